Background: an optimization exercise with open tools, aiming at small area, a short achievable clock period and few clock cycles. Do not read the settings as production practice.
Where RTL was checked, it was by simulation tests only, not by an equivalence proof against the original.
Order is by start time. A run may have started before the one above it ended, and the first run may already hold edits.
Some runs may be left out. An edit can pass the tests and still lose a function that they never use.
For runs 4 and 5, only the layout was checked, not whether the RTL still works.

--- flow/run.sh ---
#!/bin/bash
# synth_recipe.tcl (not shown) runs the flow's synth.tcl, then flattens the netlist and writes it again
# the make line also repeats each setting of config.mk as NAME=value (left out here)
make -C /OpenROAD-flow-scripts/flow DESIGN_CONFIG=/design/flow/config.mk WORK_HOME=/design/flow/orfs CLKGATE_MAP_FILE= SYNTH_SCRIPT=/design/flow/synth_recipe.tcl finish
--- flow/config.mk ---
export PLATFORM = sky130hd
export DESIGN_NAME = JAM
export DESIGN_NICKNAME = JAM
export VERILOG_FILES = /design/flow/design.v
export SDC_FILE = /design/flow/constraint.sdc
export NUM_CORES = 4
export LEC_CHECK = 0
export CAP_MARGIN = 20
export CORE_MARGIN = 2
export CORE_UTILIZATION = 40
export SLEW_MARGIN = 20
--- flow/constraint.sdc ---
create_clock -name core_clock -period 5.0 [get_ports {CLK}]
set_input_delay 1.0000 -clock core_clock [delete_from_list [all_inputs] [get_ports {CLK}]]
set_output_delay 1.0000 -clock core_clock [all_outputs]
set_load 0.01 [all_outputs]
--- flow/design.v ---
module JAM (
			input CLK,
			input RST,
			output reg [2:0] W,
			output reg [2:0] J,
			input [6:0] Cost,
			output reg [3:0] MatchCount,
			output reg [9:0] MinCost,
			output reg Valid 
			);
reg [2:0] J_data[0:7];
reg [2:0] count;
reg flag;
reg [2:0] ex_value;
reg [2:0] sort[0:7];
reg [2:0] ex_pos;
reg [2:0] exed_pos;
reg [2:0] exed_value;
reg [1:0] op;
reg [9:0] min;
reg [3:0] cost_cnt;
reg en;
integer i;
always @(posedge CLK or posedge RST) begin
	if (RST) begin
		W <= 7;
	end
	else begin
		if (W == 7) begin
			W <= (flag == 1)? ( W + 1 ) : W;
		end
		else begin
			W <= W + 1;
		end
	end
end
always @(*) begin
	J = J_data[W];
end
always @(posedge CLK or posedge RST) begin
	if (RST) begin
		for(i = 0; i < 8; i = i+1) begin
			J_data[i] <= i;
		end
	end
	else begin
		if (W == 7) begin
			for(i = 0; i < 8; i = i+1) begin
				J_data[i] <= sort[i];
			end
		end
		else begin
			for(i = 0; i < 8; i = i+1) begin
				J_data[i] <= J_data[i];
			end
		end
	end
end
always @(posedge CLK or posedge RST) begin
	if (RST) begin
		for(i = 0; i < 8; i = i+1) begin
			sort[i] <= 7 - i;
		end
	end
	else begin
		case(op)
			2: begin
				if(flag == 1) begin
					for(i = 0; i < 8; i = i+1) begin
						sort[i] <= sort[i];
					end
				end
				else begin
					sort[ex_pos] <= sort[exed_pos];
					sort[exed_pos] <= sort[ex_pos];
				end
			end
			3: begin
				if(flag == 1) begin
					for(i = 0; i < 8; i = i+1) begin
						sort[i] <= sort[i];
					end
				end
				else begin
					sort[count] <= sort[ex_pos - count - 1];
					sort[ex_pos - count - 1] <= sort[count];
				end
			end
			default: begin
				for(i = 0; i < 8; i = i+1) begin
					sort[i] <= sort[i];
				end
			end
		endcase
	end
end
always @(posedge CLK or posedge RST) begin
	if (RST) begin
		count <= 0;
	end
	else begin
		case(op)
			0: count <= 0;
			1: count <= count + 1;
			2: count <= 0;
			3: count <= (count == ( ex_pos ) >> 1 )? count : count + 1;
		endcase
	end
end
always @(posedge CLK or posedge RST) begin
	if (RST) begin
		op <= 0;
	end
	else begin
		case(op)
			0: begin
				if(W == 0) begin
					op <= op;
				end
				else begin
					if (sort[W - 1] == sort[W] + 1) begin
						op <= (flag == 1)? op : 2;
					end
					else begin
						if (sort[W - 1] > sort[W]) begin
							op <= (flag == 1)? op : 1;
						end
						else begin
							op <= op;
						end
					end
				end
			end
			1: begin
				if(ex_value + 1 == sort[count]) begin
					op <= 2;
				end
				else begin
					if (count + 1 == ex_pos) begin
						op <= 2;
					end
					else begin
						op <= op;
					end
				end
			end
			2: begin
				if (ex_pos == 1) begin
					op <= (W == 7)? 0 : op;
				end
				else begin
					op <= 3;
				end
			end
			3: begin
				if (count == ( ex_pos ) >> 1) begin
					op <= (W == 7)? 0 : op;
				end
				else begin
					op <= 3;
				end
			end
			default: op <= op;
		endcase
	end
end
always @(posedge CLK or posedge RST) begin
	if (RST) begin
		ex_pos <= 0;
		ex_value <= 0;
	end
	else begin
		if (W == 7 && flag == 1) begin
			ex_pos <= 0;
			ex_value <= 0; 
		end
		else begin
			if (sort[W - 1] > sort[W]) begin
				ex_pos <= (op == 0)? W : ex_pos;
				ex_value <= (op == 0)? sort[W] : ex_value;
			end
			else begin
				ex_pos <= ex_pos;
				ex_value <= ex_value;
			end
		end
	end
end
always @(posedge CLK or posedge RST) begin
	if (RST) begin
		exed_pos <= 0;
		exed_value <= 7;
	end
	else begin
		case(op)
			0: begin
				exed_pos <= W - 1;
				exed_value <= sort[W - 1];
			end
			1: begin
				if (ex_value + 1 == sort[count]) begin
					exed_pos <= count;
					exed_value <= sort[count];
				end
				else begin
					if (sort[count] < exed_value) begin
						exed_pos <= (sort[count] < ex_value)? exed_pos : count;
						exed_value <= (sort[count] < ex_value)? exed_value : sort[count];
					end
					else begin
						exed_pos <= exed_pos;
						exed_value <= exed_value;
					end
				end
			end
			default: begin
				exed_pos <= exed_pos;
				exed_value <= exed_value;
			end
		endcase
	end
end
always @(posedge CLK or posedge RST) begin
	if (RST) begin
		flag <= 1;
	end
	else begin
		if (W == 7 && flag == 1) begin
			flag <= 0;
		end
		else begin
			case(op)
				2: begin
					if (ex_pos == 1) begin
						flag <= 1;
					end
					else begin
						flag <= flag;
					end
				end
				3: begin
					if (count + 1 == ( ex_pos ) >> 1) begin
						flag <= 1;
					end
					else begin
						flag <= flag;
					end
				end
				default: flag <= flag;
			endcase
		end	
	end
end
always @(posedge CLK or posedge RST) begin
	if (RST) begin
		cost_cnt <= 7;
	end
	else begin
		if (en) begin
			cost_cnt <= cost_cnt + 1;
		end
		else begin
			cost_cnt <= 0;
		end
	end
end
always @(posedge CLK or posedge RST) begin
	if (RST) begin
		en <= 0;
	end
	else begin
		if (W == 6) begin
			en <= 1;
		end
		else begin
			en <= (W == 1)? 0 : en;
		end
	end
end
always @(posedge CLK or posedge RST) begin
	if (RST) begin
		min <= 0;
	end
	else begin
		if (en == 1 && W == 1) begin
			min <= Cost;
		end
		else begin
			if(en == 0 && W == 0 && J == 7) min <= 0;
			else min <= min + Cost;
		end
	end
end
always @(posedge CLK or posedge RST) begin
	if (RST) begin
		MinCost <= 10'd1023;
	end
	else begin
		MinCost <= (cost_cnt == 2)? ( ( min < MinCost )? min : MinCost ) : MinCost;
	end
end
always @(posedge CLK or posedge RST) begin
	if (RST) begin
		MatchCount <= 0;
	end
	else begin
		if (cost_cnt == 2) begin
			if (min == MinCost) begin
				MatchCount <= MatchCount + 1;
			end
			else begin
				MatchCount <= (min < MinCost)? 1 : MatchCount;
			end
		end
		else begin
			MatchCount <= MatchCount;
		end
	end
end
always @(posedge CLK or posedge RST) begin
	if (RST) begin
		Valid <= 0;
	end
	else begin
		if (cost_cnt == 4'hf) begin
			Valid <= 1;
		end
		else begin
			Valid <= 0;
		end
	end
end
endmodule
==> out/metrics.cfg, run 1 <==
[timing]
clock_skew_ns = 0.0155
drv_slew = 0
grt_setup_unrepaired = no
final.period_utilization = 0.838
slew_headroom = 0.293
fmax_mhz = 239
setup_tns_ns = 0
worstMarginPinSlew_ns = 1.03
min_period_ns = 4.19
setup_viol = 0
hold_violations = 0

[yosys]
syn-num-nets = 871
ys_seq_area_frac = 0.323
synth_enable_flop_cells = 0
synthCells = 811
ys_async_sr_fraction = 1.00
synth_ff_type = dfrtp_1
netlist_area_um2 = 7830
ys.warnings.count = 3
avgSynthCellArea_um2 = 9.66
ys_types = 86
ys_ff_latch = 99

[clock_tree]
cts_made_buffers = 9
cts_tree = built
ctsResizeCount = 0
postCtsHoldBufs = 0
root_buffer = clkbuf_16
path_clk_slew_ns = 0.09
post-cts-setup-buffers = 0
h-tree-depth = 3
clkSinkCount = 99
insertion_delay_ns = 0.37
clock_tree.buffer_depth = 2

[grt]
busiest_layer = met2
grtUsageTotal = 0.237
grt_use_met2 = 0.358
grt.met1_usage = 0.335
grt_max_degree = 47
grt-ovfl-total = 0
grt_pass1_wl_mm = 37.3
grt_util_met3 = 0.0526
antenna_found_initial = 0
grt_pass1_vias = 6307

[die]
start_util = 0.405
fp-row-count = 51
die_h_um = 144
fp.coreArea_um2 = 19300
dieWidth_um = 144
ioPinCount = 30
die-area_um2 = 20700

[drt]
drc = 0
vias = 6722
dr.pass1.iters = 7
wl_per_cell_um = 21.9
wirelength_mm = 23.9
vias_per_cell = 6.16
initialDrtViolationCount = 844
detail-route-antenna-nets = 0

[cells_and_area]
layout_commonest_cell = dfrtp_1
antenna_cells = 0
final_cell_mix = 55 x dfrtp_1, 53 x nand2_1, 50 x inv_1
syn2layout_area_growth_pct = 10.6
nets = 881
drive_above_1_share = 0.194
fillers = 1841

[worst_setup_path]
worst_setup_path_start_kind = register
worst-path-max-fanout = 22
cp.required_ns = 4.00
path_class = reg2out
crit_arrival_ns = 3.19
reg2reg_slack_ns = 1.04
endpoint_kind = output port

[placement]
port_buffers = 29
dp_hpwl_mm = 16.9
gp_congestion = 0.964

[run]
max-cap-violations = 0

[worst_hold_path]
timing.hold.worst.class = reg2reg

[outcome]
status = no timing/DRC/antenna violations

==> Yosys cell counts (8+ instances only) <==
library cell,count,area [µm²]
dfrtp_1,55,1380
nand2_1,53,199
inv_1,51,191
ha_1,49,613
mux2_2,47,529
dfstp_2,44,1160
nor2_1,39,146
a21oi_1,37,185
mux2i_1,36,360
o21ai_0,28,140
clkbuf_1,27,101
nand3_1,26,130
nor3_1,23,115
nor2b_1,22,138
a221oi_1,15,131
o21ai_1,13,65.1
a22o_1,11,96.3
nand2b_1,11,68.8
a222oi_1,10,100
a211o_1,9,78.8
a21o_1,9,67.6
a31oi_1,9,56.3
and2_1,9,56.3
buf_2,9,45.0
mux4_2,9,203
xnor2_1,9,78.8
o31a_1,8,70.1
xor2_1,8,70.1
==> metal layers <==
| layer | up-vias | share of wire |
|---|---|---|
| li1 | 3077 | - |
| met1 | 3270 | 0.45 |
| met2 | 319 | 0.44 |
| met3 | 56 | 0.082 |
| met4 | 0 | 0.028 |
| met5 | - | 0 |
==> registers in the layout, summed over array words and instances, names as in the netlist, 2 cells and up <==
register	flops
exed_value	3
cost_cnt	4
J_data	24
MinCost	10
min	10
op	2
W	3
sort	24
ex_pos	3
MatchCount	4
exed_pos	3
count	3
ex_value	3
==> area by class of cell <==
cell class	count	area, µm²	share of cell area
repair buffers	42	388	0.0448
well taps	265	332	0.0383
inverters	53	201	0.0233
multi-input cells	616	4900	0.566
flip-flops and latches	99	2530	0.292
clock buffers	9	225	0.0260
clock inverters	7	80.1	0.00924
==> worst max-delay path: stages, from the launching register on <==
cell,delay (ns)
dfstp_2,0.78
inv_1,0.22
ha_1,0.35
nor3_1,0.49
and2_1,0.25
o31a_1,0.18
clkdlybuf4s50_1,0.54
==> final timing paths <==
check | cells past startpoint | start | end
worst max-delay path | 6 | W[2] | J[2]
worst min-delay path | 1 | MatchCount[3] | MatchCount[3]
worst max register to register | 11 | W[2] | op[0]
worst min register to register | 1 | MatchCount[3] | MatchCount[3]
max in group asynchronous | 3 | RST | J_data[1][0]
min in group asynchronous | 2 | RST | exed_pos[2]
==> metrics by stage <==
| stage | setup WS, ns | area, µm² | instances | hold WS, ns | utilization |
|---|---|---|---|---|---|
| final | 0.810 | 8660 | 1091 | 0.471 | 0.448 |
| after global routing | 0.632 | 8660 | 1091 | 0.491 | 0.448 |
| after CTS | 0.809 | 8660 | 1091 | 0.477 | 0.448 |
| after detailed placement | 1.10 | 8360 | 1075 | 0.465 | 0.432 |
| after global placement | 1.17 | 8360 | 1075 | 0.472 | 0.432 |
| after floorplan | 1.28 | 7830 | 811 | 0.448 | - |
==> logic make-up (layout without fill, tap and decap cells) <==
group,count (synthesis),count (layout),share of synthesized area
xor gates and xnor gates,19,19,0.0251
buffers and inverters,96,111,0.0503
DFF,99,99,0.323
muxes,96,96,0.146
adders and majority gates,51,51,0.0834
AOI/OAI and AO/OA,223,223,0.216
and+or+nand+nor,227,227,0.155
Testbench counts, summed over its fixed seeds: cycles 5,356,720.
Power of run 1 is not shown: the default activity estimate is doubtful for this run.
==> run 2, diff against run 1 <==
==> flow/design.v (replaced) <==
module JAM (
	input CLK,
	input RST,
	output [2:0] W,
	output [2:0] J,
	input [6:0] Cost,
	output [3:0] MatchCount,
	output reg [9:0] MinCost,
	output reg Valid
);
localparam S_ITER = 2'd0, S_WALK = 2'd1, S_BM = 2'd2, S_DONE = 2'd3;
reg [1:0] st;
reg [2:0] ph;         
reg       first;      
reg [7:0] pend;       
reg [2:0] r;          
reg       dec;        
reg       vA, vB;     
reg [7:0] used;       
reg [7:0] mt;         
reg       wdone;      
reg [3:0] rdone;      
reg       ddone;      
reg [7:0] nv [0:7];   
reg [8:0] M  [0:7];   
reg [2:0] way[0:7];
reg [7:0] wroot;
reg [6:0] wc [0:7];   
reg [2:0] p  [0:7];   
reg [6:0] cm [0:7];   
reg [7:0] T  [0:7];   
reg [8:0] K;          
reg [8:0] D;          
reg [2:0] j0;         
reg [2:0] wj;         
reg [2:0] jA, rowA;
reg [8:0] KVA;
reg       lastA, startA;
reg [2:0] jB, rowB;
reg [8:0] xB;
reg [6:0] CB;
reg [7:0] UB;
reg [2:0] pB;
reg       mtB, lastB, startB;
reg [8:0] Dmin;
reg [2:0] j1;
reg [7:0] Ubest;
reg [2:0] pbest;
reg       mtbest;
reg [2:0] L;
reg [2:0] stk [0:6];
reg [7:0] um;
reg       res;
reg [3:0] cnt;
reg [3:0] kacc;
assign MatchCount = cnt;
function [2:0] lowest;
	input [7:0] m;
	begin
		casez (m)
			8'b???????1: lowest = 3'd0;
			8'b??????10: lowest = 3'd1;
			8'b?????100: lowest = 3'd2;
			8'b????1000: lowest = 3'd3;
			8'b???10000: lowest = 3'd4;
			8'b??100000: lowest = 3'd5;
			8'b?1000000: lowest = 3'd6;
			default:     lowest = 3'd7;
		endcase
	end
endfunction
function [7:0] qoh;
	input [2:0] x;
	integer i;
	begin
		for (i = 0; i < 8; i = i + 1) qoh[i] = (p[i] == x);
	end
endfunction
wire       dec_go   = dec & mtbest;               
wire [7:0] oh_j1    = 8'd1 << j1;
wire [7:0] pend_i   = dec_go ? ~(used | oh_j1) : pend;
wire       issue    = (st == S_ITER || st == S_BM) && (pend_i != 8'd0) && !(dec && !mtbest);
wire [2:0] jc       = lowest(pend_i);
wire [7:0] oh_jc    = 8'd1 << jc;
wire [8:0] Kc       = Dmin - {1'b0, Ubest};
wire [8:0] Ksel     = dec_go ? Kc : K;
wire       zinit    = (st == S_ITER) && first && (ph == 3'd0);
wire [6:0] nvj      = zinit ? 7'd0 : nv[jc][6:0];
wire [8:0] KV       = {2'b00, nvj} + Ksel;
wire [7:0] pend_n   = pend_i & ~oh_jc;
assign W = dec_go ? pbest : r;
assign J = jc;
wire [7:0] qA   = qoh(rowA);
reg  [2:0] uidx;
always @(*) begin
	uidx = jA;
	if (st != S_ITER) uidx = lowest(qA);
end
wire [7:0] UA = {1'b0, cm[uidx]} + {1'b0, nv[uidx][6:0]};
wire [8:0] Mj    = M[jB];
wire       lt_xM = xB < Mj;
wire       lt_xD = xB < Dmin;
wire       lt_MD = Mj < Dmin;
wire       less  = first | lt_xM;
wire       better = startB | (less ? lt_xD : lt_MD);
wire [8:0] newM  = less ? xB : Mj;
wire [7:0] rowL  = T[L];
wire [7:0] above = res ? ~((8'd2 << stk[L]) - 8'd1) : 8'hff;
wire [7:0] cand  = rowL & ~um & above;
wire [7:0] fr    = ~um;
wire [2:0] fa    = lowest(fr);
wire [7:0] frb   = fr & ~(8'd1 << fa);
wire [2:0] fb    = lowest(frb);
wire [7:0] T6    = T[6];
wire [7:0] T7    = T[7];
wire [1:0] leaves = {1'b0, T6[fa] & T7[fb]} + {1'b0, T6[fb] & T7[fa]};
wire       drun  = (st == S_BM) && !ddone && (rdone > {1'b0, L}) && (L != 3'd6 || rdone[3]);
always @(posedge CLK or posedge RST) begin
	if (RST) begin
		st <= S_ITER;
		ph <= 3'd0;
		first <= 1'b1;
		pend <= 8'hff;
		r <= 3'd0;
		dec <= 1'b0;
		vA <= 1'b0;
		vB <= 1'b0;
		used <= 8'd0;
		mt <= 8'd0;
		wdone <= 1'b0;
		rdone <= 4'd0;
		ddone <= 1'b0;
		K <= 9'd0;
		Valid <= 1'b0;
		L <= 3'd0;
		um <= 8'd0;
		res <= 1'b0;
		cnt <= 4'd0;
		kacc <= 4'd0;
	end else begin
		vA <= issue;
		if (issue) pend <= pend_n;
		vB <= vA;
		dec <= vB && lastB && (st == S_ITER);
		if (vB && st == S_BM && lastB) rdone <= rdone + 4'd1;
		if (dec) begin
			if (mtbest) begin
				used <= used | oh_j1;
				K <= Kc;
				r <= pbest;
				first <= 1'b0;
			end else begin
				st <= S_WALK;
				mt <= mt | oh_j1;
				wdone <= 1'b0;
			end
		end
		if (st == S_WALK) begin
			if (!wdone && wroot[wj]) wdone <= 1'b1;
			if (used != 8'd0) used <= used & ~(8'd1 << lowest(used));
			if (wdone && used == 8'd0) begin
				if (ph == 3'd7) begin
					st <= S_BM;
					r <= 3'd0;
					pend <= ~qoh(3'd0);
					K <= 9'd0;
					rdone <= 4'd0;
					kacc <= 4'd0;
					L <= 3'd0;
					um <= 8'd0;
					res <= 1'b0;
					cnt <= 4'd0;
					ddone <= 1'b0;
				end else begin
					st <= S_ITER;
					ph <= ph + 3'd1;
					r <= ph + 3'd1;
					first <= 1'b1;
					pend <= 8'hff;
					K <= 9'd0;
				end
			end
		end
		if (st == S_BM) begin
			if (issue && pend_n == 8'd0 && r != 3'd7) begin
				r <= r + 3'd1;
				pend <= ~qoh(r + 3'd1);
			end
			if (!kacc[3]) kacc <= kacc + 4'd1;
		end
		if (drun) begin
			if (L == 3'd6) begin
				cnt <= cnt + {2'b00, leaves};
				L <= 3'd5;
				um <= um & ~(8'd1 << stk[5]);
				res <= 1'b1;
			end else if (cand != 8'd0) begin
				um <= um | (8'd1 << lowest(cand));
				L <= L + 3'd1;
				res <= 1'b0;
			end else if (L == 3'd0) begin
				ddone <= 1'b1;
				Valid <= 1'b1;
			end else begin
				L <= L - 3'd1;
				um <= um & ~(8'd1 << stk[L - 3'd1]);
				res <= 1'b1;
			end
		end
		if (st == S_BM && ddone) st <= S_DONE;
	end
end
always @(posedge CLK) begin
	if (zinit && issue) nv[jc] <= 8'd0;
	jA <= jc;
	rowA <= W;
	KVA <= KV;
	lastA <= (pend_n == 8'd0);
	startA <= dec_go | (st == S_ITER && pend == 8'hff);
	jB <= jA;
	rowB <= rowA;
	xB <= {2'b00, Cost} + KVA;
	CB <= Cost;
	UB <= UA;
	pB <= p[jA];
	mtB <= mt[jA];
	lastB <= lastA;
	startB <= startA;
	if (vB && st == S_ITER) begin
		if (less) begin
			M[jB] <= xB;
			way[jB] <= j0;
			wroot[jB] <= first;
			wc[jB] <= CB;
		end
		if (better) begin
			Dmin <= newM;
			j1 <= jB;
			Ubest <= UB;
			pbest <= pB;
			mtbest <= mtB;
		end
	end
	if (vB && st == S_BM) T[rowB][jB] <= (xB == {1'b0, UB});
	if (dec) begin
		D <= Dmin;
		if (mtbest) begin
			nv[j1] <= nv[j1] - Dmin[7:0];
			j0 <= j1;
		end else begin
			wj <= j1;
		end
	end
	if (st == S_WALK) begin
		if (!wdone) begin
			p[wj] <= wroot[wj] ? ph : p[way[wj]];
			cm[wj] <= wc[wj];
			wj <= way[wj];
		end
		if (used != 8'd0) nv[lowest(used)] <= nv[lowest(used)] + D[7:0];
		if (wdone && used == 8'd0 && ph == 3'd7) begin
			T[0] <= qoh(3'd0);
			MinCost <= 10'd0;
		end
	end
	if (st == S_BM) begin
		if (issue && pend_n == 8'd0 && r != 3'd7) T[r + 3'd1] <= qoh(r + 3'd1);
		if (!kacc[3]) MinCost <= MinCost + {3'd0, cm[kacc[2:0]]};
	end
	if (drun && L != 3'd6 && cand != 8'd0) stk[L] <= lowest(cand);
end
endmodule
==> run 2 against run 1 <==
Register-to-register slack lost 0.67 ns; count of clock-buffer cells in the layout rose by 71; still clean on timing, DRC and antenna; utilization increased by 1.4 points; sequential share of layout area increased by 16 points; critical path type is now reg2reg.
==> out/metrics.cfg, run 2 <==
[yosys]
netlist_area_um2 = 30100  ; was 7830 µm²
ys.warnings.count = 1  ; was 3
yosysMostFrequentCell = edfxtp_1  ; was dfrtp_1
synthCells = 2474  ; was 811
ys_seq_area_frac = 0.520  ; was 0.323
synth-compound-area-share = 0.114  ; was 0.216
synth_enable_flop_cells = 415  ; was 0
synth_top_area_frac = 0.414  ; was 0.176
synth_top_family_by_area = multiplexers  ; was compound AO/OA/AOI/OAI gates
yosys.area_share.simple = 0.0884  ; was 0.155
yosys-top-cells-count = 415 x edfxtp_1, 215 x mux2i_1, 199 x o21ai_0  ; was 55 x dfrtp_1, 53 x nand2_1, 51 x inv_1
avgSynthCellArea_um2 = 12.2  ; was 9.66 µm²
ys_types = 86  ; unchanged
synth.area.top_cells = edfxtp_1 41%, mux2i_1 7.1%, mux4_2 7.1%  ; was dfrtp_1 18%, dfstp_2 15%, ha_1 7.8%
ys_ff_latch = 556  ; was 99
syn-num-nets = 2585  ; was 871
muxShareOfSynthArea = 0.174  ; was 0.146
synth_xor_area_frac = 0.0302  ; was 0.0251
ys_async_sr_fraction = 0.129  ; was 1.00
synth_ff_type = edfxtp_1  ; was dfrtp_1
yosysTopAreaCell = edfxtp_1  ; was dfrtp_1
yosys.area_share.adder = 0.0443  ; was 0.0834

[cells_and_area]
antenna_cells = 0  ; unchanged
largest_reg_flops = 72
layout_commonest_cell = edfxtp_1  ; was dfrtp_1
nets = 2666  ; was 881
syn2layout_area_growth_pct = 14.4  ; was 10.6%
drive_above_1_share = 0.177  ; was 0.194
final_cell_mix = 415 x edfxtp_1, 215 x mux2i_1, 199 x o21ai_0  ; was 55 x dfrtp_1, 53 x nand2_1, 50 x inv_1
regMostFlops = M
largestRegisters = M x72, T x64  ; was J_data x24, sort x24

[clock_tree]
path_clk_slew_ns = 0.06  ; was 0.09 ns
postCtsHoldBufs = 0  ; unchanged
ctsResizeCount = 0  ; unchanged
insertion_delay_ns = 0.63  ; was 0.37 ns
clkSinkCount = 556  ; was 99
h-tree-depth = 3  ; unchanged
cts_tree = built  ; unchanged
cts_made_buffers = 66  ; was 9
root_buffer = clkbuf_16  ; unchanged
clock_tree.buffer_depth = 3  ; was 2
post-cts-setup-buffers = 0  ; unchanged

[drt]
wirelength_mm = 88.3  ; was 23.9 mm
initialDrtViolationCount = 1731  ; was 844
drc = 0  ; unchanged
detail-route-antenna-nets = 0  ; unchanged
wl_per_cell_um = 24.7  ; was 21.9 µm
vias_per_cell = 5.90  ; was 6.16
dr.pass1.iters = 5  ; was 7
vias = 21100  ; was 6722

[grt]
grtUsageTotal = 0.227  ; was 0.237
grt_pass1_wl_mm = 134  ; was 37.3 mm
grt-ovfl-total = 0  ; unchanged
grt_max_degree = 57  ; was 47
antenna_found_initial = 1  ; was 0
grt_pass1_vias = 21400  ; was 6307

[timing]
setup_tns_ns = 0  ; unchanged
slew_headroom = 0.259  ; was 0.293
setup_viol = 0  ; unchanged
fmax_mhz = 216  ; was 239 MHz
hold_violations = 0  ; unchanged
final.period_utilization = 0.926  ; was 0.838
clock_skew_ns = 0.0384  ; was 0.0155 ns
grt_setup_unrepaired = no  ; unchanged
drv_slew = 0  ; unchanged
min_period_ns = 4.63  ; was 4.19 ns
worstMarginPinSlew_ns = 1.11  ; was 1.03 ns

[outcome]
status = no timing/DRC/antenna violations  ; unchanged

[worst_setup_path]
cp_slowest_cell = edfxtp_1  ; was dfstp_2
worst-path-max-fanout = 16  ; was 22
path_buf_inv = 4  ; was 2
cp_top_family = compound AO/OA/AOI/OAI gates  ; was flip-flops
path_cells = nand2_1, inv_1, buf_4, and4b_1, a2bb2o_1, a21o_1, inv_1, mux4_2, a22o_1, ha_1, fa_1, a21o_1, a21oi_1, o21bai_1, a21oi_1, inv_1, a21oi_1, nor2_1, xnor2_1  ; was inv_1, ha_1, nor3_1, and2_1, o31a_1, clkdlybuf4s50_1
cp.required_ns = 5.51  ; was 4.00 ns
path_class = reg2reg  ; was reg2out
worst_setup_path_start_kind = register  ; unchanged
endpoint_kind = register  ; was output port
slowest_delay_ns = 0.50  ; was 0.78 ns
crit_arrival_ns = 5.14  ; was 3.19 ns

[die]
fp-row-count = 100  ; was 51
fp.coreArea_um2 = 74600  ; was 19300 µm²
die_h_um = 278  ; was 144 µm
dieWidth_um = 278  ; was 144 µm
ioPinCount = 30  ; unchanged
die-area_um2 = 77600  ; was 20700 µm²
start_util = 0.404  ; was 0.405

[placement]
dp_hpwl_mm = 62.8  ; was 16.9 mm
port_buffers = 29  ; unchanged
gp_congestion = 0.933  ; was 0.964

[run]
max-cap-violations = 0  ; unchanged

[worst_hold_path]
timing.hold.worst.class = reg2reg  ; unchanged

run 2: cell types whose count changed in the layout (fill, tap and decap cells not counted), moves of 69 or more:
cell and delta:
nand2_1 +139, mux4_2 +86, buf_4 +99, o21ai_0 +171
edfxtp_1 +415, nor2_1 +69, dfxtp_1 +69, mux2i_1 +179
run 2: metrics by stage:
step	cell area [µm²]	instances	setup WS, ns	hold WS, ns	util
5_1_grt	34500	3578	0.0284	0.348	0.462
3_5_place_dp	32200	3456	0.381	0.312	0.431
3_3_place_gp	32200	3456	0.372	0.317	0.431
4_1_cts	34500	3578	0.387	0.326	0.462
2_1_floorplan	30100	2474	0.100	0.310	-
6_report	34500	3578	0.372	0.326	0.462
run 2: cell families (layout without fill, tap and decap cells):
kind of cell             Yosys count  after routing
flip-flops                       556            556
AND/OR/NAND/NOR                  550            550
AO/OA/AOI/OAI                    543            543
multiplexers                     394            394
buffers and inverters            225            360
XOR/XNOR                         104            104
adder cells (fa/ha/maj)          102            102
run 2: cell type report:
| class | count | area [µm²] |
|---|---|---|
| fill | 6675 | 40100 |
| sequential | 556 | 15700 |
| multi-input combinational | 1693 | 13700 |
| clock buffer | 80 | 1800 |
| timing repair buffer | 148 | 1260 |
| tap | 969 | 1210 |
| clock inverter | 42 | 495 |
| inverter | 90 | 339 |
run 2: worst paths after layout:
path	start	endpoint	slack [ns]	depth (start not counted)
hold reg to reg	lastA	lastB	0.33	0
setup reg to reg	mtbest	KVA[8]	0.37	19
min in group asynchronous	RST	um[6]	0.75	2
setup / recovery	mtbest	KVA[8]	0.37	19
hold / removal	lastA	lastB	0.33	0
max in group asynchronous	RST	used[4]	3.19	3
run 2: metal layers:
| layer | share of wire | wire [µm] | global-route usage |
|---|---|---|---|
| met3 | 0.058 | 5120 | 0.0322 |
| met2 | 0.48 | 42400 | 0.378 |
| met4 | 0.041 | 3660 | 0.0921 |
| met5 | 0.00015 | 13 | 0 |
| met1 | 0.42 | 37100 | 0.300 |
Testbench counts for the RTL of run 2, summed over its fixed seeds: cycles 4,373.
Power of run 2 is not shown: the default activity estimate is doubtful for this run.
==> run 3, diff against run 2 <==
==> flow/design.v (replaced) <==
module JAM (
	input CLK,
	input RST,
	output [2:0] W,
	output [2:0] J,
	input [6:0] Cost,
	output [3:0] MatchCount,
	output reg [9:0] MinCost,
	output reg Valid
);
integer k;
localparam S_ITER = 2'd0, S_WALK = 2'd1, S_BM = 2'd2, S_DONE = 2'd3;
reg [1:0] st;
reg [2:0] ph;         
reg       first;      
reg [7:0] pend;       
reg [2:0] jc;         
reg [2:0] r;          
reg       dec;        
reg       vA, vB;     
reg [7:0] used;       
reg [7:0] inT;        
reg [7:0] mt;         
reg       wdone;      
reg [3:0] rdone;      
reg       ddone;      
reg [8:0] K;          
reg [4:0] kacc;
reg [2:0] L;
reg       res;
reg [3:0] cnt;
reg [7:0] nv [0:7];   
reg [7:0] ur [0:7];   
reg [8:0] M  [0:7];   
reg [2:0] way[0:7];
reg [7:0] wroot;
reg [2:0] p  [0:7];   
reg [7:0] T  [0:7];   
reg [8:0] D;          
reg [2:0] j0;         
reg [2:0] wj;         
reg [2:0] jA, rowA;
reg [8:0] KVA;
reg       lastA, startA;
reg [2:0] jB, rowB;
reg [8:0] xB;
reg [7:0] UB;
reg [2:0] pB;
reg       mtB, lastB, startB;
reg [7:0] pnB;
reg [2:0] jnB;
reg [8:0] Dmin;
reg [2:0] j1;
reg [8:0] Kbest;
reg [2:0] pbest;
reg       mtbest;
reg [7:0] pnbest;
reg [2:0] jnbest;
reg [2:0] stk [0:5];
reg [5:0] hm;         
assign MatchCount = cnt;
function [2:0] lowest;
	input [7:0] m;
	begin
		casez (m)
			8'b???????1: lowest = 3'd0;
			8'b??????10: lowest = 3'd1;
			8'b?????100: lowest = 3'd2;
			8'b????1000: lowest = 3'd3;
			8'b???10000: lowest = 3'd4;
			8'b??100000: lowest = 3'd5;
			8'b?1000000: lowest = 3'd6;
			default:     lowest = 3'd7;
		endcase
	end
endfunction
function [7:0] qoh;
	input [2:0] x;
	integer i;
	begin
		for (i = 0; i < 8; i = i + 1) qoh[i] = (p[i] == x);
	end
endfunction
wire       issue  = (st == S_ITER || st == S_BM) && (pend != 8'd0) && !(dec && !mtbest);
wire [7:0] pend_n = pend & ~(8'd1 << jc);
wire       zinit  = (st == S_ITER) && first && (ph == 3'd0);
wire [6:0] nvj    = zinit ? 7'd0 : nv[jc][6:0];
wire [8:0] KV     = {2'b00, nvj} + (dec ? Kbest : K);
assign W = dec ? pbest : r;
assign J = jc;
wire [8:0] Mj     = M[jB];
wire       lt_xM  = xB < Mj;
wire       lt_xD  = xB < Dmin;
wire       lt_MD  = Mj < Dmin;
wire       less   = first | lt_xM;
wire       better = startB | (less ? lt_xD : lt_MD);
wire [8:0] newM   = less ? xB : Mj;
wire [8:0] Knew   = (less ? xB : Mj) - {1'b0, UB};
wire       wfin   = wdone | wroot[wj];
wire [7:0] used_r = used & (used - 8'd1);
wire [7:0] inT_r  = inT & (inT - 8'd1);
wire       trans  = (st == S_WALK) && (ph == 3'd7 ? wdone : wfin) && (used_r == 8'd0) && (inT_r == 8'd0);
reg  [7:0] um;
always @(*) begin
	um = 8'd0;
	for (k = 0; k < 6; k = k + 1)
		if (k < L) um = um | (8'd1 << stk[k]);
end
reg  [2:0] bl;
reg        bany;
always @(*) begin
	bany = 1'b0;
	bl = 3'd0;
	for (k = 0; k < 6; k = k + 1)
		if (hm[k] && k < L) begin bany = 1'b1; bl = k; end
end
wire [7:0] rowL  = T[L];
wire [7:0] above = res ? ~((8'd2 << stk[L]) - 8'd1) : 8'hff;
wire [7:0] cand  = rowL & ~um & above;
wire [7:0] fr    = ~um;
wire [2:0] fa    = lowest(fr);
wire [2:0] fb    = lowest(fr & ~(8'd1 << fa));
wire [7:0] T6    = T[6];
wire [7:0] T7    = T[7];
wire [1:0] leaves = {1'b0, T6[fa] & T7[fb]} + {1'b0, T6[fb] & T7[fa]};
wire       drun  = (st == S_BM) && !ddone && (rdone > {1'b0, L}) && (L != 3'd6 || rdone[3]);
always @(posedge CLK or posedge RST) begin
	if (RST) begin
		st <= S_ITER;
		ph <= 3'd0;
		first <= 1'b1;
		pend <= 8'hff;
		jc <= 3'd0;
		r <= 3'd0;
		dec <= 1'b0;
		vA <= 1'b0;
		vB <= 1'b0;
		used <= 8'd0;
		inT <= 8'd0;
		mt <= 8'd0;
		wdone <= 1'b0;
		rdone <= 4'd0;
		ddone <= 1'b0;
		K <= 9'd0;
		Valid <= 1'b0;
		kacc <= 5'd0;
		L <= 3'd0;
		res <= 1'b0;
		cnt <= 4'd0;
	end else begin
		vA <= issue;
		if (issue) begin
			pend <= pend_n;
			jc <= lowest(pend_n);
		end
		vB <= vA;
		dec <= vB && lastB && (st == S_ITER);
		if (vB && lastB && st == S_ITER) begin
			pend <= better ? pnB : pnbest;
			jc <= better ? jnB : jnbest;
		end
		if (vB && st == S_BM && lastB) rdone <= rdone + 4'd1;
		if (dec) begin
			if (mtbest) begin
				used <= used | (8'd1 << j1);
				inT <= inT | (8'd1 << pbest);
				K <= Kbest;
				r <= pbest;
				first <= 1'b0;
			end else begin
				st <= S_WALK;
				mt <= mt | (8'd1 << j1);
				wdone <= 1'b0;
			end
		end
		if (st == S_WALK) begin
			if (wroot[wj]) wdone <= 1'b1;
			used <= used_r;
			inT <= inT_r;
		end
		if (trans) begin
			if (ph == 3'd7) begin
				st <= S_BM;
				r <= 3'd0;
				pend <= ~qoh(3'd0);
				jc <= lowest(~qoh(3'd0));
				K <= 9'd0;
				rdone <= 4'd0;
				kacc <= 5'd0;
				L <= 3'd0;
				res <= 1'b0;
				cnt <= 4'd0;
				ddone <= 1'b0;
			end else begin
				st <= S_ITER;
				ph <= ph + 3'd1;
				r <= ph + 3'd1;
				first <= 1'b1;
				pend <= 8'hff;
				jc <= 3'd0;
				K <= 9'd0;
			end
		end
		if (st == S_BM) begin
			if (issue && pend_n == 8'd0 && r != 3'd7) begin
				r <= r + 3'd1;
				pend <= ~qoh(r + 3'd1);
				jc <= lowest(~qoh(r + 3'd1));
			end
			if (!kacc[4]) kacc <= kacc + 5'd1;
		end
		if (drun) begin
			if (L == 3'd6 || cand == 8'd0) begin
				if (L == 3'd6) cnt <= cnt + {2'b00, leaves};
				if (bany) begin
					L <= bl;
					res <= 1'b1;
				end else begin
					ddone <= 1'b1;
					Valid <= 1'b1;
				end
			end else begin
				L <= L + 3'd1;
				res <= 1'b0;
			end
		end
		if (st == S_BM && ddone) st <= S_DONE;
	end
end
always @(posedge CLK) begin
	if (zinit && issue) nv[jc] <= 8'd0;
	jA <= jc;
	rowA <= W;
	KVA <= KV;
	lastA <= (pend_n == 8'd0);
	startA <= dec || (st == S_ITER && pend == 8'hff);
	jB <= jA;
	rowB <= rowA;
	xB <= {2'b00, Cost} + KVA;
	UB <= ur[(st == S_BM) ? rowA : p[jA]];
	pB <= p[jA];
	mtB <= mt[jA];
	lastB <= lastA;
	startB <= startA;
	pnB <= ~(used | (8'd1 << jA));
	jnB <= lowest(~(used | (8'd1 << jA)));
	if (vB && st == S_ITER) begin
		if (less) begin
			M[jB] <= xB;
			way[jB] <= j0;
			wroot[jB] <= first;
		end
		if (better) begin
			Dmin <= newM;
			j1 <= jB;
			Kbest <= Knew;
			pbest <= pB;
			mtbest <= mtB;
			pnbest <= pnB;
			jnbest <= jnB;
		end
	end
	if (vB && st == S_BM) T[rowB][jB] <= (xB == {1'b0, UB});
	if (dec) begin
		D <= Dmin;
		if (mtbest) begin
			nv[j1] <= nv[j1] - Dmin[7:0];
			ur[pbest] <= ur[pbest] - Dmin[7:0];
			j0 <= j1;
		end else begin
			wj <= j1;
			ur[ph] <= Dmin[7:0];
		end
	end
	if (st == S_WALK) begin
		if (!wdone) begin
			p[wj] <= wroot[wj] ? ph : p[way[wj]];
			wj <= way[wj];
		end
		if (used != 8'd0) nv[lowest(used)] <= nv[lowest(used)] + D[7:0];
		if (inT != 8'd0) ur[lowest(inT)] <= ur[lowest(inT)] + D[7:0];
	end
	if (trans && ph == 3'd7) begin
		T[0] <= qoh(3'd0);
		MinCost <= 10'd0;
	end
	if (st == S_BM) begin
		if (issue && pend_n == 8'd0 && r != 3'd7) T[r + 3'd1] <= qoh(r + 3'd1);
		if (!kacc[4]) begin
			if (!kacc[3]) MinCost <= MinCost + {3'd0, ur[kacc[2:0]][6:0]};
			else          MinCost <= MinCost - {3'd0, nv[kacc[2:0]][6:0]};
		end
	end
	if (drun && L != 3'd6 && cand != 8'd0) begin
		stk[L] <= lowest(cand);
		hm[L] <= (cand & ~(8'd1 << lowest(cand))) != 8'd0;
	end
end
endmodule
==> run 3 against run 2 <==
Worst hold slack worse by 0.0045 ns; clock skew fell by 0.019 ns; sequential share of layout area shrank 3.9 points; largest cell class is now multi-input gates; die area rose by 8.2%; via count is 14% higher; first-iteration DRC count up 40%; critical path type unchanged; area after synthesis is 8.3% higher; still clean; setup slack got worse by 0.064 ns; count of clock-buffer cells in the layout grew 4.
==> out/metrics.cfg, run 3 <==
[yosys]
ys_seq_area_frac = 0.463  ; was 0.520
synthCells = 2818  ; was 2474
synth_top_area_frac = 0.358  ; was 0.414
ys_ff_latch = 541  ; was 556
avgSynthCellArea_um2 = 11.6  ; was 12.2 µm²
synth_ff_type = edfxtp_1  ; unchanged
ys_async_sr_fraction = 0.140  ; was 0.129
ys.warnings.count = 1  ; unchanged
syn-num-nets = 2940  ; was 2585
ys_types = 115  ; was 86
yosysTopAreaCell = edfxtp_1  ; unchanged
synth_enable_flop_cells = 389  ; was 415
netlist_area_um2 = 32600  ; was 30100 µm²
yosysMostFrequentCell = edfxtp_1  ; unchanged
synth.area.top_cells = edfxtp_1 36%, mux4_2 9.0%, mux2i_1 8.1%  ; was edfxtp_1 41%, mux2i_1 7.1%, mux4_2 7.1%
yosys-top-cells-count = 389 x edfxtp_1, 264 x mux2i_1, 214 x nand2_1  ; was 415 x edfxtp_1, 215 x mux2i_1, 199 x o21ai_0

[drt]
top_layer_used = met4  ; was met5
drc = 0  ; unchanged
initialDrtViolationCount = 2431  ; was 1731
wl_per_cell_um = 24.9  ; was 24.7 µm
vias_per_cell = 6.07  ; was 5.90
wl_met1_mm = 40.6  ; was 37.1 mm
vias = 24000  ; was 21100
dr_wl_met3_mm = 6.97  ; was 5.12 mm
dr_wl_met2_mm = 47.3  ; was 42.4 mm
dr.pass1.iters = 5  ; unchanged
wirelength_mm = 98.7  ; was 88.3 mm
detail-route-antenna-nets = 0  ; unchanged

[grt]
grt-ovfl-total = 0  ; unchanged
antenna_found_initial = 0  ; was 1
grtUsageTotal = 0.235  ; was 0.227
grt_max_degree = 45  ; was 57
grt_pass1_vias = 24000  ; was 21400
grt_pass1_wl_mm = 150  ; was 134 mm

[clock_tree]
cts_made_buffers = 61  ; was 66
clock_tree.buffer_depth = 3  ; unchanged
post-cts-setup-buffers = 0  ; unchanged
root_buffer = clkbuf_16  ; unchanged
cts_tree = built  ; unchanged
insertion_delay_ns = 0.63  ; about the same
path_clk_slew_ns = 0.06  ; about the same
clkSinkCount = 541  ; was 556
h-tree-depth = 2  ; was 3
postCtsHoldBufs = 0  ; unchanged

[cells_and_area]
largest_reg_flops = 72  ; unchanged
syn2layout_area_growth_pct = 11.4  ; was 14.4%
regMostFlops = M  ; unchanged
antenna_cells = 0  ; unchanged
largestRegisters = M x72, T x64, ur x64  ; was M x72, T x64
layout_commonest_cell = edfxtp_1  ; unchanged
fin_cells = 3960  ; was 3578
nets = 2970  ; was 2666
drive_above_1_share = 0.168  ; was 0.177
final_core_util = 0.451  ; was 0.462
final_cell_mix = 389 x edfxtp_1, 261 x mux2i_1, 214 x nand2_1  ; was 415 x edfxtp_1, 215 x mux2i_1, 199 x o21ai_0

[die]
fp-row-count = 104  ; was 100
die_h_um = 290  ; was 278 µm
start_util = 0.405  ; was 0.404
ioPinCount = 30  ; unchanged
dieWidth_um = 290  ; was 278 µm
fp.coreArea_um2 = 80700  ; was 74600 µm²
die-area_um2 = 83900  ; was 77600 µm²

[timing]
fmax_mhz = 213  ; was 216 MHz
final.period_utilization = 0.938  ; was 0.926
worstMarginPinSlew_ns = 1.12  ; was 1.11 ns
slew_headroom = 0.251  ; was 0.259
drv_slew = 0  ; unchanged
hold_violations = 0  ; unchanged
setup_viol = 0  ; unchanged
clock_skew_ns = 0.0195  ; was 0.0384 ns
setup_tns_ns = 0  ; unchanged
grt_setup_unrepaired = no  ; unchanged
min_period_ns = 4.69  ; was 4.63 ns
setup_ws_ns = 0.308  ; was 0.372 ns

[worst_setup_path]
worst_setup_path_start_kind = register  ; unchanged
path_class = reg2reg  ; unchanged
cp.required_ns = 5.51  ; about the same
endpoint_kind = register  ; unchanged
crit_arrival_ns = 5.20  ; was 5.14 ns
worst-path-max-fanout = 14  ; was 16

[run]
max-cap-violations = 0  ; unchanged

[worst_hold_path]
timing.hold.worst.class = reg2reg  ; unchanged

[placement]
place_worst_setup_slack_ns = 0.0594  ; was 0.381 ns
dp_cells = 3845  ; was 3456
port_buffers = 29  ; unchanged
gp_congestion = 0.910  ; was 0.933
dp_hpwl_mm = 70.7  ; was 62.8 mm

[outcome]
status = no timing/DRC/antenna violations  ; unchanged

## run 3: critical path, cell delays in order, from the launching register on
cell and delay [ns]:
dfrtp_1 0.56, buf_4 0.28, o21bai_2 0.22, o22ai_1 0.16
a2111oi_4 0.69, nor2_1 0.20, a32oi_1 0.38, o211ai_2 0.24
mux2_2 0.27, mux2i_1 0.06, a221oi_1 0.79, fa_1 0.35
ha_1 0.15, nand2_1 0.07, nand3_1 0.10, o21ai_1 0.06
## run 3: cells by family after synthesis
kind of cell,after synthesis,share of synthesized area
buffers and inverters,281,0.0355
AOI/OAI and AO/OA,629,0.127
xor gates and xnor gates,100,0.0273
DFF,541,0.463
muxes,469,0.197
adders and majority gates,114,0.0457
and+or+nand+nor,684,0.104
## run 3: worst paths after layout
check / startpoint / endpoint / cells after the start / slack, ns
max in group asynchronous: RST / first / 3 / 3.12
max reg2reg: L[2] / cnt[2] / 15 / 0.31
max: L[2] / cnt[2] / 15 / 0.31
min: lastA / lastB / 0 / 0.32
min reg2reg: lastA / lastB / 0 / 0.32
min in group asynchronous: RST / cnt[2] / 2 / 0.83
## run 3: area by class of cell
class | instances | area (µm²)
clock buffer | 84 | 1680
clock inverter | 31 | 277
fill | 7399 | 44300
inverter | 108 | 407
multi-input combinational | 1996 | 16400
sequential | 541 | 15100
tap | 1060 | 1330
timing repair buffer | 140 | 1120
## run 3: stage by stage
| stage | area, µm² | hold slack (ns) |
|---|---|---|
| 3_3_place_gp | 34400 | 0.313 |
| 2_1_floorplan | 32600 | 0.310 |
| 3_5_place_dp | 34400 | 0.315 |
| 6_report | 36400 | 0.321 |
| 4_1_cts | 36400 | 0.323 |
| 5_1_grt | 36400 | 0.327 |
## run 3: routing by layer
layer,GRT usage,vias up
met1,0.313,12000
met2,0.390,1060
met5,0,-
li1,-,10800
met3,0.0341,201
met4,0.0867,0
## run 3: repair_timing
action / 4_1_cts / 5_1_grt
endpoints found under the setup margin: 0 / 11
resized for setup: 0 / 3
endpoints found under the hold margin: 0 / 0
Testbench counts for the RTL of run 3, summed over its fixed seeds: cycles 4,008.
Power of run 3 is not shown: the default activity estimate is doubtful for this run.
==> run 4, diff against run 3 <==
==> flow/design.v (replaced) <==
module JAM (
	input CLK,
	input RST,
	output [2:0] W,
	output [2:0] J,
	input [6:0] Cost,
	output [3:0] MatchCount,
	output reg [9:0] MinCost,
	output reg Valid
);
integer k;
localparam S_ITER = 2'd0, S_WALK = 2'd1, S_BM = 2'd2, S_DONE = 2'd3;
reg [1:0] st;
reg [2:0] ph;         
reg       first;      
reg [7:0] pend;       
reg [2:0] jc;         
reg [2:0] r;          
reg       dec;        
reg       vA, vB;     
reg [7:0] used;       
reg [7:0] inT;        
reg [7:0] mt;         
reg       walking;    
reg       dfix;       
reg [3:0] rdone;      
reg       ddone;      
reg [8:0] K;          
reg [4:0] kacc;
reg [2:0] L;
reg       res;
reg [3:0] cnt;
reg [7:0] nv [0:7];   
reg [7:0] ur [0:7];   
reg [8:0] M  [0:7];   
reg [2:0] way[0:7];
reg [7:0] wroot;
reg [2:0] p  [0:7];   
reg [7:0] T  [0:7];   
reg [8:0] D;          
reg [2:0] j0;         
reg [2:0] wj;         
reg [2:0] wrow;       
reg [2:0] jA, rowA;
reg [8:0] KselA;
reg       foldA, zinitA;
reg [8:0] MjB;
reg       lastA, startA;
reg [2:0] jB, rowB;
reg [8:0] xB;
reg [7:0] UB;
reg [2:0] pB;
reg       mtB, lastB, startB;
reg [7:0] pnB;
reg [2:0] jnB;
reg [8:0] Dmin;
reg [2:0] j1;
reg [8:0] Kbest;
reg [2:0] pbest;
reg       mtbest;
reg [7:0] pnbest;
reg [2:0] jnbest;
reg [2:0] stk [0:5];
reg [5:0] hm;         
assign MatchCount = cnt;
function [2:0] lowest;
	input [7:0] m;
	begin
		casez (m)
			8'b???????1: lowest = 3'd0;
			8'b??????10: lowest = 3'd1;
			8'b?????100: lowest = 3'd2;
			8'b????1000: lowest = 3'd3;
			8'b???10000: lowest = 3'd4;
			8'b??100000: lowest = 3'd5;
			8'b?1000000: lowest = 3'd6;
			default:     lowest = 3'd7;
		endcase
	end
endfunction
function [9:0] fadd;
	input [9:0] a, b;
	input cin;
	reg [9:0] p, G, P, Gn, Pn;
	integer i, d;
	begin
		p = a ^ b;
		G = a & b;
		P = a | b;
		for (d = 1; d < 10; d = d * 2) begin
			Gn = G;
			Pn = P;
			for (i = d; i < 10; i = i + 1) begin
				Gn[i] = G[i] | (P[i] & G[i - d]);
				Pn[i] = P[i] & P[i - d];
			end
			G = Gn;
			P = Pn;
		end
		fadd[0] = p[0] ^ cin;
		for (i = 1; i < 10; i = i + 1)
			fadd[i] = p[i] ^ (G[i - 1] | (P[i - 1] & cin));
	end
endfunction
function flt;
	input [8:0] a, b;
	reg [8:0] G, P, Gn, Pn;
	integer i, d;
	begin
		G = a & ~b;
		P = a | ~b;
		for (d = 1; d < 9; d = d * 2) begin
			Gn = G;
			Pn = P;
			for (i = d; i < 9; i = i + 1) begin
				Gn[i] = G[i] | (P[i] & G[i - d]);
				Pn[i] = P[i] & P[i - d];
			end
			G = Gn;
			P = Pn;
		end
		flt = ~(G[8] | P[8]);
	end
endfunction
function [7:0] qoh;
	input [2:0] x;
	integer i;
	begin
		for (i = 0; i < 8; i = i + 1) qoh[i] = (p[i] == x);
	end
endfunction
wire       dec_go = dec & mtbest & (~first | dfix);    
wire       dec_fx = dec & mtbest & first & ~dfix;      
wire       issue  = (st == S_ITER || st == S_BM) && (pend != 8'd0) && !(dec && !dec_go);
wire [7:0] pend_n = pend & ~(8'd1 << jc);
wire       zinit  = (st == S_ITER) && first && !dec && (ph == 3'd0);
wire       fold   = issue && first && !dec && (st == S_ITER);
wire       fixing = (first || st == S_WALK) && !dec && (inT != 8'd0);
wire [8:0] Ksel   = used[jc] ? D : (dec ? Kbest : K);
assign W = dec ? pbest : r;
assign J = jc;
wire [7:0] nvA  = zinitA ? 8'd0 : nv[jA];
wire [9:0] opa  = {3'b000, Cost};
wire [9:0] opb  = {nvA[7], nvA[7], nvA};
wire [9:0] opc  = {1'b0, KselA};
wire [9:0] mj3  = (opa & opb) | (opa & opc) | (opb & opc);
wire [9:0] x3   = fadd(opa ^ opb ^ opc, {mj3[8:0], 1'b0}, 1'b0);
wire [9:0] nvW  = fadd(opb, opc, 1'b0);
wire [8:0] Mj     = MjB;
wire       lt_xM  = flt(xB, Mj);
wire       lt_xD  = flt(xB, Dmin);
wire       lt_MD  = flt(Mj, Dmin);
wire [9:0] Kx     = fadd({1'b0, xB}, {2'b11, ~UB}, 1'b1);
wire [9:0] KM     = fadd({1'b0, Mj}, {2'b11, ~UB}, 1'b1);
wire       less   = first | lt_xM;
wire       better = startB | (less ? lt_xD : lt_MD);
wire [8:0] newM   = less ? xB : Mj;
wire [8:0] Knew   = less ? Kx[8:0] : KM[8:0];
wire [7:0] used_r = used & (used - 8'd1);
wire [7:0] inT_r  = inT & (inT - 8'd1);
wire       trans  = (st == S_WALK) && !walking && (used_r == 8'd0) && (inT_r == 8'd0);
reg  [2:0] bl;
reg        bany;
reg  [7:0] um;        
reg  [7:0] umj;       
always @(*) begin
	umj = 8'd0;
	for (k = 0; k < 5; k = k + 1)
		if (k < bl) umj = umj | (8'd1 << stk[k]);
end
always @(*) begin
	bany = 1'b0;
	bl = 3'd0;
	for (k = 0; k < 6; k = k + 1)
		if (hm[k] && k < L) begin bany = 1'b1; bl = k; end
end
wire [7:0] rowL  = T[L];
wire [7:0] above = res ? ~((8'd2 << stk[L]) - 8'd1) : 8'hff;
wire [7:0] cand  = rowL & ~um & above;
wire [7:0] fr    = ~um;
wire [7:0] x6    = T[6] & fr;
wire [7:0] x7    = T[7] & fr;
wire       two   = (x6 == fr) && (x7 == fr);
wire       one   = (x6 != 8'd0) && (x7 != 8'd0) && ((x6 | x7) == fr);
wire [1:0] leaves = two ? 2'd2 : (one ? 2'd1 : 2'd0);
wire       drun  = (st == S_BM) && !ddone && (rdone > {1'b0, L}) && (L != 3'd6 || rdone[3]);
always @(posedge CLK or posedge RST) begin
	if (RST) begin
		st <= S_ITER;
		ph <= 3'd0;
		first <= 1'b1;
		pend <= 8'hff;
		jc <= 3'd0;
		r <= 3'd0;
		dec <= 1'b0;
		vA <= 1'b0;
		vB <= 1'b0;
		used <= 8'd0;
		inT <= 8'd0;
		mt <= 8'd0;
		walking <= 1'b0;
		dfix <= 1'b0;
		rdone <= 4'd0;
		ddone <= 1'b0;
		K <= 9'd0;
		Valid <= 1'b0;
		kacc <= 5'd0;
		L <= 3'd0;
		um <= 8'd0;
		res <= 1'b0;
		cnt <= 4'd0;
	end else begin
		vA <= issue;
		if (issue) begin
			pend <= pend_n;
			jc <= lowest(pend_n);
		end
		vB <= vA;
		dec <= vB && lastB && (st == S_ITER);
		if (vB && lastB && st == S_ITER) begin
			pend <= better ? pnB : pnbest;
			jc <= better ? jnB : jnbest;
		end
		if (vB && st == S_BM && lastB) rdone <= rdone + 4'd1;
		if (fold) used <= used & ~(8'd1 << jc);
		if (dec_fx) begin
			dfix <= 1'b1;
			dec <= 1'b1;
		end
		if (dec_go) begin
			used <= used | (8'd1 << j1);
			inT <= inT | (8'd1 << pbest);
			K <= Kbest;
			r <= pbest;
			first <= 1'b0;
			dfix <= 1'b0;
		end
		if (dec && !mtbest) begin
			mt <= mt | (8'd1 << j1);
			walking <= 1'b1;
			dfix <= 1'b0;
			if (ph == 3'd7) begin
				st <= S_WALK;
			end else begin
				ph <= ph + 3'd1;
				r <= ph + 3'd1;
				first <= 1'b1;
				pend <= 8'hff;
				jc <= 3'd0;
				K <= 9'd0;
			end
		end
		if (walking && wroot[wj]) walking <= 1'b0;
		if (fixing) inT <= inT_r;
		if (st == S_WALK) used <= used_r;
		if (trans) begin
			st <= S_BM;
			r <= 3'd0;
			pend <= ~qoh(3'd0);
			jc <= lowest(~qoh(3'd0));
			K <= 9'd0;
			rdone <= 4'd0;
			kacc <= 5'd0;
			L <= 3'd0;
			um <= 8'd0;
			res <= 1'b0;
			cnt <= 4'd0;
			ddone <= 1'b0;
		end
		if (st == S_BM) begin
			if (issue && pend_n == 8'd0 && r != 3'd7) begin
				r <= r + 3'd1;
				pend <= ~qoh(r + 3'd1);
				jc <= lowest(~qoh(r + 3'd1));
			end
			if (!kacc[4]) kacc <= kacc + 5'd1;
		end
		if (drun) begin
			if (L == 3'd6 || cand == 8'd0) begin
				if (L == 3'd6) cnt <= cnt + {2'b00, leaves};
				if (bany) begin
					L <= bl;
					um <= umj;
					res <= 1'b1;
				end else begin
					ddone <= 1'b1;
					Valid <= 1'b1;
				end
			end else begin
				L <= L + 3'd1;
				um <= um | (8'd1 << lowest(cand));
				res <= 1'b0;
			end
		end
		if (st == S_BM && ddone) st <= S_DONE;
	end
end
always @(posedge CLK) begin
	jA <= jc;
	rowA <= W;
	KselA <= Ksel;
	foldA <= fold;
	zinitA <= zinit;
	lastA <= (pend_n == 8'd0);
	startA <= dec || (st == S_ITER && pend == 8'hff);
	jB <= jA;
	rowB <= rowA;
	xB <= x3[8:0];
	MjB <= M[jA];
	if (foldA) nv[jA] <= nvW[7:0];
	UB <= ur[(st == S_BM) ? rowA : p[jA]];
	pB <= p[jA];
	mtB <= mt[jA];
	lastB <= lastA;
	startB <= startA;
	pnB <= ~((first ? 8'd0 : used) | (8'd1 << jA));
	jnB <= lowest(~((first ? 8'd0 : used) | (8'd1 << jA)));
	if (vB && st == S_ITER) begin
		if (less) M[jB] <= xB;
		if (less && !first) begin
			way[jB] <= j0;
			wroot[jB] <= 1'b0;
		end
		if (better) begin
			Dmin <= newM;
			j1 <= jB;
			Kbest <= Knew;
			pbest <= pB;
			mtbest <= mtB;
			pnbest <= pnB;
			jnbest <= jnB;
		end
	end
	if (vB && st == S_BM) T[rowB][jB] <= (xB == {1'b0, UB});
	if (dec && first && !dfix) wroot <= 8'hff;
	if (dec_fx) begin
		pbest <= p[j1];
		Kbest <= fadd({1'b0, Dmin}, {2'b11, ~ur[p[j1]]}, 1'b1);
	end
	if (dec_go) begin
		D <= Dmin;
		nv[j1] <= fadd({2'b00, nv[j1]}, {2'b11, ~Dmin[7:0]}, 1'b1);
		ur[pbest] <= fadd({2'b00, ur[pbest]}, {2'b11, ~Dmin[7:0]}, 1'b1);
		j0 <= j1;
	end
	if (dec && !mtbest) begin
		D <= Dmin;
		wj <= j1;
		wrow <= ph;
		ur[ph] <= Dmin[7:0];
	end
	if (walking) begin
		p[wj] <= wroot[wj] ? wrow : p[way[wj]];
		wj <= way[wj];
	end
	if (fixing) ur[lowest(inT)] <= fadd({2'b00, ur[lowest(inT)]}, {2'b00, D[7:0]}, 1'b0);
	if (st == S_WALK && used != 8'd0) nv[lowest(used)] <= fadd({2'b00, nv[lowest(used)]}, {2'b00, D[7:0]}, 1'b0);
	if (trans) begin
		T[0] <= qoh(3'd0);
		MinCost <= 10'd0;
	end
	if (st == S_BM) begin
		if (issue && pend_n == 8'd0 && r != 3'd7) T[r + 3'd1] <= qoh(r + 3'd1);
		if (!kacc[4]) begin
			if (!kacc[3]) MinCost <= fadd(MinCost, {3'd0, ur[kacc[2:0]][6:0]}, 1'b0);
			else          MinCost <= fadd(MinCost, {3'b111, ~nv[kacc[2:0]][6:0]}, 1'b1);
		end
	end
	if (drun && L != 3'd6 && cand != 8'd0) begin
		stk[L] <= lowest(cand);
		hm[L] <= (cand & ~(8'd1 << lowest(cand))) != 8'd0;
	end
end
endmodule
--- a/flow/config.mk
+++ b/flow/config.mk
@@ -5,7 +5,9 @@
 export SDC_FILE = /design/flow/constraint.sdc
 export NUM_CORES = 4
 export LEC_CHECK = 0
+export ABC_CLOCK_PERIOD_IN_PS = 2500
 export CAP_MARGIN = 20
 export CORE_MARGIN = 2
 export CORE_UTILIZATION = 40
+export SETUP_SLACK_MARGIN = 2.0
 export SLEW_MARGIN = 20
==> run 4 against run 3 <==
Largest cell class unchanged; register-to-register slack improved by 0.97 ns; worst hold slack improved by 0.0037 ns; cell area rose by 27%; critical path depth rose by 2; fmax rose by 26%; setup slack improved by 0.97 ns.
==> out/metrics.cfg, run 4 <==
[cells_and_area]
layout_commonest_cell = edfxtp_1  ; unchanged
syn2layout_area_growth_pct = 27.7  ; was 11.4%
largest_reg_flops = 72  ; unchanged
regMostFlops = M  ; unchanged
nets = 3876  ; was 2970
fillers = 7759  ; was 7399
drive_above_1_share = 0.326  ; was 0.168
final_cell_mix = 396 x edfxtp_1, 292 x nand2_1, 230 x nor2_1  ; was 389 x edfxtp_1, 261 x mux2i_1, 214 x nand2_1
fin_area_um2 = 46200  ; was 36400 µm²

[clock_tree]
cts_tree = built  ; unchanged
h-tree-depth = 3  ; was 2
insertion_delay_ns = 0.64  ; was 0.63 ns
postCtsHoldBufs = 0  ; unchanged
path_clk_slew_ns = 0.06  ; about the same
cts_made_buffers = 67  ; was 61
clock_tree.buffer_depth = 3  ; unchanged
root_buffer = clkbuf_16  ; unchanged
clkSinkCount = 576  ; was 541

[die]
die-area_um2 = 92800  ; was 83900 µm²
ioPinCount = 30  ; unchanged
dieWidth_um = 305  ; was 290 µm
fp.coreArea_um2 = 89700  ; was 80700 µm²
start_util = 0.403  ; was 0.405
die_h_um = 305  ; was 290 µm
fp-row-count = 110  ; was 104

[grt]
grt.met1_usage = 0.354  ; was 0.313
grtUsageTotal = 0.258  ; was 0.235
grt_max_degree = 86  ; was 45
antenna_found_initial = 4  ; was 0
grt_use_met2 = 0.411  ; was 0.390
grt_util_met3 = 0.0451  ; was 0.0341
busiest_layer = met2  ; unchanged
grt-ovfl-total = 0  ; unchanged
grt_pass1_vias = 28000  ; was 24000
grt_pass1_wl_mm = 182  ; was 150 mm

[worst_setup_path]
slowest_delay_ns = 0.52  ; was 0.79 ns
cp.required_ns = 5.35  ; was 5.51 ns
worst_setup_path_start_kind = register  ; unchanged
endpoint_kind = register  ; unchanged
cp_slowest_cell = or4_4  ; was a221oi_1
path_class = reg2reg  ; unchanged
worst-path-max-fanout = 8  ; was 14
cp_common_cell = a21oi_2
worstReg2RegStart = used[1]  ; was L[2]
path_cells = or4_4, or3_4, buf_12, buf_8, a21oi_2, nor2_1, o211a_4, ha_4, nand2b_4, a21oi_4, o21ai_1, a21oi_1, nor2_2, o21bai_1, a21oi_2, xor3_2, o22ai_2  ; was buf_4, o21bai_2, o22ai_1, a2111oi_4, nor2_1, a32oi_1, o211ai_2, mux2_2, mux2i_1, a221oi_1, fa_1, ha_1, nand2_1, nand3_1, o21ai_1
reg2reg_slack_ns = 1.28  ; was 0.31 ns
r2r_end = nv[1][7]  ; was cnt[2]
path_buf_inv = 2  ; was 1
r2r_cells = 17  ; was 15
cp_top_family = simple AND/OR/NAND/NOR gates  ; was compound AO/OA/AOI/OAI gates
crit_arrival_ns = 4.08  ; was 5.20 ns

[timing]
hold-worst-slack_ns = 0.325  ; was 0.321 ns
min_period_ns = 3.72  ; was 4.69 ns
clock_skew_ns = 0.0450  ; was 0.0195 ns
grt_setup_unrepaired = yes  ; was no
drv_slew = 0  ; unchanged
slew_headroom = 0.218  ; was 0.251
worstMarginPinSlew_ns = 1.17  ; was 1.12 ns
final.period_utilization = 0.745  ; was 0.938
fmax_mhz = 269  ; was 213 MHz
hold_violations = 0  ; unchanged
setup_tns_ns = 0  ; unchanged
setup_viol = 0  ; unchanged

[worst_hold_path]
min_to = lastB  ; unchanged
hp-start = lastA  ; unchanged
timing.hold.worst.class = reg2reg  ; unchanged
min_path_cells = 0  ; unchanged

[drt]
vias_per_cell = 6.00  ; was 6.07
vias = 29500  ; was 24000
wirelength_mm = 123  ; was 98.7 mm
detail-route-antenna-nets = 0  ; unchanged
drc = 0  ; unchanged
initialDrtViolationCount = 3372  ; was 2431
wl_per_cell_um = 25.1  ; was 24.9 µm
dr.pass1.iters = 6  ; was 5

[yosys]
netlist_area_um2 = 36100  ; was 32600 µm²
ys.warnings.count = 1  ; unchanged
ys_async_sr_fraction = 0.148  ; was 0.140
yosysMostFrequentCell = edfxtp_1  ; unchanged
ys_ff_latch = 576  ; was 541
synth.area.top_cells = edfxtp_1 33%, mux4_2 9.3%, ha_1 6.2%  ; was edfxtp_1 36%, mux4_2 9.0%, mux2i_1 8.1%
avgSynthCellArea_um2 = 10.7  ; was 11.6 µm²
synth_enable_flop_cells = 396  ; was 389
synth_top_area_frac = 0.329  ; was 0.358
ys_types = 102  ; was 115
yosys-top-cells-count = 396 x edfxtp_1, 328 x nand2_1, 279 x nor2_1  ; was 389 x edfxtp_1, 264 x mux2i_1, 214 x nand2_1
synthCells = 3379  ; was 2818
syn-num-nets = 3581  ; was 2940
synth_ff_type = edfxtp_1  ; unchanged
ys_seq_area_frac = 0.441  ; was 0.463
yosysTopAreaCell = edfxtp_1  ; unchanged

[placement]
dp_hpwl_mm = 84.5  ; was 70.7 mm
port_buffers = 29  ; unchanged
placed_cell_area_um2 = 38300  ; was 34400 µm²
gp_congestion = 0.932  ; was 0.910

[outcome]
status = no timing/DRC/antenna violations  ; unchanged

[run]
max-cap-violations = 0  ; unchanged

run 4: cell count changes after synthesis, moves of 20 or more:
cell | previous run | this run
inv_1 | 106 | 228
nor2_1 | 171 | 279
mux2i_1 | 264 | 203
a211oi_1 | 7 | 45
clkbuf_1 | 106 | 126
o21ai_1 | 35 | 7
nand2_1 | 214 | 328
a21oi_1 | 133 | 231
nor2b_1 | 32 | 54
o21ai_0 | 160 | 190
ha_1 | 104 | 180
run 4: stage by stage:
| step | setup WS, ns | utilization | std cells |
|---|---|---|---|
| floorplan | 1.31 | - | 3379 |
| CTS | 1.24 | 0.495 | 4834 |
| global placement | 0.840 | 0.427 | 4500 |
| finish | 1.28 | 0.514 | 4907 |
| detailed placement | 0.798 | 0.427 | 4501 |
| global route | 1.16 | 0.514 | 4905 |
run 4: cells by family after synthesis:
family,Yosys count,synth area share
AO/OA/AOI/OAI,750,0.131
adder cells (fa/ha/maj),205,0.0729
multiplexers,415,0.169
XOR/XNOR,106,0.0261
AND/OR/NAND/NOR,925,0.116
buffers and inverters,402,0.0441
flip-flops,576,0.441
run 4: worst reg2reg max path: stages (launching register included):
cell      delay [ns]
dfrtp_2         0.42
or4_4           0.52
or3_4           0.37
buf_12          0.15
buf_8           0.13
a21oi_2         0.10
nor2_1          0.06
o211a_4         0.17
ha_4            0.16
nand2b_4        0.14
a21oi_4         0.16
o21ai_1         0.08
a21oi_1         0.21
nor2_2          0.07
o21bai_1        0.18
a21oi_2         0.09
xor3_2          0.36
o22ai_2         0.10
run 4: layer usage:
layer	vias to the layer above	wire (µm)
met1	14700	51000
met5	-	38
met4	6	5130
li1	13100	-
met3	307	10100
met2	1396	56900
run 4: worst max path at each step:
stage / startpoint / endpoint / cells past startpoint
finish: used[1] / nv[1][7] / 17
detailed placement: register / Kbest[8] / 14
CTS: register / Kbest[8] / 18
floorplan: L[1] / stk[2][0] / 16
global placement: Dmin[1] / Kbest[1] / 9
global route: used[1] / nv[1][7] / 17
run 4: area by class of cell:
type	instances	area [µm²]	share of cell area
Timing Repair Buffer	391	3930	0.0851
Timing Repair inverter	1	7.51	0.000163
Antenna cell	2	5.00	0.000108
Sequential cell	576	16000	0.346
Tap cell	1176	1470	0.0319
Inverter	232	921	0.0199
Clock buffer	88	1860	0.0403
Multi-Input combinational cell	2405	21600	0.467
Clock inverter	36	398	0.00862
run 4: what timing repair did:
| action | in CTS | in global routing |
|---|---|---|
| setup endpoints to repair | 603 | 604 |
| endpoints found under the hold margin | 0 | 0 |
| setup buffers | 202 | 68 |
| pin swaps | 174 | 107 |
| gates cloned | 7 | 3 |
| gates resized for setup | 539 | 280 |
Power of run 4 is not shown: the default activity estimate is doubtful for this run.
==> run 5, diff against run 4 <==
==> flow/config.mk (replaced) <==
export PLATFORM = sky130hd
export DESIGN_NAME = JAM
export DESIGN_NICKNAME = JAM
export VERILOG_FILES = /design/flow/design.v
export SDC_FILE = /design/flow/constraint.sdc
export NUM_CORES = 4
export LEC_CHECK = 0
export ABC_CLOCK_PERIOD_IN_PS = 3500
export CAP_MARGIN = 20
export CORE_MARGIN = 2
export CORE_UTILIZATION = 40
export SETUP_SLACK_MARGIN = 1.0
export SLEW_MARGIN = 20
==> run 5 against run 4 <==
Still clean on timing, DRC and antenna; critical path depth shrank 9; via count shrank 5.5%; register-to-register slack lost 0.32 ns; sequential share of layout area grew 4.3 points; critical path type unchanged; largest cell class unchanged.
==> out/metrics.cfg, run 5 <==
[worst_setup_path]
reg2reg_slack_ns = 0.95  ; was 1.28 ns
cp-endpoint = T[5][3]  ; was nv[1][7]
r2r_cells = 8  ; was 17
path_class = reg2reg  ; unchanged
r2r_end = T[5][3]  ; was nv[1][7]
worst-path-max-fanout = 18  ; was 8
worstReg2RegStart = jc[1]  ; was used[1]
endpoint_kind = register  ; unchanged
cp.required_ns = 5.31  ; was 5.35 ns
startpoint = jc[1]  ; was used[1]
worst_setup_path_start_kind = register  ; unchanged
crit_arrival_ns = 4.35  ; was 4.08 ns

[run]
max-cap-violations = 0  ; unchanged

[grt]
busiest_layer = met2  ; unchanged
grt_util_met3 = 0.0344  ; was 0.0451
grt_pass1_wl_mm = 174  ; was 182 mm
grt-ovfl-total = 0  ; unchanged
grt_max_degree = 49  ; was 86
antenna_found_initial = 0  ; was 4
grt.met1_usage = 0.336  ; was 0.354
grtUsageTotal = 0.246  ; was 0.258
grt_pass1_vias = 26800  ; was 28000
grt_use_met2 = 0.398  ; was 0.411

[drt]
vias_per_cell = 5.95  ; was 6.00
wl_per_cell_um = 24.8  ; was 25.1 µm
detail-route-antenna-nets = 0  ; unchanged
wirelength_mm = 116  ; was 123 mm
initialDrtViolationCount = 3238  ; was 3372
vias = 27800  ; was 29500
drc = 0  ; unchanged
dr.pass1.iters = 6  ; unchanged

[cells_and_area]
nets = 3650  ; was 3876
antenna_cells = 0  ; was 2
largest_reg_flops = 72  ; unchanged
fin_area_um2 = 41000  ; was 46200 µm²
drive_above_1_share = 0.165  ; was 0.326
layout_commonest_cell = edfxtp_1  ; unchanged
fin_cells = 4679  ; was 4907
regMostFlops = M  ; unchanged
final_cell_mix = 396 x edfxtp_1, 324 x nand2_1, 271 x nor2_1  ; was 396 x edfxtp_1, 292 x nand2_1, 230 x nor2_1
final_core_util = 0.457  ; was 0.514
syn2layout_area_growth_pct = 13.4  ; was 27.7%

[die]
die-area_um2 = 92800  ; unchanged
die_h_um = 305  ; unchanged
fp-row-count = 110  ; unchanged
start_util = 0.403  ; unchanged
fp.coreArea_um2 = 89700  ; unchanged
dieWidth_um = 305  ; unchanged
ioPinCount = 30  ; unchanged

[timing]
drv_slew = 0  ; unchanged
slew_headroom = 0.268  ; was 0.218
fmax_mhz = 247  ; was 269 MHz
clock_skew_ns = 0.0246  ; was 0.0450 ns
setup_tns_ns = 0  ; unchanged
grt_setup_unrepaired = yes  ; unchanged
setup_viol = 0  ; unchanged
worstMarginPinSlew_ns = 1.09  ; was 1.17 ns
hold_violations = 0  ; unchanged
min_period_ns = 4.05  ; was 3.72 ns
final.period_utilization = 0.809  ; was 0.745

[yosys]
ys_seq_area_frac = 0.441  ; unchanged
synth_top_area_frac = 0.329  ; unchanged
yosys.area_share.simple = 0.116  ; unchanged
yosys.area_share.adder = 0.0729  ; unchanged
yosysMostFrequentCell = edfxtp_1  ; unchanged
yosysTopAreaCell = edfxtp_1  ; unchanged
synth_ff_type = edfxtp_1  ; unchanged
ys_async_sr_fraction = 0.148  ; unchanged
synth_xor_area_frac = 0.0261  ; unchanged
ys_ff_latch = 576  ; unchanged
avgSynthCellArea_um2 = 10.7  ; unchanged
synth-compound-area-share = 0.131  ; unchanged
syn-num-nets = 3581  ; unchanged
muxShareOfSynthArea = 0.169  ; unchanged
synth_enable_flop_cells = 396  ; unchanged
netlist_area_um2 = 36100  ; unchanged
synth.area.top_cells = edfxtp_1 33%, mux4_2 9.3%, ha_1 6.2%  ; unchanged
ys_types = 102  ; unchanged
synth_top_family_by_area = multiplexers  ; unchanged
ys.warnings.count = 1  ; unchanged
synthCells = 3379  ; unchanged
yosys-top-cells-count = 396 x edfxtp_1, 328 x nand2_1, 279 x nor2_1  ; unchanged

[clock_tree]
postCtsHoldBufs = 0  ; unchanged
clock_tree.buffer_depth = 3  ; unchanged
cts_tree = built  ; unchanged
path_clk_slew_ns = 0.06  ; about the same
root_buffer = clkbuf_16  ; unchanged
insertion_delay_ns = 0.63  ; was 0.64 ns
h-tree-depth = 3  ; unchanged
clkSinkCount = 576  ; unchanged
cts_made_buffers = 67  ; unchanged

[placement]
placed_cell_area_um2 = 38000  ; was 38300 µm²
dp_hpwl_mm = 84.4  ; was 84.5 mm
gp_congestion = 0.950  ; was 0.932
port_buffers = 29  ; unchanged
dp_cells = 4505  ; was 4501

[outcome]
status = no timing/DRC/antenna violations  ; unchanged

[worst_hold_path]
timing.hold.worst.class = reg2reg  ; unchanged

run 5: metal layers:
layer  vias up  part of all wire
li1      12600                 -
met1     13800              0.42
met2      1274              0.46
met3       219             0.075
met4         0             0.038
met5         -                 0
run 5: worst max-delay path, cell delays in order, from the launching register on:
cell     delay, ns
dfrtp_1       0.61
nor2_1        0.47
a31oi_1       0.21
nor2_1        0.25
nand3_1       0.13
or4_1         0.71
nor2_1        0.44
nand2_1       0.60
o21ai_0       0.30
run 5: cells by family (layout without fill, tap and decap cells):
kind of cell / Yosys count / after routing
flip-flops: 576 / 576
XOR/XNOR: 106 / 106
multiplexers: 415 / 415
AO/OA/AOI/OAI: 750 / 750
adder cells (fa/ha/maj): 205 / 205
buffers and inverters: 402 / 526
AND/OR/NAND/NOR: 925 / 925
run 5: final cells by class:
| type | count | area (µm²) |
|---|---|---|
| Fill cell | 8334 | 48700 |
| Multi-Input combinational cell | 2401 | 19000 |
| Sequential cell | 576 | 16000 |
| Clock buffer | 76 | 1760 |
| Tap cell | 1176 | 1470 |
| Timing Repair Buffer | 170 | 1420 |
| Inverter | 232 | 881 |
| Clock inverter | 48 | 532 |
run 5: timing repair:
item / CTS / global route
hold endpoints to repair: 0 / 0
gates resized for setup: 26 / 53
pin swaps: 3 / 9
setup buffers: 13 / 34
endpoints found under the setup margin: 139 / 222
cloned: 0 / 2
run 5: how the worst min path moves through the flow:
stage          startpoint  depth (start not counted)    end
2_1_floorplan       lastA                          0  lastB
3_3_place_gp        lastA                          0  lastB
3_5_place_dp        lastA                          0  lastB
4_1_cts             lastA                          0  lastB
5_1_grt             lastA                          0  lastB
6_report            lastA                          0  lastB
run 5: metrics by stage:
stage / hold slack [ns] / setup WS [ns]
2_1_floorplan: 0.310 / 1.03
3_3_place_gp: 0.313 / 0.616
3_5_place_dp: 0.321 / 0.524
4_1_cts: 0.335 / 0.884
5_1_grt: 0.346 / 0.713
6_report: 0.332 / 0.954
Power of run 5 is not shown: the default activity estimate is doubtful for this run.
==> run 6, diff against run 5 <==
--- a/flow/design.v
+++ b/flow/design.v
@@ -174,6 +174,12 @@
 	for (k = 0; k < 6; k = k + 1)
 		if (hm[k] && k < L) begin bany = 1'b1; bl = k; end
 end
+reg        dead;
+always @(*) begin
+	dead = 1'b0;
+	for (k = 1; k < 8; k = k + 1)
+		if (k > L && rdone > k && (T[k] & ~um) == 8'd0) dead = 1'b1;
+end
 wire [7:0] rowL  = T[L];
 wire [7:0] above = res ? ~((8'd2 << stk[L]) - 8'd1) : 8'hff;
 wire [7:0] cand  = rowL & ~um & above;
@@ -276,7 +282,7 @@
 			if (!kacc[4]) kacc <= kacc + 5'd1;
 		end
 		if (drun) begin
-			if (L == 3'd6 || cand == 8'd0) begin
+			if (L == 3'd6 || cand == 8'd0 || dead) begin
 				if (L == 3'd6) cnt <= cnt + {2'b00, leaves};
 				if (bany) begin
 					L <= bl;
@@ -366,7 +372,7 @@
 			else          MinCost <= fadd(MinCost, {3'b111, ~nv[kacc[2:0]][6:0]}, 1'b1);
 		end
 	end
-	if (drun && L != 3'd6 && cand != 8'd0) begin
+	if (drun && L != 3'd6 && cand != 8'd0 && !dead) begin
 		stk[L] <= lowest(cand);
 		hm[L] <= (cand & ~(8'd1 << lowest(cand))) != 8'd0;
 	end
==> flow/config.mk (replaced) <==
export PLATFORM = sky130hd
export DESIGN_NAME = JAM
export DESIGN_NICKNAME = JAM
export VERILOG_FILES = /design/flow/design.v
export SDC_FILE = /design/flow/constraint.sdc
export NUM_CORES = 4
export LEC_CHECK = 0
export CAP_MARGIN = 20
export CORE_MARGIN = 2
export CORE_UTILIZATION = 40
export SLEW_MARGIN = 20
==> run 6 against run 5 <==
Count of clock-buffer cells in the layout rose by 10; sequential share of layout area decreased by 0.16 points; non-clock buffer count decreased by 27; synthesized cell count is 0.36% higher; routed wire length up 0.27%.
==> out/metrics.cfg, run 6 <==
[grt]
grtUsageTotal = 0.245  ; was 0.246
antenna_found_initial = 3  ; was 0
grt_max_degree = 60  ; was 49
grt_pass1_vias = 27000  ; was 26800
grt-ovfl-total = 0  ; unchanged
grt_pass1_wl_mm = 174  ; about the same

[timing]
worstMarginPinSlew_ns = 1.01  ; was 1.09 ns
slew_headroom = 0.313  ; was 0.268
hold_violations = 0  ; unchanged
fmax_mhz = 225  ; was 247 MHz
clock_skew_ns = 0.0416  ; was 0.0246 ns
setup_viol = 0  ; unchanged
final.period_utilization = 0.890  ; was 0.809
min_period_ns = 4.45  ; was 4.05 ns
drv_slew = 0  ; unchanged
grt_setup_unrepaired = no  ; was yes
hold-worst-slack_ns = 0.330  ; was 0.332 ns
setup_tns_ns = 0  ; unchanged

[die]
die-area_um2 = 94200  ; was 92800 µm²
ioPinCount = 30  ; unchanged
fp-row-count = 111  ; was 110
dieWidth_um = 307  ; was 305 µm
die_h_um = 307  ; was 305 µm
fp.coreArea_um2 = 91200  ; was 89700 µm²
start_util = 0.402  ; was 0.403

[clock_tree]
cts_tree = built  ; unchanged
insertion_delay_ns = 0.65  ; was 0.63 ns
root_buffer = clkbuf_16  ; unchanged
path_clk_slew_ns = 0.06  ; about the same
post-cts-setup-buffers = 0  ; was 13
clkSinkCount = 576  ; unchanged
cts_made_buffers = 69  ; was 67
clock_tree.buffer_depth = 3  ; unchanged
h-tree-depth = 3  ; unchanged

[cells_and_area]
antenna_cells = 0  ; unchanged
layout_commonest_cell = edfxtp_1  ; unchanged
drive_above_1_share = 0.153  ; was 0.165
nets = 3625  ; was 3650
syn2layout_area_growth_pct = 12.0  ; was 13.4%
regMostFlops = M  ; unchanged
largest_reg_flops = 72  ; unchanged
final_cell_mix = 396 x edfxtp_1, 321 x nand2_1, 220 x inv_1  ; was 396 x edfxtp_1, 324 x nand2_1, 271 x nor2_1

[drt]
dr.pass1.iters = 8  ; was 6
wl_per_cell_um = 25.0  ; was 24.8 µm
vias_per_cell = 6.01  ; was 5.95
wirelength_mm = 117  ; was 116 mm
detail-route-antenna-nets = 0  ; unchanged
initialDrtViolationCount = 3095  ; was 3238
vias = 28000  ; was 27800
drc = 0  ; unchanged

[worst_setup_path]
r2r_cells = 18  ; was 8
cp.required_ns = 5.49  ; was 5.31 ns
path_class = reg2reg  ; unchanged
crit_arrival_ns = 4.94  ; was 4.35 ns
worst_setup_path_start_kind = register  ; unchanged
endpoint_kind = register  ; unchanged
worst-path-max-fanout = 22  ; was 18

[yosys]
ys_ff_latch = 576  ; unchanged
synth_top_area_frac = 0.324  ; was 0.329
yosysTopAreaCell = edfxtp_1  ; unchanged
synth_enable_flop_cells = 396  ; unchanged
ys.warnings.count = 1  ; unchanged
synth_ff_type = edfxtp_1  ; unchanged
netlist_area_um2 = 36700  ; was 36100 µm²
synth.area.top_cells = edfxtp_1 32%, mux4_2 9.1%, ha_1 6.3%  ; was edfxtp_1 33%, mux4_2 9.3%, ha_1 6.2%
ys_types = 106  ; was 102
yosysMostFrequentCell = edfxtp_1  ; unchanged
avgSynthCellArea_um2 = 10.8  ; was 10.7 µm²
ys_seq_area_frac = 0.434  ; was 0.441
syn-num-nets = 3599  ; was 3581
synthCells = 3391  ; was 3379
yosys-top-cells-count = 396 x edfxtp_1, 321 x nand2_1, 225 x mux2i_1  ; was 396 x edfxtp_1, 328 x nand2_1, 279 x nor2_1
ys_async_sr_fraction = 0.148  ; unchanged

[placement]
dp_hpwl_mm = 84.2  ; was 84.4 mm
port_buffers = 29  ; unchanged
gp_congestion = 0.952  ; was 0.950

[worst_hold_path]
timing.hold.worst.class = reg2reg  ; unchanged
min_path_cells = 0  ; unchanged

[outcome]
status = no timing/DRC/antenna violations  ; unchanged

[run]
max-cap-violations = 0  ; unchanged

run 6: timing repair:
item,CTS,global route
endpoints found under the setup margin,0,8
hold buffers,0,0
gates resized for setup,0,1
run 6: final timing paths:
| path | startpoint | to | slack, ns |
|---|---|---|---|
| setup / recovery | used[3] | nv[0][6] | 0.55 |
| hold / removal | lastA | lastB | 0.33 |
| setup reg to reg | used[3] | nv[0][6] | 0.55 |
| hold reg to reg | lastA | lastB | 0.33 |
| max in group asynchronous | RST | used[6] | 3.21 |
| min in group asynchronous | RST | kacc[1] | 0.91 |
run 6: logic make-up after synthesis:
logic type / Yosys count / synth area share
buffers and inverters: 413 / 0.0447
flip-flops: 576 / 0.434
adder cells (fa/ha/maj): 214 / 0.0747
AO/OA/AOI/OAI: 744 / 0.129
XOR/XNOR: 107 / 0.0255
multiplexers: 456 / 0.178
AND/OR/NAND/NOR: 881 / 0.114
run 6: final cells by class:
cell class	instances	area [µm²]
well taps	1186	1480
fillers	8425	50100
repair buffers	143	1160
clock buffers	86	1910
flip-flops and latches	576	15900
multi-input cells	2402	19300
clock inverters	42	527
inverters	225	847
run 6: metrics by stage:
| step | cell area, µm² | utilization | setup WS [ns] | instances |
|---|---|---|---|---|
| CTS | 41100 | 0.451 | 0.379 | 4660 |
| global route | 41100 | 0.451 | 0.0963 | 4660 |
| detailed placement | 38700 | 0.424 | 0.395 | 4532 |
| floorplan | 36700 | - | 0.770 | 3391 |
| global placement | 38700 | 0.424 | 0.456 | 4532 |
| finish | 41100 | 0.451 | 0.550 | 4660 |
run 6: worst max-delay path, stage by stage, from the launching register on:
cell	delay, ns
dfrtp_1	0.47
or4_1	0.63
nor2_1	0.31
a21oi_4	0.21
buf_4	0.29
mux2i_1	0.15
a211oi_1	0.32
ha_1	0.23
inv_1	0.06
fa_1	0.44
o21bai_1	0.15
a21oi_1	0.11
nor2_1	0.10
nor2_1	0.05
nor2_1	0.08
nor2_1	0.07
xnor2_2	0.37
nor2_1	0.10
a21oi_1	0.15
run 6: routing by layer:
| metal | global-route usage | routed length [µm] | vias up |
|---|---|---|---|
| li1 | - | - | 12600 |
| met1 | 0.330 | 48200 | 13900 |
| met2 | 0.394 | 54700 | 1316 |
| met3 | 0.0413 | 9100 | 252 |
| met4 | 0.0952 | 4540 | 6 |
| met5 | 0 | 42 | - |
Testbench counts for the RTL of run 6, summed over its fixed seeds: cycles 3,720.
Power of run 6 is not shown: the default activity estimate is doubtful for this run.
==> run 7, diff against run 6 <==
--- a/flow/design.v
+++ b/flow/design.v
@@ -22,11 +22,9 @@
 reg [7:0] inT;        
 reg [7:0] mt;         
 reg       walking;    
-reg       dfix;       
 reg [3:0] rdone;      
 reg       ddone;      
 reg [8:0] K;          
-reg [4:0] kacc;
 reg [2:0] L;
 reg       res;
 reg [3:0] cnt;
@@ -51,15 +49,11 @@
 reg [7:0] UB;
 reg [2:0] pB;
 reg       mtB, lastB, startB;
-reg [7:0] pnB;
-reg [2:0] jnB;
 reg [8:0] Dmin;
 reg [2:0] j1;
-reg [8:0] Kbest;
+reg [7:0] Ubest;
 reg [2:0] pbest;
 reg       mtbest;
-reg [7:0] pnbest;
-reg [2:0] jnbest;
 reg [2:0] stk [0:5];
 reg [5:0] hm;         
 assign MatchCount = cnt;
@@ -129,16 +123,22 @@
 		for (i = 0; i < 8; i = i + 1) qoh[i] = (p[i] == x);
 	end
 endfunction
-wire       dec_go = dec & mtbest & (~first | dfix);    
-wire       dec_fx = dec & mtbest & first & ~dfix;      
-wire       issue  = (st == S_ITER || st == S_BM) && (pend != 8'd0) && !(dec && !dec_go);
-wire [7:0] pend_n = pend & ~(8'd1 << jc);
+wire       dec_go = dec & mtbest;                           
+wire       newph  = dec & ~mtbest & (ph != 3'd7) & (st == S_ITER);  
+wire [2:0] p1     = p[j1];
+wire [2:0] pcur   = first ? p1 : pbest;
+wire [9:0] Kc     = fadd({1'b0, Dmin}, {2'b11, ~(first ? ur[p1] : Ubest)}, 1'b1);
+wire [8:0] Kcur   = Kc[8:0];
+wire       issue  = (st == S_ITER || st == S_BM) && (newph || dec_go || ((pend != 8'd0) && !dec));
+wire [7:0] pendi  = newph ? 8'hff : (dec_go ? ~(used | (8'd1 << j1)) : pend);
+wire [2:0] jci    = newph ? 3'd0 : (dec_go ? lowest(pendi) : jc);
+wire [7:0] pend_n = pendi & ~(8'd1 << jci);
 wire       zinit  = (st == S_ITER) && first && !dec && (ph == 3'd0);
-wire       fold   = issue && first && !dec && (st == S_ITER);
+wire       fold   = issue && (st == S_ITER) && ((first && !dec) || newph);
 wire       fixing = (first || st == S_WALK) && !dec && (inT != 8'd0);
-wire [8:0] Ksel   = used[jc] ? D : (dec ? Kbest : K);
-assign W = dec ? pbest : r;
-assign J = jc;
+wire [8:0] Ksel   = used[jci] ? (newph ? Dmin : D) : (newph ? 9'd0 : (dec ? Kcur : K));
+assign W = newph ? ph + 3'd1 : (dec ? pcur : r);
+assign J = jci;
 wire [7:0] nvA  = zinitA ? 8'd0 : nv[jA];
 wire [9:0] opa  = {3'b000, Cost};
 wire [9:0] opb  = {nvA[7], nvA[7], nvA};
@@ -150,12 +150,9 @@
 wire       lt_xM  = flt(xB, Mj);
 wire       lt_xD  = flt(xB, Dmin);
 wire       lt_MD  = flt(Mj, Dmin);
-wire [9:0] Kx     = fadd({1'b0, xB}, {2'b11, ~UB}, 1'b1);
-wire [9:0] KM     = fadd({1'b0, Mj}, {2'b11, ~UB}, 1'b1);
 wire       less   = first | lt_xM;
 wire       better = startB | (less ? lt_xD : lt_MD);
 wire [8:0] newM   = less ? xB : Mj;
-wire [8:0] Knew   = less ? Kx[8:0] : KM[8:0];
 wire [7:0] used_r = used & (used - 8'd1);
 wire [7:0] inT_r  = inT & (inT - 8'd1);
 wire       trans  = (st == S_WALK) && !walking && (used_r == 8'd0) && (inT_r == 8'd0);
@@ -205,12 +202,10 @@
 		inT <= 8'd0;
 		mt <= 8'd0;
 		walking <= 1'b0;
-		dfix <= 1'b0;
 		rdone <= 4'd0;
 		ddone <= 1'b0;
 		K <= 9'd0;
 		Valid <= 1'b0;
-		kacc <= 5'd0;
 		L <= 3'd0;
 		um <= 8'd0;
 		res <= 1'b0;
@@ -223,36 +218,24 @@
 		end
 		vB <= vA;
 		dec <= vB && lastB && (st == S_ITER);
-		if (vB && lastB && st == S_ITER) begin
-			pend <= better ? pnB : pnbest;
-			jc <= better ? jnB : jnbest;
-		end
 		if (vB && st == S_BM && lastB) rdone <= rdone + 4'd1;
-		if (fold) used <= used & ~(8'd1 << jc);
-		if (dec_fx) begin
-			dfix <= 1'b1;
-			dec <= 1'b1;
-		end
+		if (fold) used <= used & ~(8'd1 << jci);
 		if (dec_go) begin
 			used <= used | (8'd1 << j1);
-			inT <= inT | (8'd1 << pbest);
-			K <= Kbest;
-			r <= pbest;
+			inT <= inT | (8'd1 << pcur);
+			K <= Kcur;
+			r <= pcur;
 			first <= 1'b0;
-			dfix <= 1'b0;
 		end
 		if (dec && !mtbest) begin
 			mt <= mt | (8'd1 << j1);
 			walking <= 1'b1;
-			dfix <= 1'b0;
 			if (ph == 3'd7) begin
 				st <= S_WALK;
 			end else begin
 				ph <= ph + 3'd1;
 				r <= ph + 3'd1;
 				first <= 1'b1;
-				pend <= 8'hff;
-				jc <= 3'd0;
 				K <= 9'd0;
 			end
 		end
@@ -266,7 +249,6 @@
 			jc <= lowest(~qoh(3'd0));
 			K <= 9'd0;
 			rdone <= 4'd0;
-			kacc <= 5'd0;
 			L <= 3'd0;
 			um <= 8'd0;
 			res <= 1'b0;
@@ -279,7 +261,6 @@
 				pend <= ~qoh(r + 3'd1);
 				jc <= lowest(~qoh(r + 3'd1));
 			end
-			if (!kacc[4]) kacc <= kacc + 5'd1;
 		end
 		if (drun) begin
 			if (L == 3'd6 || cand == 8'd0 || dead) begin
@@ -302,7 +283,7 @@
 	end
 end
 always @(posedge CLK) begin
-	jA <= jc;
+	jA <= jci;
 	rowA <= W;
 	KselA <= Ksel;
 	foldA <= fold;
@@ -319,8 +300,6 @@
 	mtB <= mt[jA];
 	lastB <= lastA;
 	startB <= startA;
-	pnB <= ~((first ? 8'd0 : used) | (8'd1 << jA));
-	jnB <= lowest(~((first ? 8'd0 : used) | (8'd1 << jA)));
 	if (vB && st == S_ITER) begin
 		if (less) M[jB] <= xB;
 		if (less && !first) begin
@@ -330,27 +309,22 @@
 		if (better) begin
 			Dmin <= newM;
 			j1 <= jB;
-			Kbest <= Knew;
+			Ubest <= UB;
 			pbest <= pB;
 			mtbest <= mtB;
-			pnbest <= pnB;
-			jnbest <= jnB;
 		end
 	end
 	if (vB && st == S_BM) T[rowB][jB] <= (xB == {1'b0, UB});
-	if (dec && first && !dfix) wroot <= 8'hff;
-	if (dec_fx) begin
-		pbest <= p[j1];
-		Kbest <= fadd({1'b0, Dmin}, {2'b11, ~ur[p[j1]]}, 1'b1);
-	end
+	if (dec && first) wroot <= 8'hff;
 	if (dec_go) begin
 		D <= Dmin;
 		nv[j1] <= fadd({2'b00, nv[j1]}, {2'b11, ~Dmin[7:0]}, 1'b1);
-		ur[pbest] <= fadd({2'b00, ur[pbest]}, {2'b11, ~Dmin[7:0]}, 1'b1);
+		ur[pcur] <= fadd({2'b00, ur[pcur]}, {2'b11, ~Dmin[7:0]}, 1'b1);
 		j0 <= j1;
 	end
 	if (dec && !mtbest) begin
 		D <= Dmin;
+		MinCost <= fadd((ph == 3'd0) ? 10'd0 : MinCost, {1'b0, Dmin}, 1'b0);
 		wj <= j1;
 		wrow <= ph;
 		ur[ph] <= Dmin[7:0];
@@ -363,14 +337,9 @@
 	if (st == S_WALK && used != 8'd0) nv[lowest(used)] <= fadd({2'b00, nv[lowest(used)]}, {2'b00, D[7:0]}, 1'b0);
 	if (trans) begin
 		T[0] <= qoh(3'd0);
-		MinCost <= 10'd0;
 	end
 	if (st == S_BM) begin
 		if (issue && pend_n == 8'd0 && r != 3'd7) T[r + 3'd1] <= qoh(r + 3'd1);
-		if (!kacc[4]) begin
-			if (!kacc[3]) MinCost <= fadd(MinCost, {3'd0, ur[kacc[2:0]][6:0]}, 1'b0);
-			else          MinCost <= fadd(MinCost, {3'b111, ~nv[kacc[2:0]][6:0]}, 1'b1);
-		end
 	end
 	if (drun && L != 3'd6 && cand != 8'd0 && !dead) begin
 		stk[L] <= lowest(cand);
==> run 7 against run 6 <==
Critical path depth is 9 lower; clock skew is 0.029 ns higher; sequential share of layout area is 1.1 points higher; routed wire length is 6.1% lower; count of clock-buffer cells in the layout is 12 lower; setup slack worse by 0.39 ns; global-route usage is 0.30 points lower; cell area is 6.9% lower; die area is 6.4% lower; synthesized cell count is 6.4% lower; fmax is 8.0% lower; first-iteration DRC count is 1.3% lower; highest routed layer is now met4.
==> out/metrics.cfg, run 7 <==
[outcome]
status = no timing/DRC/antenna violations  ; unchanged

[die]
fp.coreArea_um2 = 85100  ; was 91200 µm²
fp-row-count = 107  ; was 111
start_util = 0.403  ; was 0.402
ioPinCount = 30  ; unchanged
dieWidth_um = 297  ; was 307 µm
die_h_um = 297  ; was 307 µm
die-area_um2 = 88200  ; was 94200 µm²

[grt]
grt-ovfl-total = 0  ; unchanged
antenna_found_initial = 0  ; was 3
grtUsageTotal = 0.242  ; was 0.245
grt_max_degree = 40  ; was 60
grt_pass1_vias = 25300  ; was 27000
grt_pass1_wl_mm = 164  ; was 174 mm

[cells_and_area]
seqCellArea_um2 = 15200  ; was 15900 µm²
multi_input_area_um2 = 17700  ; was 19300 µm²
fin_cells = 4395  ; was 4660
final_cell_mix = 394 x edfxtp_1, 285 x nand2_1, 250 x nor2_1  ; was 396 x edfxtp_1, 321 x nand2_1, 220 x inv_1
layout_commonest_cell = edfxtp_1  ; unchanged
nets = 3363  ; was 3625
syn2layout_area_growth_pct = 11.5  ; was 12.0%
final_core_util = 0.449  ; was 0.451
fillers = 7982  ; was 8425
largest_reg_flops = 72  ; unchanged
antenna_cells = 0  ; unchanged
regMostFlops = M  ; unchanged
drive_above_1_share = 0.145  ; was 0.153

[yosys]
ys_types = 107  ; was 106
netlist_area_um2 = 34300  ; was 36700 µm²
ys_seq_area_frac = 0.444  ; was 0.434
synth_xor_area_frac = 0.0246  ; was 0.0255
synth_top_family_by_area = multiplexers  ; unchanged
ys.warnings.count = 1  ; unchanged
syn-num-nets = 3338  ; was 3599
avgSynthCellArea_um2 = 10.8  ; about the same
yosys-top-cells-count = 394 x edfxtp_1, 285 x nand2_1, 250 x nor2_1  ; was 396 x edfxtp_1, 321 x nand2_1, 225 x mux2i_1
ys_ff_latch = 544  ; was 576
synth_top_area_frac = 0.345  ; was 0.324
yosysMostFrequentCell = edfxtp_1  ; unchanged
ys_async_sr_fraction = 0.145  ; was 0.148
yosys.area_share.adder = 0.0623  ; was 0.0747
synthCells = 3174  ; was 3391
yosysTopAreaCell = edfxtp_1  ; unchanged
synth-compound-area-share = 0.144  ; was 0.129
synth_enable_flop_cells = 394  ; was 396
muxShareOfSynthArea = 0.159  ; was 0.178
yosys.area_share.simple = 0.122  ; was 0.114
synth.area.top_cells = edfxtp_1 34%, mux4_2 8.0%, mux2i_1 6.2%  ; was edfxtp_1 32%, mux4_2 9.1%, ha_1 6.3%
synth_ff_type = edfxtp_1  ; unchanged

[worst_setup_path]
path_class = reg2out  ; was reg2reg
worst-path-max-fanout = 18  ; was 22
cp.required_ns = 4.00  ; was 5.49 ns
crit_arrival_ns = 3.84  ; was 4.94 ns
endpoint_kind = output port  ; was register
worst_setup_path_start_kind = register  ; unchanged

[drt]
wirelength_mm = 109  ; was 117 mm
vias_per_cell = 6.01  ; about the same
detail-route-antenna-nets = 0  ; unchanged
dr.pass1.iters = 6  ; was 8
vias = 26400  ; was 28000
initialDrtViolationCount = 3054  ; was 3095
drc = 0  ; unchanged
wl_per_cell_um = 24.9  ; was 25.0 µm

[timing]
worstMarginPinSlew_ns = 1.16  ; was 1.01 ns
slew_headroom = 0.222  ; was 0.313
min_period_ns = 4.84  ; was 4.45 ns
clock_skew_ns = 0.0704  ; was 0.0416 ns
final.period_utilization = 0.967  ; was 0.890
setup_tns_ns = 0  ; unchanged
drv_slew = 0  ; unchanged
fmax_mhz = 207  ; was 225 MHz
hold-worst-slack_ns = 0.291  ; was 0.330 ns
hold_violations = 0  ; unchanged
grt_setup_unrepaired = no  ; unchanged
setup_viol = 0  ; unchanged

[clock_tree]
cts_made_buffers = 60  ; was 69
insertion_delay_ns = 0.68  ; was 0.65 ns
path_clk_slew_ns = 0.06  ; about the same
clock_tree.buffer_depth = 3  ; unchanged
cts_tree = built  ; unchanged
clkSinkCount = 544  ; was 576
h-tree-depth = 2  ; was 3
root_buffer = clkbuf_16  ; unchanged

[worst_hold_path]
timing.hold.worst.class = reg2reg  ; unchanged

[placement]
gp_congestion = 0.941  ; was 0.952
dp_hpwl_mm = 79.2  ; was 84.2 mm
dp_cells = 4280  ; was 4532
port_buffers = 29  ; unchanged

[run]
max-cap-violations = 0  ; unchanged

-- run 7: changes by cell type after synthesis, sizes merged, moves of 27 or more --
| cell | change |
|---|---|
| mux2 | -30 |
| inv | -34 |
| o21ai | -40 |
| ha | -44 |
| nor2 | +40 |
| nand2 | -34 |
| a211oi | +28 |
| clkbuf | -35 |
| mux4 | -27 |
-- run 7: layer usage --
layer  global-route usage  part of all wire
met4               0.0857             0.037
met2                0.376              0.45
met1                0.342              0.43
met5                    0                 0
met3               0.0367             0.079
-- run 7: kinds of logic after synthesis --
logic type                 count (synthesis)
and+or+nand+nor                          867
AOI/OAI and AO/OA                        755
DFF                                      544
muxes                                    386
buffers and inverters                    362
adders and majority gates                165
xor gates and xnor gates                  95
-- run 7: worst paths after layout --
check | start | endpoint | slack [ns] | cells past startpoint
worst max-delay path | register | W[2] | 0.16 | 9
worst min-delay path | lastA | lastB | 0.29 | 0
worst max register to register | register | ur[1][7] | 0.30 | 20
worst min register to register | lastA | lastB | 0.29 | 0
max in group asynchronous | RST | used[1] | 3.49 | 3
min in group asynchronous | RST | cnt[2] | 0.64 | 2
-- run 7: area by class of cell --
cell class,instances,area share
Clock inverter,40,0.0122
Multi-Input combinational cell,2268,0.463
Tap cell,1144,0.0374
Inverter,190,0.0187
Sequential cell,544,0.398
Clock buffer,74,0.0422
Timing Repair Buffer,135,0.0284
-- run 7: worst max-delay path, cell delays in order (launching register included) --
cell and delay (ns):
dfxtp_1 0.50, buf_4 0.40, mux4_2 0.56, mux2i_2 0.34, a21o_1 0.22, clkinv_1 0.11
buf_4 0.17, mux2i_1 0.14, o21ai_0 0.17, clkdlybuf4s50_1 0.55
-- run 7: per-stage QoR --
stage                     worst slack (ns)  instance area, µm²
after global placement               0.380               36200
final                                0.163               38300
after global routing               0.00567               38300
after detailed placement             0.285               36200
after floorplan                      0.187               34300
after CTS                            0.126               38200
-- run 7: repair_timing --
action / CTS / global route
resized for setup: 0 / 3
buffers inserted: 0 / 0
hold buffers: 0 / 0
endpoints found under the setup margin: 0 / 14
hold endpoints to repair: 0 / 0
Testbench counts for the RTL of run 7, summed over its fixed seeds: cycles 3,556.
Power of run 7 is not shown: the default activity estimate is doubtful for this run.
==> run 8, diff against run 7 <==
--- a/flow/design.v
+++ b/flow/design.v
@@ -75,45 +75,14 @@
 function [9:0] fadd;
 	input [9:0] a, b;
 	input cin;
-	reg [9:0] p, G, P, Gn, Pn;
-	integer i, d;
 	begin
-		p = a ^ b;
-		G = a & b;
-		P = a | b;
-		for (d = 1; d < 10; d = d * 2) begin
-			Gn = G;
-			Pn = P;
-			for (i = d; i < 10; i = i + 1) begin
-				Gn[i] = G[i] | (P[i] & G[i - d]);
-				Pn[i] = P[i] & P[i - d];
-			end
-			G = Gn;
-			P = Pn;
-		end
-		fadd[0] = p[0] ^ cin;
-		for (i = 1; i < 10; i = i + 1)
-			fadd[i] = p[i] ^ (G[i - 1] | (P[i - 1] & cin));
+		fadd = a + b + {9'd0, cin};
 	end
 endfunction
 function flt;
 	input [8:0] a, b;
-	reg [8:0] G, P, Gn, Pn;
-	integer i, d;
 	begin
-		G = a & ~b;
-		P = a | ~b;
-		for (d = 1; d < 9; d = d * 2) begin
-			Gn = G;
-			Pn = P;
-			for (i = d; i < 9; i = i + 1) begin
-				Gn[i] = G[i] | (P[i] & G[i - d]);
-				Pn[i] = P[i] & P[i - d];
-			end
-			G = Gn;
-			P = Pn;
-		end
-		flt = ~(G[8] | P[8]);
+		flt = a < b;
 	end
 endfunction
 function [7:0] qoh;
==> run 8 against run 7 <==
Utilization about the same; count of clock-buffer cells in the layout up 6; highest routed layer unchanged; final cell count down 3.3%; clock skew up 0.013 ns; sequential share of layout area up 0.85 points; synthesized cell count down 2.9%; global-route usage down 0.10 points.
==> out/metrics.cfg, run 8 <==
[outcome]
status = no timing/DRC/antenna violations  ; unchanged

[cells_and_area]
regMostFlops = M  ; unchanged
nets = 3254  ; was 3363
fillers = 7738  ; was 7982
seqCellArea_um2 = 15200  ; unchanged
final_cell_mix = 394 x edfxtp_1, 345 x nand2_1, 244 x nor2_1  ; was 394 x edfxtp_1, 285 x nand2_1, 250 x nor2_1
largest_reg_flops = 72  ; unchanged
multi_input_area_um2 = 17100  ; was 17700 µm²
fin_cells = 4251  ; was 4395
drive_above_1_share = 0.158  ; was 0.145
layout_commonest_cell = edfxtp_1  ; unchanged
syn2layout_area_growth_pct = 11.9  ; was 11.5%

[clock_tree]
clock_tree.buffer_depth = 3  ; unchanged
cts_tree = built  ; unchanged
h-tree-depth = 2  ; unchanged
path_clk_slew_ns = 0.07  ; was 0.06 ns
insertion_delay_ns = 0.70  ; was 0.68 ns
cts_made_buffers = 61  ; was 60
ctsResizeCount = 0  ; unchanged
root_buffer = clkbuf_16  ; unchanged
post-cts-setup-buffers = 0  ; unchanged
clkSinkCount = 544  ; unchanged
postCtsHoldBufs = 0  ; unchanged

[drt]
wirelength_mm = 105  ; was 109 mm
vias = 25600  ; was 26400
dr.pass1.iters = 7  ; was 6
drc = 0  ; unchanged
wl_per_cell_um = 24.6  ; was 24.9 µm
initialDrtViolationCount = 2745  ; was 3054
vias_per_cell = 6.02  ; was 6.01
detail-route-antenna-nets = 0  ; unchanged

[worst_setup_path]
worst_setup_path_start_kind = register  ; unchanged
worst-path-max-fanout = 13  ; was 18
crit_arrival_ns = 3.85  ; was 3.84 ns
cp_slowest_cell = clkdlybuf4s50_1  ; was mux4_2
path_cells = ha_1, ha_1, nor3b_2, buf_4, nand2_1, buf_4, nand3_1, o41a_4, a21oi_4, clkdlybuf4s50_1  ; was buf_4, mux4_2, mux2i_2, a21o_1, clkinv_1, buf_4, mux2i_1, o21ai_0, clkdlybuf4s50_1
slowest_delay_ns = 0.77  ; was 0.56 ns
path_class = reg2out  ; unchanged
endpoint_kind = output port  ; unchanged
reg2reg_slack_ns = 0.36  ; was 0.30 ns
cp.required_ns = 4.00  ; about the same

[yosys]
syn-num-nets = 3218  ; was 3338
yosysMostFrequentCell = edfxtp_1  ; unchanged
synth_enable_flop_cells = 394  ; unchanged
synth.area.top_cells = edfxtp_1 35%, mux4_2 9.1%, dfrtp_1 5.2%  ; was edfxtp_1 34%, mux4_2 8.0%, mux2i_1 6.2%
synth_ff_type = edfxtp_1  ; unchanged
ys_async_sr_fraction = 0.145  ; unchanged
ys_seq_area_frac = 0.455  ; was 0.444
ys_ff_latch = 544  ; unchanged
yosys-top-cells-count = 394 x edfxtp_1, 345 x nand2_1, 246 x nor2_1  ; was 394 x edfxtp_1, 285 x nand2_1, 250 x nor2_1
ys.warnings.count = 1  ; unchanged
synthCells = 3081  ; was 3174
netlist_area_um2 = 33500  ; was 34300 µm²
synth_top_area_frac = 0.353  ; was 0.345
yosysTopAreaCell = edfxtp_1  ; unchanged
ys_types = 118  ; was 107
avgSynthCellArea_um2 = 10.9  ; was 10.8 µm²

[timing]
min_period_ns = 4.85  ; was 4.84 ns
slew_headroom = 0.245  ; was 0.222
hold_violations = 0  ; unchanged
setup_tns_ns = 0  ; unchanged
drv_slew = 0  ; unchanged
clock_skew_ns = 0.0832  ; was 0.0704 ns
setup_viol = 0  ; unchanged
grt_setup_unrepaired = no  ; unchanged
fmax_mhz = 206  ; was 207 MHz
worstMarginPinSlew_ns = 1.12  ; was 1.16 ns
final.period_utilization = 0.970  ; was 0.967

[grt]
grt_max_degree = 43  ; was 40
grt_pass1_vias = 24800  ; was 25300
busiest_layer = met2  ; unchanged
grtUsageTotal = 0.241  ; was 0.242
grt.met1_usage = 0.320  ; was 0.342
grt_pass1_wl_mm = 158  ; was 164 mm
grt_util_met3 = 0.0415  ; was 0.0367
grt-ovfl-total = 0  ; unchanged
grt_use_met2 = 0.389  ; was 0.376
antenna_found_initial = 0  ; unchanged

[placement]
dp_hpwl_mm = 75.9  ; was 79.2 mm
port_buffers = 29  ; unchanged
gp_congestion = 0.942  ; was 0.941
dp_cells = 4131  ; was 4280

[die]
ioPinCount = 30  ; unchanged
die-area_um2 = 86000  ; was 88200 µm²
fp.coreArea_um2 = 83300  ; was 85100 µm²
fp-row-count = 106  ; was 107
start_util = 0.402  ; was 0.403
die_h_um = 293  ; was 297 µm
dieWidth_um = 293  ; was 297 µm

[run]
max-cap-violations = 0  ; unchanged

[worst_hold_path]
timing.hold.worst.class = reg2reg  ; unchanged

run 8: changes by cell type after synthesis, moves of 14 or more:
cell	previous run	this run
xnor2_1	71	55
a21oi_1	195	214
clkbuf_1	107	125
and3_1	9	24
mux2_2	50	70
a211oi_1	76	56
mux4_2	122	136
nand2_1	285	345
mux2i_1	212	139
inv_1	183	127
ha_1	142	112
run 8: final timing paths:
path                               start        to  depth (start not counted)
worst min register to register     lastA     lastB                          0
worst min-delay path               lastA     lastB                          0
min in group asynchronous            RST     Valid                          2
worst max-delay path               ph[0]      J[0]                         10
max in group asynchronous            RST       dec                          3
worst max register to register  register  ur[7][6]                         18
run 8: critical path: cells and delay by family (launching register included):
family          cells  cell delay, ns
simple gates        3            0.31
fa+ha+maj           2            0.42
flops               1            0.44
buf+inv             3            1.14
compound gates      2            0.84
run 8: per-stage QoR:
step | utilization | cell area (µm²) | hold slack (ns) | worst slack (ns)
floorplan | - | 33500 | 0.310 | 0.162
global placement | 0.424 | 35400 | 0.311 | 0.320
detailed placement | 0.424 | 35400 | 0.312 | 0.324
CTS | 0.449 | 37400 | 0.323 | 0.177
global route | 0.450 | 37500 | 0.331 | 0.0131
finish | 0.450 | 37500 | 0.321 | 0.149
run 8: logic make-up (layout without fill, tap and decap cells):
logic type	after synthesis	count (layout)	share of synthesized area
simple gates	952	952	0.137
compound gates	715	715	0.139
flops	544	544	0.455
mux	346	346	0.157
buf+inv	306	395	0.0370
fa+ha+maj	132	132	0.0526
xor+xnor	86	86	0.0225
other cells	0	1	0
run 8: layout make-up:
| type | count | area share |
|---|---|---|
| Multi-Input combinational cell | 2231 | 0.456 |
| Sequential cell | 544 | 0.407 |
| Clock buffer | 80 | 0.0448 |
| Tap cell | 1080 | 0.0361 |
| Timing Repair Buffer | 147 | 0.0321 |
| Inverter | 132 | 0.0133 |
| Clock inverter | 36 | 0.0104 |
| Antenna cell | 1 | 0.0000668 |
run 8: metal layers:
metal,up-vias,wire length (µm)
li1,11600,-
met1,12700,43200
met2,1123,48800
met3,225,8150
met4,0,4590
met5,-,0
Testbench counts for the RTL of run 8, summed over its fixed seeds: cycles 3,556.
Power of run 8 is not shown: the default activity estimate is doubtful for this run.
==> run 9, diff against run 8 <==
--- a/flow/config.mk
+++ b/flow/config.mk
@@ -7,5 +7,5 @@
 export LEC_CHECK = 0
 export CAP_MARGIN = 20
 export CORE_MARGIN = 2
-export CORE_UTILIZATION = 40
+export CORE_UTILIZATION = 65
 export SLEW_MARGIN = 20
==> run 9 against run 8 <==
Critical path type unchanged; setup slack improved by 0.12 ns; sequential share of layout area rose by 0.54 points; area after synthesis did not move; die area fell by 38%; sequential cell count did not move; count of clock-buffer cells in the layout fell by 5; clock skew fell by 0.033 ns; final cell count fell by 9.8%; highest routed layer unchanged; via count rose by 5.4%; still clean on timing, DRC and antenna; critical path depth fell by 1; fmax rose by 2.6%.
==> out/metrics.cfg, run 9 <==
[outcome]
status = no timing/DRC/antenna violations  ; unchanged

[drt]
dr.pass1.iters = 6  ; was 7
vias = 27000  ; was 25600
drc = 0  ; unchanged
vias_per_cell = 7.04  ; was 6.02
wirelength_mm = 106  ; was 105 mm
wl_per_cell_um = 27.7  ; was 24.6 µm
initialDrtViolationCount = 3448  ; was 2745
detail-route-antenna-nets = 0  ; unchanged

[yosys]
netlist_area_um2 = 33500  ; unchanged
ys_async_sr_fraction = 0.145  ; unchanged
synth.area.top_cells = edfxtp_1 35%, mux4_2 9.1%, dfrtp_1 5.2%  ; unchanged
syn-num-nets = 3218  ; unchanged
avgSynthCellArea_um2 = 10.9  ; unchanged
yosys-top-cells-count = 394 x edfxtp_1, 345 x nand2_1, 246 x nor2_1  ; unchanged
ys_types = 118  ; unchanged
ys_ff_latch = 544  ; unchanged
ys_seq_area_frac = 0.455  ; unchanged
ys.warnings.count = 1  ; unchanged
synthCells = 3081  ; unchanged
synth_ff_type = edfxtp_1  ; unchanged
synth_top_area_frac = 0.353  ; unchanged
synth_enable_flop_cells = 394  ; unchanged
yosysTopAreaCell = edfxtp_1  ; unchanged
yosysMostFrequentCell = edfxtp_1  ; unchanged

[timing]
setup_tns_ns = 0  ; unchanged
hold-worst-slack_ns = 0.332  ; was 0.321 ns
fmax_mhz = 212  ; was 206 MHz
hold_violations = 0  ; unchanged
clock_skew_ns = 0.0507  ; was 0.0832 ns
worstMarginPinSlew_ns = 1.23  ; was 1.12 ns
slew_headroom = 0.179  ; was 0.245
grt_setup_unrepaired = no  ; unchanged
final.period_utilization = 0.946  ; was 0.970
setup_viol = 0  ; unchanged
min_period_ns = 4.73  ; was 4.85 ns
drv_slew = 0  ; unchanged

[die]
fp.coreArea_um2 = 51100  ; was 83300 µm²
dieWidth_um = 231  ; was 293 µm
ioPinCount = 30  ; unchanged
die-area_um2 = 53300  ; was 86000 µm²
fp-row-count = 83  ; was 106
start_util = 0.655  ; was 0.402
die_h_um = 231  ; was 293 µm

[worst_setup_path]
path_class = reg2out  ; unchanged
crit_arrival_ns = 3.73  ; was 3.85 ns
worst_setup_path_start_kind = register  ; unchanged
endpoint_kind = output port  ; unchanged
reg2reg_slack_ns = 0.30  ; was 0.36 ns
cp.required_ns = 4.00  ; about the same
worst-path-max-fanout = 19  ; was 13
r2r_cells = 17  ; was 18
worstReg2RegStart = p[1][1]
r2r_end = ur[0][7]  ; was ur[7][6]

[cells_and_area]
fin_cells = 3834  ; was 4251
drive_above_1_share = 0.157  ; was 0.158
final_cell_mix = 394 x edfxtp_1, 345 x nand2_1, 245 x nor2_1  ; was 394 x edfxtp_1, 345 x nand2_1, 244 x nor2_1
syn2layout_area_growth_pct = 10.4  ; was 11.9%
layout_commonest_cell = edfxtp_1  ; unchanged
largest_reg_flops = 72  ; unchanged
seqCellArea_um2 = 15200  ; about the same
antenna_cells = 0  ; was 1
regMostFlops = M  ; unchanged
fillers = 3572  ; was 7738
nets = 3242  ; was 3254
multi_input_area_um2 = 17100  ; about the same

[run]
max-cap-violations = 0  ; unchanged

[placement]
dp_cells = 3723  ; was 4131
dp_hpwl_mm = 76.2  ; was 75.9 mm
port_buffers = 29  ; unchanged
gp_congestion = 0.973  ; was 0.942

[worst_hold_path]
hp-start = lastA  ; unchanged
min_path_cells = 0  ; unchanged
min_to = lastB  ; unchanged
timing.hold.worst.class = reg2reg  ; unchanged

[clock_tree]
cts_tree = built  ; unchanged
h-tree-depth = 2  ; unchanged
clock_tree.buffer_depth = 3  ; unchanged
cts_made_buffers = 57  ; was 61
path_clk_slew_ns = 0.06  ; was 0.07 ns
clkSinkCount = 544  ; unchanged
insertion_delay_ns = 0.66  ; was 0.70 ns
root_buffer = clkbuf_16  ; unchanged
postCtsHoldBufs = 0  ; unchanged

[grt]
antenna_found_initial = 0  ; unchanged
grt_pass1_vias = 26400  ; was 24800
grtUsageTotal = 0.400  ; was 0.241
grt-ovfl-total = 0  ; unchanged
grt_max_degree = 50  ; was 43
grt_pass1_wl_mm = 161  ; was 158 mm

-- run 9: cell count changes in the layout (fill, tap and decap cells not counted), sizes merged, moves of 3 or more --
cell,delta
clkbuf,-4
inv,+3
clkinv,-12
clkinvlp,+3
bufinv,+3
buf,-9
-- run 9: cell families (layout without fill, tap and decap cells) --
| kind of cell | Yosys count | in the layout | share of synthesized area |
|---|---|---|---|
| AND/OR/NAND/NOR | 952 | 952 | 0.137 |
| AO/OA/AOI/OAI | 715 | 715 | 0.139 |
| flip-flops | 544 | 544 | 0.455 |
| multiplexers | 346 | 346 | 0.157 |
| buffers and inverters | 306 | 379 | 0.0370 |
| adder cells (fa/ha/maj) | 132 | 132 | 0.0526 |
| XOR/XNOR | 86 | 86 | 0.0225 |
-- run 9: critical path, stage by stage (launching register included) --
cell and delay, ns:
dfrtp_1 0.44, ha_1 0.23, ha_1 0.25, nor3b_2 0.52
nand2_1 0.20, buf_4 0.26, a311o_1 0.34, nand3_2 0.19
inv_1 0.14, clkdlybuf4s50_1 0.50
-- run 9: routing by layer --
metal	wire, µm	vias up	GRT usage
li1	-	11600	-
met1	38900	13100	0.523
met2	50200	1876	0.650
met3	11100	393	0.0673
met4	6090	0	0.202
met5	0	-	0
-- run 9: timing repair --
item                       in CTS  in global routing
buffers inserted                0                  2
setup endpoints to repair       0                 20
resized for setup               0                  8
-- run 9: worst max-delay path by stage --
stage,start,endpoint,slack [ns],depth (start not counted)
finish,ph[0],J[1],0.27,9
global route,register,ur[0][7],0.01,17
CTS,register,KselA[8],0.04,20
detailed placement,register,ur[1][7],0.09,16
global placement,register,KselA[8],0.25,20
floorplan,register,KselA[8],0.16,21
-- run 9: final cells by class --
class                      instances  share of cell area
clock buffer                      75              0.0446
clock inverter                    33              0.0128
inverter                         132              0.0135
multi-input combinational       2231               0.462
sequential                       544               0.412
tap                              680              0.0230
timing repair buffer             139              0.0312
-- run 9: per-stage QoR --
step,setup slack [ns],utilization,instance area (µm²)
2_1_floorplan,0.162,-,33500
3_3_place_gp,0.249,0.681,34800
3_5_place_dp,0.0907,0.681,34800
4_1_cts,0.0352,0.723,36900
5_1_grt,0.00997,0.724,37000
6_report,0.272,0.724,37000
Power of run 9 is not shown: the default activity estimate is doubtful for this run.
==> run 10, diff against run 9 <==
--- a/flow/config.mk
+++ b/flow/config.mk
@@ -5,7 +5,8 @@
 export SDC_FILE = /design/flow/constraint.sdc
 export NUM_CORES = 4
 export LEC_CHECK = 0
+export ABC_AREA = 1
 export CAP_MARGIN = 20
 export CORE_MARGIN = 2
-export CORE_UTILIZATION = 65
+export CORE_UTILIZATION = 40
 export SLEW_MARGIN = 20
==> run 10 against run 9 <==
Die area up 62%; routed wire length up 11%; global-route usage down 13 points; critical path type is now reg2reg; first-iteration DRC count up 10%; non-clock buffer count down 17; cell area up 0.90%; largest cell class unchanged; highest routed layer is now met5; sequential cell count unchanged; critical endpoint is now nv[6][7].
==> out/metrics.cfg, run 10 <==
[outcome]
status = no timing/DRC/antenna violations  ; unchanged

[cells_and_area]
final_cell_mix = 855 x nand2_1, 499 x inv_1, 480 x o21ai_0  ; was 394 x edfxtp_1, 345 x nand2_1, 245 x nor2_1
syn2layout_area_growth_pct = 11.2  ; was 10.4%
nets = 4325  ; was 3242
antenna_cells = 0  ; unchanged
fin_area_um2 = 37300  ; was 37000 µm²
drive_above_1_share = 0.0665  ; was 0.157
fillers = 8221  ; was 3572
regMostFlops = M  ; unchanged
largest_reg_flops = 72  ; unchanged
layout_commonest_cell = nand2_1  ; was edfxtp_1

[yosys]
synthCells = 4164  ; was 3081
yosys-top-cells-count = 858 x nand2_1, 501 x inv_1, 484 x o21ai_0  ; was 394 x edfxtp_1, 345 x nand2_1, 246 x nor2_1
syn-num-nets = 4301  ; was 3218
yosysTopAreaCell = edfxtp_1  ; unchanged
ys_seq_area_frac = 0.454  ; was 0.455
synth_enable_flop_cells = 394  ; unchanged
netlist_area_um2 = 33500  ; about the same
ys_ff_latch = 544  ; unchanged
synth.area.top_cells = edfxtp_1 35%, nand2_1 9.6%, o21ai_0 7.2%  ; was edfxtp_1 35%, mux4_2 9.1%, dfrtp_1 5.2%
ys_types = 64  ; was 118
ys.warnings.count = 1  ; unchanged
synth_top_area_frac = 0.353  ; about the same
avgSynthCellArea_um2 = 8.06  ; was 10.9 µm²
yosysMostFrequentCell = nand2_1  ; was edfxtp_1
synth_ff_type = edfxtp_1  ; unchanged
ys_async_sr_fraction = 0.145  ; unchanged

[timing]
drv_slew = 0  ; unchanged
slew_headroom = 0.235  ; was 0.179
fmax_mhz = 218  ; was 212 MHz
setup_tns_ns = 0  ; unchanged
clock_skew_ns = 0.0420  ; was 0.0507 ns
setup_viol = 0  ; unchanged
hold_violations = 0  ; unchanged
grt_setup_unrepaired = no  ; unchanged
min_period_ns = 4.58  ; was 4.73 ns
worstMarginPinSlew_ns = 1.14  ; was 1.23 ns
final.period_utilization = 0.916  ; was 0.946
hold-worst-slack_ns = 0.316  ; was 0.332 ns

[worst_setup_path]
startpoint = used[1]  ; was ph[0]
path_class = reg2reg  ; was reg2out
endpoint_kind = register  ; was output port
worst_setup_path_start_kind = register  ; unchanged
cp.required_ns = 5.38  ; was 4.00 ns
worst-path-max-fanout = 12  ; was 19
crit_arrival_ns = 4.96  ; was 3.73 ns
worstReg2RegStart = used[1]  ; was p[1][1]

[clock_tree]
insertion_delay_ns = 0.67  ; was 0.66 ns
cts_made_buffers = 61  ; was 57
cts_tree = built  ; unchanged
clkSinkCount = 544  ; unchanged
h-tree-depth = 2  ; unchanged
root_buffer = clkbuf_16  ; unchanged
path_clk_slew_ns = 0.06  ; about the same
clock_tree.buffer_depth = 3  ; unchanged
postCtsHoldBufs = 0  ; unchanged

[placement]
port_buffers = 29  ; unchanged
gp_congestion = 0.998  ; was 0.973
placed_cell_area_um2 = 35100  ; was 34800 µm²
dp_hpwl_mm = 88.6  ; was 76.2 mm

[drt]
wirelength_mm = 118  ; was 106 mm
drc = 0  ; unchanged
dr.pass1.iters = 8  ; was 6
wl_per_cell_um = 22.2  ; was 27.7 µm
vias = 30900  ; was 27000
vias_per_cell = 5.82  ; was 7.04
detail-route-antenna-nets = 0  ; unchanged
initialDrtViolationCount = 3795  ; was 3448

[grt]
antenna_found_initial = 1  ; was 0
grtUsageTotal = 0.269  ; was 0.400
grt_pass1_wl_mm = 178  ; was 161 mm
grt-ovfl-total = 0  ; unchanged
grt_pass1_vias = 28900  ; was 26400
grt_max_degree = 69  ; was 50

[worst_hold_path]
timing.hold.worst.class = reg2reg  ; unchanged
hp-start = rowA[1]  ; was lastA

[die]
die_h_um = 294  ; was 231 µm
ioPinCount = 30  ; unchanged
start_util = 0.403  ; was 0.655
fp.coreArea_um2 = 83300  ; was 51100 µm²
fp-row-count = 106  ; was 83
dieWidth_um = 294  ; was 231 µm
die-area_um2 = 86200  ; was 53300 µm²

[run]
max-cap-violations = 0  ; unchanged

-- run 10: cells by family after synthesis --
group / count (synthesis) / synth area share
multiplexers: 2 / 0.000597
flip-flops: 544 / 0.454
AND/OR/NAND/NOR: 1603 / 0.200
XOR/XNOR: 75 / 0.0196
buffers and inverters: 685 / 0.0805
AO/OA/AOI/OAI: 1127 / 0.194
adder cells (fa/ha/maj): 128 / 0.0513
-- run 10: path summary, 6_finish.rpt --
kind                             to  slack, ns  depth (start not counted)
max                        nv[6][7]       0.42                         24
max in group asynchronous     first       3.20                          3
min reg2reg                 rowB[1]       0.32                          0
min in group asynchronous      r[1]       0.82                          2
min                         rowB[1]       0.32                          0
max reg2reg                nv[6][7]       0.42                         24
-- run 10: cell type report --
| type | instances | area, µm² | share of cell area |
|---|---|---|---|
| clock buffer | 67 | 1550 | 0.0415 |
| multi-input combinational | 2935 | 15700 | 0.421 |
| timing repair buffer | 122 | 996 | 0.0267 |
| inverter | 524 | 1980 | 0.0531 |
| tap | 1080 | 1350 | 0.0362 |
| clock inverter | 48 | 490 | 0.0131 |
| sequential | 544 | 15200 | 0.409 |
-- run 10: repair_timing --
action	in CTS	in global routing
setup buffers	0	4
endpoints found under the setup margin	0	36
gates resized for setup	0	17
-- run 10: critical path, stage by stage (launching register included) --
cell,delay (ns)
dfrtp_1,0.43
inv_1,0.11
nand2_1,0.26
nor2_1,0.09
nand2_1,0.10
nor2_1,0.07
o21ai_0,0.10
nand2_2,0.17
inv_1,0.30
buf_4,0.26
nand2_1,0.07
o211ai_1,0.09
nand2_1,0.08
a221oi_1,0.26
ha_1,0.34
a21oi_1,0.14
nand2_1,0.09
a21oi_1,0.16
o21bai_1,0.11
nand2_1,0.07
nand2_1,0.05
a21oi_1,0.20
xor2_2,0.38
xnor2_4,0.23
o21ai_0,0.14
-- run 10: per-stage QoR --
step | setup slack (ns) | util | instances
after floorplan | 0.823 | - | 4164
after global placement | 0.236 | 0.422 | 5199
after detailed placement | 0.136 | 0.422 | 5199
after CTS | 0.123 | 0.446 | 5314
after global routing | 0.0551 | 0.448 | 5320
final | 0.420 | 0.448 | 5320
-- run 10: layer usage --
layer  part of all wire  vias to the layer above  track usage
li1                   -                    14400            -
met2               0.46                     1508        0.437
met3              0.080                      299       0.0376
met5            0.00010                        -            0
met1               0.42                    14700        0.361
met4              0.042                        2        0.107
Power of run 10 is not shown: the default activity estimate is doubtful for this run.
==> run 11, diff against run 10 <==
--- a/flow/design.v
+++ b/flow/design.v
@@ -51,7 +51,6 @@
 reg       mtB, lastB, startB;
 reg [8:0] Dmin;
 reg [2:0] j1;
-reg [7:0] Ubest;
 reg [2:0] pbest;
 reg       mtbest;
 reg [2:0] stk [0:5];
@@ -94,20 +93,17 @@
 endfunction
 wire       dec_go = dec & mtbest;                           
 wire       newph  = dec & ~mtbest & (ph != 3'd7) & (st == S_ITER);  
-wire [2:0] p1     = p[j1];
-wire [2:0] pcur   = first ? p1 : pbest;
-wire [9:0] Kc     = fadd({1'b0, Dmin}, {2'b11, ~(first ? ur[p1] : Ubest)}, 1'b1);
+wire [9:0] Kc     = fadd({1'b0, Dmin}, {2'b11, ~ur[r]}, 1'b1);
 wire [8:0] Kcur   = Kc[8:0];
-wire       issue  = (st == S_ITER || st == S_BM) && (newph || dec_go || ((pend != 8'd0) && !dec));
-wire [7:0] pendi  = newph ? 8'hff : (dec_go ? ~(used | (8'd1 << j1)) : pend);
-wire [2:0] jci    = newph ? 3'd0 : (dec_go ? lowest(pendi) : jc);
-wire [7:0] pend_n = pendi & ~(8'd1 << jci);
+wire       issue  = (st == S_ITER || st == S_BM) && (pend != 8'd0) && (!dec || mtbest || newph);
+wire [2:0] jci    = jc;
+wire [7:0] pend_n = pend & ~(8'd1 << jc);
 wire       zinit  = (st == S_ITER) && first && !dec && (ph == 3'd0);
 wire       fold   = issue && (st == S_ITER) && ((first && !dec) || newph);
 wire       fixing = (first || st == S_WALK) && !dec && (inT != 8'd0);
 wire [8:0] Ksel   = used[jci] ? (newph ? Dmin : D) : (newph ? 9'd0 : (dec ? Kcur : K));
-assign W = newph ? ph + 3'd1 : (dec ? pcur : r);
-assign J = jci;
+assign W = r;
+assign J = jc;
 wire [7:0] nvA  = zinitA ? 8'd0 : nv[jA];
 wire [9:0] opa  = {3'b000, Cost};
 wire [9:0] opb  = {nvA[7], nvA[7], nvA};
@@ -122,6 +118,11 @@
 wire       less   = first | lt_xM;
 wire       better = startB | (less ? lt_xD : lt_MD);
 wire [8:0] newM   = less ? xB : Mj;
+wire       sb     = vB && lastB && (st == S_ITER);
+wire [2:0] j1f    = better ? jB : j1;
+wire       mtf    = better ? mtB : mtbest;
+wire [2:0] pf     = first ? p[j1f] : (better ? pB : pbest);
+wire [7:0] pnf    = ~(used | (8'd1 << j1f));
 wire [7:0] used_r = used & (used - 8'd1);
 wire [7:0] inT_r  = inT & (inT - 8'd1);
 wire       trans  = (st == S_WALK) && !walking && (used_r == 8'd0) && (inT_r == 8'd0);
@@ -188,12 +189,22 @@
 		vB <= vA;
 		dec <= vB && lastB && (st == S_ITER);
 		if (vB && st == S_BM && lastB) rdone <= rdone + 4'd1;
+		if (sb) begin
+			if (mtf) begin
+				r <= pf;
+				pend <= pnf;
+				jc <= lowest(pnf);
+			end else if (ph != 3'd7) begin
+				r <= ph + 3'd1;
+				pend <= 8'hff;
+				jc <= 3'd0;
+			end
+		end
 		if (fold) used <= used & ~(8'd1 << jci);
 		if (dec_go) begin
 			used <= used | (8'd1 << j1);
-			inT <= inT | (8'd1 << pcur);
+			inT <= inT | (8'd1 << r);
 			K <= Kcur;
-			r <= pcur;
 			first <= 1'b0;
 		end
 		if (dec && !mtbest) begin
@@ -203,7 +214,6 @@
 				st <= S_WALK;
 			end else begin
 				ph <= ph + 3'd1;
-				r <= ph + 3'd1;
 				first <= 1'b1;
 				K <= 9'd0;
 			end
@@ -264,7 +274,7 @@
 	xB <= x3[8:0];
 	MjB <= M[jA];
 	if (foldA) nv[jA] <= nvW[7:0];
-	UB <= ur[(st == S_BM) ? rowA : p[jA]];
+	UB <= ur[rowA];
 	pB <= p[jA];
 	mtB <= mt[jA];
 	lastB <= lastA;
@@ -278,7 +288,6 @@
 		if (better) begin
 			Dmin <= newM;
 			j1 <= jB;
-			Ubest <= UB;
 			pbest <= pB;
 			mtbest <= mtB;
 		end
@@ -288,7 +297,7 @@
 	if (dec_go) begin
 		D <= Dmin;
 		nv[j1] <= fadd({2'b00, nv[j1]}, {2'b11, ~Dmin[7:0]}, 1'b1);
-		ur[pcur] <= fadd({2'b00, ur[pcur]}, {2'b11, ~Dmin[7:0]}, 1'b1);
+		ur[r] <= fadd({2'b00, ur[r]}, {2'b11, ~Dmin[7:0]}, 1'b1);
 		j0 <= j1;
 	end
 	if (dec && !mtbest) begin
--- a/flow/config.mk
+++ b/flow/config.mk
@@ -5,7 +5,6 @@
 export SDC_FILE = /design/flow/constraint.sdc
 export NUM_CORES = 4
 export LEC_CHECK = 0
-export ABC_AREA = 1
 export CAP_MARGIN = 20
 export CORE_MARGIN = 2
 export CORE_UTILIZATION = 40
==> run 11 against run 10 <==
Still clean; register-to-register slack got worse by 0.08 ns; sequential cell count fell by 8; die area fell by 4.2%; critical path type unchanged.
==> out/metrics.cfg, run 11 <==
[outcome]
status = no timing/DRC/antenna violations  ; unchanged

[clock_tree]
ctsResizeCount = 0  ; unchanged
path_clk_slew_ns = 0.06  ; about the same
cts_tree = built  ; unchanged
cts_made_buffers = 61  ; unchanged
clock_tree.buffer_depth = 3  ; unchanged
root_buffer = clkbuf_16  ; unchanged
h-tree-depth = 2  ; unchanged
postCtsHoldBufs = 0  ; unchanged
post-cts-setup-buffers = 0  ; unchanged
clkSinkCount = 536  ; was 544
insertion_delay_ns = 0.68  ; was 0.67 ns

[yosys]
syn-num-nets = 3102  ; was 4301
ys_types = 92  ; was 64
yosysMostFrequentCell = edfxtp_1  ; was nand2_1
synthCells = 2961  ; was 4164
synth_top_family_by_area = multiplexers  ; was simple AND/OR/NAND/NOR gates
netlist_area_um2 = 32100  ; was 33500 µm²
muxShareOfSynthArea = 0.149  ; was 0.000597
yosysTopAreaCell = edfxtp_1  ; unchanged
synth_ff_type = edfxtp_1  ; unchanged
yosys.area_share.simple = 0.131  ; was 0.200
synth-compound-area-share = 0.137  ; was 0.194
ys_seq_area_frac = 0.467  ; was 0.454
synth.area.top_cells = edfxtp_1 36%, mux4_2 8.9%, dfrtp_1 5.5%  ; was edfxtp_1 35%, nand2_1 9.6%, o21ai_0 7.2%
ys_async_sr_fraction = 0.147  ; was 0.145
synth_top_area_frac = 0.361  ; was 0.353
ys.warnings.count = 1  ; unchanged
yosys-top-cells-count = 386 x edfxtp_1, 307 x nand2_1, 242 x nor2_1  ; was 858 x nand2_1, 501 x inv_1, 484 x o21ai_0
avgSynthCellArea_um2 = 10.8  ; was 8.06 µm²
synth_xor_area_frac = 0.0251  ; was 0.0196
ys_ff_latch = 536  ; was 544
synth_enable_flop_cells = 386  ; was 394
yosys.area_share.adder = 0.0564  ; was 0.0513

[drt]
dr.pass1.iters = 6  ; was 8
wirelength_mm = 106  ; was 118 mm
vias_per_cell = 6.17  ; was 5.82
initialDrtViolationCount = 2993  ; was 3795
vias = 25300  ; was 30900
wl_per_cell_um = 25.8  ; was 22.2 µm
detail-route-antenna-nets = 0  ; unchanged
drc = 0  ; unchanged

[cells_and_area]
largest_reg_flops = 72  ; unchanged
drive_above_1_share = 0.147  ; was 0.0665
fillers = 7323  ; was 8221
antenna_cells = 0  ; unchanged
nets = 3137  ; was 4325
fin_cells = 4099  ; was 5320
layout_commonest_cell = edfxtp_1  ; was nand2_1
regMostFlops = M  ; unchanged
fin_area_um2 = 36100  ; was 37300 µm²
syn2layout_area_growth_pct = 12.4  ; was 11.2%
final_cell_mix = 386 x edfxtp_1, 307 x nand2_1, 242 x nor2_1  ; was 855 x nand2_1, 499 x inv_1, 480 x o21ai_0
seqCellArea_um2 = 15000  ; was 15200 µm²
multi_input_area_um2 = 16100  ; was 15700 µm²

[grt]
antenna_found_initial = 0  ; was 1
grt.met1_usage = 0.340  ; was 0.361
grt_pass1_wl_mm = 159  ; was 178 mm
grt-ovfl-total = 0  ; unchanged
grt_util_met3 = 0.0359  ; was 0.0376
grt_use_met2 = 0.413  ; was 0.437
grt_pass1_vias = 24900  ; was 28900
grtUsageTotal = 0.254  ; was 0.269
busiest_layer = met2  ; unchanged
grt_max_degree = 52  ; was 69

[placement]
dp_cells = 3981  ; was 5199
dp_hpwl_mm = 76.2  ; was 88.6 mm
gp_congestion = 0.954  ; was 0.998
placed_cell_area_um2 = 33900  ; was 35100 µm²
port_buffers = 29  ; unchanged

[worst_setup_path]
reg2reg_slack_ns = 0.34  ; was 0.42 ns
worst_setup_path_start_kind = register  ; unchanged
endpoint_kind = register  ; unchanged
r2r_cells = 17  ; was 24
path_class = reg2reg  ; unchanged
cp.required_ns = 5.38  ; about the same
crit_arrival_ns = 5.04  ; was 4.96 ns
worst-path-max-fanout = 13  ; was 12

[timing]
drv_slew = 0  ; unchanged
setup_viol = 0  ; unchanged
worstMarginPinSlew_ns = 1.06  ; was 1.14 ns
slew_headroom = 0.277  ; was 0.235
fmax_mhz = 215  ; was 218 MHz
setup_tns_ns = 0  ; unchanged
hold-worst-slack_ns = 0.328  ; was 0.316 ns
final.period_utilization = 0.932  ; was 0.916
min_period_ns = 4.66  ; was 4.58 ns
grt_setup_unrepaired = no  ; unchanged
clock_skew_ns = 0.0599  ; was 0.0420 ns
hold_violations = 0  ; unchanged

[die]
fp-row-count = 103  ; was 106
fp.coreArea_um2 = 79300  ; was 83300 µm²
die-area_um2 = 82500  ; was 86200 µm²
ioPinCount = 30  ; unchanged
start_util = 0.405  ; was 0.403
die_h_um = 287  ; was 294 µm
dieWidth_um = 287  ; was 294 µm

[worst_hold_path]
timing.hold.worst.class = reg2reg  ; unchanged
min_path_cells = 0  ; unchanged

[run]
max-cap-violations = 0  ; unchanged

-- run 11: changes by cell type in the layout (fill, tap and decap cells not counted), moves of 66 or more --
cell / previous run / this run
a21oi_1: 283 / 217
nand3_1: 206 / 75
inv_1: 499 / 111
nor2_1: 400 / 242
nand2_1: 855 / 307
o21ai_0: 480 / 182
mux4_2: 0 / 127
mux2i_1: 2 / 129
-- run 11: worst max-delay path: stages, from the launching register on --
cell      delay, ns
dfrtp_1        0.46
or2_1          0.27
or3_1          0.38
nor2_1         0.30
a21o_1         0.45
buf_4          0.21
buf_4          0.21
mux2i_1        0.21
a32oi_1        0.06
and3_1         0.19
ha_1           0.27
inv_1          0.06
o21bai_1       0.15
a21oi_1        0.14
o21bai_1       0.14
a21oi_1        0.09
xnor2_1        0.60
mux2i_1        0.19
-- run 11: cell families after synthesis --
| kind of cell | Yosys count |
|---|---|
| simple gates | 901 |
| compound gates | 700 |
| flops | 536 |
| mux | 312 |
| buf+inv | 284 |
| fa+ha+maj | 136 |
| xor+xnor | 92 |
-- run 11: path summary, 6_finish.rpt --
check                      endpoint    start
min in group asynchronous    cnt[3]      RST
setup reg to reg           nv[4][7]  used[0]
hold / removal                lastB    lastA
max in group asynchronous     first      RST
hold reg to reg               lastB    lastA
setup / recovery           nv[4][7]  used[0]
-- run 11: metal layers --
| metal | vias to the layer above | wire length, µm |
|---|---|---|
| met1 | 12500 | 43200 |
| li1 | 11200 | - |
| met3 | 301 | 7960 |
| met2 | 1291 | 49700 |
| met5 | - | 0 |
| met4 | 0 | 5030 |
-- run 11: layout make-up --
| type | instances | area share |
|---|---|---|
| multi-input combinational | 2141 | 0.445 |
| sequential | 536 | 0.416 |
| clock buffer | 77 | 0.0474 |
| tap | 1050 | 0.0364 |
| timing repair buffer | 139 | 0.0313 |
| inverter | 117 | 0.0122 |
| clock inverter | 39 | 0.0122 |
-- run 11: through the flow --
step	util	setup slack, ns
global placement	0.428	0.569
finish	0.455	0.340
floorplan	-	0.481
global route	0.455	0.0337
detailed placement	0.428	0.423
CTS	0.455	0.377
Testbench counts for the RTL of run 11, summed over its fixed seeds: cycles 3,556.
Power of run 11 is not shown: the default activity estimate is doubtful for this run.
==> run 12, diff against run 11 <==
==> flow/design.v (replaced) <==
module JAM (
	input CLK,
	input RST,
	output [2:0] W,
	output [2:0] J,
	input [6:0] Cost,
	output [3:0] MatchCount,
	output reg [9:0] MinCost,
	output reg Valid
);
integer k;
localparam S_ITER = 2'd0, S_WALK = 2'd1, S_BM = 2'd2, S_DONE = 2'd3;
reg [1:0] st;
reg [2:0] ph;         
reg       first;      
reg [7:0] pend;       
reg [2:0] jc;         
reg [2:0] r;          
reg       dec;        
reg       spec1;      
reg       specok;     
reg       vA;         
reg [7:0] used;       
reg [7:0] inT;        
reg [7:0] mt;         
reg       walking;    
reg [3:0] rdone;      
reg       ddone;      
reg [8:0] K;          
reg [2:0] L;
reg       res;
reg [3:0] cnt;
reg [7:0] nv [0:7];   
reg [7:0] ur [0:7];   
reg [8:0] M  [0:7];   
reg [2:0] way[0:7];
reg [7:0] wroot;
reg [2:0] p  [0:7];   
reg [7:0] T  [0:7];   
reg [8:0] D;          
reg [2:0] j0;         
reg [2:0] wj;         
reg [2:0] wrow;       
reg [2:0] jA, rowA;
reg [9:0] nvKA;       
reg [8:0] MA;
reg [2:0] pA;
reg       mtA, lastA, startA;
reg [7:0] pnA;
reg [2:0] jnA;
reg [8:0] Dmin;
reg [2:0] j1;
reg [2:0] pbest;
reg       mtbest;
reg [7:0] pnbest;
reg [2:0] jnbest;
reg [2:0] stk [0:5];
reg [5:0] hm;         
assign MatchCount = cnt;
function [2:0] lowest;
	input [7:0] m;
	begin
		casez (m)
			8'b???????1: lowest = 3'd0;
			8'b??????10: lowest = 3'd1;
			8'b?????100: lowest = 3'd2;
			8'b????1000: lowest = 3'd3;
			8'b???10000: lowest = 3'd4;
			8'b??100000: lowest = 3'd5;
			8'b?1000000: lowest = 3'd6;
			default:     lowest = 3'd7;
		endcase
	end
endfunction
function [9:0] fadd;
	input [9:0] a, b;
	input cin;
	begin
		fadd = a + b + {9'd0, cin};
	end
endfunction
function flt;
	input [8:0] a, b;
	begin
		flt = a < b;
	end
endfunction
function [7:0] qoh;
	input [2:0] x;
	integer i;
	begin
		for (i = 0; i < 8; i = i + 1) qoh[i] = (p[i] == x);
	end
endfunction
wire       dupd   = dec & mtbest;                           
wire       dec_go = dupd & ~specok;                         
wire       dK     = dec_go | spec1 | (dec & specok);        
wire       newph  = dec & ~mtbest & (st == S_ITER);         
wire [2:0] rr     = (dec_go && first) ? p[j1] : r;
wire [7:0] Ur     = ur[rr];
wire       issue  = (st == S_ITER || st == S_BM) && (pend != 8'd0) && (!dec || mtbest || newph) &&
                    !(st == S_BM && walking && pend_n == 8'd0);    
wire [7:0] pend_n = pend & ~(8'd1 << jc);
wire       zinit  = (st == S_ITER) && first && !dec && !spec1 && (ph == 3'd0);
wire       fold   = issue && (((st == S_ITER) && ((first && !dec && !spec1) || newph)) || (st == S_BM && r == 3'd0));
wire       fixing = (first || st == S_BM) && !dec && (inT != 8'd0);
wire [7:0] nvj    = zinit ? 8'd0 : nv[jc];
wire [9:0] kop    = dK ? {1'b0, Dmin} :
                    used[jc] ? {1'b0, (newph ? Dmin : D)} :
                    newph ? 10'd0 : {K[8], K};
wire [9:0] uop    = dK ? {2'b11, ~Ur} : 10'd0;
wire [9:0] nvK    = {nvj[7], nvj[7], nvj} + kop + uop + {9'd0, dK};
wire [7:0] nvF    = nvj + ((used[jc] && !zinit) ? (newph ? Dmin[7:0] : D[7:0]) : 8'd0);
wire [9:0] Kn     = {1'b0, Dmin} + {2'b11, ~Ur} + 10'd1;
wire [7:0] usedE  = dK ? (used | (8'd1 << j1)) : ((first || newph) ? 8'd0 : used);
wire [7:0] pnI    = ~(usedE | (8'd1 << jc));
assign W = rr;
assign J = jc;
wire [8:0] x      = {2'b00, Cost} + nvKA[8:0];
wire [9:0] CA     = {1'b0, MA} - nvKA;
wire [9:0] DK     = {1'b0, Dmin} - nvKA;
wire       lt_xM  = {3'b100, Cost} < {~CA[9], CA[8:0]};
wire       lt_xD  = {3'b100, Cost} < {~DK[9], DK[8:0]};
wire       lt_MD  = MA < Dmin;
wire       firstE = first & ~(dec & specok);    
wire       less   = firstE | lt_xM;
wire       better = startA | (less ? lt_xD : lt_MD);
wire [8:0] newM   = less ? x : MA;
wire       sb     = vA && lastA && (st == S_ITER);
wire       mtf    = better ? mtA : mtbest;
wire [2:0] pf     = better ? pA : pbest;
wire [7:0] pnf    = better ? pnA : pnbest;
wire [2:0] jnf    = better ? jnA : jnbest;
wire       bV     = vA && (st == S_ITER) && better;
wire       lastI  = issue && (st == S_ITER) && (pend_n == 8'd0);
wire       mt_r   = bV ? mtA : mtbest;
wire [2:0] j1_r   = bV ? jA : j1;
wire       specgo = lastI && vA && !lastA && mt_r && !dec && !spec1 && (!first || !walking);
wire [2:0] rspec  = first ? p[j1_r] : (bV ? pA : pbest);
wire [7:0] urE    = ur[rowA] + (inT[rowA] ? D[7:0] : 8'd0);
wire [7:0] used_r = used & (used - 8'd1);
wire [7:0] inT_r  = inT & (inT - 8'd1);
reg  [2:0] bl;
reg        bany;
reg  [7:0] um;        
reg  [7:0] umj;       
always @(*) begin
	umj = 8'd0;
	for (k = 0; k < 5; k = k + 1)
		if (k < bl) umj = umj | (8'd1 << stk[k]);
end
always @(*) begin
	bany = 1'b0;
	bl = 3'd0;
	for (k = 0; k < 6; k = k + 1)
		if (hm[k] && k < L) begin bany = 1'b1; bl = k; end
end
reg        dead;
always @(*) begin
	dead = 1'b0;
	for (k = 1; k < 8; k = k + 1)
		if (k > L && rdone > k && (T[k] & ~um) == 8'd0) dead = 1'b1;
end
wire [7:0] rowL  = T[L];
wire [7:0] above = res ? ~((8'd2 << stk[L]) - 8'd1) : 8'hff;
wire [7:0] cand  = rowL & ~um & above;
wire [7:0] fr    = ~um;
wire [7:0] x6    = T[6] & fr;
wire [7:0] x7    = T[7] & fr;
wire       two   = (x6 == fr) && (x7 == fr);
wire       one   = (x6 != 8'd0) && (x7 != 8'd0) && ((x6 | x7) == fr);
wire [1:0] leaves = two ? 2'd2 : (one ? 2'd1 : 2'd0);
wire       drun  = (st == S_BM) && !ddone && (rdone > {1'b0, L}) && (L != 3'd6 || rdone[3]);
always @(posedge CLK or posedge RST) begin
	if (RST) begin
		st <= S_ITER;
		ph <= 3'd0;
		first <= 1'b1;
		pend <= 8'hff;
		jc <= 3'd0;
		r <= 3'd0;
		dec <= 1'b0;
		spec1 <= 1'b0;
		specok <= 1'b0;
		vA <= 1'b0;
		used <= 8'd0;
		inT <= 8'd0;
		mt <= 8'd0;
		walking <= 1'b0;
		rdone <= 4'd0;
		ddone <= 1'b0;
		K <= 9'd0;
		Valid <= 1'b0;
		L <= 3'd0;
		um <= 8'd0;
		res <= 1'b0;
		cnt <= 4'd0;
	end else begin
		vA <= issue && !(spec1 && better);
		spec1 <= specgo;
		specok <= spec1 && !better;
		if (issue) begin
			pend <= pend_n;
			jc <= lowest(pend_n);
		end
		dec <= sb;
		if (vA && st == S_BM && lastA) rdone <= rdone + 4'd1;
		if (sb && !(spec1 && !better)) begin
			if (mtf) begin
				r <= pf;
				pend <= pnf;
				jc <= jnf;
			end else begin
				r <= (ph == 3'd7) ? 3'd0 : ph + 3'd1;
				pend <= 8'hff;
				jc <= 3'd0;
			end
		end
		if (fold) used <= used & ~(8'd1 << jc);
		if (specgo) begin
			r <= rspec;
			pend <= bV ? pnA : pnbest;
			jc <= bV ? jnA : jnbest;
		end
		if (dupd) begin
			used <= used | (8'd1 << j1);
			inT <= inT | (8'd1 << rr);
			K <= Kn[8:0];
			if (!specok) r <= rr;
			first <= 1'b0;
		end
		if (dec && !mtbest) begin
			mt <= mt | (8'd1 << j1);
			walking <= 1'b1;
			K <= 9'd0;
			if (ph == 3'd7) begin
				st <= S_BM;
				rdone <= 4'd0;
				L <= 3'd0;
				um <= 8'd0;
				res <= 1'b0;
				cnt <= 4'd0;
				ddone <= 1'b0;
			end else begin
				ph <= ph + 3'd1;
				first <= 1'b1;
				K <= 9'd0;
			end
		end
		if (walking && wroot[wj]) walking <= 1'b0;
		if (fixing) inT <= inT_r;
		if (st == S_BM) begin
			if (issue && pend_n == 8'd0 && r != 3'd7) begin
				r <= r + 3'd1;
				pend <= ~qoh(r + 3'd1);
				jc <= lowest(~qoh(r + 3'd1));
			end
		end
		if (drun) begin
			if (L == 3'd6 || cand == 8'd0 || dead) begin
				if (L == 3'd6) cnt <= cnt + {2'b00, leaves};
				if (bany) begin
					L <= bl;
					um <= umj;
					res <= 1'b1;
				end else begin
					ddone <= 1'b1;
					Valid <= 1'b1;
				end
			end else begin
				L <= L + 3'd1;
				um <= um | (8'd1 << lowest(cand));
				res <= 1'b0;
			end
		end
		if (st == S_BM && ddone) st <= S_DONE;
	end
end
always @(posedge CLK) begin
	if (fold) nv[jc] <= nvF;
	jA <= jc;
	rowA <= r;
	nvKA <= nvK;
	MA <= (vA && (st == S_ITER) && less && jA == jc) ? x : M[jc];    
	pA <= p[jc];
	mtA <= mt[jc] | (newph && jc == j1);
	pnA <= pnI;
	jnA <= lowest(pnI);
	lastA <= (pend_n == 8'd0);
	startA <= (dec && !specok) || spec1 || (st == S_ITER && pend == 8'hff);
	if (dec && first) wroot <= 8'hff;
	if (vA && st == S_ITER) begin
		if (less) M[jA] <= x;
		if (less && !firstE) begin
			way[jA] <= (dec && specok) ? j1 : j0;
			wroot[jA] <= 1'b0;
		end
		if (better) begin
			Dmin <= newM;
			j1 <= jA;
			pbest <= pA;
			mtbest <= mtA;
			pnbest <= pnA;
			jnbest <= jnA;
		end
	end
	if (vA && st == S_BM) T[rowA][jA] <= (x == {1'b0, urE});
	if (dupd) begin
		D <= Dmin;
		nv[j1] <= fadd({2'b00, nv[j1]}, {2'b11, ~Dmin[7:0]}, 1'b1);
		ur[rr] <= fadd({2'b00, ur[rr]}, {2'b11, ~Dmin[7:0]}, 1'b1);
		j0 <= j1;
	end
	if (dec && !mtbest) begin
		D <= Dmin;
		MinCost <= fadd((ph == 3'd0) ? 10'd0 : MinCost, {1'b0, Dmin}, 1'b0);
		wj <= j1;
		wrow <= ph;
		ur[ph] <= Dmin[7:0];
	end
	if (walking) begin
		p[wj] <= wroot[wj] ? wrow : p[way[wj]];
		wj <= way[wj];
	end
	if (fixing) ur[lowest(inT)] <= fadd({2'b00, ur[lowest(inT)]}, {2'b00, D[7:0]}, 1'b0);
	if (st == S_BM) begin
		if (issue && pend_n == 8'd0 && r != 3'd7) T[r + 3'd1] <= qoh(r + 3'd1);
	end
	if (drun && L != 3'd6 && cand != 8'd0 && !dead) begin
		stk[L] <= lowest(cand);
		hm[L] <= (cand & ~(8'd1 << lowest(cand))) != 8'd0;
	end
end
endmodule
--- a/flow/config.mk
+++ b/flow/config.mk
@@ -5,6 +5,7 @@
 export SDC_FILE = /design/flow/constraint.sdc
 export NUM_CORES = 4
 export LEC_CHECK = 0
+export ABC_AREA = 1
 export CAP_MARGIN = 20
 export CORE_MARGIN = 2
 export CORE_UTILIZATION = 40
==> run 12 against run 11 <==
Die area increased by 0.55%; routed wire length is 7.4% higher; first-iteration DRC count is 13% higher; sequential share of layout area down 1.5 points; fmax barely moved; critical endpoint is now nvKA[9]; via count increased by 15%; critical path depth rose by 11; synthesized cell count rose by 28%; utilization is 0.76 points higher.
==> out/metrics.cfg, run 12 <==
[timing]
worstMarginPinSlew_ns = 1.07  ; was 1.06 ns
setup_viol = 0  ; unchanged
final.period_utilization = 0.933  ; was 0.932
min_period_ns = 4.66  ; about the same
fmax_mhz = 214  ; was 215 MHz
setup_tns_ns = 0  ; unchanged
hold-worst-slack_ns = 0.466  ; was 0.328 ns
hold_violations = 0  ; unchanged
slew_headroom = 0.282  ; was 0.277
clock_skew_ns = 0.0628  ; was 0.0599 ns
drv_slew = 0  ; unchanged

[yosys]
synth_top_area_frac = 0.369  ; was 0.361
netlist_area_um2 = 32300  ; was 32100 µm²
ys.warnings.count = 1  ; unchanged
ys_seq_area_frac = 0.461  ; was 0.467
synth_ff_type = edfxtp_1  ; unchanged
syn-num-nets = 3959  ; was 3102
yosys-top-cells-count = 678 x nand2_1, 502 x inv_1, 401 x o21ai_0  ; was 386 x edfxtp_1, 307 x nand2_1, 242 x nor2_1
yosysMostFrequentCell = nand2_1  ; was edfxtp_1
ys_ff_latch = 524  ; was 536
synth.area.top_cells = edfxtp_1 37%, nand2_1 7.9%, o21ai_0 6.2%  ; was edfxtp_1 36%, mux4_2 8.9%, dfrtp_1 5.5%
avgSynthCellArea_um2 = 8.51  ; was 10.8 µm²
synth_enable_flop_cells = 397  ; was 386
synthCells = 3795  ; was 2961
yosysTopAreaCell = edfxtp_1  ; unchanged
ys_types = 72  ; was 92
ys_async_sr_fraction = 0.153  ; was 0.147

[grt]
grt_pass1_wl_mm = 169  ; was 159 mm
grt_pass1_vias = 27200  ; was 24900
antenna_found_initial = 2  ; was 0
grtUsageTotal = 0.270  ; was 0.254
grt_max_degree = 49  ; was 52
grt-ovfl-total = 0  ; unchanged

[drt]
detail-route-antenna-nets = 0  ; unchanged
wirelength_mm = 114  ; was 106 mm
vias_per_cell = 5.71  ; was 6.17
dr.pass1.iters = 7  ; was 6
vias = 29100  ; was 25300
wl_per_cell_um = 22.3  ; was 25.8 µm
drc = 0  ; unchanged
initialDrtViolationCount = 3369  ; was 2993

[cells_and_area]
nets = 4146  ; was 3137
largest_reg_flops = 72  ; unchanged
antenna_cells = 0  ; unchanged
fin_area_um2 = 37100  ; was 36100 µm²
final_cell_mix = 676 x nand2_1, 499 x inv_1, 399 x o21ai_0  ; was 386 x edfxtp_1, 307 x nand2_1, 242 x nor2_1
drive_above_1_share = 0.114  ; was 0.147
syn2layout_area_growth_pct = 15.0  ; was 12.4%
layout_commonest_cell = nand2_1  ; was edfxtp_1
regMostFlops = M  ; unchanged

[die]
die_h_um = 288  ; was 287 µm
start_util = 0.403  ; was 0.405
die-area_um2 = 83000  ; was 82500 µm²
fp-row-count = 104  ; was 103
fp.coreArea_um2 = 80200  ; was 79300 µm²
dieWidth_um = 288  ; was 287 µm
ioPinCount = 30  ; unchanged

[clock_tree]
postCtsHoldBufs = 0  ; unchanged
path_clk_slew_ns = 0.07  ; was 0.06 ns
insertion_delay_ns = 0.66  ; was 0.68 ns
h-tree-depth = 2  ; unchanged
root_buffer = clkbuf_16  ; unchanged
cts_tree = built  ; unchanged
clock_tree.buffer_depth = 3  ; unchanged
cts_made_buffers = 59  ; was 61
clkSinkCount = 524  ; was 536

[worst_setup_path]
slowest_delay_ns = 0.48  ; was 0.60 ns
cp.required_ns = 5.58  ; was 5.38 ns
path_class = reg2reg  ; unchanged
cp_slowest_cell = fa_1  ; was xnor2_1
endpoint_kind = register  ; unchanged
worst_setup_path_start_kind = register  ; unchanged
worst-path-max-fanout = 17  ; was 13
cp_common_cell = nand2_1
crit_arrival_ns = 5.24  ; was 5.04 ns

[placement]
gp_congestion = 0.995  ; was 0.954
dp_hpwl_mm = 86.0  ; was 76.2 mm
placed_cell_area_um2 = 35000  ; was 33900 µm²
port_buffers = 29  ; unchanged

[run]
max-cap-violations = 0  ; unchanged

[worst_hold_path]
timing.hold.worst.class = reg2reg  ; unchanged
hp-start = mt[1]  ; was lastA

[outcome]
status = no timing/DRC/antenna violations  ; unchanged

run 12: cell types whose count changed in the layout (fill, tap and decap cells not counted), moves of 46 or more:
| cell | before | now |
|---|---|---|
| nand3_1 | 75 | 132 |
| nor2b_1 | 46 | 0 |
| mux2i_1 | 129 | 13 |
| o22ai_1 | 12 | 108 |
| buf_4 | 108 | 224 |
| mux2_2 | 54 | 4 |
| nand2_1 | 307 | 676 |
| mux4_2 | 127 | 0 |
| o21ai_1 | 3 | 67 |
| nor2_1 | 242 | 331 |
| o21ai_0 | 182 | 399 |
| inv_1 | 111 | 499 |
run 12: cell families (layout without fill, tap and decap cells):
group	count (synthesis)	after routing	share of synthesized area
compound gates	1017	1017	0.186
fa+ha+maj	155	155	0.0650
mux	17	17	0.00543
xor+xnor	95	95	0.0258
flops	524	524	0.461
simple gates	1309	1309	0.174
buf+inv	678	916	0.0829
run 12: final timing paths:
check	to	slack [ns]	cells past startpoint
worst max-delay path	nvKA[9]	0.34	28
worst min register to register	mt[1]	0.47	2
worst min-delay path	mt[1]	0.47	2
max in group asynchronous	used[3]	3.25	4
worst max register to register	nvKA[9]	0.34	28
min in group asynchronous	L[0]	0.61	2
run 12: what timing repair did:
item / CTS / global route
gates resized for setup: 0 / 35
setup endpoints to repair: 0 / 181
setup buffers: 0 / 5
run 12: final cells by class:
cell class	count	area (µm²)
sequential	524	14900
clock buffer	83	1680
fill	7848	43000
multi-input combinational	2593	14800
clock inverter	29	264
timing repair buffer	257	2050
tap	1060	1330
inverter	547	2070
run 12: critical path: cells and delay by family (launching register included):
kind	cells	cell delay, ns
AO/OA/AOI/OAI	10	1.51
XOR/XNOR	1	0.14
adder cells (fa/ha/maj)	2	0.81
buffers and inverters	6	0.87
flip-flops	1	0.45
AND/OR/NAND/NOR	9	0.81
run 12: per-layer routing:
layer / GRT usage / wire [µm]
met3: 0.0429 / 10300
met4: 0.102 / 4720
met5: 0 / 13
met1: 0.375 / 48000
met2: 0.424 / 50800
run 12: stage by stage:
step	cells	util	setup WS [ns]
finish	5093	0.463	0.336
global route	5093	0.463	-0.0520
CTS	5087	0.461	0.0428
detailed placement	4975	0.436	0.0545
global placement	4975	0.436	0.144
floorplan	3795	-	0.248
Testbench counts for the RTL of run 12, summed over its fixed seeds: cycles 3,066.
Power of run 12 is not shown: the default activity estimate is doubtful for this run.
==> run 13, diff against run 12 <==
--- a/flow/config.mk
+++ b/flow/config.mk
@@ -5,8 +5,8 @@
 export SDC_FILE = /design/flow/constraint.sdc
 export NUM_CORES = 4
 export LEC_CHECK = 0
-export ABC_AREA = 1
 export CAP_MARGIN = 20
 export CORE_MARGIN = 2
 export CORE_UTILIZATION = 40
+export SETUP_SLACK_MARGIN = 0.3
 export SLEW_MARGIN = 20
==> run 13 against run 12 <==
The layout now fails its checks (negative setup slack); setup slack worse by 0.43 ns; non-clock buffer count rose by 82; critical path depth decreased by 3; via count fell by 11%; register-to-register slack got worse by 0.43 ns; area after synthesis decreased by 1.9%; first-iteration DRC count shrank 13%; sequential cell count did not move; cell area grew 3.2%; critical path type unchanged; critical endpoint is now r[0]; highest routed layer is now met4.
==> out/metrics.cfg, run 13 <==
[outcome]
status = finished with violations  ; was no timing/DRC/antenna violations
violations = negative setup slack

[yosys]
yosys-top-cells-count = 397 x edfxtp_1, 215 x nand2_1, 195 x o21ai_0  ; was 678 x nand2_1, 502 x inv_1, 401 x o21ai_0
ys.warnings.count = 1  ; unchanged
synth_enable_flop_cells = 397  ; unchanged
ys_types = 88  ; was 72
avgSynthCellArea_um2 = 11.0  ; was 8.51 µm²
ys_seq_area_frac = 0.470  ; was 0.461
ys_async_sr_fraction = 0.153  ; unchanged
ys_ff_latch = 524  ; unchanged
yosysTopAreaCell = edfxtp_1  ; unchanged
syn-num-nets = 3055  ; was 3959
synth.area.top_cells = edfxtp_1 38%, mux2i_1 5.7%, mux4_2 5.7%  ; was edfxtp_1 37%, nand2_1 7.9%, o21ai_0 6.2%
netlist_area_um2 = 31700  ; was 32300 µm²
synth_top_area_frac = 0.376  ; was 0.369
yosysMostFrequentCell = edfxtp_1  ; was nand2_1
synth_ff_type = edfxtp_1  ; unchanged
synthCells = 2891  ; was 3795

[timing]
hold_violations = 0  ; unchanged
setup_viol = 3  ; was 0
setup_ws_ns = -0.0960  ; was 0.336 ns
fmax_mhz = 196  ; was 214 MHz
min_period_ns = 5.10  ; was 4.66 ns
hold-worst-slack_ns = 0.458  ; was 0.466 ns
clock_skew_ns = 0.0214  ; was 0.0628 ns
drv_slew = 0  ; unchanged
grt_setup_unrepaired = yes
final.period_utilization = 1.02  ; was 0.933
slew_headroom = 0.234  ; was 0.282
worstMarginPinSlew_ns = 1.14  ; was 1.07 ns

[drt]
vias = 25900  ; was 29100
vias_per_cell = 6.11  ; was 5.71
wl_per_cell_um = 25.6  ; was 22.3 µm
dr.pass1.iters = 6  ; was 7
initialDrtViolationCount = 2941  ; was 3369
drc = 0  ; unchanged
wirelength_mm = 109  ; was 114 mm
detail-route-antenna-nets = 0  ; unchanged

[run]
max-cap-violations = 0  ; unchanged

[clock_tree]
cts_made_buffers = 58  ; was 59
insertion_delay_ns = 0.65  ; was 0.66 ns
clock_tree.buffer_depth = 3  ; unchanged
clkSinkCount = 524  ; unchanged
cts_tree = built  ; unchanged
path_clk_slew_ns = 0.07  ; about the same
h-tree-depth = 2  ; unchanged
root_buffer = clkbuf_16  ; unchanged

[cells_and_area]
syn2layout_area_growth_pct = 21.0  ; was 15.0%
fin_area_um2 = 38300  ; was 37100 µm²
layout_commonest_cell = edfxtp_1  ; was nand2_1
fillers = 6993  ; was 7848
final_cell_mix = 397 x edfxtp_1, 269 x buf_4, 203 x nand2_1  ; was 676 x nand2_1, 499 x inv_1, 399 x o21ai_0
largest_reg_flops = 72  ; unchanged
fin_cells = 4242  ; was 5093
nets = 3306  ; was 4146
drive_above_1_share = 0.231  ; was 0.114
regMostFlops = M  ; unchanged
antenna_cells = 0  ; unchanged

[placement]
dp_hpwl_mm = 78.9  ; was 86.0 mm
placed_cell_area_um2 = 34800  ; was 35000 µm²
dp_cells = 4079  ; was 4975
gp_congestion = 0.946  ; was 0.995
place_worst_setup_slack_ns = -0.355  ; was 0.0545 ns
port_buffers = 29  ; unchanged

[grt]
grt_pass1_wl_mm = 162  ; was 169 mm
antenna_found_initial = 0  ; was 2
grt_pass1_vias = 25800  ; was 27200
grt_max_degree = 37  ; was 49
grt-ovfl-total = 0  ; unchanged
grtUsageTotal = 0.261  ; was 0.270

[die]
fp.coreArea_um2 = 78700  ; was 80200 µm²
ioPinCount = 30  ; unchanged
die-area_um2 = 81400  ; was 83000 µm²
fp-row-count = 103  ; was 104
die_h_um = 285  ; was 288 µm
start_util = 0.402  ; was 0.403
dieWidth_um = 285  ; was 288 µm

[worst_setup_path]
cp_slowest_cell = mux4_2  ; was fa_1
path_class = reg2reg  ; unchanged
worst-path-max-fanout = 15  ; was 17
endpoint_kind = register  ; unchanged
worst_setup_path_start_kind = register  ; unchanged
crit_arrival_ns = 5.68  ; was 5.24 ns
cp.required_ns = 5.59  ; was 5.58 ns
slowest_delay_ns = 0.48  ; about the same

[worst_hold_path]
timing.hold.worst.class = reg2reg  ; unchanged

run 13: changes by cell type after synthesis, sizes merged, moves of 48 or more:
cell,previous run,this run
nor2b,0,48
mux2,4,57
mux2i,13,181
o22ai,108,60
mux4,0,80
inv,541,149
nand3,142,56
nor2,353,195
nand2,694,215
o21ai,475,200
run 13: routing by layer:
metal  vias up  track usage  wire length [µm]
met1     13000        0.353             45400
met3       304       0.0323              7530
li1      11400            -                 -
met2      1282        0.423             50600
met5         -            0                 0
met4         0        0.114              4970
run 13: layout make-up:
class / instances / area, µm² / area share
flip-flops and latches: 524 / 14900 / 0.389
multi-input cells: 2061 / 16600 / 0.433
repair buffers: 339 / 2850 / 0.0745
clock inverters: 45 / 549 / 0.0143
clock buffers: 65 / 1520 / 0.0396
inverters: 158 / 603 / 0.0157
well taps: 1050 / 1310 / 0.0343
run 13: worst paths after layout:
| path | from | to | slack, ns | depth (start not counted) |
|---|---|---|---|---|
| setup / recovery | jA[0] | r[0] | -0.1 | 25 |
| hold / removal | mt[4] | mt[4] | 0.46 | 1 |
| setup reg to reg | jA[0] | r[0] | -0.1 | 25 |
| hold reg to reg | mt[4] | mt[4] | 0.46 | 1 |
| max in group asynchronous | RST | used[3] | 3.38 | 3 |
| min in group asynchronous | RST | inT[1] | 0.77 | 2 |
run 13: stage by stage:
stage / utilization / TNS (ns)
after global placement: 0.442 / -3.78
after global routing: 0.487 / -2.55
after CTS: 0.478 / -0.379
final: 0.487 / -0.231
after detailed placement: 0.442 / -4.71
after floorplan: - / -0.282
run 13: cell families (layout without fill, tap and decap cells):
logic type | after synthesis | after routing | synth area share
AOI/OAI and AO/OA | 763 | 763 | 0.153
xor gates and xnor gates | 115 | 115 | 0.0318
adders and majority gates | 155 | 155 | 0.0662
buffers and inverters | 307 | 607 | 0.0378
DFF | 524 | 524 | 0.470
muxes | 318 | 319 | 0.135
and+or+nand+nor | 709 | 709 | 0.106
run 13: what timing repair did:
item                                    CTS  global route
hold buffers                              0             0
gates cloned                              2             0
buffers inserted                         35            16
endpoints found under the setup margin  132           303
hold endpoints to repair                  0             0
pin swaps                                59            59
gates resized for setup                 119           110
run 13: worst max-delay path: cells and delay by family, from the launching register on:
kind            cells  cell delay (ns)
mux                 3             0.96
simple gates        7             0.78
flops               1             0.36
buf+inv             3             0.43
fa+ha+maj           2             0.57
xor+xnor            1             0.13
compound gates      9             1.80
Power of run 13 is not shown: the default activity estimate is doubtful for this run.
==> run 14, diff against run 13 <==
--- a/flow/design.v
+++ b/flow/design.v
@@ -46,12 +46,14 @@
 reg [8:0] MA;
 reg [2:0] pA;
 reg       mtA, lastA, startA;
+reg       pfA;        
 reg [7:0] pnA;
 reg [2:0] jnA;
 reg [8:0] Dmin;
 reg [2:0] j1;
 reg [2:0] pbest;
 reg       mtbest;
+reg       pfbest;
 reg [7:0] pnbest;
 reg [2:0] jnbest;
 reg [2:0] stk [0:5];
@@ -134,9 +136,8 @@
 wire       bV     = vA && (st == S_ITER) && better;
 wire       lastI  = issue && (st == S_ITER) && (pend_n == 8'd0);
 wire       mt_r   = bV ? mtA : mtbest;
-wire [2:0] j1_r   = bV ? jA : j1;
-wire       specgo = lastI && vA && !lastA && mt_r && !dec && !spec1 && (!first || !walking);
-wire [2:0] rspec  = first ? p[j1_r] : (bV ? pA : pbest);
+wire       specgo = lastI && vA && !lastA && mt_r && !dec && !spec1 && (!first || (bV ? pfA : pfbest));
+wire [2:0] rspec  = bV ? pA : pbest;
 wire [7:0] urE    = ur[rowA] + (inT[rowA] ? D[7:0] : 8'd0);
 wire [7:0] used_r = used & (used - 8'd1);
 wire [7:0] inT_r  = inT & (inT - 8'd1);
@@ -283,6 +284,7 @@
 	nvKA <= nvK;
 	MA <= (vA && (st == S_ITER) && less && jA == jc) ? x : M[jc];    
 	pA <= p[jc];
+	pfA <= !walking && !newph;
 	mtA <= mt[jc] | (newph && jc == j1);
 	pnA <= pnI;
 	jnA <= lowest(pnI);
@@ -300,6 +302,7 @@
 			j1 <= jA;
 			pbest <= pA;
 			mtbest <= mtA;
+			pfbest <= pfA;
 			pnbest <= pnA;
 			jnbest <= jnA;
 		end
--- a/flow/config.mk
+++ b/flow/config.mk
@@ -5,6 +5,7 @@
 export SDC_FILE = /design/flow/constraint.sdc
 export NUM_CORES = 4
 export LEC_CHECK = 0
+export ABC_AREA = 1
 export CAP_MARGIN = 20
 export CORE_MARGIN = 2
 export CORE_UTILIZATION = 40
==> run 14 against run 13 <==
Now clean on timing, DRC and antenna; routed wire length up 5.8%; sequential share of layout area rose by 0.98 points; critical path depth is 9 higher; largest cell class unchanged; synthesized cell count is 32% higher; fmax increased by 12%; register-to-register slack improved by 0.55 ns; final cell count is 20% higher; global-route usage is 0.95 points higher; via count increased by 13%; setup slack better by 0.55 ns.
==> out/metrics.cfg, run 14 <==
[drt]
wl_per_cell_um = 22.6  ; was 25.6 µm
wirelength_mm = 115  ; was 109 mm
initialDrtViolationCount = 3455  ; was 2941
dr.pass1.iters = 8  ; was 6
detail-route-antenna-nets = 0  ; unchanged
drc = 0  ; unchanged
vias_per_cell = 5.75  ; was 6.11
vias = 29200  ; was 25900

[worst_setup_path]
path_class = reg2reg  ; unchanged
worst_setup_path_start_kind = register  ; unchanged
worst-path-max-fanout = 10  ; was 15
cp.required_ns = 5.57  ; was 5.59 ns
slowest_delay_ns = 0.38  ; was 0.48 ns
endpoint_kind = register  ; unchanged
startpoint = jA[1]  ; was jA[0]
worstReg2RegStart = jA[1]  ; was jA[0]
r2r_cells = 34  ; was 25
cp_slowest_cell = dfxtp_4  ; was mux4_2
crit_arrival_ns = 5.12  ; was 5.68 ns
cp_common_cell = nand2_1

[grt]
grtUsageTotal = 0.271  ; was 0.261
antenna_found_initial = 1  ; was 0
grt-ovfl-total = 0  ; unchanged
grt_pass1_wl_mm = 171  ; was 162 mm
grt_pass1_vias = 27400  ; was 25800
grt_max_degree = 65  ; was 37

[cells_and_area]
drive_above_1_share = 0.122  ; was 0.231
seqCellArea_um2 = 14900  ; about the same
antenna_cells = 0  ; unchanged
nets = 4135  ; was 3306
fillers = 7849  ; was 6993
layout_commonest_cell = nand2_1  ; was edfxtp_1
regMostFlops = M  ; unchanged
largest_reg_flops = 72  ; unchanged
multi_input_area_um2 = 15200  ; was 16600 µm²
syn2layout_area_growth_pct = 15.6  ; was 21.0%
final_cell_mix = 637 x nand2_1, 479 x inv_1, 398 x edfxtp_1  ; was 397 x edfxtp_1, 269 x buf_4, 203 x nand2_1

[yosys]
syn-num-nets = 3973  ; was 3055
avgSynthCellArea_um2 = 8.52  ; was 11.0 µm²
yosys-top-cells-count = 649 x nand2_1, 485 x inv_1, 398 x edfxtp_1  ; was 397 x edfxtp_1, 215 x nand2_1, 195 x o21ai_0
yosysTopAreaCell = edfxtp_1  ; unchanged
synth_top_area_frac = 0.368  ; was 0.376
synth_enable_flop_cells = 398  ; was 397
synthCells = 3808  ; was 2891
ys.warnings.count = 1  ; unchanged
yosysMostFrequentCell = nand2_1  ; was edfxtp_1
ys_async_sr_fraction = 0.152  ; was 0.153
ys_seq_area_frac = 0.460  ; was 0.470
netlist_area_um2 = 32400  ; was 31700 µm²
ys_ff_latch = 526  ; was 524
synth_ff_type = edfxtp_1  ; unchanged
synth.area.top_cells = edfxtp_1 37%, nand2_1 7.5%, o21ai_0 6.1%  ; was edfxtp_1 38%, mux2i_1 5.7%, mux4_2 5.7%
ys_types = 67  ; was 88

[clock_tree]
postCtsHoldBufs = 0  ; unchanged
clkSinkCount = 526  ; was 524
path_clk_slew_ns = 0.06  ; was 0.07 ns
cts_made_buffers = 60  ; was 58
cts_tree = built  ; unchanged
insertion_delay_ns = 0.66  ; was 0.65 ns
root_buffer = clkbuf_16  ; unchanged
h-tree-depth = 2  ; unchanged
clock_tree.buffer_depth = 3  ; unchanged

[timing]
final.period_utilization = 0.909  ; was 1.02
clock_skew_ns = 0.0328  ; was 0.0214 ns
setup_viol = 0  ; was 3
hold_violations = 0  ; unchanged
fmax_mhz = 220  ; was 196 MHz
grt_setup_unrepaired = yes  ; unchanged
min_period_ns = 4.54  ; was 5.10 ns
drv_slew = 0  ; unchanged
setup_tns_ns = 0  ; was -0.231 ns
slew_headroom = 0.250  ; was 0.234
worstMarginPinSlew_ns = 1.12  ; was 1.14 ns

[worst_hold_path]
min_path_cells = 0  ; was 1
hp-start = pfA  ; was mt[4]
timing.hold.worst.class = reg2reg  ; unchanged

[die]
fp-row-count = 104  ; was 103
ioPinCount = 30  ; unchanged
dieWidth_um = 289  ; was 285 µm
die-area_um2 = 83400  ; was 81400 µm²
start_util = 0.403  ; was 0.402
fp.coreArea_um2 = 80400  ; was 78700 µm²
die_h_um = 289  ; was 285 µm

[placement]
port_buffers = 29  ; unchanged
gp_congestion = 0.974  ; was 0.946
dp_hpwl_mm = 84.9  ; was 78.9 mm

[outcome]
status = no timing/DRC/antenna violations  ; was finished with violations

[run]
max-cap-violations = 0  ; unchanged

==> run 14: changes by cell type after synthesis, moves of 48 or more <==
| cell | delta |
|---|---|
| nand2_1 | +434 |
| inv_1 | +337 |
| o21ai_0 | +201 |
| mux2i_1 | -176 |
| nor2_1 | +128 |
| nand3_1 | +86 |
| nand4_1 | +85 |
| o21ai_1 | +83 |
| mux4_2 | -80 |
| o211ai_1 | +56 |
| mux2_2 | -51 |
| o22ai_1 | +50 |
| nor2b_1 | -48 |
==> run 14: worst max-delay path: cells and delay by family (launching register included) <==
| family | cells | cell delay (ns) |
|---|---|---|
| buffers and inverters | 4 | 0.63 |
| and+or+nand+nor | 24 | 2.24 |
| DFF | 1 | 0.38 |
| xor gates and xnor gates | 1 | 0.15 |
| AOI/OAI and AO/OA | 3 | 0.36 |
| adders and majority gates | 2 | 0.69 |
==> run 14: routing by layer <==
layer | wire length (µm) | GRT usage
met1 | 47900 | 0.374
met2 | 51000 | 0.420
met3 | 10100 | 0.0399
met4 | 5700 | 0.122
met5 | 13 | 0
==> run 14: final timing paths <==
path	to	slack, ns
hold / removal	pfbest	0.44
setup reg to reg	pend[0]	0.46
min in group asynchronous	L[1]	0.78
max in group asynchronous	jc[2]	3.19
setup / recovery	pend[0]	0.46
hold reg to reg	pfbest	0.44
==> run 14: kinds of logic after synthesis <==
kind of cell	synth area share
AND/OR/NAND/NOR	0.182
AO/OA/AOI/OAI	0.181
buffers and inverters	0.0826
flip-flops	0.460
adder cells (fa/ha/maj)	0.0650
XOR/XNOR	0.0256
multiplexers	0.00297
==> run 14: repair_timing <==
action	CTS	global route
gates cloned	1	5
setup buffers	2	31
pin swaps	4	24
setup endpoints to repair	110	167
resized for setup	27	94
==> run 14: metrics by stage <==
| step | utilization | instance area (µm²) | cells | setup slack (ns) | hold WS (ns) |
|---|---|---|---|---|---|
| 5_1_grt | 0.466 | 37500 | 5082 | 0.172 | 0.445 |
| 3_3_place_gp | 0.433 | 34800 | 4929 | 0.188 | 0.418 |
| 4_1_cts | 0.458 | 36900 | 5046 | 0.306 | 0.436 |
| 6_report | 0.466 | 37500 | 5082 | 0.456 | 0.441 |
| 3_5_place_dp | 0.433 | 34800 | 4929 | 0.0721 | 0.421 |
| 2_1_floorplan | - | 32400 | 3808 | 0.428 | 0.408 |
==> run 14: final cells by class <==
class | instances | area share
Timing Repair Buffer | 245 | 0.0546
Inverter | 519 | 0.0531
Sequential cell | 526 | 0.399
Clock inverter | 40 | 0.00971
Tap cell | 1060 | 0.0354
Clock buffer | 74 | 0.0420
Multi-Input combinational cell | 2615 | 0.406
Timing Repair inverter | 3 | 0.000634
Testbench counts for the RTL of run 14, summed over its fixed seeds: cycles 3,082.
Power of run 14 is not shown: default switching activity piles up to over one toggle a cycle in this logic, so the estimate is an artifact.
==> run 15, diff against run 14 <==
--- a/flow/config.mk
+++ b/flow/config.mk
@@ -9,5 +9,4 @@
 export CAP_MARGIN = 20
 export CORE_MARGIN = 2
 export CORE_UTILIZATION = 40
-export SETUP_SLACK_MARGIN = 0.3
 export SLEW_MARGIN = 20
==> run 15 against run 14 <==
Still clean on timing, DRC and antenna; via count is 1.0% lower; utilization is 0.63 points lower; die area stayed put.
==> out/metrics.cfg, run 15 <==
[drt]
vias = 28900  ; was 29200
wirelength_mm = 114  ; was 115 mm
drc = 0  ; unchanged
initialDrtViolationCount = 3184  ; was 3455
dr.pass1.iters = 6  ; was 8
vias_per_cell = 5.73  ; was 5.75
wl_per_cell_um = 22.5  ; was 22.6 µm
detail-route-antenna-nets = 0  ; unchanged

[yosys]
synth.area.top_cells = edfxtp_1 37%, nand2_1 7.5%, o21ai_0 6.1%  ; unchanged
ys_types = 67  ; unchanged
synth_ff_type = edfxtp_1  ; unchanged
synth_top_area_frac = 0.368  ; unchanged
syn-num-nets = 3973  ; unchanged
yosysMostFrequentCell = nand2_1  ; unchanged
netlist_area_um2 = 32400  ; unchanged
synth_enable_flop_cells = 398  ; unchanged
ys_seq_area_frac = 0.460  ; unchanged
ys_async_sr_fraction = 0.152  ; unchanged
ys_ff_latch = 526  ; unchanged
synthCells = 3808  ; unchanged
yosysTopAreaCell = edfxtp_1  ; unchanged
yosys-top-cells-count = 649 x nand2_1, 485 x inv_1, 398 x edfxtp_1  ; unchanged
ys.warnings.count = 1  ; unchanged
avgSynthCellArea_um2 = 8.52  ; unchanged

[grt]
grt_pass1_vias = 27100  ; was 27400
grt_pass1_wl_mm = 170  ; was 171 mm
grt_max_degree = 65  ; unchanged
grtUsageTotal = 0.268  ; was 0.271
antenna_found_initial = 0  ; was 1
grt-ovfl-total = 0  ; unchanged

[cells_and_area]
multi_input_area_um2 = 15000  ; was 15200 µm²
nets = 4103  ; was 4135
antenna_cells = 0  ; unchanged
fillers = 7860  ; was 7849
largest_reg_flops = 72  ; unchanged
regMostFlops = M  ; unchanged
seqCellArea_um2 = 14900  ; about the same
layout_commonest_cell = nand2_1  ; unchanged
final_cell_mix = 647 x nand2_1, 483 x inv_1, 398 x edfxtp_1  ; was 637 x nand2_1, 479 x inv_1, 398 x edfxtp_1
fin_cells = 5050  ; was 5082
drive_above_1_share = 0.105  ; was 0.122
syn2layout_area_growth_pct = 14.0  ; was 15.6%

[worst_setup_path]
cp_slowest_cell = dfstp_2  ; was dfxtp_4
worst_setup_path_start_kind = register  ; unchanged
cp_common_cell = inv_1  ; was nand2_1
slowest_delay_ns = 0.60  ; was 0.38 ns
path_class = reg2reg  ; unchanged
endpoint_kind = register  ; unchanged
worst-path-max-fanout = 7  ; was 10
cp.required_ns = 5.57  ; about the same
crit_arrival_ns = 5.18  ; was 5.12 ns

[clock_tree]
cts_made_buffers = 60  ; unchanged
h-tree-depth = 2  ; unchanged
clkSinkCount = 526  ; unchanged
cts_tree = built  ; unchanged
insertion_delay_ns = 0.65  ; was 0.66 ns
path_clk_slew_ns = 0.07  ; was 0.06 ns
clock_tree.buffer_depth = 3  ; unchanged
root_buffer = clkbuf_16  ; unchanged

[placement]
dp_hpwl_mm = 84.7  ; was 84.9 mm
place_worst_setup_slack_ns = 0.0557  ; was 0.0721 ns
port_buffers = 29  ; unchanged
gp_congestion = 0.972  ; was 0.974
dp_cells = 4926  ; was 4929

[timing]
final.period_utilization = 0.923  ; was 0.909
min_period_ns = 4.61  ; was 4.54 ns
drv_slew = 0  ; unchanged
setup_ws_ns = 0.387  ; was 0.456 ns
clock_skew_ns = 0.0171  ; was 0.0328 ns
setup_viol = 0  ; unchanged
worstMarginPinSlew_ns = 1.13  ; was 1.12 ns
hold_violations = 0  ; unchanged
fmax_mhz = 217  ; was 220 MHz
slew_headroom = 0.247  ; was 0.250

[die]
dieWidth_um = 289  ; unchanged
fp.coreArea_um2 = 80400  ; unchanged
die_h_um = 289  ; unchanged
ioPinCount = 30  ; unchanged
fp-row-count = 104  ; unchanged
start_util = 0.403  ; unchanged
die-area_um2 = 83400  ; unchanged

[run]
max-cap-violations = 0  ; unchanged

[worst_hold_path]
timing.hold.worst.class = reg2reg  ; unchanged

[outcome]
status = no timing/DRC/antenna violations  ; unchanged

## run 15: cell counts after synthesis
Identical to the previous run, type by type.
## run 15: cells by family after synthesis
group           after synthesis  share of synthesized area
flops                       526                      0.460
mux                           9                    0.00297
buf+inv                     667                     0.0826
xor+xnor                     93                     0.0256
compound gates             1011                      0.181
simple gates               1346                      0.182
fa+ha+maj                   156                     0.0650
## run 15: cell type report
class	count	share of cell area
tap	1060	0.0359
clock buffer	81	0.0444
clock inverter	33	0.00978
timing repair buffer	215	0.0478
multi-input combinational	2616	0.405
inverter	519	0.0531
sequential	526	0.404
## run 15: path summary, 6_finish.rpt
path,startpoint,endpoint,cells after the start,slack (ns)
hold reg to reg,pfA,pfbest,0,0.44
min in group asynchronous,RST,cnt[1],2,0.83
setup / recovery,first,nvKA[9],25,0.39
max in group asynchronous,RST,mt[3],3,3.32
hold / removal,pfA,pfbest,0,0.44
setup reg to reg,first,nvKA[9],25,0.39
## run 15: timing repair
action | in CTS | in global routing
setup buffers | 0 | 9
gates resized for setup | 0 | 25
hold buffers | 0 | 0
endpoints found under the setup margin | 0 | 127
hold endpoints to repair | 0 | 0
## run 15: layer usage
layer | wire, µm | share of wire | global-route usage
met5 | 0 | 0 | 0
met4 | 5610 | 0.049 | 0.124
met3 | 9250 | 0.081 | 0.0366
met2 | 50400 | 0.44 | 0.414
met1 | 48300 | 0.42 | 0.373
## run 15: metrics by stage
| step | utilization | hold WS, ns | setup TNS (ns) | instance area [µm²] |
|---|---|---|---|---|
| after floorplan | - | 0.408 | 0 | 32400 |
| after global placement | 0.432 | 0.416 | 0 | 34800 |
| after detailed placement | 0.432 | 0.419 | 0 | 34800 |
| after CTS | 0.457 | 0.435 | 0 | 36800 |
| after global routing | 0.460 | 0.449 | -0.000836 | 37000 |
| final | 0.460 | 0.436 | 0 | 37000 |
## run 15: worst max-delay path: cells and delay by family, from the launching register on
kind / cells / cell delay [ns]
simple gates: 8 / 0.90
fa+ha+maj: 2 / 0.69
buf+inv: 6 / 0.70
compound gates: 8 / 1.47
xor+xnor: 1 / 0.13
flops: 1 / 0.60
Power of run 15 is left out for the same reason.
==> run 16, diff against run 15 <==
--- a/flow/config.mk
+++ b/flow/config.mk
@@ -9,4 +9,5 @@
 export CAP_MARGIN = 20
 export CORE_MARGIN = 2
 export CORE_UTILIZATION = 40
+export SETUP_SLACK_MARGIN = 0.8
 export SLEW_MARGIN = 20
==> run 16 against run 15 <==
Die area unchanged; sequential share of layout area decreased by 2.0 points; global-route usage increased by 0.24 points.
==> out/metrics.cfg, run 16 <==
[outcome]
status = no timing/DRC/antenna violations  ; unchanged

[clock_tree]
clkSinkCount = 526  ; unchanged
postCtsHoldBufs = 0  ; unchanged
insertion_delay_ns = 0.65  ; about the same
cts_tree = built  ; unchanged
h-tree-depth = 2  ; unchanged
clock_tree.buffer_depth = 3  ; unchanged
root_buffer = clkbuf_16  ; unchanged
cts_made_buffers = 60  ; unchanged
path_clk_slew_ns = 0.07  ; about the same

[placement]
port_buffers = 29  ; unchanged
gp_congestion = 0.982  ; was 0.972
dp_hpwl_mm = 84.6  ; was 84.7 mm

[drt]
vias = 29700  ; was 28900
wirelength_mm = 116  ; was 114 mm
initialDrtViolationCount = 3379  ; was 3184
wl_per_cell_um = 22.6  ; was 22.5 µm
dr_wl_met2_mm = 52.4  ; was 50.4 mm
dr.pass1.iters = 6  ; unchanged
dr_wl_met3_mm = 9.31  ; was 9.25 mm
vias_per_cell = 5.76  ; was 5.73
detail-route-antenna-nets = 0  ; unchanged
top_layer_used = met4  ; unchanged
wl_met1_mm = 49.3  ; was 48.3 mm
drc = 0  ; unchanged

[cells_and_area]
syn2layout_area_growth_pct = 20.0  ; was 14.0%
final_core_util = 0.484  ; was 0.460
largest_reg_flops = 72  ; unchanged
fillers = 7595  ; was 7860
layout_commonest_cell = nand2_1  ; unchanged
multi_input_area_um2 = 15900  ; was 15000 µm²
drive_above_1_share = 0.170  ; was 0.105
antenna_cells = 0  ; unchanged
nets = 4208  ; was 4103
seqCellArea_um2 = 15000  ; was 14900 µm²
regMostFlops = M  ; unchanged
final_cell_mix = 618 x nand2_1, 464 x inv_1, 398 x edfxtp_1  ; was 647 x nand2_1, 483 x inv_1, 398 x edfxtp_1

[timing]
clock_skew_ns = 0.0218  ; was 0.0171 ns
hold_violations = 0  ; unchanged
setup_tns_ns = 0  ; unchanged
hold-worst-slack_ns = 0.459  ; was 0.436 ns
slew_headroom = 0.210  ; was 0.247
drv_slew = 0  ; unchanged
min_period_ns = 4.43  ; was 4.61 ns
fmax_mhz = 226  ; was 217 MHz
setup_viol = 0  ; unchanged
worstMarginPinSlew_ns = 1.18  ; was 1.13 ns
final.period_utilization = 0.885  ; was 0.923
grt_setup_unrepaired = yes

[worst_setup_path]
slowest_delay_ns = 0.51  ; was 0.60 ns
startpoint = jA[0]  ; was first
worst_setup_path_start_kind = register  ; unchanged
reg2reg_slack_ns = 0.57  ; was 0.39 ns
cp.depth = 25  ; unchanged
endpoint_kind = register  ; unchanged
r2r_cells = 25  ; unchanged
cp_slowest_cell = a221oi_1  ; was dfstp_2
cp.required_ns = 5.57  ; about the same
path_buf_inv = 5  ; was 6
cp-endpoint = pend[3]  ; was nvKA[9]
r2r_end = pend[3]  ; was nvKA[9]
worst-path-max-fanout = 8  ; was 7
cp_top_family = simple AND/OR/NAND/NOR gates  ; was compound AO/OA/AOI/OAI gates
worstReg2RegStart = jA[0]  ; was first
crit_arrival_ns = 4.99  ; was 5.18 ns
path_class = reg2reg  ; unchanged

[yosys]
yosys-top-cells-count = 649 x nand2_1, 485 x inv_1, 398 x edfxtp_1  ; unchanged
yosysTopAreaCell = edfxtp_1  ; unchanged
synth.area.top_cells = edfxtp_1 37%, nand2_1 7.5%, o21ai_0 6.1%  ; unchanged
synth_enable_flop_cells = 398  ; unchanged
yosysMostFrequentCell = nand2_1  ; unchanged
ys_seq_area_frac = 0.460  ; unchanged
syn-num-nets = 3973  ; unchanged
netlist_area_um2 = 32400  ; unchanged
ys.warnings.count = 1  ; unchanged
synthCells = 3808  ; unchanged
ys_async_sr_fraction = 0.152  ; unchanged
ys_types = 67  ; unchanged
ys_ff_latch = 526  ; unchanged
synth_top_area_frac = 0.368  ; unchanged
avgSynthCellArea_um2 = 8.52  ; unchanged
synth_ff_type = edfxtp_1  ; unchanged

[die]
start_util = 0.403  ; unchanged
dieWidth_um = 289  ; unchanged
ioPinCount = 30  ; unchanged
fp-row-count = 104  ; unchanged
die-area_um2 = 83400  ; unchanged
fp.coreArea_um2 = 80400  ; unchanged
die_h_um = 289  ; unchanged

[grt]
grt_pass1_vias = 27500  ; was 27100
grt_max_degree = 65  ; unchanged
grt-ovfl-total = 0  ; unchanged
grtUsageTotal = 0.270  ; was 0.268
antenna_found_initial = 0  ; unchanged
grt_pass1_wl_mm = 171  ; was 170 mm

[run]
max-cap-violations = 0  ; unchanged

[worst_hold_path]
timing.hold.worst.class = reg2reg  ; unchanged

## run 16: cell counts after synthesis
No cell type changed its count.
## run 16: kinds of logic after synthesis
group | after synthesis | synth area share
muxes | 9 | 0.00297
and+or+nand+nor | 1346 | 0.182
adders and majority gates | 156 | 0.0650
DFF | 526 | 0.460
xor gates and xnor gates | 93 | 0.0256
AOI/OAI and AO/OA | 1011 | 0.181
buffers and inverters | 667 | 0.0826
## run 16: repair_timing
action,in CTS,in global routing
cloned,4,3
setup buffers,56,52
pin swaps,51,85
setup endpoints to repair,259,346
gates resized for setup,146,214
## run 16: worst min path at each step
stage	endpoint	slack (ns)	cells past startpoint	startpoint
6_report	pfbest	0.46	0	pfA
5_1_grt	pfbest	0.47	0	pfA
4_1_cts	pfbest	0.45	0	pfA
3_5_place_dp	pfbest	0.44	0	pfA
3_3_place_gp	pfbest	0.42	0	pfA
2_1_floorplan	pfbest	0.41	0	pfA
## run 16: cell type report
class	instances	share of cell area
Multi-Input combinational cell	2617	0.408
Sequential cell	526	0.384
Timing Repair Buffer	317	0.0696
Inverter	519	0.0518
Clock buffer	78	0.0437
Tap cell	1060	0.0341
Clock inverter	35	0.00810
Timing Repair inverter	2	0.000386
## run 16: per-stage QoR
step | cells | cell area [µm²] | setup WS, ns
global route | 5154 | 38900 | 0.302
global placement | 4926 | 34800 | 0.334
detailed placement | 4926 | 34800 | 0.115
CTS | 5099 | 37700 | 0.760
floorplan | 3808 | 32500 | 0.808
finish | 5154 | 38900 | 0.573
## run 16: layer usage
layer,up-vias,global-route usage
met3,280,0.0314
met4,0,0.110
met1,14200,0.379
met5,-,0
met2,1470,0.426
li1,13800,-
Power of run 16 is left out for the same reason.
==> run 17, diff against run 16 <==
--- a/flow/config.mk
+++ b/flow/config.mk
@@ -8,6 +8,6 @@
 export ABC_AREA = 1
 export CAP_MARGIN = 20
 export CORE_MARGIN = 2
-export CORE_UTILIZATION = 40
-export SETUP_SLACK_MARGIN = 0.8
+export CORE_UTILIZATION = 50
+export SETUP_SLACK_MARGIN = 0.3
 export SLEW_MARGIN = 20
==> run 17 against run 16 <==
Still clean; clock skew up 0.055 ns; first-iteration DRC count up 2.9%; global-route usage up 7.9 points; critical path depth up 3; non-clock buffer count down 40; cell area down 4.1%; routed wire length up 2.2%.
==> out/metrics.cfg, run 17 <==
[outcome]
status = no timing/DRC/antenna violations  ; unchanged

[yosys]
yosysTopAreaCell = edfxtp_1  ; unchanged
syn-num-nets = 3973  ; unchanged
synth_enable_flop_cells = 398  ; unchanged
ys_seq_area_frac = 0.460  ; unchanged
yosysMostFrequentCell = nand2_1  ; unchanged
netlist_area_um2 = 32400  ; unchanged
synth.area.top_cells = edfxtp_1 37%, nand2_1 7.5%, o21ai_0 6.1%  ; unchanged
ys.warnings.count = 1  ; unchanged
ys_ff_latch = 526  ; unchanged
avgSynthCellArea_um2 = 8.52  ; unchanged
synthCells = 3808  ; unchanged
ys_types = 67  ; unchanged
yosys-top-cells-count = 649 x nand2_1, 485 x inv_1, 398 x edfxtp_1  ; unchanged
synth_ff_type = edfxtp_1  ; unchanged
ys_async_sr_fraction = 0.152  ; unchanged
synth_top_area_frac = 0.368  ; unchanged

[drt]
wl_per_cell_um = 24.2  ; was 22.6 µm
drc = 0  ; unchanged
vias = 30100  ; was 29700
detail-route-antenna-nets = 0  ; unchanged
wirelength_mm = 119  ; was 116 mm
dr.pass1.iters = 8  ; was 6
initialDrtViolationCount = 3476  ; was 3379
vias_per_cell = 6.14  ; was 5.76

[placement]
dp_hpwl_mm = 89.7  ; was 84.6 mm
dp_cells = 4765  ; was 4926
gp_congestion = 1.02  ; was 0.982
port_buffers = 29  ; unchanged

[worst_setup_path]
cp_top_family = simple AND/OR/NAND/NOR gates  ; unchanged
cp.required_ns = 5.58  ; was 5.57 ns
worst-path-max-fanout = 16  ; was 8
r2r_end = jc[0]  ; was pend[3]
worstReg2RegStart = jA[0]  ; unchanged
reg2reg_slack_ns = 0.48  ; was 0.57 ns
crit_arrival_ns = 5.09  ; was 4.99 ns
endpoint_kind = register  ; unchanged
worst_setup_path_start_kind = register  ; unchanged
slowest_delay_ns = 0.38  ; was 0.51 ns
r2r_cells = 28  ; was 25
path_buf_inv = 5  ; unchanged
cp_common_cell = nand2_1
path_class = reg2reg  ; unchanged
cp_slowest_cell = dfxtp_4  ; was a221oi_1

[timing]
final.period_utilization = 0.904  ; was 0.885
min_period_ns = 4.52  ; was 4.43 ns
fmax_mhz = 221  ; was 226 MHz
setup_viol = 0  ; unchanged
worstMarginPinSlew_ns = 1.11  ; was 1.18 ns
slew_headroom = 0.257  ; was 0.210
clock_skew_ns = 0.0769  ; was 0.0218 ns
grt_setup_unrepaired = yes  ; unchanged
setup_tns_ns = 0  ; unchanged
hold_violations = 0  ; unchanged
drv_slew = 0  ; unchanged

[die]
fp-row-count = 93  ; was 104
die_h_um = 259  ; was 289 µm
ioPinCount = 30  ; unchanged
start_util = 0.504  ; was 0.403
fp.coreArea_um2 = 64300  ; was 80400 µm²
die-area_um2 = 66900  ; was 83400 µm²
dieWidth_um = 259  ; was 289 µm

[clock_tree]
postCtsHoldBufs = 0  ; unchanged
clkSinkCount = 526  ; unchanged
path_clk_slew_ns = 0.06  ; was 0.07 ns
cts_tree = built  ; unchanged
cts_made_buffers = 58  ; was 60
h-tree-depth = 2  ; unchanged
insertion_delay_ns = 0.67  ; was 0.65 ns
clock_tree.buffer_depth = 3  ; unchanged
root_buffer = clkbuf_16  ; unchanged

[worst_hold_path]
min_to = pfbest  ; unchanged
min_path_cells = 0  ; unchanged
hp-start = pfA  ; unchanged
timing.hold.worst.class = reg2reg  ; unchanged

[grt]
grt_pass1_wl_mm = 178  ; was 171 mm
grt-ovfl-total = 0  ; unchanged
antenna_found_initial = 4  ; was 0
grtUsageTotal = 0.350  ; was 0.270
grt_max_degree = 65  ; unchanged
grt_pass1_vias = 28400  ; was 27500

[cells_and_area]
fin_cells = 4904  ; was 5154
layout_commonest_cell = nand2_1  ; unchanged
drive_above_1_share = 0.125  ; was 0.170
largest_reg_flops = 72  ; unchanged
final_core_util = 0.580  ; was 0.484
final_cell_mix = 642 x nand2_1, 479 x inv_1, 398 x edfxtp_1  ; was 618 x nand2_1, 464 x inv_1, 398 x edfxtp_1
fillers = 5741  ; was 7595
nets = 4165  ; was 4208
regMostFlops = M  ; unchanged
syn2layout_area_growth_pct = 15.1  ; was 20.0%

[run]
max-cap-violations = 0  ; unchanged

-- run 17: kinds of logic (layout without fill, tap and decap cells) --
logic type	count (synthesis)	in the layout	share of synthesized area
buffers and inverters	667	907	0.0826
multiplexers	9	9	0.00297
AO/OA/AOI/OAI	1011	1011	0.181
XOR/XNOR	93	93	0.0256
flip-flops	526	526	0.460
adder cells (fa/ha/maj)	156	156	0.0650
other	0	1	0
AND/OR/NAND/NOR	1346	1346	0.182
-- run 17: stage by stage --
stage | hold WS [ns] | cell area [µm²] | setup slack [ns]
floorplan | 0.408 | 32400 | 0.428
global placement | 0.429 | 34800 | 0.220
detailed placement | 0.420 | 34800 | 0.0189
CTS | 0.435 | 36800 | 0.305
global route | 0.459 | 37300 | 0.216
finish | 0.441 | 37300 | 0.482
-- run 17: repair_timing --
item	4_1_cts	5_1_grt
pin swaps	4	13
setup endpoints to repair	103	191
gates resized for setup	12	86
cloned	0	3
setup buffers	6	21
-- run 17: final cells by class --
class | instances | area [µm²] | share of cell area
repair inverters | 3 | 20.0 | 0.000536
clock inverters | 31 | 315 | 0.00845
well taps | 855 | 1070 | 0.0287
repair buffers | 277 | 2250 | 0.0604
diodes | 1 | 2.50 | 0.0000670
inverters | 519 | 1970 | 0.0529
multi-input cells | 2615 | 15200 | 0.407
clock buffers | 77 | 1580 | 0.0424
flip-flops and latches | 526 | 14900 | 0.400
-- run 17: metal layers --
layer	GRT usage	part of all wire	up-vias
met5	0	0.00011	-
met4	0.143	0.046	2
met3	0.0570	0.093	307
li1	-	-	13700
met1	0.472	0.41	14500
met2	0.562	0.46	1648
-- run 17: worst register-to-register path, delay by kind of cell (launching register included) --
family,cells,cell delay [ns]
simple gates,15,1.57
fa+ha+maj,2,0.64
compound gates,5,0.83
xor+xnor,1,0.20
flops,1,0.38
buf+inv,5,0.80
-- run 17: worst max-delay path by stage --
| stage | startpoint | to | slack, ns | cells after the start |
|---|---|---|---|---|
| detailed placement | jA[0] | jc[0] | 0.02 | 28 |
| CTS | jA[1] | jc[0] | 0.31 | 28 |
| global route | jA[2] | pend[1] | 0.22 | 31 |
| finish | jA[0] | jc[0] | 0.48 | 28 |
| floorplan | jA[0] | jc[0] | 0.43 | 31 |
| global placement | jA[0] | register | 0.22 | 27 |
Power of run 17 is left out for the same reason.
==> run 18, diff against run 17 <==
--- a/flow/config.mk
+++ b/flow/config.mk
@@ -8,6 +8,6 @@
 export ABC_AREA = 1
 export CAP_MARGIN = 20
 export CORE_MARGIN = 2
-export CORE_UTILIZATION = 50
+export CORE_UTILIZATION = 45
 export SETUP_SLACK_MARGIN = 0.3
 export SLEW_MARGIN = 20
==> run 18 against run 17 <==
Utilization shrank 5.5 points; fmax shrank 1.5%; clock skew shrank 0.045 ns; global-route usage shrank 5.1 points; non-clock buffer count shrank 26; critical path type unchanged; critical endpoint is now jc[2]; largest cell class unchanged.
==> out/metrics.cfg, run 18 <==
[outcome]
status = no timing/DRC/antenna violations  ; unchanged

[timing]
setup_tns_ns = 0  ; unchanged
drv_slew = 0  ; unchanged
min_period_ns = 4.58  ; was 4.52 ns
setup_viol = 0  ; unchanged
slew_headroom = 0.206  ; was 0.257
clock_skew_ns = 0.0318  ; was 0.0769 ns
worstMarginPinSlew_ns = 1.19  ; was 1.11 ns
grt_setup_unrepaired = yes  ; unchanged
final.period_utilization = 0.917  ; was 0.904
fmax_mhz = 218  ; was 221 MHz
hold_violations = 0  ; unchanged

[cells_and_area]
multi_input_area_um2 = 15300  ; was 15200 µm²
seqCellArea_um2 = 14900  ; about the same
fin_area_um2 = 37500  ; was 37300 µm²
drive_above_1_share = 0.123  ; was 0.125
fin_cells = 4976  ; was 4904
largest_reg_flops = 72  ; unchanged
syn2layout_area_growth_pct = 15.7  ; was 15.1%
nets = 4140  ; was 4165
antenna_cells = 0  ; was 1
fillers = 6677  ; was 5741
regMostFlops = M  ; unchanged
final_cell_mix = 637 x nand2_1, 478 x inv_1, 398 x edfxtp_1  ; was 642 x nand2_1, 479 x inv_1, 398 x edfxtp_1
layout_commonest_cell = nand2_1  ; unchanged

[drt]
dr.pass1.iters = 6  ; was 8
initialDrtViolationCount = 3638  ; was 3476
vias = 29200  ; was 30100
wl_per_cell_um = 22.8  ; was 24.2 µm
vias_per_cell = 5.87  ; was 6.14
drc = 0  ; unchanged
detail-route-antenna-nets = 0  ; unchanged
wirelength_mm = 114  ; was 119 mm

[die]
die-area_um2 = 74200  ; was 66900 µm²
start_util = 0.454  ; was 0.504
die_h_um = 272  ; was 259 µm
fp-row-count = 98  ; was 93
ioPinCount = 30  ; unchanged
dieWidth_um = 272  ; was 259 µm
fp.coreArea_um2 = 71500  ; was 64300 µm²

[clock_tree]
cts_tree = built  ; unchanged
h-tree-depth = 2  ; unchanged
clock_tree.buffer_depth = 3  ; unchanged
path_clk_slew_ns = 0.07  ; was 0.06 ns
root_buffer = clkbuf_16  ; unchanged
clkSinkCount = 526  ; unchanged
insertion_delay_ns = 0.65  ; was 0.67 ns
cts_made_buffers = 60  ; was 58

[yosys]
syn-num-nets = 3973  ; unchanged
yosysTopAreaCell = edfxtp_1  ; unchanged
ys_ff_latch = 526  ; unchanged
synth_top_area_frac = 0.368  ; unchanged
netlist_area_um2 = 32400  ; unchanged
synth.area.top_cells = edfxtp_1 37%, nand2_1 7.5%, o21ai_0 6.1%  ; unchanged
yosysMostFrequentCell = nand2_1  ; unchanged
ys_seq_area_frac = 0.460  ; unchanged
yosys-top-cells-count = 649 x nand2_1, 485 x inv_1, 398 x edfxtp_1  ; unchanged
ys_types = 67  ; unchanged
ys_async_sr_fraction = 0.152  ; unchanged
synth_ff_type = edfxtp_1  ; unchanged
synthCells = 3808  ; unchanged
avgSynthCellArea_um2 = 8.52  ; unchanged
ys.warnings.count = 1  ; unchanged
synth_enable_flop_cells = 398  ; unchanged

[worst_setup_path]
reg2reg_slack_ns = 0.42  ; was 0.48 ns
startpoint = jA[2]  ; was jA[0]
crit_arrival_ns = 5.14  ; was 5.09 ns
cp_common_cell = nand2_1  ; unchanged
cp_slowest_cell = ha_4  ; was dfxtp_4
path_buf_inv = 6  ; was 5
path_class = reg2reg  ; unchanged
endpoint_kind = register  ; unchanged
worstReg2RegStart = jA[2]  ; was jA[0]
worst-path-max-fanout = 10  ; was 16
worst_setup_path_start_kind = register  ; unchanged
cp.required_ns = 5.56  ; was 5.58 ns
cp_top_family = simple AND/OR/NAND/NOR gates  ; unchanged
slowest_delay_ns = 0.39  ; was 0.38 ns

[run]
max-cap-violations = 0  ; unchanged

[grt]
grt_pass1_vias = 27100  ; was 28400
grt-ovfl-total = 0  ; unchanged
grtUsageTotal = 0.299  ; was 0.350
antenna_found_initial = 0  ; was 4
grt_pass1_wl_mm = 168  ; was 178 mm
grt_max_degree = 65  ; unchanged

[worst_hold_path]
timing.hold.worst.class = reg2reg  ; unchanged
hp-start = pfA  ; unchanged

[placement]
dp_hpwl_mm = 84.6  ; was 89.7 mm
dp_cells = 4809  ; was 4765
placed_cell_area_um2 = 34600  ; was 34800 µm²
port_buffers = 29  ; unchanged
gp_congestion = 0.969  ; was 1.02

run 18: path summary, 6_finish.rpt:
kind | to | cells after the start
setup / recovery | jc[2] | 30
hold / removal | pfbest | 0
setup reg to reg | jc[2] | 30
hold reg to reg | pfbest | 0
max in group asynchronous | res | 3
min in group asynchronous | L[0] | 2
run 18: area by class of cell:
class,instances,area share
Timing Repair inverter,1,0.000200
Inverter,519,0.0534
Sequential cell,526,0.398
Multi-Input combinational cell,2616,0.407
Timing Repair Buffer,251,0.0564
Tap cell,950,0.0317
Clock inverter,34,0.00947
Clock buffer,79,0.0439
run 18: cell families (layout without fill, tap and decap cells):
kind of cell,after synthesis,count (layout),synth area share
xor gates and xnor gates,93,93,0.0256
buffers and inverters,667,884,0.0826
adders and majority gates,156,156,0.0650
and+or+nand+nor,1346,1347,0.182
muxes,9,9,0.00297
AOI/OAI and AO/OA,1011,1011,0.181
DFF,526,526,0.460
run 18: layer usage:
layer | up-vias | routed length (µm) | track usage
met3 | 246 | 10300 | 0.0517
met4 | 0 | 4970 | 0.122
met1 | 13800 | 47500 | 0.412
met5 | - | 0 | 0
li1 | 13600 | - | -
met2 | 1483 | 51000 | 0.465
run 18: what timing repair did:
action / in CTS / in global routing
pin swaps: 3 / 32
setup endpoints to repair: 52 / 235
gates resized for setup: 18 / 111
buffers inserted: 10 / 40
gates cloned: 0 / 4
hold buffers: 0 / 0
run 18: through the flow:
step / hold WS (ns) / utilization / worst slack, ns
2_1_floorplan: 0.408 / - / 0.428
3_3_place_gp: 0.434 / 0.483 / 0.0676
3_5_place_dp: 0.436 / 0.483 / -0.0394
4_1_cts: 0.442 / 0.514 / 0.307
5_1_grt: 0.462 / 0.525 / 0.224
6_report: 0.448 / 0.525 / 0.416
run 18: worst register-to-register path: cells and delay by family, from the launching register on:
family	cells	cell delay (ns)
buf+inv	6	0.90
xor+xnor	1	0.17
fa+ha+maj	2	0.70
simple gates	17	1.79
flops	1	0.36
compound gates	4	0.58
Power of run 18 is left out for the same reason.
==> run 19, diff against run 18 <==
--- a/flow/config.mk
+++ b/flow/config.mk
@@ -8,6 +8,6 @@
 export ABC_AREA = 1
 export CAP_MARGIN = 20
 export CORE_MARGIN = 2
-export CORE_UTILIZATION = 45
+export CORE_UTILIZATION = 58
 export SETUP_SLACK_MARGIN = 0.3
 export SLEW_MARGIN = 20
==> run 19 against run 18 <==
Critical path depth decreased by 8; critical endpoint is now pend[0]; via count increased by 3.4%; register-to-register slack improved by 0.03 ns.
==> out/metrics.cfg, run 19 <==
[yosys]
yosys.area_share.adder = 0.0650  ; unchanged
synthCells = 3808  ; unchanged
netlist_area_um2 = 32400  ; unchanged
syn-num-nets = 3973  ; unchanged
synth_top_family_by_area = simple AND/OR/NAND/NOR gates  ; unchanged
yosysTopAreaCell = edfxtp_1  ; unchanged
synth.area.top_cells = edfxtp_1 37%, nand2_1 7.5%, o21ai_0 6.1%  ; unchanged
yosysMostFrequentCell = nand2_1  ; unchanged
synth_top_area_frac = 0.368  ; unchanged
synth_ff_type = edfxtp_1  ; unchanged
ys_async_sr_fraction = 0.152  ; unchanged
synth_xor_area_frac = 0.0256  ; unchanged
synth_enable_flop_cells = 398  ; unchanged
ys_types = 67  ; unchanged
ys_seq_area_frac = 0.460  ; unchanged
muxShareOfSynthArea = 0.00297  ; unchanged
synth-compound-area-share = 0.181  ; unchanged
avgSynthCellArea_um2 = 8.52  ; unchanged
yosys-top-cells-count = 649 x nand2_1, 485 x inv_1, 398 x edfxtp_1  ; unchanged
yosys.area_share.simple = 0.182  ; unchanged
ys_ff_latch = 526  ; unchanged
ys.warnings.count = 1  ; unchanged

[timing]
hold-worst-slack_ns = 0.439  ; was 0.448 ns
drv_slew = 0  ; unchanged
clock_skew_ns = 0.0588  ; was 0.0318 ns
fmax_mhz = 220  ; was 218 MHz
setup_viol = 0  ; unchanged
hold_violations = 0  ; unchanged
worstMarginPinSlew_ns = 1.14  ; was 1.19 ns
min_period_ns = 4.55  ; was 4.58 ns
grt_setup_unrepaired = yes  ; unchanged
final.period_utilization = 0.910  ; was 0.917
slew_headroom = 0.229  ; was 0.206

[cells_and_area]
largest_reg_flops = 72  ; unchanged
drive_above_1_share = 0.118  ; was 0.123
nets = 4099  ; was 4140
final_cell_mix = 640 x nand2_1, 476 x inv_1, 398 x edfxtp_1  ; was 637 x nand2_1, 478 x inv_1, 398 x edfxtp_1
regMostFlops = M  ; unchanged
syn2layout_area_growth_pct = 13.7  ; was 15.7%
layout_commonest_cell = nand2_1  ; unchanged
seqCellArea_um2 = 15000  ; was 14900 µm²
fillers = 4465  ; was 6677
multi_input_area_um2 = 15300  ; about the same

[grt]
grt_max_degree = 65  ; unchanged
grt-ovfl-total = 0  ; unchanged
grt_pass1_vias = 28700  ; was 27100
grt_pass1_wl_mm = 170  ; was 168 mm
grtUsageTotal = 0.392  ; was 0.299
antenna_found_initial = 2  ; was 0

[worst_setup_path]
path_class = reg2reg  ; unchanged
endpoint_kind = register  ; unchanged
cp_common_cell = nand4_1  ; was nand2_1
r2r_cells = 22  ; was 30
cp_slowest_cell = ha_1  ; was ha_4
path_cells = buf_4, nor3_4, buf_4, a22o_1, a221oi_1, nand4_1, ha_1, inv_1, nor3_1, nand3_1, nand4_1, nand2_1, nand2_2, nand2_2, nand2_4, nand4_1, nand2_4, clkinvlp_4, o21ai_0, nand2_1, nor2_1, nor2_1
worst-path-max-fanout = 11  ; was 10
worst_setup_path_start_kind = register  ; unchanged
slowest_delay_ns = 0.49  ; was 0.39 ns
cp.required_ns = 5.58  ; was 5.56 ns
crit_arrival_ns = 5.13  ; was 5.14 ns

[drt]
detail-route-antenna-nets = 0  ; unchanged
initialDrtViolationCount = 3984  ; was 3638
vias_per_cell = 6.38  ; was 5.87
vias = 30200  ; was 29200
drc = 0  ; unchanged
wirelength_mm = 114  ; about the same
wl_per_cell_um = 24.1  ; was 22.8 µm
dr.pass1.iters = 9  ; was 6

[die]
fp-row-count = 86  ; was 98
start_util = 0.588  ; was 0.454
fp.coreArea_um2 = 55200  ; was 71500 µm²
dieWidth_um = 240  ; was 272 µm
die-area_um2 = 57800  ; was 74200 µm²
die_h_um = 240  ; was 272 µm
ioPinCount = 30  ; unchanged

[placement]
port_buffers = 29  ; unchanged
gp_congestion = 1.03  ; was 0.969
dp_hpwl_mm = 84.5  ; was 84.6 mm

[clock_tree]
root_buffer = clkbuf_16  ; unchanged
clock_tree.buffer_depth = 3  ; unchanged
postCtsHoldBufs = 0  ; unchanged
h-tree-depth = 2  ; unchanged
cts_made_buffers = 58  ; was 60
insertion_delay_ns = 0.67  ; was 0.65 ns
path_clk_slew_ns = 0.07  ; about the same
cts_tree = built  ; unchanged
clkSinkCount = 526  ; unchanged

[outcome]
status = no timing/DRC/antenna violations  ; unchanged

[run]
max-cap-violations = 0  ; unchanged

[worst_hold_path]
timing.hold.worst.class = reg2reg  ; unchanged
min_path_cells = 0  ; unchanged

run 19: cell count changes in the layout (fill, tap and decap cells not counted), moves of 5 or more:
cell,before,now
a21oi_2,4,9
bufinv_16,7,2
clkbuf_16,64,59
nand3_2,8,3
clkinv_1,10,4
clkbuf_1,14,19
a21oi_1,177,172
o21ai_1,102,94
buf_4,205,172
o21ai_2,8,14
run 19: logic make-up after synthesis:
logic type	Yosys count
AO/OA/AOI/OAI	1011
XOR/XNOR	93
adder cells (fa/ha/maj)	156
buffers and inverters	667
flip-flops	526
multiplexers	9
AND/OR/NAND/NOR	1346
run 19: path summary, 6_finish.rpt:
check | to | from | slack (ns)
setup / recovery | pend[0] | jA[2] | 0.45
hold / removal | pfbest | pfA | 0.44
setup reg to reg | pend[0] | jA[2] | 0.45
hold reg to reg | pfbest | pfA | 0.44
max in group asynchronous | pend[2] | RST | 3.11
min in group asynchronous | jc[1] | RST | 0.88
run 19: worst max-delay path: cells and delay by family (launching register included):
kind                     cells  cell delay (ns)
AND/OR/NAND/NOR             14             2.03
buffers and inverters        4             0.69
adder cells (fa/ha/maj)      1             0.49
AO/OA/AOI/OAI                3             0.84
flip-flops                   1             0.39
run 19: metrics by stage:
stage               instance area (µm²)  setup slack [ns]  std cells   util  TNS, ns
floorplan                         32400             0.428       3808      -        0
global route                      36900             0.172       4732  0.668        0
finish                            36900             0.448       4734  0.668        0
CTS                               36200             0.301       4699  0.655        0
global placement                  34100             0.219       4581  0.618        0
detailed placement                34100           -0.0257       4581  0.618  -0.0258
run 19: per-layer routing:
layer,share of wire,vias up,track usage
li1,-,13500,-
met1,0.37,14200,0.509
met2,0.45,2000,0.621
met3,0.12,430,0.0867
met4,0.055,0,0.196
met5,0,-,0
run 19: area by class of cell:
cell class,count,share of cell area
Tap cell,748,0.0254
Timing Repair inverter,1,0.000203
Sequential cell,526,0.405
Multi-Input combinational cell,2616,0.416
Clock buffer,84,0.0442
Timing Repair Buffer,212,0.0477
Clock inverter,26,0.00726
Antenna cell,2,0.000136
Inverter,519,0.0543
run 19: repair_timing:
item | in CTS | in global routing
gates cloned | 0 | 3
pin swaps | 6 | 33
setup endpoints to repair | 122 | 219
setup buffers | 8 | 26
resized for setup | 19 | 122
Power of run 19 is left out for the same reason.

-- static timing again, ports no longer ideal --
In the flow no input, the clock included, has a driving cell. The finished layouts below were timed again as built, in two steps.
Step 1 assumes that a clkbuf_16 drives the clock port and a buf_2 every other input.
Step 2 moves the port delays by t, midway between the first and last clock arrival at a register: inputs arrive t later, outputs are due t later. That takes back most of the time a late clock gives input paths.
a / b / c = ideal / step 1 / step 2; a / b = the first two.
run | shift t [ns] | setup slack, ns | hold slack, ns | worst setup path after step 2 | worst slew at a driven data input, ns
run 1 | 0.408 | 0.810 / 0.763 / 1.044 | 0.471 / 0.471 / 0.471 | register to register | 0.03
run 2 | 0.677 | 0.372 / 0.372 / 0.372 | 0.326 / 0.326 / 0.326 | register to register | 0.03
run 3 | 0.686 | 0.308 / 0.308 / 0.308 | 0.321 / 0.321 / 0.321 | register to register | 0.03
run 4 | 0.682 | 1.276 / 1.276 / 1.276 | 0.325 / 0.325 / 0.325 | register to register | 0.03
run 5 | 0.686 | 0.954 / 0.954 / 0.954 | 0.332 / 0.332 / 0.332 | register to register | 0.07
run 6 | 0.700 | 0.550 / 0.550 / 0.550 | 0.330 / 0.330 / 0.330 | register to register | 0.04
run 7 | 0.709 | 0.163 / 0.094 / 0.301 | 0.291 / 0.291 / 0.291 | register to register | 0.04
run 8 | 0.725 | 0.149 / 0.079 / 0.364 | 0.321 / 0.321 / 0.321 | register to register | 0.04
run 9 | 0.701 | 0.272 / 0.209 / 0.301 | 0.332 / 0.332 / 0.332 | register to register | 0.03
run 10 | 0.716 | 0.420 / 0.420 / 0.420 | 0.316 / 0.316 / 0.316 | register to register | 0.05
run 11 | 0.727 | 0.340 / 0.340 / 0.340 | 0.328 / 0.328 / 0.328 | register to register | 0.05
run 12 | 0.693 | 0.336 / 0.336 / 0.336 | 0.466 / 0.466 / 0.466 | register to register | 0.04
run 13 | 0.700 | -0.096 / -0.096 / -0.096 | 0.458 / 0.458 / 0.458 | register to register | 0.03
run 14 | 0.712 | 0.456 / 0.456 / 0.456 | 0.441 / 0.441 / 0.441 | register to register | 0.03
run 15 | 0.712 | 0.387 / 0.387 / 0.387 | 0.436 / 0.436 / 0.436 | register to register | 0.03
run 16 | 0.702 | 0.573 / 0.573 / 0.481 | 0.459 / 0.459 / 0.459 | input to register | 0.03
run 17 | 0.695 | 0.482 / 0.482 / 0.482 | 0.441 / 0.441 / 0.441 | register to register | 0.05
run 18 | 0.701 | 0.416 / 0.416 / 0.416 | 0.448 / 0.448 / 0.448 | register to register | 0.03
run 19 | 0.705 | 0.448 / 0.448 / 0.448 | 0.439 / 0.439 / 0.439 | register to register | 0.03
The setup slack of run 16, which loses most, moves by 0.000 ns with the drivers and by -0.092 ns with both steps.
